Source: an optimization exercise on an open RTL-to-GDS flow (aim: small area, a short achievable clock period and few clock cycles). Production flows keep margins and buffers that such runs may drop.
RTL that was checked went through simulation tests only; none was proved equivalent to the original.
Runs are listed by start time; runs that overlapped did not see each other's results, and the first one shown may already differ from the original design.
Some runs may be left out. An edit can pass the tests and still lose a function that they never use.
The RTL of runs 2, 9, 11 to 15 and 20 was laid out without a check of its function.
No activity file was given, so power comes from the tool's default toggle rates.

### design/flow/design.v
module ifetch(
  input clk,rst,
  input stall,             
  input redirect,          
  input [9:0] target,      
  output [9:0] fetch_addr,
  output reg [9:0] pc_id   
);
  assign fetch_addr = redirect ? target : (stall ? pc_id : pc_id + 10'd1);
  always@(posedge clk)begin
    if (rst) pc_id <= 10'h3ff;    
    else pc_id <= fetch_addr;
  end
endmodule
module decode(
  input clk,
  input [31:0] IR,
  input we,                
  input [4:0] rd_w,
  input [31:0] wdata,
  output [31:0] A,         
  output [31:0] B,         
  output [31:0] D,         
  output [31:0] Imm,
  output use_rs1, use_rs2, use_rd,
  output writes_rd,
  output is_ld, is_st, is_br, is_hlt
);
  reg [31:0] reg_b [1:31]; 
  wire [5:0] op = IR[31:26];
  wire [4:0] rd = IR[25:21];
  wire [4:0] rs1 = IR[20:16];
  wire [4:0] rs2 = IR[15:11];
  wire is_alu = ~op[5] & (op[3:0] <= 4'd5);
  assign is_ld  = (op == 6'b110000);
  assign is_st  = (op == 6'b110001);
  assign is_br  = (op[5:1] == 5'b11010);
  assign is_hlt = (op == 6'b111111);
  assign use_rs1 = is_alu | is_ld | is_st | is_br;
  assign use_rs2 = is_alu & ~op[4];
  assign use_rd  = is_st;
  assign writes_rd = (is_alu | is_ld) & (rd != 5'd0);
  assign Imm = {{16{IR[15]}},IR[15:0]};
  assign A = (rs1 == 5'd0) ? 32'd0 : reg_b[rs1];
  assign B = (rs2 == 5'd0) ? 32'd0 : reg_b[rs2];
  assign D = (rd  == 5'd0) ? 32'd0 : reg_b[rd];
  always@(posedge clk)begin
    if (we) reg_b[rd_w] <= wdata;
  end
endmodule
module exe(
  input [31:0] A,
  input [31:0] B,
  input [31:0] Imm,
  input [5:0] opcode,
  input [9:0] NPC,         
  input is_br,
  output reg [31:0] ALU_out,
  output [9:0] target,
  output cond
);
  wire [31:0] a = A;
  wire [31:0] b = opcode[4] ? Imm : B;
  always@(*) begin 
    if(~opcode[5])begin
      case(opcode[3:0])
        4'd0: ALU_out = a+b;
        4'd1: ALU_out = a-b;
        4'd2: ALU_out = a^b;
        4'd3: ALU_out = a&b;
        4'd4: ALU_out = a|b;
        4'd5: ALU_out = (a>b)?32'd1:32'd0;
        default: ALU_out = 32'd0;
      endcase
    end             
    else begin
      ALU_out = a+b;  
    end
  end
  assign cond = is_br & (opcode[0] ^ (A == 32'd0));  
  assign target = NPC + Imm[9:0];
endmodule
module wb(
  input is_ld,
  input [31:0] ALU, LMD,
  output [31:0] data
);
  assign data = is_ld ? LMD : ALU;
endmodule
module mips32(
  input clk,
  input rst,
  output [9:0] imem_addr,
  input [31:0] imem_rdata,
  output [9:0] dmem_addr,
  output [31:0] dmem_wdata,
  output dmem_we,
  output dmem_re,
  input [31:0] dmem_rdata,
  output halted
);
  reg v_id;             
  reg stop;             
  reg redirect;         
  reg [9:0] target_r;
  reg halt_r;
  reg v_ex, ld_ex, st_ex, br_ex, hlt_ex, wr_ex;
  reg [4:0] rd_ex;
  reg [5:0] op_ex;
  reg [31:0] Ax, Bx, Dx, Ix;
  reg [9:0] npc_ex;
  reg v_mem, ld_mem, st_mem, hlt_mem, wr_mem;
  reg [4:0] rd_mem;
  reg [31:0] alu_mem, D_mem;
  reg v_wb, ld_wb, wr_wb;
  reg [4:0] rd_wb;
  reg [31:0] alu_wb;
  wire [9:0] pc_id;
  wire [31:0] A, B, D, Imm;
  wire use_rs1, use_rs2, use_rd, writes_rd, is_ld, is_st, is_br, is_hlt;
  wire [31:0] alux, w_data;
  wire [9:0] targetx;
  wire sel;
  wire [31:0] IR = imem_rdata;
  wire [4:0] rd  = IR[25:21];
  wire [4:0] rs1 = IR[20:16];
  wire [4:0] rs2 = IR[15:11];
  wire live_id = v_id & ~stop;
  wire hz_ex  = v_ex  & ld_ex  & wr_ex  &
                ((use_rs1 & (rd_ex == rs1)) | (use_rs2 & (rd_ex == rs2)) | (use_rd & (rd_ex == rd)));
  wire hz_mem = v_mem & ld_mem & wr_mem &
                ((use_rs1 & (rd_mem == rs1)) | (use_rs2 & (rd_mem == rs2)) | (use_rd & (rd_mem == rd)));
  wire ld_hzd = live_id & (hz_ex | hz_mem);
  wire taken = v_ex & sel;
  ifetch i_f (
    .clk(clk), .rst(rst),
    .stall(ld_hzd), .redirect(redirect), .target(target_r),
    .fetch_addr(imem_addr), .pc_id(pc_id)
  );
  decode id(
    .clk(clk), .IR(IR),
    .we(v_wb & wr_wb), .rd_w(rd_wb), .wdata(w_data),
    .A(A), .B(B), .D(D), .Imm(Imm),
    .use_rs1(use_rs1), .use_rs2(use_rs2), .use_rd(use_rd), .writes_rd(writes_rd),
    .is_ld(is_ld), .is_st(is_st), .is_br(is_br), .is_hlt(is_hlt)
  );
  reg [31:0] fA, fB, fD;
  always@(*)begin
    if (rs1 == 5'd0) fA = 32'd0;
    else if (v_ex & wr_ex & ~ld_ex & (rd_ex == rs1)) fA = alux;
    else if (v_mem & wr_mem & ~ld_mem & (rd_mem == rs1)) fA = alu_mem;
    else if (v_wb & wr_wb & (rd_wb == rs1)) fA = w_data;
    else fA = A;
    if (rs2 == 5'd0) fB = 32'd0;
    else if (v_ex & wr_ex & ~ld_ex & (rd_ex == rs2)) fB = alux;
    else if (v_mem & wr_mem & ~ld_mem & (rd_mem == rs2)) fB = alu_mem;
    else if (v_wb & wr_wb & (rd_wb == rs2)) fB = w_data;
    else fB = B;
    if (rd == 5'd0) fD = 32'd0;
    else if (v_ex & wr_ex & ~ld_ex & (rd_ex == rd)) fD = alux;
    else if (v_mem & wr_mem & ~ld_mem & (rd_mem == rd)) fD = alu_mem;
    else if (v_wb & wr_wb & (rd_wb == rd)) fD = w_data;
    else fD = D;
  end
  always@(posedge clk)begin
    if (rst) begin
      v_id <= 1'b0;
      stop <= 1'b0;
      redirect <= 1'b0;
      v_ex <= 1'b0;
    end
    else begin
      v_id <= ~taken;                        
      redirect <= taken;
      if (live_id & is_hlt & ~taken) stop <= 1'b1;
      v_ex <= live_id & ~ld_hzd & ~taken;    
    end
    target_r <= targetx;
    ld_ex <= is_ld;
    st_ex <= is_st;
    br_ex <= is_br;
    hlt_ex <= is_hlt;
    wr_ex <= writes_rd;
    rd_ex <= rd;
    op_ex <= IR[31:26];
    Ax <= fA;
    Bx <= fB;
    Dx <= fD;
    Ix <= Imm;
    npc_ex <= pc_id + 10'd1;
  end
  exe ex(
    .A(Ax), .B(Bx), .Imm(Ix), .opcode(op_ex), .NPC(npc_ex), .is_br(br_ex),
    .ALU_out(alux), .target(targetx), .cond(sel)
  );
  always@(posedge clk)begin
    if (rst) v_mem <= 1'b0;
    else v_mem <= v_ex;
    ld_mem <= ld_ex;
    st_mem <= st_ex;
    hlt_mem <= hlt_ex;
    wr_mem <= wr_ex;
    rd_mem <= rd_ex;
    alu_mem <= alux;
    D_mem <= Dx;
  end
  assign dmem_addr = alu_mem[9:0];
  assign dmem_wdata = D_mem;
  assign dmem_we = v_mem & st_mem;
  assign dmem_re = v_mem & ld_mem;
  always@(posedge clk)begin
    if (rst) begin
      v_wb <= 1'b0;
      halt_r <= 1'b0;
    end
    else begin
      v_wb <= v_mem;
      if (v_mem & hlt_mem) halt_r <= 1'b1;
    end
    ld_wb <= ld_mem;
    wr_wb <= wr_mem;
    rd_wb <= rd_mem;
    alu_wb <= alu_mem;
  end
  wb w_b(.is_ld(ld_wb), .ALU(alu_wb), .LMD(dmem_rdata), .data(w_data));
  assign halted = halt_r;
endmodule
### design/flow/run.sh
#!/bin/bash
# synth_recipe.tcl (not shown) runs the flow's synth.tcl, then flattens the netlist and writes it again
# the make line also repeats each setting of config.mk as NAME=value (left out here)
make -C /OpenROAD-flow-scripts/flow DESIGN_CONFIG=/design/flow/config.mk WORK_HOME=/design/flow/orfs CLKGATE_MAP_FILE= SYNTH_SCRIPT=/design/flow/synth_recipe.tcl finish
### design/flow/config.mk
export PLATFORM = sky130hd
export DESIGN_NAME = mips32
export DESIGN_NICKNAME = mips32
export VERILOG_FILES = /design/flow/design.v
export SDC_FILE = /design/flow/constraint.sdc
export NUM_CORES = 8
export LEC_CHECK = 0
export CAP_MARGIN = 20
export CORE_MARGIN = 2
export CORE_UTILIZATION = 40
export SLEW_MARGIN = 20
### design/flow/constraint.sdc
create_clock -name core_clock -period 8.0 [get_ports {clk}]
set_input_delay 1.6000 -clock core_clock [delete_from_list [all_inputs] [get_ports {clk}]]
set_output_delay 1.6000 -clock core_clock [all_outputs]
set_load 0.01 [all_outputs]
==> results of run 1 <==
[metrics by stage]
step | power (mW) | utilization (%) | hold slack (ps)
finish | 17.8 | 44.9 | 325
global route | 18.4 | 44.9 | 327
CTS | 17.8 | 44.9 | 326
detailed placement | 11.4 | 42.3 | 312
global placement | 11.4 | 42.3 | 312
floorplan | 10.1 | - | 310
[routing by layer]
layer  GRT usage [%]  vias up  part of all wire [%]
li1                -    19600                     -
met1            36.3    25000                    36
met2            44.0     3282                    46
met3            6.83      793                    11
met4            17.7        0                   7.1
met5               0        -                     0
[cell type report]
cell class	count	area (um^2)	area share [%]
clock inverters	77	648	0.830
multi-input cells	2990	32500	41.6
repair buffers	245	2270	2.91
well taps	2325	2910	3.72
diodes	7	17.5	0.0224
flip-flops and latches	1269	35300	45.2
inverters	150	563	0.721
clock buffers	172	3900	4.99
[final timing paths]
check / to / slack [ps] / cells after the start
worst min register to register: D_mem[25] / 320 / 0
worst max-delay path: imem_addr[4] / 1620 / 10
worst min-delay path: D_mem[25] / 320 / 0
worst max register to register: Dx[0] / 1970 / 12
[cells in the final DEF, fill, tap and decap left out, types with 17 or more instances in the layout]
cell	instances
sky130_fd_sc_hd__nand3_1	35
sky130_fd_sc_hd__mux2_2	23
sky130_fd_sc_hd__nor3_1	56
sky130_fd_sc_hd__nand2_1	102
sky130_fd_sc_hd__a221oi_1	22
sky130_fd_sc_hd__clkbuf_16	150
sky130_fd_sc_hd__inv_1	145
sky130_fd_sc_hd__clkinv_2	32
sky130_fd_sc_hd__o31ai_1	20
sky130_fd_sc_hd__mux2i_1	332
sky130_fd_sc_hd__o22ai_1	65
sky130_fd_sc_hd__dfxtp_1	276
sky130_fd_sc_hd__o21ai_0	108
sky130_fd_sc_hd__nor2_1	303
sky130_fd_sc_hd__buf_4	120
sky130_fd_sc_hd__mux4_2	727
sky130_fd_sc_hd__ha_1	118
sky130_fd_sc_hd__clkdlybuf4s50_1	105
sky130_fd_sc_hd__clkinv_1	21
sky130_fd_sc_hd__o221ai_1	68
sky130_fd_sc_hd__xor2_1	52
sky130_fd_sc_hd__a211oi_1	288
sky130_fd_sc_hd__a21oi_1	287
sky130_fd_sc_hd__nor2b_1	17
sky130_fd_sc_hd__edfxtp_1	992
sky130_fd_sc_hd__nor2_4	32
sky130_fd_sc_hd__nor4_1	24
sky130_fd_sc_hd__a21o_1	17
sky130_fd_sc_hd__a31oi_1	21
sky130_fd_sc_hd__xnor2_1	50
[power by group through the flow]
stage	logic [mW]	clock network, mW	registers, mW
global placement	3.21	0	8.17
global route	3.50	6.80	8.05
detailed placement	3.23	0	8.16
floorplan	2.12	0	8.02
CTS	3.24	6.55	8.03
finish	3.31	6.50	8.04
[logic make-up after synthesis]
family | count (synthesis)
muxes | 1082
AOI/OAI and AO/OA | 1005
DFF | 1269
and+or+nand+nor | 680
xor gates and xnor gates | 102
buffers and inverters | 568
adders and majority gates | 121
[registers in the layout, summed over array words and instances, names as in the netlist, 16 cells and up]
name      count
Dx           32
alu_mem      32
id.reg_b    992
Ix           16
Ax           32
D_mem        32
alu_wb       32
Bx           32
[worst max-delay path, cell delays in order]
cell and delay, ps:
sky130_fd_sc_hd__clkdlybuf4s50_1 520, sky130_fd_sc_hd__nor2_1 160, sky130_fd_sc_hd__nor4bb_1 510, sky130_fd_sc_hd__nand3_1 130, sky130_fd_sc_hd__a31oi_1 270, sky130_fd_sc_hd__o21ai_1 370, sky130_fd_sc_hd__nor2b_1 290, sky130_fd_sc_hd__xnor2_1 120
sky130_fd_sc_hd__o21ai_0 220, sky130_fd_sc_hd__clkdlybuf4s50_1 590
==> impl.org, run 1 <==
** Timing
- Setup repair after global routing left no endpoint under its margin.
- The worst pin sits at a relative slew slack of 16.3%.
- The worst path meets setup with 1620 ps of slack.
- The number of failing hold endpoints at the final stage came to 0.
- The routed design could run at a clock period as short as 6380 ps.
- Number of setup violations in the final report :: 0
- Clock skew after layout :: 32.5 ps
- For the pin with the worst max-slew slack, the measured transition is 1260 ps.
- Final period util :: 79.7%
- Number of max-slew violations in the final report :: 0
- Final total negative setup slack :: 0 ps
- Max Clock Freq :: 157 MHz

** Cells and area
- Final cell count without fillers :: 7235
- Once layout is done, the placed cells without fillers occupy 78100 um^2.
- Fraction of layout cells with a size suffix above 1 :: 24.2%
- Count of nets after finishing :: 4981
- Number of inserted filler cells in the final layout :: 15200
- Layout-stage area growth over the synthesis result :: 11.4%

** Global route
- The number of global-route vias before repair is 47400.
- Entering global routing, the biggest net connects 118 pins.
- Remaining Overflow, GRT :: 0
- The first global-routing pass estimated 363 mm of wire.
- Across every metal layer, demand over resource in global routing totals 28.6%.
- The initial antenna violation count is 4.

** Yosys
- Count of mapped cells out of synthesis :: 4827
- The cell area that synthesis handed to floorplanning was 70100 um^2.
- The number of nets handed over by synthesis was 5014.
- Async S/R FF share, synth :: 0%
- Fraction of synthesized cell area taken by the top area cell type :: 42.5%
- Flops & latches, synth :: 1269
- In the post-synthesis netlist, the biggest area contributors are sky130_fd_sc_hd__edfxtp_1 (42%), sky130_fd_sc_hd__mux4_2 (23%), sky130_fd_sc_hd__dfxtp_1 (7.9%).
- The synthesized netlist devotes 4.44% of its cell area to simple gates.
- Top cells by count, synth :: sky130_fd_sc_hd__edfxtp_1 (992), sky130_fd_sc_hd__mux4_2 (727), sky130_fd_sc_hd__nor2_1 (334)
- For this run, the number of Yosys warnings is 4.
- In this run, distinct cell masters in the synthesized netlist total 94.
- Largest family of logic cells by synthesized area :: multiplexers
- Main flop type after synthesis :: sky130_fd_sc_hd__edfxtp_1
- Cell with the most instances after synthesis :: sky130_fd_sc_hd__edfxtp_1
- The share of the Yosys chip area taken by registers is 50.4%.
- Number of synthesized flops with an enable pin :: 992
- The portion of synthesized area spent on multiplexers is 28.5%.
- Post-Synth XOR/XNOR Area :: 1.27%
- The largest total area in the synthesized netlist belongs to sky130_fd_sc_hd__edfxtp_1.
- Adder and majority gate portion of the synthesized area :: 2.19%
- Synthesized area divided by synthesized cell count :: 14.5 um^2
- The synthesized netlist devotes 9.53% of its cell area to compound gates.

** Die
- The die covers 179000 um^2.
- Row generation in the floorplan step produced 153 rows.
- The floorplan step defined a core boundary enclosing 174000 um^2.
- Vertical extent of the die :: 423 um
- From left edge to right edge, the die measures 423 um.
- Initial Utilization :: 40.3%
- 121 I/O pins were placed.

** Pwr
- Clock power frac :: 36.4%
- Switching part of the total :: 29.1%
- Design internal power :: 12.7 mW
- Cell Pwr Density :: 228 nW/um^2
- Comb power frac :: 18.5%
- Peak supply drop :: 164 uV
- Relative contribution of sequential cells to total power :: 45.0%
- NetSw :: 5.19 mW
- Leakage Power :: 26.4 nW

** Routing
- The routed layout has 48700 vias.
- Wire per inst :: 35.8 um
- Detail Route Antenna Nets :: 0
- After detailed routing, the number of remaining DRC violations is 0.
- Violation count after the first detailed-route iteration :: 6956
- The first TritonRoute pass finished after 8 iterations.
- Using the TritonRoute via totals, the vias-per-cell ratio works out to 6.73.
- For this block, the routed nets add up to 259 mm of wire.

** Clocking
- Clock transition time at the flip-flop clock pins of the worst setup and hold paths :: 60 ps
- Max Buffers Root-to-Sink :: 3
- Buffers inserted to repair hold after CTS numbered 0.
- In this run, post-CTS repair resized a total of 0 instances.
- TritonCTS built the clock tree.
- H-tree level count :: 4
- Clock latency reported for the late side of the worst-skew pair :: 820 ps
- Post-CTS setup buffer count :: 0
- The root buffer cell chosen for the clock tree is sky130_fd_sc_hd__clkbuf_16.
- For this design, the sink count on the clock tree is 1269.
- Counting the buffers created by CTS gives 138.

** Min path
- Launch instance of the worst min-delay path :: Dx[25]
- Min-delay worst type :: reg -> reg

** Placed design
- Placed Instances :: 6979
- DP Wirelength :: 160 mm
- Final RePlAce weighted congestion :: 0.967
- Port Buffers :: 120
- OpenSTA, run right after detailed placement, puts the worst setup slack at 1600 ps.
- After detailed placement, the total cell area comes to 73600 um^2.

** Critical path
- Kind of capture point of the worst setup path :: output pin
- The critical path is of the in -> out type.
- Data required time at the worst endpoint :: 6400 ps
- Data arrives at the worst endpoint at 4780 ps.
- Launching instance or port of the critical path :: imem_rdata[29]
- In this run the worst path has a maximum fanout of 10.
- In this run the critical register-to-register path is launched from op_ex[4].
- Type of element launching the critical path :: primary input

** Status
- The run finished with no timing, DRC or antenna violations.

** Run
- Number of maximum-capacitance constraint violations :: 0
Testbench counts, summed over its fixed seeds: cycles 313,575.
==> inputs of run 2 (changes only) <==
==> design/flow/design.v (replaced) <==
module mips32(
  input clk,
  input rst,
  output [9:0] imem_addr,
  input [31:0] imem_rdata,
  output [9:0] dmem_addr,
  output [31:0] dmem_wdata,
  output dmem_we,
  output dmem_re,
  input [31:0] dmem_rdata,
  output halted
);
  localparam NB = 4;       
  reg [9:0] fpc;           
  reg v_id;                
  reg hold;                
  reg [31:0] ir_hold;
  reg [9:0] pc_id;
  reg pred_id;             
  reg stop;                
  reg halt_r;
  reg [NB-1:0] bt_v;
  reg [9:0] bt_pc [0:NB-1];
  reg [9:0] bt_tg [0:NB-1];
  reg [1:0] bt_ptr;
  reg v_ex, ld_ex, st_ex, br_ex, bnez_ex, wr_ex, pred_ex;
  reg f_add, f_sub, f_slt, f_xor, f_and, f_or;
  reg [4:0] rd_ex;
  reg [31:0] Ax, Bx;
  reg [9:0] Tx;            
  reg [9:0] pc_ex;
  reg a_mem, a_wbl, a_wba, a_rf;    
  reg b_mem, b_wbl, b_wba, b_rf;    
  reg ld_mem, wr_mem, we_mem, re_mem;
  reg [4:0] rd_mem;
  reg [31:0] alu_mem, d_mem;
  reg [9:0] addr_mem;
  reg ld_wb, wr_wb;
  reg [4:0] rd_wb;
  reg [31:0] alu_wb;
  reg [31:0] rf [1:31];
  wire [31:0] w_data = ld_wb ? dmem_rdata : alu_wb;
  wire [31:0] opa = ({32{a_mem}} & alu_mem) | ({32{a_wbl}} & dmem_rdata)
                  | ({32{a_wba}} & alu_wb)  | ({32{a_rf}}  & Ax);
  wire [31:0] opb = ({32{b_mem}} & alu_mem) | ({32{b_wbl}} & dmem_rdata)
                  | ({32{b_wba}} & alu_wb)  | ({32{b_rf}}  & Bx);
  wire [31:0] bb = (f_sub | f_slt) ? ~opb : opb;
  wire [33:0] sum2 = {1'b0, opa, 1'b1} + {1'b0, bb, f_sub};    
  wire [32:0] sum = sum2[33:1];
  wire [31:0] alux = ({32{f_add | f_sub}} & sum[31:0])
                   | ({32{f_slt}} & {31'd0, sum[32]})
                   | ({32{f_xor}} & (opa ^ opb))
                   | ({32{f_and}} & (opa & opb))
                   | ({32{f_or}}  & (opa | opb));
  wire taken = bnez_ex ^ (opa == 32'd0);
  wire misp = v_ex & br_ex & (taken ^ pred_ex);
  wire [9:0] fix_pc = taken ? Tx : pc_ex + 10'd1;
  wire bt_alloc = v_ex & br_ex & taken & ~pred_ex;
  wire [31:0] IR = hold ? ir_hold : imem_rdata;
  wire [5:0] op  = IR[31:26];
  wire [4:0] rd  = IR[25:21];
  wire [4:0] rs1 = IR[20:16];
  wire [4:0] rs2 = IR[15:11];
  wire [4:0] rsb = op[5] ? rd : rs2;       
  wire is_alu = ~op[5] & (op[3:0] <= 4'd5);
  wire is_ld  = (op == 6'b110000);
  wire is_st  = (op == 6'b110001);
  wire is_br  = (op[5:1] == 5'b11010);
  wire is_hlt = (op == 6'b111111);
  wire is_imm = ~op[5] & op[4];
  wire use_a  = is_alu | is_ld | is_st | is_br;
  wire use_b  = (is_alu & ~op[4]) | is_st;
  wire live   = v_id & ~stop & ~misp;
  wire ex_a  = v_ex & wr_ex & (rd_ex == rs1);
  wire ex_b  = v_ex & wr_ex & (rd_ex == rsb);
  wire mem_a = wr_mem & (rd_mem == rs1);
  wire mem_b = wr_mem & (rd_mem == rsb);
  wire wb_a  = wr_wb & (rd_wb == rs1);
  wire wb_b  = wr_wb & (rd_wb == rsb);
  wire stall = live & ld_ex & ((use_a & ex_a) | (use_b & ex_b));
  reg [31:0] ra, rb;
  integer k;
  always @(*) begin
    ra = 32'd0;
    rb = 32'd0;
    for (k = 1; k < 32; k = k + 1) begin
      ra = ra | ({32{rs1 == k}} & rf[k]);
      rb = rb | ({32{rsb == k}} & rf[k]);
    end
  end
  wire [31:0] simm = {{16{IR[15]}}, IR[15:0]};
  wire [9:0] target = pc_id + 10'd1 + IR[9:0];
  reg bt_hit;
  reg [9:0] bt_next;
  always @(*) begin
    bt_hit = 1'b0;
    bt_next = fpc + 10'd1;
    for (k = 0; k < NB; k = k + 1)
      if (bt_v[k] & (bt_pc[k] == fpc)) begin
        bt_hit = 1'b1;
        bt_next = bt_tg[k];
      end
  end
  assign imem_addr = fpc;
  always @(posedge clk) begin
    if (rst) begin
      fpc <= 10'd0;
      v_id <= 1'b0;
      hold <= 1'b0;
      stop <= 1'b0;
      halt_r <= 1'b0;
      v_ex <= 1'b0;
      wr_mem <= 1'b0;
      we_mem <= 1'b0;
      re_mem <= 1'b0;
      wr_wb <= 1'b0;
      bt_v <= {NB{1'b0}};
      bt_ptr <= 2'd0;
    end
    else begin
      fpc <= misp ? fix_pc : stall ? fpc : bt_next;
      v_id <= ~misp;
      hold <= stall;
      if (live & is_hlt) stop <= 1'b1;
      halt_r <= stop;
      v_ex <= live & ~stall & (use_a | is_hlt);
      wr_mem <= v_ex & wr_ex;
      we_mem <= v_ex & st_ex;
      re_mem <= v_ex & ld_ex;
      wr_wb <= wr_mem;
      if (bt_alloc) begin
        bt_v[bt_ptr] <= 1'b1;
        bt_ptr <= bt_ptr + 2'd1;
      end
    end
    ir_hold <= IR;
    if (~stall) begin
      pc_id <= fpc;
      pred_id <= bt_hit;
    end
    if (bt_alloc) begin
      bt_pc[bt_ptr] <= pc_ex;
      bt_tg[bt_ptr] <= Tx;
    end
    ld_ex <= is_ld;
    st_ex <= is_st;
    br_ex <= is_br;
    bnez_ex <= op[0];
    pred_ex <= pred_id;
    pc_ex <= pc_id;
    wr_ex <= (is_alu | is_ld) & (rd != 5'd0);
    rd_ex <= rd;
    f_add <= ~op[5] & (op[3:0] == 4'd0);
    f_sub <= ~op[5] & (op[3:0] == 4'd1);
    f_xor <= ~op[5] & (op[3:0] == 4'd2);
    f_and <= ~op[5] & (op[3:0] == 4'd3);
    f_or  <= ~op[5] & (op[3:0] == 4'd4);
    f_slt <= ~op[5] & (op[3:0] == 4'd5);
    a_mem <= ex_a;
    a_wbl <= ~ex_a & mem_a & ld_mem;
    a_wba <= ~ex_a & mem_a & ~ld_mem;
    a_rf  <= ~ex_a & ~mem_a;
    b_mem <= ~is_imm & ex_b;
    b_wbl <= ~is_imm & ~ex_b & mem_b & ld_mem;
    b_wba <= ~is_imm & ~ex_b & mem_b & ~ld_mem;
    b_rf  <= is_imm | (~ex_b & ~mem_b);
    Ax <= wb_a ? w_data : ra;
    Bx <= is_imm ? simm : wb_b ? w_data : rb;
    Tx <= is_br ? target : IR[9:0];
    ld_mem <= ld_ex;
    rd_mem <= rd_ex;
    alu_mem <= alux;
    d_mem <= opb;
    addr_mem <= opa[9:0] + Tx;
    ld_wb <= ld_mem;
    rd_wb <= rd_mem;
    alu_wb <= alu_mem;
    if (wr_wb) rf[rd_wb] <= w_data;
  end
  assign dmem_addr  = addr_mem;
  assign dmem_wdata = d_mem;
  assign dmem_we    = we_mem;
  assign dmem_re    = re_mem;
  assign halted     = halt_r;
endmodule
==> impl.org, run 2 <==
** Routing
- In the routed design, unresolved DRC markers number 0.
- Using the TritonRoute via totals, the vias-per-cell ratio works out to 7.43.
- The detail route stage leaves a number of antenna-violating nets equal to 0.
- Final Routed Wirelength :: 286 mm
- In the final routed layout, each cell accounts on average for 42.0 um.
- In this run, the number of DRC markers left after iteration 0 of detailed routing was 12100.
- Detailed routing inserted a total of 50600 vias.
- Pre-antenna DRT Iters :: 15

** Cells and area
- Reg with most FFs :: rf
- Fraction of layout cells with a size suffix above 1 :: 12.8%
- The library cells used most frequently in the layout, excluding fill and tap cells, are sky130_fd_sc_hd__edfxtp_1 (1083), sky130_fd_sc_hd__a22oi_1 (450), sky130_fd_sc_hd__a22o_1 (289).
- Measured on the finished design, the core utilization comes to 46.4%.
- Count of nets after finishing :: 4838
- The largest registers in the layout are rf: 992 flops, bt_pc: 40 flops, bt_tg: 40 flops.
- Most common cell after layout, fill and taps aside :: sky130_fd_sc_hd__edfxtp_1
- Max reg flops :: 992
- Layout-stage area growth over the synthesis result :: 15.5%

** Yosys
- Count of mapped cells out of synthesis :: 4520
- Of all flip-flops after synthesis, the portion carrying an async set or reset was 0%.
- sky130_fd_sc_hd__edfxtp_1 is the most common cell in the netlist.
- Synthesized area divided by synthesized cell count :: 13.3 um^2
- Flops & latches, synth :: 1361
- After synthesis, the most frequently instantiated cells are sky130_fd_sc_hd__edfxtp_1 (1083), sky130_fd_sc_hd__a22oi_1 (450), sky130_fd_sc_hd__a22o_1 (290).
- Post-synthesis net count :: 4711
- Fraction of synthesized cell area taken by the top area cell type :: 54.2%
- Top cells by area in the synthesized netlist :: sky130_fd_sc_hd__edfxtp_1 (54%), sky130_fd_sc_hd__dfxtp_1 (9.3%), sky130_fd_sc_hd__a22oi_1 (5.6%)
- For this run, the number of Yosys warnings is 1.
- Biggest area consumer among synthesized cells :: sky130_fd_sc_hd__edfxtp_1
- Number of synthesized flops with an enable pin :: 1083
- Main flop type after synthesis :: sky130_fd_sc_hd__edfxtp_1
- The number of different library cells used by synthesis comes to 88.
- The mapped netlist covers 60000 um^2.
- Part of the Yosys area used for sequential elements :: 63.4%

** Die
- For this configuration, the core starts out at a cell density of 40.2%.
- Die Span X :: 391 um
- Area of the die :: 153000 um^2
- Num ports :: 121
- The core region is 149000 um^2.
- Vertical extent of the die :: 391 um
- Number of placement rows :: 142

** Timing
- Clock period minus final worst setup slack :: 5870 ps
- Transition time at the pin with the least slew margin :: 1310 ps
- After layout, the worst path uses 73.4% of the clock period.
- The number of failing hold endpoints at the final stage is 0.
- Measured against its own limit, the worst slew margin works out to 12.5%.
- Setup violations remaining at the end of the flow were counted as 0.
- Static timing analysis puts the maximum clock frequency at 170 MHz.
- Clock skew after layout :: 72.2 ps
- Setup total negative slack on the finished layout was measured at 0 ps.
- The tightest hold path in the finished design has a slack of 347 ps.
- Setup repair after global routing left no endpoint under its margin.
- The number of max-slew violations in the final report came to 0.

** Clocking
- Clock transition time at the flip-flop clock pins of the worst setup and hold paths :: 60 ps
- Buffers added to address setup during post-CTS repair amount to 0.
- The H-tree generated during clock tree synthesis spans 4 levels.
- Max Buffers Root-to-Sink :: 3
- Total CTS buffers :: 142
- CTS Root Buffer Type :: sky130_fd_sc_hd__clkbuf_16
- Post-CTS resize count :: 0
- Sinks on Clock Net :: 1361
- Hold repair after CTS inserted 0 buffers.
- TritonCTS clock tree :: yes
- Clock latency reported for the late side of the worst-skew pair :: 810 ps

** Pwr
- Cell Pwr Density :: 243 nW/um^2
- Leakage Power :: 23.6 nW
- Peak supply drop :: 174 uV

** Critical path
- Counting both buffers and inverters, the worst setup path holds a total of 3.
- Kind of capture point of the worst setup path :: flop
- Slowest Stage Delay on Critical Path :: 970 ps
- Critical-path maximum fanout :: 16
- The worst setup path is launched from a primary input.
- In this run the critical register-to-register path is launched from hold.
- Traced cell by cell, the critical path runs through clkdlybuf4s50_1 > mux2i_4 > inv_2 > nand2_1 > a2bb2oi_2 > nor2_4 > buf_4 > a22o_1 > a221oi_1 > nand4_1 > or4_1 > o221ai_1 > o21ai_0.
- Delay-heaviest family, CP :: compound AO/OA/AOI/OAI gates
- Crit path kind :: in -> reg
- The slowest stage of the critical path belongs to the cell sky130_fd_sc_hd__a2bb2oi_2.
- At the worst endpoint, the arrival time is 6540 ps.
- Data required time at the worst endpoint :: 8670 ps
- In this run the worst setup path begins at imem_rdata[14].

** Min path
- Launch instance of the worst min-delay path :: pred_id
- The worst hold path belongs to the class reg -> reg.

** Placed design
- Routability-driven placement finished with a final weighted congestion of 1.02.
- Port Buffers :: 120
- The wire-length estimate of the detail-placed layout is 165 mm.

** Global route
- Wire length of the first global-routing pass :: 382 mm
- Global routing finished with a remaining overflow of 0.
- Via count of the first global-routing pass :: 46000
- Antenna violations before repair :: 26
- The global routing stage identified its most utilized layer as met2.
- Global routing consumed, on the met3 layer, 19.2% of the routing resources.
- Met2 layer usage reported by global route :: 50.6%
- Global routing consumed, over all layers together, 36.3% of the routing resources.
- Entering global routing, the biggest net connects 39 pins.
- Routing usage on met1 :: 43.7%

** Run
- Number of maximum-capacitance constraint violations :: 0

** Status
- The flow ran to the end and the layout has no timing, DRC or antenna violations.
[run 2: changes by cell type after synthesis, sizes merged, moves of 90 or more]
| cell | delta |
|---|---|
| a22o | +291 |
| mux4 | -727 |
| a21oi | -186 |
| a221oi | +156 |
| mux2i | -287 |
| a221o | +90 |
| nor2 | -171 |
| nand2 | +127 |
| buf | -102 |
| edfxtp | +91 |
| a211oi | -282 |
| a22oi | +445 |
[run 2: cells by family after synthesis]
family	share of synthesized area [%]
AND/OR/NAND/NOR	6.99
adder cells (fa/ha/maj)	2.64
AO/OA/AOI/OAI	19.5
multiplexers	2.13
XOR/XNOR	2.35
flip-flops	63.4
buffers and inverters	2.92
[run 2: where the power goes]
part           internal [mW]  total, mW  switching [mW]
combinational          0.664       1.92            1.26
sequential              7.87       8.04           0.175
clock                   3.83       6.86            3.03
total                   12.4       16.8            4.47
[run 2: metal layers]
layer | part of all wire, % | wire [um] | vias up
li1 | - | - | 18700
met1 | 33 | 95400 | 24300
met2 | 40 | 114000 | 5790
met3 | 18 | 51900 | 1776
met4 | 8.4 | 23900 | 24
met5 | 0.072 | 207 | -
[run 2: layout make-up]
cell class	instances	area [um^2]
fill	13100	80100
multi-input combinational	2719	20900
timing repair buffer	283	2460
clock buffer	173	3830
clock inverter	90	957
inverter	140	526
antenna	24	60.1
sequential	1361	38100
tap	2016	2520
[run 2: worst paths after layout]
path / endpoint / slack, ps / depth (start not counted)
worst min register to register: pred_ex / 350 / 0
worst max-delay path: Bx[0] / 2130 / 13
worst min-delay path: pred_ex / 350 / 0
worst max register to register: Bx[0] / 2200 / 13
[run 2: metrics by stage]
step	total power [mW]	setup WS (ps)	cell area, um^2	std cells
finish	16.8	2130	69300	6806
global placement	9.96	1690	64400	6515
floorplan	9.15	3540	60000	4520
CTS	16.7	2520	69200	6780
global route	17.2	2130	69300	6785
detailed placement	9.98	1690	64400	6517
==> inputs of run 3 (changes only) <==
==> design/flow/design.v (replaced) <==
module mips32(
  input clk,
  input rst,
  output [9:0] imem_addr,
  input [31:0] imem_rdata,
  output [9:0] dmem_addr,
  output [31:0] dmem_wdata,
  output dmem_we,
  output dmem_re,
  input [31:0] dmem_rdata,
  output halted
);
  localparam NB = 4;       
  reg [9:0] fpc;           
  reg v_q, pred_q;         
  reg [9:0] pc_q;
  reg v_sk, pred_sk;       
  reg [9:0] pc_sk;
  reg [31:0] sk;
  reg v_id, pred_id;       
  reg [9:0] pc_id;
  reg [31:0] ir;
  reg [31:1] sa, sb;       
  reg stop;                
  reg halt_r;
  reg [NB-1:0] bt_v;
  reg [9:0] bt_pc [0:NB-1];
  reg [9:0] bt_tg [0:NB-1];
  reg [1:0] bt_ptr;
  reg v_ex, ld_ex, st_ex, br_ex, bnez_ex, wr_ex, pred_ex;
  reg f_arith, f_cin, f_slt, f_xor, f_and, f_or;
  reg [4:0] rd_ex;
  reg [31:0] Ax, Bx;
  reg [9:0] Tx;            
  reg [9:0] pc_ex;
  reg ld_mem, wr_mem, we_mem, re_mem;
  reg [4:0] rd_mem;
  reg [31:0] alu_mem, d_mem;
  reg [9:0] addr_mem;
  reg ld_wb, wr_wb;
  reg [4:0] rd_wb;
  reg [31:0] alu_wb;
  reg [31:0] rf [1:31];
  wire [31:0] w_data = ld_wb ? dmem_rdata : alu_wb;
  wire [31:0] opa = Ax;
  wire [31:0] opb = Bx;
  wire [33:0] sum2 = {1'b0, opa, 1'b1} + {1'b0, opb, f_cin};   
  wire [32:0] sum = sum2[33:1];
  wire [31:0] alux = ({32{f_arith}} & sum[31:0])
                   | ({32{f_slt}} & {31'd0, sum[32]})
                   | ({32{f_xor}} & (opa ^ opb))
                   | ({32{f_and}} & (opa & opb))
                   | ({32{f_or}}  & (opa | opb));
  wire taken = bnez_ex ^ (opa == 32'd0);
  wire misp = v_ex & br_ex & (taken ^ pred_ex);
  wire [9:0] fix_pc = taken ? Tx : pc_ex + 10'd1;
  wire bt_alloc = v_ex & br_ex & taken & ~pred_ex;
  wire [5:0] op  = ir[31:26];
  wire [4:0] rd  = ir[25:21];
  wire [4:0] rs1 = ir[20:16];
  wire [4:0] rs2 = ir[15:11];
  wire [4:0] rsb = op[5] ? rd : rs2;       
  wire is_alu = ~op[5] & (op[3:0] <= 4'd5);
  wire is_ld  = (op == 6'b110000);
  wire is_st  = (op == 6'b110001);
  wire is_br  = (op[5:1] == 5'b11010);
  wire is_hlt = (op == 6'b111111);
  wire is_imm = ~op[5] & op[4];
  wire use_a  = is_alu | is_ld | is_st | is_br;
  wire use_b  = (is_alu & ~op[4]) | is_st;
  reg ex_a, ex_b, mem_a, mem_b, wb_a, wb_b, hz;
  wire stall = v_id & ~stop & hz;
  wire live = v_id & ~stop & ~misp;
  reg [31:0] ra, rb;
  integer k;
  always @(*) begin
    ra = 32'd0;
    rb = 32'd0;
    for (k = 1; k < 32; k = k + 1) begin
      ra = ra | ({32{sa[k]}} & rf[k]);
      rb = rb | ({32{sb[k]}} & rf[k]);
    end
  end
  wire is_inv = ~op[5] & ((op[3:0] == 4'd1) | (op[3:0] == 4'd5));    
  wire [31:0] simm = {{16{ir[15]}}, ir[15:0]};
  wire [9:0] target = pc_id + 10'd1 + ir[9:0];
  reg bt_hit;
  reg [9:0] bt_next;
  always @(*) begin
    bt_hit = 1'b0;
    bt_next = fpc + 10'd1;
    for (k = 0; k < NB; k = k + 1)
      if (bt_v[k] & (bt_pc[k] == fpc)) begin
        bt_hit = 1'b1;
        bt_next = bt_tg[k];
      end
  end
  wire drop = stall & v_sk & v_q;
  wire [31:0] ir_in = v_sk ? sk : imem_rdata;
  wire [4:0] rs1_in = ir_in[20:16];
  wire [4:0] rsb_in = ir_in[31] ? ir_in[25:21] : ir_in[15:11];
  reg [31:1] sa_in, sb_in;
  always @(*)
    for (k = 1; k < 32; k = k + 1) begin
      sa_in[k] = (rs1_in == k);
      sb_in[k] = (rsb_in == k);
    end
  wire [5:0] op_in = ir_in[31:26];
  wire alu_in = ~op_in[5] & (op_in[3:0] <= 4'd5);
  wire use_a_in = alu_in | (op_in == 6'b110000) | (op_in == 6'b110001) | (op_in[5:1] == 5'b11010);
  wire use_b_in = (alu_in & ~op_in[4]) | (op_in == 6'b110001);
  wire [4:0] rs1_n = stall ? rs1 : rs1_in;
  wire [4:0] rsb_n = stall ? rsb : rsb_in;
  wire use_a_n = stall ? use_a : use_a_in;
  wire use_b_n = stall ? use_b : use_b_in;
  wire issue = v_id & ~stop & ~stall;      
  wire wr_id = (is_alu | is_ld) & (rd != 5'd0);
  wire ex_a_n  = issue & wr_id & (rd == rs1_in);
  wire ex_b_n  = issue & wr_id & (rd == rsb_in);
  wire mem_a_n = v_ex & wr_ex & (rd_ex == rs1_n);
  wire mem_b_n = v_ex & wr_ex & (rd_ex == rsb_n);
  wire wb_a_n  = wr_mem & (rd_mem == rs1_n);
  wire wb_b_n  = wr_mem & (rd_mem == rsb_n);
  wire hz_n = (is_ld & ((use_a_in & ex_a_n) | (use_b_in & ex_b_n))) |
              (ld_ex & ((use_a_n & mem_a_n) | (use_b_n & mem_b_n)));
  assign imem_addr = fpc;
  always @(posedge clk) begin
    if (rst) begin
      fpc <= 10'd0;
      v_q <= 1'b0;
      v_sk <= 1'b0;
      v_id <= 1'b0;
      stop <= 1'b0;
      halt_r <= 1'b0;
      v_ex <= 1'b0;
      wr_mem <= 1'b0;
      we_mem <= 1'b0;
      re_mem <= 1'b0;
      wr_wb <= 1'b0;
      bt_v <= {NB{1'b0}};
      bt_ptr <= 2'd0;
    end
    else begin
      fpc <= misp ? fix_pc : drop ? pc_q : bt_next;
      v_q <= ~misp & ~drop;
      if (misp) begin
        v_sk <= 1'b0;
        v_id <= 1'b0;
      end
      else if (stall) begin
        if (~v_sk) v_sk <= v_q;
      end
      else begin
        v_sk <= v_sk & v_q;
        v_id <= v_sk | v_q;
      end
      if (live & ~stall & is_hlt) stop <= 1'b1;
      halt_r <= stop;
      v_ex <= live & ~stall & use_a;
      wr_mem <= v_ex & wr_ex;
      we_mem <= v_ex & st_ex;
      re_mem <= v_ex & ld_ex;
      wr_wb <= wr_mem;
      if (bt_alloc) begin
        bt_v[bt_ptr] <= 1'b1;
        bt_ptr <= bt_ptr + 2'd1;
      end
    end
    ex_a <= ex_a_n;
    ex_b <= ex_b_n;
    mem_a <= mem_a_n;
    mem_b <= mem_b_n;
    wb_a <= wb_a_n;
    wb_b <= wb_b_n;
    hz <= hz_n;
    pc_q <= fpc;
    pred_q <= bt_hit;
    if (~stall | ~v_sk) begin
      sk <= imem_rdata;
      pc_sk <= pc_q;
      pred_sk <= pred_q;
    end
    if (~stall) begin
      ir <= ir_in;
      sa <= sa_in;
      sb <= sb_in;
      pc_id <= v_sk ? pc_sk : pc_q;
      pred_id <= v_sk ? pred_sk : pred_q;
    end
    if (bt_alloc) begin
      bt_pc[bt_ptr] <= pc_ex;
      bt_tg[bt_ptr] <= Tx;
    end
    ld_ex <= is_ld;
    st_ex <= is_st;
    br_ex <= is_br;
    bnez_ex <= op[0];
    pred_ex <= pred_id;
    pc_ex <= pc_id;
    wr_ex <= wr_id;
    rd_ex <= rd;
    f_arith <= ~op[5] & ((op[3:0] == 4'd0) | (op[3:0] == 4'd1));
    f_cin <= ~op[5] & (op[3:0] == 4'd1);
    f_xor <= ~op[5] & (op[3:0] == 4'd2);
    f_and <= ~op[5] & (op[3:0] == 4'd3);
    f_or  <= ~op[5] & (op[3:0] == 4'd4);
    f_slt <= ~op[5] & (op[3:0] == 4'd5);
    Ax <= ex_a ? alux : mem_a ? alu_mem : wb_a ? w_data : ra;
    Bx <= {32{is_inv}} ^ (is_imm ? simm : ex_b ? alux : mem_b ? alu_mem : wb_b ? w_data : rb);
    Tx <= is_br ? target : ir[9:0];
    ld_mem <= ld_ex;
    rd_mem <= rd_ex;
    alu_mem <= alux;
    d_mem <= opb;
    addr_mem <= opa[9:0] + Tx;
    ld_wb <= ld_mem;
    rd_wb <= rd_mem;
    alu_wb <= alu_mem;
    if (wr_wb) rf[rd_wb] <= w_data;
  end
  assign dmem_addr  = addr_mem;
  assign dmem_wdata = d_mem;
  assign dmem_we    = we_mem;
  assign dmem_re    = re_mem;
  assign halted     = halt_r;
endmodule
--- a/design/flow/config.mk
+++ b/design/flow/config.mk
@@ -10,2 +10,3 @@
 export CORE_UTILIZATION = 40
+export SETUP_SLACK_MARGIN = 5
 export SLEW_MARGIN = 20
==> impl.org, run 3 <==
** Status
- The flow ran to the end and the layout has no timing, DRC or antenna violations.

** Critical path
- Arr. time, crit path :: 3730 ps
- STA classifies the critical path startpoint as a flop.
- Counting buffers and inverters, the worst setup path is 8 cells deep.
- Launching instance or port of the critical path :: sa[16]
- Critical-path maximum fanout :: 25
- For this run, the slowest stage of the critical path takes 750 ps.
- The most critical setup path has its endpoint at Ax[28].
- The endpoint identified for the worst register-to-register timing path is Ax[28].
- Data required time at the worst endpoint :: 8640 ps
- The slowest stage of the critical path is the sky130_fd_sc_hd__edfxtp_1 cell.
- Traced cell by cell, the critical path runs through buf_6 > a22o_1 > a221oi_1 > nand4_1 > nor3_4 > a211oi_1 > a21oi_1 > o21ai_0.
- For the worst flop-to-flop path, the logic depth is 8.
- The critical path is of the reg -> reg type.
- Reg2Reg Setup Slack :: 4910 ps
- Worst R2R Start :: sa[16]
- The number of buffers and inverters on the critical path is 1.
- Among cell families on the critical path, the largest total delay comes from compound AO/OA/AOI/OAI gates.
- The worst setup path is captured at a flop.

** Routing
- Pre-antenna DRT Iters :: 14
- Dividing the detail-routed wire length by the instance count gives 39.3 um.
- Final Routed Wirelength :: 275 mm
- Violation count after the first detailed-route iteration :: 10600
- Routed via count :: 50000
- DRC violation count after routing :: 0
- The detail route stage leaves a number of antenna-violating nets equal to 0.
- Drt via density :: 7.14

** Pwr
- Leakage Power :: 25.1 nW
- Peak supply drop :: 246 uV
- For this design the ratio of total power to cell area is 248 nW/um^2.

** Global route
- Remaining Overflow, GRT :: 0
- In the global route stage, overall resource usage came out at 32.9%.
- Antenna violations before repair :: 9
- Entering global routing, the biggest net connects 80 pins.
- Via count of the first global-routing pass :: 47000
- Wire length of the first global-routing pass :: 372 mm

** Timing
- Clock period minus final worst setup slack :: 3090 ps
- Final period util :: 38.7%
- The number of failing hold endpoints at the final stage is 0.
- Headroom to the max-slew limit came out at 20.3%.
- Transition time at the pin with the least slew margin :: 1200 ps
- The number of max-slew violations in the final report is 0.
- After layout, the worst setup slack is 4910 ps.
- Setup violations remaining at the end of the flow were counted as 0.
- Across the routed clock network, the largest skew measured is 37.8 ps.
- For the final routed database, the setup TNS stands at 0 ps.
- Static timing analysis puts the maximum clock frequency at 323 MHz.
- Setup repair after global routing could not meet its margin everywhere.

** Clocking
- Total CTS buffers :: 149
- For this design, the sink count on the clock tree is 1483.
- Clock latency reported for the late side of the worst-skew pair :: 830 ps
- The H-tree was split into 4 levels.
- Hold buffer count at CTS :: 0
- Counting along the longest clock path gives a buffer depth of 3.
- TritonCTS built the clock tree.
- Clock transition time at the flip-flop clock pins of the worst setup and hold paths :: 60 ps
- CTS Root Buffer Type :: sky130_fd_sc_hd__clkbuf_16

** Yosys
- Ranked by instance count, the synthesized netlist is headed by sky130_fd_sc_hd__edfxtp_1 (1220), sky130_fd_sc_hd__a22oi_1 (456), sky130_fd_sc_hd__a221oi_1 (265).
- In this run the biggest area consumer among cell types represents 58.1% of the synthesized area.
- Biggest area consumer among synthesized cells :: sky130_fd_sc_hd__edfxtp_1
- In the post-synthesis netlist, the cell with the most instances is sky130_fd_sc_hd__edfxtp_1.
- Main flop type after synthesis :: sky130_fd_sc_hd__edfxtp_1
- Flops & latches, synth :: 1483
- Of the synthesized area, sequential elements account for 66.5%.
- The cell area that synthesis handed to floorplanning was 63000 um^2.
- After technology mapping, the gate count stands at 4643.
- Of all flip-flops after synthesis, the portion carrying an async set or reset was 0%.
- Synthesized area divided by synthesized cell count :: 13.6 um^2
- The number of different library cells used by synthesis comes to 88.
- Counting flops with a built-in enable in the synthesized netlist gives 1220.
- When the netlist entered floorplanning its net count stood at 4802.
- Top cells by area in the synthesized netlist :: sky130_fd_sc_hd__edfxtp_1 (58%), sky130_fd_sc_hd__dfxtp_1 (8.4%), sky130_fd_sc_hd__a22oi_1 (5.4%)
- Yosys Warn Count :: 1

** Cells and area
- Reg with most FFs :: rf
- Layout-stage area growth over the synthesis result :: 16.7%
- Largest registers :: rf: 992 flops, bt_pc: 40 flops, bt_tg: 40 flops
- Registers take 42000 um^2.
- Top library cells by usage in the layout, fill and taps aside :: sky130_fd_sc_hd__edfxtp_1 (1220), sky130_fd_sc_hd__a22oi_1 (456), sky130_fd_sc_hd__a221oi_1 (257)
- The library cell used most frequently in the layout, excluding fill and tap cells, is sky130_fd_sc_hd__edfxtp_1.
- In the final layout, the multi-input gates occupy 20600 um^2.
- The net count of the finished layout is 4978.
- Max reg flops :: 992
- Number of inserted filler cells in the final layout :: 13700
- The post-route netlist has 15.0% of its cells at a drive strength greater than 1.

** Die
- Row generation in the floorplan step produced 145 rows.
- The total area inside the core boundary comes to 156000 um^2.
- The initial utilization of the core area, before any placement, comes to 40.3%.
- The die covers 161000 um^2.
- Num ports :: 121
- The die is 401 um tall.
- Die Span X :: 401 um

** Placed design
- At the placement stage, the worst setup path has a slack of 3810 ps.
- Final RePlAce weighted congestion :: 0.927
- In this run the tool buffered the top-level ports with 120 buffer cells.
- DP Wirelength :: 145 mm

** Run
- Across the run, the number of max-cap violations was 0.

** Min path
- The min-delay analysis places its worst path in the category reg -> reg.
- Launch instance of the worst min-delay path :: pred_id
==> run 3: cell types whose count changed after synthesis, moves of 24 or more <==
cell,change
sky130_fd_sc_hd__a211oi_1,+112
sky130_fd_sc_hd__a21oi_1,+86
sky130_fd_sc_hd__a221o_1,-92
sky130_fd_sc_hd__a221oi_1,+87
sky130_fd_sc_hd__a222oi_1,-66
sky130_fd_sc_hd__a22o_1,-34
sky130_fd_sc_hd__edfxtp_1,+137
sky130_fd_sc_hd__ha_1,-32
sky130_fd_sc_hd__nand2_1,-71
sky130_fd_sc_hd__nand4_1,+45
sky130_fd_sc_hd__o221ai_1,-25
sky130_fd_sc_hd__xnor2_1,-24
==> run 3: timing repair <==
| action | 4_1_cts | 5_1_grt |
|---|---|---|
| setup endpoints to repair | 222 | 84 |
| pin swaps | 30 | 52 |
| resized for setup | 280 | 163 |
| cloned | 0 | 1 |
| setup buffers | 38 | 37 |
==> run 3: worst min-delay path by stage <==
stage,to,cells after the start
after floorplan,ld_wb,0
after global placement,ld_wb,0
after detailed placement,ld_wb,0
after CTS,ld_wb,0
after global routing,ld_wb,0
final,pred_ex,0
==> run 3: kinds of logic after synthesis <==
kind of cell,share of synthesized area (%)
simple gates,6.46
flops,66.5
xor+xnor,2.07
fa+ha+maj,1.88
compound gates,18.3
mux,1.94
buf+inv,2.84
==> run 3: worst register-to-register path, stage by stage, from the launching register on <==
cell and delay [ps]:
sky130_fd_sc_hd__edfxtp_1 750, sky130_fd_sc_hd__buf_6 440, sky130_fd_sc_hd__a22o_1 380, sky130_fd_sc_hd__a221oi_1 200
sky130_fd_sc_hd__nand4_1 200, sky130_fd_sc_hd__nor3_4 460, sky130_fd_sc_hd__a211oi_1 140, sky130_fd_sc_hd__a21oi_1 190
sky130_fd_sc_hd__o21ai_0 150
==> run 3: through the flow <==
| stage | util (%) | cell area (um^2) | total power [mW] | hold slack, ps | std cells |
|---|---|---|---|---|---|
| 4_1_cts | 46.5 | 72700 | 18.0 | 333 | 6963 |
| 3_5_place_dp | 42.8 | 67000 | 11.0 | 322 | 6649 |
| 2_1_floorplan | - | 63100 | 10.2 | 310 | 4643 |
| 3_3_place_gp | 42.8 | 67000 | 11.0 | 317 | 6649 |
| 5_1_grt | 47.0 | 73500 | 18.6 | 348 | 7003 |
| 6_report | 47.0 | 73600 | 18.2 | 326 | 7006 |
==> run 3: cell type report <==
type / instances / area share [%]
Sequential cell: 1483 / 57.1
Multi-Input combinational cell: 2693 / 28.0
Clock buffer: 195 / 5.62
Timing Repair Buffer: 334 / 4.00
Tap cell: 2058 / 3.50
Clock inverter: 81 / 0.971
Inverter: 158 / 0.823
Antenna cell: 4 / 0.0136
==> run 3: power by group <==
part,internal (mW),leakage [nW],switching [mW]
Combinational,0.774,8.99,1.49
Sequential,8.72,13.7,0.183
Clock,3.96,2.38,3.09
==> run 3: layer usage <==
metal / share of wire [%] / track usage [%]
met5: 0.17 / 0.952
met4: 8.5 / 21.7
met3: 16 / 14.6
met2: 42 / 48.0
met1: 33 / 39.3
Testbench counts for the RTL of run 3, summed over its fixed seeds: cycles 269,706.
==> inputs of run 4 (changes only) <==
--- a/design/flow/config.mk
+++ b/design/flow/config.mk
@@ -10,2 +10,3 @@
 export CORE_UTILIZATION = 40
+export PLACE_DENSITY = 0.5
 export SETUP_SLACK_MARGIN = 5
==> impl.org, run 4 <==
** Status
- Result of the run :: finished clean

** Routing
- In the final routed layout, each cell accounts on average for 41.8 um.
- Met3 layer wire length in the routed design :: 43.0 mm
- For this block, the initial DRC count from the detailed router was 9485.
- The routed design uses 126 mm of met2 wire.
- DRC violation count after routing :: 0
- Wires add up to 295 mm.
- Routed via count :: 49700
- Highest signal layer in the routed design :: met5
- Dividing the detail-routed via count by the number of cells gives 7.04.
- Met1 Wirelength :: 106 mm
- Detail Route Antenna Nets :: 0
- Pre-antenna DRT Iters :: 8

** Global route
- Entering global routing, the biggest net connects 71 pins.
- Wire length of the first global-routing pass :: 392 mm
- For this run the aggregate overflow at the end of global routing stands at 0.
- Global routing consumed, over all layers together, 35.1% of the routing resources.
- The initial antenna violation count was 11.
- The number of global-route vias before repair came to 46600.

** Cells and area
- In the final layout, the registers with the most flip-flops are rf: 992 flops, bt_pc: 40 flops, bt_tg: 40 flops.
- More flip-flops sit in one register than any other, and that register is rf.
- Total non-filler cell area in the finished layout :: 74900 um^2
- Fill cells in the final layout number 13700.
- The post-route netlist has 16.8% of its cells at a drive strength greater than 1.
- Top library cells by usage in the layout, fill and taps aside :: sky130_fd_sc_hd__edfxtp_1 (1220), sky130_fd_sc_hd__a22oi_1 (455), sky130_fd_sc_hd__a22o_1 (256)
- The library cell used most frequently in the layout, excluding fill and tap cells, is sky130_fd_sc_hd__edfxtp_1.
- The register with the most flip-flops in the layout has 992 of them.
- Count of nets after finishing :: 5028
- Layout-stage area growth over the synthesis result :: 18.8%

** Pwr
- Leakage Power :: 25.6 nW
- Peak supply drop :: 241 uV
- Cell Pwr Density :: 252 nW/um^2

** Timing
- Transition time at the pin with the least slew margin :: 1220 ps
- Setup violations remaining at the end of the flow were counted as 0.
- Number of max-slew violations in the final report :: 0
- The number of failing hold endpoints at the final stage is 0.
- After layout, the minimum clock period comes to 3150 ps.
- Hold is met by 329 ps.
- In this run the tightest slew margin relative to its limit is 18.8%.
- Max Clock Freq :: 318 MHz
- Summed over all failing endpoints, the final setup total negative slack is 0 ps.
- Setup repair after global routing could not meet its margin everywhere.
- Final period util :: 39.3%
- For the final database, setup skew stands at 31.0 ps.

** Critical path
- Critical-path maximum fanout :: 31
- The worst setup path is launched from a primary input.
- The worst setup path is of the in -> reg kind.
- For the worst setup path, the data required time is 8370 ps.
- Data arrives at the worst endpoint at 3520 ps.
- STA classifies the critical path endpoint as a flop.

** Clocking
- In this run, CTS created clock tree buffers numbering 159.
- Hold buffer count at CTS :: 0
- Clock-pin slew was measured on the worst setup and hold paths at 60 ps.
- CTS Root Buffer Type :: sky130_fd_sc_hd__clkbuf_16
- TritonCTS clock tree :: yes
- The clock tree synthesis step divided the H-tree into 4 levels.
- The clock drives 1483 sinks.
- No sink is reached through more buffers than the 3 on the longest clock path.
- At the later pin of the worst-skew pair, clock insertion delay measures 820 ps.

** Yosys
- By instance count, the leading cell after synthesis is sky130_fd_sc_hd__edfxtp_1.
- Number of synthesized flops with an enable pin :: 1220
- After Yosys synthesis, full adders, half adders and majority gates account for 1.88% of the synthesized area.
- Each instance of the synthesized netlist takes up on average 13.6 um^2.
- Top cells by count, synth :: sky130_fd_sc_hd__edfxtp_1 (1220), sky130_fd_sc_hd__a22oi_1 (456), sky130_fd_sc_hd__a221oi_1 (265)
- The synthesized design devotes to its leading area cell type 58.1% of total area.
- The synthesized netlist devotes 18.3% of its cell area to compound gates.
- Counting flops with an async set or reset pin after synthesis yields a share of 0%.
- Count of mapped cells out of synthesis :: 4643
- Post-synthesis share of cell area spent on and, or, nand and nor gates :: 6.46%
- Yosys Warn Count :: 1
- For this run, the leading register cell type out of synthesis is sky130_fd_sc_hd__edfxtp_1.
- Largest family of logic cells by synthesized area :: compound AO/OA/AOI/OAI gates
- Portion of netlist area occupied by mux cells :: 1.94%
- Flops & latches, synth :: 1483
- sky130_fd_sc_hd__edfxtp_1 takes more of the synthesized area than any other cell.
- Counting every net in the synthesized netlist gives 4802.
- Yosys attributes the largest share of cell area to sky130_fd_sc_hd__edfxtp_1 (58%), sky130_fd_sc_hd__dfxtp_1 (8.4%), sky130_fd_sc_hd__a22oi_1 (5.4%).
- After synthesis the cells add up to 63000 um^2.
- The synthesized netlist devotes 2.07% of its cell area to XOR and XNOR gates.
- Sequential elements use 66.5% of the synthesized area.
- Distinct cells, synth :: 88

** Die
- Pin placement for this block handled 121 I/O pins.
- The die covers 161000 um^2.
- Die Span X :: 401 um
- For this configuration, the core starts out at a cell density of 40.3%.
- Vertical extent of the die :: 401 um
- The core region is 156000 um^2.
- Number of placement rows :: 145

** Placed design
- Input and output buffers added on the ports amount to 120.
- At the end of routability-driven placement, the weighted congestion stood at 0.919.
- DP Area :: 67200 um^2
- Detailed placement ended at an HPWL of 155 mm.

** Min path
- Min-delay worst type :: reg -> reg

** Run
- Number of maximum-capacitance constraint violations :: 0
## run 4: cell families after synthesis
| group | count (synthesis) |
|---|---|
| DFF | 1483 |
| buffers and inverters | 467 |
| xor gates and xnor gates | 149 |
| and+or+nand+nor | 809 |
| adders and majority gates | 93 |
| AOI/OAI and AO/OA | 1530 |
| muxes | 112 |
## run 4: cell type report
cell class	instances	area [um^2]	share of cell area (%)
Timing Repair inverter	1	7.51	0.0100
Clock buffer	208	4350	5.81
Clock inverter	81	890	1.19
Antenna cell	8	20.0	0.0267
Timing Repair Buffer	373	3650	4.87
Inverter	158	639	0.853
Multi-Input combinational cell	2693	20800	27.8
Tap cell	2058	2570	3.44
Sequential cell	1483	42000	56.1
## run 4: where the power goes
group          internal [mW]  leakage [nW]  switching [mW]
Sequential              8.72          13.7           0.179
Clock                   4.31          2.53            3.24
Combinational          0.829          9.30            1.57
Total                   13.9          25.6            4.99
## run 4: worst paths after layout
path                        from         end  slack [ps]  cells after the start
setup / recovery  dmem_rdata[12]  rf[17][12]        4850                      3
hold / removal            ld_mem       ld_wb         330                      0
setup reg to reg          sa[11]      Ax[20]        4910                      8
hold reg to reg           ld_mem       ld_wb         330                      0
## run 4: through the flow
| step | util [%] | cells | setup WS, ps | total power, mW |
|---|---|---|---|---|
| global placement | 43.0 | 6669 | 3870 | 11.1 |
| floorplan | - | 4643 | 4670 | 10.2 |
| finish | 47.9 | 7063 | 4850 | 18.8 |
| global route | 47.9 | 7055 | 4900 | 19.3 |
| CTS | 46.8 | 6990 | 5000 | 18.6 |
| detailed placement | 43.0 | 6669 | 3780 | 11.1 |
## run 4: repair_timing
action,in CTS,in global routing
endpoints found under the hold margin,0,0
setup endpoints to repair,218,202
cloned,0,6
setup buffers,32,54
resized for setup,323,239
pin swaps,26,77
## run 4: layer usage
| layer | GRT usage, % | vias to the layer above |
|---|---|---|
| met3 | 13.7 | 1225 |
| met2 | 52.8 | 4488 |
| met1 | 43.8 | 24700 |
| met5 | 0.506 | - |
| met4 | 17.7 | 6 |
| li1 | - | 19300 |
## run 4: critical path, stage by stage
cell                              delay [ps]
sky130_fd_sc_hd__clkdlybuf4s50_1         490
sky130_fd_sc_hd__mux2i_1                 730
sky130_fd_sc_hd__inv_1                   680
==> inputs of run 5 (changes only) <==
--- a/design/flow/config.mk
+++ b/design/flow/config.mk
@@ -10,3 +10,4 @@
 export CORE_UTILIZATION = 40
-export PLACE_DENSITY = 0.5
+export CTS_CLUSTER_DIAMETER = 100
+export CTS_CLUSTER_SIZE = 20
 export SETUP_SLACK_MARGIN = 5
==> impl.org, run 5 <==
** Status
- The flow ran to the end and the layout has no timing, DRC or antenna violations.

** Yosys
- Yosys mapped a number of flops with a built-in enable equal to 1220.
- Counting instances in the post-synthesis netlist gives the leading cell types as sky130_fd_sc_hd__edfxtp_1 (1220), sky130_fd_sc_hd__a22oi_1 (456), sky130_fd_sc_hd__a221oi_1 (265).
- Async S/R FF share, synth :: 0%
- For this run, the number of Yosys warnings is 1.
- Counting distinct cell types in the post-synthesis netlist gives 88.
- After synthesis the netlist holds a flip-flop and latch count of 1483.
- In this run the cell area of the synthesized design comes to 63000 um^2.
- Portion of netlist area occupied by mux cells :: 1.94%
- The average instance in the mapped netlist occupies 13.6 um^2.
- The synthesized netlist devotes 1.88% of its cell area to adder and majority cells.
- In the synthesized netlist, the number of instances is 4643.
- Top cells by area in the synthesized netlist :: sky130_fd_sc_hd__edfxtp_1 (58%), sky130_fd_sc_hd__dfxtp_1 (8.4%), sky130_fd_sc_hd__a22oi_1 (5.4%)
- Post-synthesis net count :: 4802
- Share of the synthesized area in compound gates (AO/OA/AOI/OAI) :: 18.3%
- After Yosys synthesis, XOR and XNOR cells account for 2.07% of the synthesized area.
- The share of synthesized area in the top cell type comes to 58.1%.
- After synthesis, the largest family of logic cells by area is compound AO/OA/AOI/OAI gates.
- Main flop type after synthesis :: sky130_fd_sc_hd__edfxtp_1
- Cell with the most instances after synthesis :: sky130_fd_sc_hd__edfxtp_1
- Part of the Yosys area used for sequential elements :: 66.5%
- Post-synthesis share of cell area spent on and, or, nand and nor gates :: 6.46%
- Summed over all instances, the cell type with the most area after synthesis is sky130_fd_sc_hd__edfxtp_1.

** Critical path
- Counting both buffers and inverters, the worst setup path holds a total of 1.
- In this design, the stage delay of the slowest critical-path cell is 750 ps.
- Arr. time, crit path :: 3820 ps
- Tracing the worst setup path back leads to its startpoint at sb[19].
- Cell-by-cell trace of the critical path :: buf_4 > a221oi_1 > nand3_1 > nor4_4 > a211oi_1 > a211oi_1 > a211oi_1 > a21oi_1 > xnor2_1
- The cell that appears most often on the critical path is sky130_fd_sc_hd__a211oi_1.
- Along the worst path, the maximum fanout reaches 32.
- Kind of capture point of the worst setup path :: flop
- The worst setup path is launched from a flop.
- Data required time at the worst endpoint :: 8680 ps
- Crit path kind :: reg -> reg
- The startpoint identified for the worst register-to-register timing path is sb[19].
- Worst-path cell with the longest stage delay :: sky130_fd_sc_hd__nor4_4
- Delay-heaviest family, CP :: compound AO/OA/AOI/OAI gates

** Routing
- Violation count after the first detailed-route iteration :: 9807
- DRC violation count after routing :: 0
- Detail Route Antenna Nets :: 0
- In the routed layout, each cell is associated on average with a via count of 7.16.
- Wire per inst :: 39.9 um
- Across all layers, the routed design uses 49100 vias.
- Final Routed Wirelength :: 274 mm
- The pre-antenna-repair detailed-routing pass consisted of 9 iterations.

** Cells and area
- The library cell used most frequently in the layout, excluding fill and tap cells, is sky130_fd_sc_hd__edfxtp_1.
- Top library cells by usage in the layout, fill and taps aside :: sky130_fd_sc_hd__edfxtp_1 (1220), sky130_fd_sc_hd__a22oi_1 (456), sky130_fd_sc_hd__a221oi_1 (257)
- Largest registers :: rf: 992 flops, bt_pc: 40 flops, bt_tg: 40 flops
- The area growth from synthesis to layout is 13.0%.
- More flip-flops sit in one register than any other, and that register is rf.
- Max reg flops :: 992
- Count of nets after finishing :: 4913
- Total non-filler cell area in the finished layout :: 71200 um^2
- The post-route netlist has 12.3% of its cells at a drive strength greater than 1.

** Global route
- All-Layer GR Usage :: 32.7%
- The initial antenna violation count was 10.
- The number of global-route vias before repair was 46300.
- Remaining Overflow, GRT :: 0
- Pin count of the biggest net entering global routing :: 80
- The first global-routing pass estimated 369 mm of wire.

** Min path
- The path class of the tightest hold or removal check is reg -> reg.
- In this run the most critical hold path is launched from ld_mem.

** Placed design
- During placement, the flow inserted port buffers numbering 120.
- DP Area :: 67000 um^2
- Final RePlAce weighted congestion :: 0.927
- Detailed placement finished with a half-perimeter wire length of 145 mm.

** Timing
- Setup repair after global routing missed its margin :: true
- Max Clock Freq :: 319 MHz
- The worst pin sits at a relative slew slack of 19.1%.
- On the final layout, the worst hold slack is 336 ps.
- Number of max-slew violations in the final report :: 0
- The routed design could run at a clock period as short as 3140 ps.
- Setup violations remaining at the end of the flow were counted as 0.
- Hold Fails Final Rpt :: 0
- For the pin with the worst max-slew slack, the measured transition is 1210 ps.
- Final period util :: 39.2%
- Clock skew after layout :: 43.7 ps
- Final total negative setup slack :: 0 ps

** Die
- The initialized floorplan defines 145 standard-cell rows.
- Pin placement for this block handled 121 I/O pins.
- The die covers 161000 um^2.
- The floorplan step defined a core boundary enclosing 156000 um^2.
- Vertical extent of the die :: 401 um
- From left edge to right edge, the die measures 401 um.
- The initial utilization of the core area, before any placement, comes to 40.3%.

** Pwr
- Cell Pwr Density :: 222 nW/um^2
- Leakage Power :: 23.9 nW
- VDD sags by at most 171 uV.

** Clocking
- CTS Root Buffer Type :: sky130_fd_sc_hd__clkbuf_16
- In this run the number of H-tree levels came out at 3.
- Clock tree synthesis found a total of 1483 sinks.
- In this run the deepest clock path goes through 3 buffers.
- The later pin in the worst-skew pair is clocked with a latency of 770 ps.
- TritonCTS clock tree :: yes
- Clock tree synthesis inserted a total of 84 buffers.
- Buffers inserted to repair hold after CTS numbered 0.
- Clock transition time at the flip-flop clock pins of the worst setup and hold paths :: 90 ps

** Run
- Max-cap violations in this run came to 0.
run 5: cell types whose count changed in the layout (fill, tap and decap cells not counted), sizes merged, moves of 10 or more:
cell / change
clkinv: -49
dlygate4sd2: +33
clkdlybuf4s15: -10
bufinv: -15
clkbuf: -88
clkinvlp: -15
buf: -56
run 5: worst paths after layout:
path,end,depth (start not counted),slack (ps)
setup / recovery,Bx[2],9,4860
hold / removal,ld_wb,0,340
setup reg to reg,Bx[2],9,4860
hold reg to reg,ld_wb,0,340
run 5: layer usage:
metal  up-vias  routed length (um)  part of all wire (%)  global-route usage (%)
li1      18900                   -                     -                       -
met1     23800               92000                    34                    39.6
met2      4882              113000                    41                    47.8
met3      1534               44200                    16                    13.2
met4        23               23500                   8.6                    21.4
met5         -                 359                  0.13                   0.922
run 5: kinds of logic after synthesis:
| family | count (synthesis) |
|---|---|
| DFF | 1483 |
| AOI/OAI and AO/OA | 1530 |
| adders and majority gates | 93 |
| buffers and inverters | 467 |
| muxes | 112 |
| xor gates and xnor gates | 149 |
| and+or+nand+nor | 809 |
run 5: timing repair:
item                       4_1_cts  5_1_grt
setup endpoints to repair      219      104
gates cloned                     0        1
buffers inserted                40       35
gates resized for setup        228      168
pin swaps                       28       54
run 5: where the power goes:
part | internal [mW] | switching, mW
Sequential | 8.71 | 0.181
Clock | 2.02 | 2.59
Combinational | 0.781 | 1.50
Total | 11.5 | 4.27
run 5: final cells by class:
cell class	instances	area, um^2
fillers	13900	85200
flip-flops and latches	1483	42000
multi-input cells	2693	20700
repair buffers	333	2990
well taps	2058	2570
clock buffers	124	2320
inverters	158	604
clock inverters	6	76.3
diodes	3	7.51
repair inverters	1	5.00
run 5: metrics by stage:
| step | power [mW] | std cells | worst slack (ps) | util [%] |
|---|---|---|---|---|
| 2_1_floorplan | 10.2 | 4643 | 4670 | - |
| 4_1_cts | 15.5 | 6819 | 5000 | 44.9 |
| 3_3_place_gp | 11.0 | 6649 | 3770 | 42.8 |
| 3_5_place_dp | 11.0 | 6649 | 3810 | 42.8 |
| 5_1_grt | 16.1 | 6856 | 4880 | 45.5 |
| 6_report | 15.8 | 6859 | 4860 | 45.5 |
==> inputs of run 6 (changes only) <==
--- a/design/flow/design.v
+++ b/design/flow/design.v
@@ -70,3 +70,3 @@
   wire use_b  = (is_alu & ~op[4]) | is_st;
-  reg ex_a, ex_b, mem_a, mem_b, wb_a, wb_b, hz;
+  reg a_ex, a_mem, a_wb, a_rf, b_imm, b_ex, b_mem, b_wb, b_rf, hz;
   wire stall = v_id & ~stop & hz;
@@ -101,8 +101,2 @@
   wire [4:0] rsb_in = ir_in[31] ? ir_in[25:21] : ir_in[15:11];
-  reg [31:1] sa_in, sb_in;
-  always @(*)
-    for (k = 1; k < 32; k = k + 1) begin
-      sa_in[k] = (rs1_in == k);
-      sb_in[k] = (rsb_in == k);
-    end
   wire [5:0] op_in = ir_in[31:26];
@@ -125,2 +119,10 @@
               (ld_ex & ((use_a_n & mem_a_n) | (use_b_n & mem_b_n)));
+  wire imm_in = ~op_in[5] & op_in[4];
+  wire imm_n = stall ? is_imm : imm_in;
+  reg [31:1] sa_n, sb_n;
+  always @(*)
+    for (k = 1; k < 32; k = k + 1) begin
+      sa_n[k] = (rs1_n == k);
+      sb_n[k] = (rsb_n == k);
+    end
   assign imem_addr = fpc;
@@ -168,9 +170,14 @@
     end
-    ex_a <= ex_a_n;
-    ex_b <= ex_b_n;
-    mem_a <= mem_a_n;
-    mem_b <= mem_b_n;
-    wb_a <= wb_a_n;
-    wb_b <= wb_b_n;
+    a_ex  <= ex_a_n;
+    a_mem <= ~ex_a_n & mem_a_n;
+    a_wb  <= ~ex_a_n & ~mem_a_n & wb_a_n;
+    a_rf  <= ~ex_a_n & ~mem_a_n & ~wb_a_n;
+    b_imm <= imm_n;
+    b_ex  <= ~imm_n & ex_b_n;
+    b_mem <= ~imm_n & ~ex_b_n & mem_b_n;
+    b_wb  <= ~imm_n & ~ex_b_n & ~mem_b_n & wb_b_n;
+    b_rf  <= ~imm_n & ~ex_b_n & ~mem_b_n & ~wb_b_n;
     hz <= hz_n;
+    sa <= sa_n;
+    sb <= sb_n;
     pc_q <= fpc;
@@ -184,4 +191,2 @@
       ir <= ir_in;
-      sa <= sa_in;
-      sb <= sb_in;
       pc_id <= v_sk ? pc_sk : pc_q;
@@ -207,4 +212,5 @@
     f_slt <= ~op[5] & (op[3:0] == 4'd5);
-    Ax <= ex_a ? alux : mem_a ? alu_mem : wb_a ? w_data : ra;
-    Bx <= {32{is_inv}} ^ (is_imm ? simm : ex_b ? alux : mem_b ? alu_mem : wb_b ? w_data : rb);
+    Ax <= ({32{a_ex}} & alux) | ({32{a_mem}} & alu_mem) | ({32{a_wb}} & w_data) | ({32{a_rf}} & ra);
+    Bx <= {32{is_inv}} ^ (({32{b_imm}} & simm) | ({32{b_ex}} & alux) | ({32{b_mem}} & alu_mem)
+                          | ({32{b_wb}} & w_data) | ({32{b_rf}} & rb));
     Tx <= is_br ? target : ir[9:0];
==> impl.org, run 6 <==
** Critical path
- Arr. time, crit path :: 3720 ps
- STA puts the critical path data required time at 8630 ps.
- In this design, the stage delay of the slowest critical-path cell is 710 ps.
- Type of element launching the critical path :: flop
- The worst setup path is of the reg -> reg kind.
- Worst-path cell with the longest stage delay :: sky130_fd_sc_hd__o21ai_1
- Delay-heaviest family, CP :: compound AO/OA/AOI/OAI gates
- Counting cells, the worst reg-to-reg path comes to 8.
- Cell-by-cell trace of the critical path :: buf_4 > a22o_1 > a221oi_1 > nand4_1 > o21ai_1 > nand2_1 > a21oi_1 > xnor2_1
- Critical-path maximum fanout :: 23
- Buffers and inverters on the worst path :: 1
- Kind of capture point of the worst setup path :: flop
- Depth of the critical timing path with buffers and inverters included :: 8

** Routing
- In the routed layout, each cell is associated on average with a via count of 7.24.
- After detailed routing, the total wire length is 266 mm.
- DRC violation count after routing :: 0
- Routed via count :: 47600
- Dividing the detail-routed wire length by the instance count gives 40.4 um.
- Detail Route Antenna Nets :: 0
- The first TritonRoute pass finished after 14 iterations.
- The detailed router finished its first iteration with 10200 violations.

** Yosys
- Biggest area consumer among synthesized cells :: sky130_fd_sc_hd__edfxtp_1
- Synthesis produced 4419 cells.
- In the synthesized netlist the async set-or-reset flop fraction comes to 0%.
- For this run, the number of Yosys warnings is 1.
- Counting instances in the post-synthesis netlist gives the leading cell types as sky130_fd_sc_hd__edfxtp_1 (1158), sky130_fd_sc_hd__dfxtp_1 (328), sky130_fd_sc_hd__a221oi_1 (327).
- Synthesis inferred 1486 register bits.
- Yosys instantiated no cell more often than sky130_fd_sc_hd__edfxtp_1.
- In this run, distinct cell masters in the synthesized netlist total 86.
- Of the post-synthesis cell area, the dominant cell type holds 56.4%.
- Top cells by area in the synthesized netlist :: sky130_fd_sc_hd__edfxtp_1 (56%), sky130_fd_sc_hd__dfxtp_1 (11%), sky130_fd_sc_hd__a221oi_1 (4.6%)
- Synthesized area divided by synthesized cell count :: 13.9 um^2
- Post-synthesis instance area :: 61600 um^2
- Post-synthesis net count :: 4578
- Number of synthesized flops with an enable pin :: 1158
- In the synthesized netlist the dominant register cell turns out to be sky130_fd_sc_hd__edfxtp_1.
- Sequential cells were found to cover 67.1% of the synthesized design area.

** Global route
- Most used routing layer in global routing :: met2
- Pin count of the biggest net entering global routing :: 49
- Remaining Overflow, GRT :: 0
- The first global-routing pass estimated 358 mm of wire.
- GR Layer Usage met3 :: 13.4%
- Antenna violations before repair :: 11
- Met2 layer usage reported by global route :: 47.9%
- Routing usage on met1 :: 40.1%
- Global routing used 32.6% of the available tracks.
- Via count of the first global-routing pass :: 44300

** Min path
- Min-delay worst type :: reg -> reg
- Worst hold stages :: 0

** Die
- Number of placement rows :: 144
- Vertical extent of the die :: 396 um
- Area of the die :: 157000 um^2
- Core Box Area :: 154000 um^2
- The initial utilization of the core area, before any placement, comes to 40.1%.
- Die Span X :: 396 um
- Num ports :: 121

** Clocking
- Clock latency reported for the late side of the worst-skew pair :: 760 ps
- Total CTS buffers :: 84
- Clock transition time at the flip-flop clock pins of the worst setup and hold paths :: 90 ps
- TritonCTS built the clock tree.
- The clock drives 1486 sinks.
- No sink is reached through more buffers than the 3 on the longest clock path.
- H-tree level count :: 3
- CTS Root Buffer Type :: sky130_fd_sc_hd__clkbuf_16

** Timing
- Slew HR :: 19.7%
- Adding up every negative setup slack in the final design gives 0 ps.
- For this run, the top clock speed supported by timing is 324 MHz.
- The number of max-slew violations in the final report was 0.
- Setup slack on the critical path of the routed design comes to 4910 ps.
- For the final database, setup skew stands at 55.6 ps.
- Setup repair after global routing could not meet its margin everywhere.
- Hold Fails Final Rpt :: 0
- Final hold slack :: 331 ps
- The clock period could shrink to 3090 ps.
- Transition time at the pin with the least slew margin :: 1200 ps
- Final period util :: 38.6%
- Number of setup violations in the final report :: 0

** Pwr
- Combinational logic burns 13.0% of the power.
- Relative contribution of sequential cells to total power :: 57.6%
- Clock power frac :: 29.5%
- The analysis attributes to cell leakage a power of 22.8 nW.
- NetSw :: 4.10 mW
- Cell Pwr Density :: 224 nW/um^2
- Switching part of the total :: 26.5%
- Design internal power :: 11.4 mW
- IR analysis of the VDD net gives a maximum drop of 169 uV.

** Run
- Max-cap violations in this run came to 0.

** Placed design
- Routability-driven placement finished with a final weighted congestion of 0.939.
- The count of buffers added on input and output ports is 120.
- DP Wirelength :: 137 mm
- Worst slack at placement :: 3870 ps

** Cells and area
- Cells fill 45.0% of the core in the end.
- Layout-stage area growth over the synthesis result :: 12.0%
- The library cell used most frequently in the layout, excluding fill and tap cells, is sky130_fd_sc_hd__edfxtp_1.
- Count of nets after finishing :: 4632
- Reg with most FFs :: rf
- The largest registers in the layout are rf: 992 flops, bt_pc: 40 flops, bt_tg: 40 flops.
- The register with the most flip-flops in the layout has 992 of them.
- Leaving out fill and tap cells, the most frequent cells in the layout are sky130_fd_sc_hd__edfxtp_1 (1158), sky130_fd_sc_hd__a221oi_1 (327), sky130_fd_sc_hd__a22o_1 (311).
- The post-route netlist has 13.2% of its cells at a drive strength greater than 1.

** Status
- The flow ran to the end and the layout has no timing, DRC or antenna violations.
==> run 6: changes by cell type after synthesis, sizes merged, moves of 62 or more <==
cell,change
edfxtp,-62
a21oi,-94
a22oi,-163
dfxtp,+65
a211oi,-110
a221oi,+63
a222oi,+108
==> run 6: kinds of logic (layout without fill, tap and decap cells) <==
logic type               Yosys count  after routing  share of synthesized area, %
XOR/XNOR                         155            155                          2.20
buffers and inverters            399            497                          2.48
AO/OA/AOI/OAI                   1392           1392                          18.0
multiplexers                     104            104                          1.84
AND/OR/NAND/NOR                  790            790                          6.40
other                              0             12                             0
flip-flops                      1486           1486                          67.1
adder cells (fa/ha/maj)           93             93                          1.93
==> run 6: per-stage QoR <==
stage          power [mW]  instance area [um^2]  cells
5_1_grt              15.9                 69000   6563
6_report             15.5                 69000   6573
4_1_cts              15.2                 68400   6535
3_3_place_gp         10.7                 65300   6371
3_5_place_dp         10.8                 65300   6371
2_1_floorplan        9.98                 61600   4419
==> run 6: layer usage <==
| layer | up-vias | wire length (um) |
|---|---|---|
| met1 | 23300 | 89800 |
| met2 | 4860 | 112000 |
| li1 | 18100 | - |
| met3 | 1328 | 43700 |
| met4 | 14 | 20100 |
| met5 | - | 293 |
==> run 6: final timing paths <==
path          start  slack, ps     end
max          sb[11]       4910  Bx[13]
min          ld_mem        330   ld_wb
max reg2reg  sb[11]       4910  Bx[13]
min reg2reg  ld_mem        330   ld_wb
==> run 6: layout make-up <==
class / instances / area, um^2
flip-flops and latches: 1486 / 41700
well taps: 2044 / 2560
fillers: 13600 / 84500
diodes: 12 / 30.0
inverters: 109 / 415
clock inverters: 6 / 73.8
repair buffers: 258 / 2220
clock buffers: 124 / 2300
multi-input cells: 2534 / 19800
==> run 6: worst register-to-register path, stage by stage (launching register included) <==
cell and delay, ps:
sky130_fd_sc_hd__dfxtp_2 490, sky130_fd_sc_hd__buf_4 450, sky130_fd_sc_hd__a22o_1 310, sky130_fd_sc_hd__a221oi_1 390, sky130_fd_sc_hd__nand4_1 160, sky130_fd_sc_hd__o21ai_1 710
sky130_fd_sc_hd__nand2_1 200, sky130_fd_sc_hd__a21oi_1 190, sky130_fd_sc_hd__xnor2_1 80
==> run 6: timing repair <==
action	CTS	global route
pin swaps	31	51
gates resized for setup	230	95
buffers inserted	34	24
hold buffers	0	0
endpoints found under the setup margin	220	57
==> run 6: power by group through the flow <==
stage / logic [mW] / registers (mW) / clock network, mW
after detailed placement: 1.69 / 9.07 / 0
after global routing: 2.11 / 8.92 / 4.82
final: 2.01 / 8.92 / 4.56
after global placement: 1.67 / 9.07 / 0
after floorplan: 1.07 / 8.91 / 0
after CTS: 1.77 / 8.89 / 4.54
Testbench counts for the RTL of run 6, summed over its fixed seeds: cycles 269,706.
==> inputs of run 7 (changes only) <==
==> design/flow/flow/run.sh (new file) <==
#!/bin/bash
# Layout flow: the standard flow's own layout (standard.sh, with the standard synthesis
# unchanged), run with plain buffers rather than delay cells on the ports
# and a deeper setup margin for the timing repair steps.
set -euo pipefail
export BUFFER_PORTS_ARGS="-buffer_cell sky130_fd_sc_hd__buf_4"
export SETUP_SLACK_MARGIN=5.3
bash standard.sh > standard.log 2>&1
==> design/flow/standard.sh (new file) <==
#!/bin/bash
# synth_recipe.tcl (not shown) runs the flow's synth.tcl, then flattens the netlist and writes it again
# the make line also repeats each setting of config.mk as NAME=value (left out here)
make -C /OpenROAD-flow-scripts/flow DESIGN_CONFIG=/design/flow/config.mk WORK_HOME=/design/flow/orfs CLKGATE_MAP_FILE= SYNTH_SCRIPT=/design/flow/synth_recipe.tcl "${@:-finish}"
--- a/design/flow/config.mk
+++ b/design/flow/config.mk
@@ -12,3 +12,2 @@
 export CTS_CLUSTER_SIZE = 20
-export SETUP_SLACK_MARGIN = 5
 export SLEW_MARGIN = 20
removed: design/flow/run.sh
==> impl.org, run 7 <==
** Status
- Result of the run :: finished clean

** Clocking
- At the later pin of the worst-skew pair, clock insertion delay measures 780 ps.
- Clock-pin slew was measured on the worst setup and hold paths at 90 ps.
- In this run the number of H-tree levels came out at 3.
- Sinks on Clock Net :: 1486
- TritonCTS created 84 clock buffers.
- CTS Root Buffer Type :: sky130_fd_sc_hd__clkbuf_16
- Max Buffers Root-to-Sink :: 3
- TritonCTS built the clock tree.
- Hold buffer count at CTS :: 0

** Timing
- Final hold slack :: 347 ps
- Based on the critical path, the design can be clocked at up to 341 MHz.
- Hold Fails Final Rpt :: 0
- Adding up every negative setup slack in the final design gives 0 ps.
- Number of setup violations in the final report :: 0
- Setup repair after global routing could not meet its margin everywhere.
- The number of max-slew violations in the final report was 0.
- Clock period minus final worst setup slack :: 2940 ps
- Clock skew after layout :: 51.6 ps
- At the pin with the least slew margin, the transition time is 1170 ps.
- Dividing the final minimum period by the clock period gives 36.7%.
- Slew HR :: 21.8%

** Yosys
- Post-synthesis net count :: 4578
- Synthesis produced 4419 cells.
- Flops & latches, synth :: 1486
- Sequential cells were found to cover 67.1% of the synthesized design area.
- In this run the mean area of a mapped cell was 13.9 um^2.
- Top cells by count, synth :: sky130_fd_sc_hd__edfxtp_1 (1158), sky130_fd_sc_hd__dfxtp_1 (328), sky130_fd_sc_hd__a221oi_1 (327)
- Main flop type after synthesis :: sky130_fd_sc_hd__edfxtp_1
- In the post-synthesis netlist, the cell with the most instances is sky130_fd_sc_hd__edfxtp_1.
- The cell area that synthesis handed to floorplanning was 61600 um^2.
- The synthesized design spends more area on one cell type than any other, namely sky130_fd_sc_hd__edfxtp_1.
- Distinct cells, synth :: 86
- After synthesis, the share of flip-flops with an asynchronous set or reset is 0%.
- Number of synthesized flops with an enable pin :: 1158
- For this run, the number of Yosys warnings is 1.
- Fraction of synthesized cell area taken by the top area cell type :: 56.4%
- By area the synthesized netlist is led by sky130_fd_sc_hd__edfxtp_1 (56%), sky130_fd_sc_hd__dfxtp_1 (11%), sky130_fd_sc_hd__a221oi_1 (4.6%).

** Pwr
- The analysis attributes to net switching a power of 4.29 mW.
- Total power after layout :: 15.9 mW
- Of the total power, the share spent switching nets is 27.0%.
- Across the VDD grid, the largest voltage drop is 200 uV.
- Registers are responsible for 56.0% of the overall power.
- For this design the ratio of total power to cell area is 225 nW/um^2.
- The internal power of the cells totals 11.6 mW.
- The clock network accounts for 29.1% of the total power.
- The analysis attributes to cell leakage a power of 23.6 nW.
- Comb power frac :: 14.9%

** Global route
- After global routing the overflow that remains totals 0.
- All-Layer GR Usage :: 33.1%
- Via count of the first global-routing pass :: 45400
- Entering global routing, the biggest net connects 53 pins.
- Wire length of the first global-routing pass :: 364 mm
- The initial antenna violation count is 11.

** Critical path
- The critical path is of the reg -> reg type.
- Data arrives at the worst endpoint at 3540 ps.
- Along the worst path, the maximum fanout reaches 17.
- Setup slack on the worst reg-to-reg path comes out at 5060 ps.
- STA classifies the critical path endpoint as a flop.
- Type of element launching the critical path :: flop
- At the worst endpoint, the required time is 8610 ps.

** Cells and area
- Relative to the synthesized area, the layout overhead comes to 14.6%.
- Max reg flops :: 992
- Final standard cell utilization of the core :: 46.0%
- Leaving out fill and tap cells, the most frequent cell in the layout is sky130_fd_sc_hd__edfxtp_1.
- With fillers left out, the area of the finished cells amounts to 70600 um^2.
- Number of inserted filler cells in the final layout :: 13500
- Top library cells by usage in the layout, fill and taps aside :: sky130_fd_sc_hd__edfxtp_1 (1158), sky130_fd_sc_hd__a221oi_1 (325), sky130_fd_sc_hd__a22o_1 (311)
- Largest registers :: rf: 992 flops, bt_pc: 40 flops, bt_tg: 40 flops
- The net count of the finished layout is 4744.
- Reg with most FFs :: rf
- Fraction of layout cells with a size suffix above 1 :: 20.6%

** Routing
- Detail Route Antenna Nets :: 0
- Dividing the detail-routed wire length by the instance count gives 40.5 um.
- For this block, the routed nets add up to 271 mm of wire.
- In the routed design, unresolved DRC markers number 0.
- After the first detailed-routing iteration, the DRC count stood at 10500.
- The first detailed-routing pass took 13 iterations.
- Using the TritonRoute via totals, the vias-per-cell ratio works out to 7.23.
- Routed via count :: 48400

** Die
- Core Box Area :: 154000 um^2
- The initial utilization of the core area, before any placement, comes to 40.1%.
- The floorplan has 144 rows.
- The die covers 157000 um^2.
- The die is 396 um wide.
- The die is 396 um tall.
- For this design the top-level I/O count stands at 121.

** Placed design
- At the end of routability-driven placement, the weighted congestion stood at 0.939.
- DP Wirelength :: 140 mm
- Once placement finished, the instance area stood at 65100 um^2.
- In this run the tool buffered the top-level ports with 120 buffer cells.

** Run
- Number of maximum-capacitance constraint violations :: 0

** Min path
- The min-delay analysis places its worst path in the category reg -> reg.
-- run 7: path summary, 6_finish.rpt --
check | startpoint | endpoint | cells after the start
hold / removal | ld_mem | ld_wb | 0
setup reg to reg | sb[2] | Bx[23] | 8
setup / recovery | sb[2] | Bx[23] | 8
hold reg to reg | ld_mem | ld_wb | 0
-- run 7: logic make-up after synthesis --
group	count (synthesis)	synth area share (%)
AND/OR/NAND/NOR	790	6.40
buffers and inverters	399	2.48
multiplexers	104	1.84
flip-flops	1486	67.1
AO/OA/AOI/OAI	1392	18.0
adder cells (fa/ha/maj)	93	1.93
XOR/XNOR	155	2.20
-- run 7: metal layers --
layer  GRT usage [%]  routed length (um)  vias to the layer above
li1                -                   -                    18300
met1            40.3               90300                    23600
met2            48.4              112000                     5011
met3            13.8               44900                     1472
met4            21.1               22900                       14
met5           0.246                 147                        -
-- run 7: worst max-delay path: stages (launching register included) --
cell and delay [ps]:
sky130_fd_sc_hd__dfxtp_2 920, sky130_fd_sc_hd__buf_4 590, sky130_fd_sc_hd__a22o_1 260, sky130_fd_sc_hd__a221oi_1 60, sky130_fd_sc_hd__nand4_1 170, sky130_fd_sc_hd__o21ai_0 220, sky130_fd_sc_hd__nand2_1 260, sky130_fd_sc_hd__a21oi_1 100
sky130_fd_sc_hd__xnor2_1 200
-- run 7: cell type report --
cell class,instances,area (um^2),share of cell area [%]
Sequential cell,1486,41700,59.1
Antenna cell,10,25.0,0.0354
Inverter,109,419,0.593
Clock inverter,6,72.6,0.103
Multi-Input combinational cell,2538,20300,28.7
Tap cell,2044,2560,3.62
Timing Repair Buffer,366,3200,4.53
Clock buffer,130,2320,3.28
-- run 7: per-stage QoR --
step | std cells | worst slack, ps
floorplan | 4419 | 4700
global placement | 6377 | 4120
detailed placement | 6377 | 4080
CTS | 6616 | 5110
global route | 6680 | 5060
finish | 6689 | 5060
-- run 7: power groups by stage --
stage	logic (mW)	registers, mW	clock network, mW
after floorplan	1.08	8.92	0
after global placement	1.69	9.04	0
after detailed placement	1.71	9.05	0
after CTS	2.09	8.89	4.59
after global routing	2.48	8.91	4.85
final	2.37	8.90	4.63
-- run 7: what timing repair did --
| item | CTS | global route |
|---|---|---|
| setup buffers | 103 | 57 |
| setup endpoints to repair | 429 | 264 |
| pin swaps | 87 | 84 |
| gates cloned | 0 | 6 |
| gates resized for setup | 361 | 147 |
==> inputs of run 8 (changes only) <==
--- a/design/flow/design.v
+++ b/design/flow/design.v
@@ -16,5 +16,2 @@
   reg [9:0] pc_q;
-  reg v_sk, pred_sk;       
-  reg [9:0] pc_sk;
-  reg [31:0] sk;
   reg v_id, pred_id;       
@@ -97,4 +94,4 @@
   end
-  wire drop = stall & v_sk & v_q;
-  wire [31:0] ir_in = v_sk ? sk : imem_rdata;
+  wire drop = stall & v_q;
+  wire [31:0] ir_in = imem_rdata;
   wire [4:0] rs1_in = ir_in[20:16];
@@ -132,3 +129,2 @@
       v_q <= 1'b0;
-      v_sk <= 1'b0;
       v_id <= 1'b0;
@@ -147,13 +143,4 @@
       v_q <= ~misp & ~drop;
-      if (misp) begin
-        v_sk <= 1'b0;
-        v_id <= 1'b0;
-      end
-      else if (stall) begin
-        if (~v_sk) v_sk <= v_q;
-      end
-      else begin
-        v_sk <= v_sk & v_q;
-        v_id <= v_sk | v_q;
-      end
+      if (misp) v_id <= 1'b0;
+      else if (~stall) v_id <= v_q;
       if (live & ~stall & is_hlt) stop <= 1'b1;
@@ -184,11 +171,6 @@
     pred_q <= bt_hit;
-    if (~stall | ~v_sk) begin
-      sk <= imem_rdata;
-      pc_sk <= pc_q;
-      pred_sk <= pred_q;
-    end
     if (~stall) begin
       ir <= ir_in;
-      pc_id <= v_sk ? pc_sk : pc_q;
-      pred_id <= v_sk ? pred_sk : pred_q;
+      pc_id <= pc_q;
+      pred_id <= pred_q;
     end
==> design/flow/run.sh (new file) <==
#!/bin/bash
# synth_recipe.tcl (not shown) runs the flow's synth.tcl, then flattens the netlist and writes it again
# the make line also repeats each setting of config.mk as NAME=value (left out here)
make -C /OpenROAD-flow-scripts/flow DESIGN_CONFIG=/design/flow/config.mk WORK_HOME=/design/flow/orfs CLKGATE_MAP_FILE= SYNTH_SCRIPT=/design/flow/synth_recipe.tcl finish
--- a/design/flow/config.mk
+++ b/design/flow/config.mk
@@ -12,2 +12,3 @@
 export CTS_CLUSTER_SIZE = 20
+export SETUP_SLACK_MARGIN = 5
 export SLEW_MARGIN = 20
removed: design/flow/flow/run.sh
removed: design/flow/standard.sh
==> impl.org, run 8 <==
** Die
- The die covers 153000 um^2.
- Num ports :: 121
- After floorplanning, the core was divided into 141 placement rows.
- Vertical extent of the die :: 391 um
- Die Span X :: 391 um
- Initial Utilization :: 40.4%
- Core Box Area :: 148000 um^2

** Yosys
- By count the netlist is led by sky130_fd_sc_hd__edfxtp_1 (1115), sky130_fd_sc_hd__a221oi_1 (327), sky130_fd_sc_hd__dfxtp_1 (327).
- Biggest area consumer among synthesized cells :: sky130_fd_sc_hd__edfxtp_1
- Async S/R FF share, synth :: 0%
- Flops & latches, synth :: 1442
- Part of the Yosys area used for sequential elements :: 66.9%
- Synthesized area divided by synthesized cell count :: 13.9 um^2
- Cell with the most instances after synthesis :: sky130_fd_sc_hd__edfxtp_1
- Yosys mapped a number of flops with a built-in enable equal to 1115.
- Count of mapped cells out of synthesis :: 4304
- In this run, distinct cell masters in the synthesized netlist total 88.
- Post-synthesis net count :: 4463
- The cell area that synthesis handed to floorplanning was 59800 um^2.
- In the synthesized netlist the dominant register cell turns out to be sky130_fd_sc_hd__edfxtp_1.
- After synthesis, the largest area contributor takes up 56.0% of total cell area.
- By area the synthesized netlist is led by sky130_fd_sc_hd__edfxtp_1 (56%), sky130_fd_sc_hd__dfxtp_1 (11%), sky130_fd_sc_hd__a221oi_1 (4.8%).
- Yosys Warn Count :: 1

** Placed design
- Counting tap cells, the placed design contains a total of 6171 instances.
- The congestion estimate from routability-driven global placement came to 0.925.
- DP Wirelength :: 140 mm
- At the placement stage, the worst setup path has a slack of 3760 ps.
- Port Buffers :: 120
- DP Area :: 63500 um^2

** Cells and area
- Excluding fillers, the count of instances in the completed layout stands at 6335.
- Registers take 40200 um^2.
- Max reg flops :: 992
- Count of nets after finishing :: 4511
- For this run, the share of the core covered by cells in the final layout is 45.0%.
- The post-route netlist has 11.7% of its cells at a drive strength greater than 1.
- Top library cells by usage in the layout, fill and taps aside :: sky130_fd_sc_hd__edfxtp_1 (1115), sky130_fd_sc_hd__a221oi_1 (327), sky130_fd_sc_hd__a22o_1 (313)
- Counting the fill cells in the layout gives 13200.
- The area growth from synthesis to layout is 11.4%.
- Reg with most FFs :: rf
- Multi-input logic area :: 19100 um^2
- Total non-filler cell area in the finished layout :: 66600 um^2
- Largest registers :: rf: 992 flops, bt_pc: 40 flops, bt_tg: 40 flops
- Leaving out fill and tap cells, the most frequent cell in the layout is sky130_fd_sc_hd__edfxtp_1.

** Routing
- Pre-antenna DRT Iters :: 13
- Wire per inst :: 41.8 um
- The routed layout has 46300 vias.
- After detailed routing, the total wire length is 265 mm.
- Violation count after the first detailed-route iteration :: 10100
- After detailed routing, the number of remaining DRC violations is 0.
- In the routed layout, each cell is associated on average with a via count of 7.31.
- Detail Route Antenna Nets :: 0

** Critical path
- STA puts the critical path data required time at 8660 ps.
- On the critical path, the stage with the largest delay is an instance of sky130_fd_sc_hd__o21ai_0.
- STA classifies the critical path endpoint as a flop.
- Crit path kind :: reg -> reg
- The largest single stage delay on the critical path is 780 ps.
- R2R depth :: 8
- In this run the worst path has a maximum fanout of 26.
- Type of element launching the critical path :: flop
- Traced cell by cell, the critical path runs through buf_4 > a22o_1 > a221oi_1 > nand4_1 > o21ai_0 > nand3_1 > a31oi_2 > xnor2_1.
- STA puts the critical path data arrival time at 3820 ps.

** Global route
- Wire length of the first global-routing pass :: 357 mm
- Via count of the first global-routing pass :: 44000
- For this run, the total global-route usage over all layers was measured as 33.7%.
- The total overflow left after global routing is 0.
- Entering global routing, the biggest net connects 47 pins.
- The initial antenna violation count is 8.

** Timing
- Of the available clock period, the critical path in the final layout requires 39.6%.
- Setup repair after global routing could not meet its margin everywhere.
- The number of failing hold endpoints at the final stage is 0.
- Across all hold checks on the routed design, the worst slack comes to 348 ps.
- Number of setup violations in the final report :: 0
- Max Clock Freq :: 316 MHz
- Transition time at the pin with the least slew margin :: 1160 ps
- Clock skew after layout :: 33.2 ps
- For the final routed database, the setup TNS stands at 0 ps.
- Worst Setup Slack, final :: 4830 ps
- The number of max-slew violations in the final report came to 0.
- In this run the tightest slew margin relative to its limit is 22.4%.
- Clock period minus final worst setup slack :: 3170 ps

** Run
- Number of maximum-capacitance constraint violations :: 0

** Clocking
- Max Buffers Root-to-Sink :: 3
- TritonCTS clock tree :: yes
- CTS saw 1442 sinks.
- Total CTS buffers :: 82
- Clock latency reported for the late side of the worst-skew pair :: 730 ps
- The H-tree generated during clock tree synthesis spans 3 levels.
- After clock tree synthesis, the clock-pin slew on the worst setup and hold paths is 90 ps.
- CTS Root Buffer Type :: sky130_fd_sc_hd__clkbuf_16
- Hold buffer count at CTS :: 0

** Min path
- The worst hold path belongs to the class reg -> reg.
- Worst hold stages :: 0

** Pwr
- Switching part of the total :: 26.6%
- The clock network is responsible for 29.8% of the overall power.
- Combinational cells account for 13.0% of the total power.
- NetSw :: 3.98 mW
- Peak supply drop :: 171 uV
- The share of total power dissipated in sequential elements is 57.2%.
- For this design the ratio of total power to cell area is 225 nW/um^2.
- Leakage Power :: 22.3 nW
- The design draws 15.0 mW.
- The internal power of the cells totals 11.0 mW.

** Status
- The run finished with no timing, DRC or antenna violations.
-- run 8: cell types whose count changed after synthesis, sizes merged, moves of 10 or more --
cell and change:
a21oi +15, edfxtp -43, mux2 -30, clkbuf -10
o221ai -10, o21ai -21, nand2 -31
-- run 8: power by group through the flow --
| stage | Sequential (mW) | Clock (mW) | Combinational (mW) |
|---|---|---|---|
| global placement | 8.73 | 0 | 1.73 |
| detailed placement | 8.73 | 0 | 1.75 |
| floorplan | 8.62 | 0 | 1.05 |
| finish | 8.57 | 4.46 | 1.94 |
| global route | 8.58 | 4.70 | 2.04 |
| CTS | 8.55 | 4.45 | 1.79 |
-- run 8: area by class of cell --
cell class                 instances  share of cell area, %
timing repair buffer             252                   3.23
clock inverter                     4                 0.0676
antenna                            4                 0.0150
clock buffer                     129                   3.42
multi-input combinational       2469                   28.7
tap                             1930                   3.62
inverter                         105                  0.595
sequential                      1442                   60.3
-- run 8: cell families (layout without fill, tap and decap cells) --
family                     after synthesis  in the layout  share of synthesized area (%)
AOI/OAI and AO/OA                     1397           1397                           18.8
xor gates and xnor gates               157            157                           2.31
adders and majority gates               93             93                           1.98
buffers and inverters                  394            490                           2.54
DFF                                   1442           1442                           66.9
muxes                                   74             74                           1.33
other                                    0              4                              0
and+or+nand+nor                        747            748                           6.17
-- run 8: worst paths after layout --
check / start / endpoint / slack [ps]
min: pred_id / pred_ex / 350
min reg2reg: pred_id / pred_ex / 350
max: sb[17] / Bx[29] / 4830
max reg2reg: sb[17] / Bx[29] / 4830
-- run 8: what timing repair did --
| item | in CTS | in global routing |
|---|---|---|
| gates cloned | 0 | 1 |
| pin swaps | 20 | 22 |
| buffers inserted | 19 | 7 |
| setup endpoints to repair | 243 | 131 |
| resized for setup | 172 | 86 |
-- run 8: worst max-delay path: cells and delay by family (launching register included) --
family                 cells  cell delay (ps)
XOR/XNOR                   1              130
flip-flops                 1              510
buffers and inverters      1              490
AO/OA/AOI/OAI              4             1610
AND/OR/NAND/NOR            2              330
-- run 8: per-layer routing --
metal | GRT usage, % | routed length (um) | vias to the layer above | share of wire, %
met3 | 14.2 | 42800 | 1319 | 16
li1 | - | - | 17700 | -
met5 | 0.702 | 92 | - | 0.035
met1 | 40.3 | 88500 | 22800 | 33
met4 | 21.2 | 21000 | 10 | 7.9
met2 | 50.0 | 112000 | 4524 | 42
Testbench counts for the RTL of run 8, summed over its fixed seeds: cycles 271,754.
==> inputs of run 9 (changes only) <==
--- a/design/flow/design.v
+++ b/design/flow/design.v
@@ -14,2 +14,3 @@
   reg [9:0] fpc;           
+  reg [9:0] fpc_o;         
   reg v_q, pred_q;         
@@ -20,2 +21,3 @@
   reg [31:1] sa, sb;       
+  reg [31:1] sa2, sb2;     
   reg stop;                
@@ -45,7 +47,10 @@
   wire [32:0] sum = sum2[33:1];
+  wire [31:0] lx = opa ^ opb;
+  wire [31:0] la = opa & opb;
+  wire [31:0] lo = opa | opb;
   wire [31:0] alux = ({32{f_arith}} & sum[31:0])
                    | ({32{f_slt}} & {31'd0, sum[32]})
-                   | ({32{f_xor}} & (opa ^ opb))
-                   | ({32{f_and}} & (opa & opb))
-                   | ({32{f_or}}  & (opa | opb));
+                   | ({32{f_xor}} & lx)
+                   | ({32{f_and}} & la)
+                   | ({32{f_or}}  & lo);
   wire taken = bnez_ex ^ (opa == 32'd0);
@@ -67,3 +72,4 @@
   wire use_b  = (is_alu & ~op[4]) | is_st;
-  reg a_ex, a_mem, a_wb, a_rf, b_imm, b_ex, b_mem, b_wb, b_rf, hz;
+  reg a_mem, a_wb, a_rf, b_imm, b_mem, b_wb, b_rf, hz;
+  reg a_add, a_slt, a_xor, a_and, a_or, b_add, b_slt, b_xor, b_and, b_or;
   wire stall = v_id & ~stop & hz;
@@ -76,4 +82,4 @@
     for (k = 1; k < 32; k = k + 1) begin
-      ra = ra | ({32{sa[k]}} & rf[k]);
-      rb = rb | ({32{sb[k]}} & rf[k]);
+      ra = ra | ({{16{sa2[k]}}, {16{sa[k]}}} & rf[k]);
+      rb = rb | ({{16{sb2[k]}}, {16{sb[k]}}} & rf[k]);
     end
@@ -124,3 +130,4 @@
     end
-  assign imem_addr = fpc;
+  wire [9:0] fpc_n = misp ? fix_pc : drop ? pc_q : bt_next;
+  assign imem_addr = fpc_o;
   always @(posedge clk) begin
@@ -128,2 +135,3 @@
       fpc <= 10'd0;
+      fpc_o <= 10'd0;
       v_q <= 1'b0;
@@ -141,3 +149,4 @@
     else begin
-      fpc <= misp ? fix_pc : drop ? pc_q : bt_next;
+      fpc <= fpc_n;
+      fpc_o <= fpc_n;
       v_q <= ~misp & ~drop;
@@ -157,3 +166,7 @@
     end
-    a_ex  <= ex_a_n;
+    a_add <= ex_a_n & ~op[5] & ((op[3:0] == 4'd0) | (op[3:0] == 4'd1));
+    a_slt <= ex_a_n & ~op[5] & (op[3:0] == 4'd5);
+    a_xor <= ex_a_n & ~op[5] & (op[3:0] == 4'd2);
+    a_and <= ex_a_n & ~op[5] & (op[3:0] == 4'd3);
+    a_or  <= ex_a_n & ~op[5] & (op[3:0] == 4'd4);
     a_mem <= ~ex_a_n & mem_a_n;
@@ -162,3 +175,7 @@
     b_imm <= imm_n;
-    b_ex  <= ~imm_n & ex_b_n;
+    b_add <= ~imm_n & ex_b_n & ~op[5] & ((op[3:0] == 4'd0) | (op[3:0] == 4'd1));
+    b_slt <= ~imm_n & ex_b_n & ~op[5] & (op[3:0] == 4'd5);
+    b_xor <= ~imm_n & ex_b_n & ~op[5] & (op[3:0] == 4'd2);
+    b_and <= ~imm_n & ex_b_n & ~op[5] & (op[3:0] == 4'd3);
+    b_or  <= ~imm_n & ex_b_n & ~op[5] & (op[3:0] == 4'd4);
     b_mem <= ~imm_n & ~ex_b_n & mem_b_n;
@@ -169,2 +186,4 @@
     sb <= sb_n;
+    sa2 <= sa_n;
+    sb2 <= sb_n;
     pc_q <= fpc;
@@ -194,4 +213,8 @@
     f_slt <= ~op[5] & (op[3:0] == 4'd5);
-    Ax <= ({32{a_ex}} & alux) | ({32{a_mem}} & alu_mem) | ({32{a_wb}} & w_data) | ({32{a_rf}} & ra);
-    Bx <= {32{is_inv}} ^ (({32{b_imm}} & simm) | ({32{b_ex}} & alux) | ({32{b_mem}} & alu_mem)
+    Ax <= ({32{a_add}} & sum[31:0]) | ({32{a_slt}} & {31'd0, sum[32]}) | ({32{a_xor}} & lx)
+        | ({32{a_and}} & la) | ({32{a_or}} & lo)
+        | ({32{a_mem}} & alu_mem) | ({32{a_wb}} & w_data) | ({32{a_rf}} & ra);
+    Bx <= {32{is_inv}} ^ (({32{b_imm}} & simm)
+                          | ({32{b_add}} & sum[31:0]) | ({32{b_slt}} & {31'd0, sum[32]}) | ({32{b_xor}} & lx)
+                          | ({32{b_and}} & la) | ({32{b_or}} & lo) | ({32{b_mem}} & alu_mem)
                           | ({32{b_wb}} & w_data) | ({32{b_rf}} & rb));
==> design/flow/flow/run.sh (new file) <==
#!/bin/bash
# Layout flow: the standard flow's own layout (standard.sh, with the standard synthesis
# unchanged), run with plain buffers rather than delay cells on the ports
# and a deeper setup margin for the timing repair steps.
set -euo pipefail
export BUFFER_PORTS_ARGS="-buffer_cell sky130_fd_sc_hd__buf_4"
export SETUP_SLACK_MARGIN=5.3
bash standard.sh > standard.log 2>&1
==> design/flow/standard.sh (new file) <==
#!/bin/bash
# synth_recipe.tcl (not shown) runs the flow's synth.tcl, then flattens the netlist and writes it again
# the make line also repeats each setting of config.mk as NAME=value (left out here)
make -C /OpenROAD-flow-scripts/flow DESIGN_CONFIG=/design/flow/config.mk WORK_HOME=/design/flow/orfs CLKGATE_MAP_FILE= SYNTH_SCRIPT=/design/flow/synth_recipe.tcl "${@:-finish}"
--- a/design/flow/config.mk
+++ b/design/flow/config.mk
@@ -12,3 +12,2 @@
 export CTS_CLUSTER_SIZE = 20
-export SETUP_SLACK_MARGIN = 5
 export SLEW_MARGIN = 20
removed: design/flow/run.sh
==> impl.org, run 9 <==
** Die
- Area of the die :: 157000 um^2
- Vertical extent of the die :: 396 um
- Die Span X :: 396 um
- In this run the standard cell core region covers 152000 um^2.
- Pin placement for this block handled 121 I/O pins.
- Initial Utilization :: 40.3%
- The floorplan has 143 rows.

** Cells and area
- The register with the most flip-flops in the layout has 992 of them.
- Leaving out fill and tap cells, the most frequent cell in the layout is sky130_fd_sc_hd__edfxtp_1.
- For this run, the post-layout net count is 4832.
- In the layout the commonest cells are sky130_fd_sc_hd__edfxtp_1 (1115), sky130_fd_sc_hd__a221oi_1 (453), sky130_fd_sc_hd__a22o_1 (430).
- Reg with most FFs :: rf
- From synthesis to final layout, the design area changed by 14.4%.
- The largest registers in the layout are rf: 992 flops, bt_pc: 40 flops, bt_tg: 40 flops.
- In the final layout, the share of cells above drive strength 1 is 19.8%.

** Yosys
- By area the synthesized netlist is led by sky130_fd_sc_hd__edfxtp_1 (55%), sky130_fd_sc_hd__dfxtp_1 (11%), sky130_fd_sc_hd__a221oi_1 (6.5%).
- Cell with the most instances after synthesis :: sky130_fd_sc_hd__edfxtp_1
- Sequential elements use 65.5% of the synthesized area.
- When the netlist entered floorplanning its net count stood at 4678.
- Of all flip-flops after synthesis, the portion carrying an async set or reset was 0%.
- Counting flops and latches in the post-synthesis netlist gives 1450.
- Synthesis handed over a netlist of 4519 instances.
- Of all cell types, the one taking the most synthesized area is sky130_fd_sc_hd__edfxtp_1.
- Yosys Warn Count :: 1
- By count the netlist is led by sky130_fd_sc_hd__edfxtp_1 (1115), sky130_fd_sc_hd__a221oi_1 (454), sky130_fd_sc_hd__a22o_1 (430).
- The most used flip-flop cell after synthesis is sky130_fd_sc_hd__edfxtp_1.
- Synthesized area divided by synthesized cell count :: 13.6 um^2
- Fraction of synthesized cell area taken by the top area cell type :: 54.5%
- Yosys mapped a number of flops with a built-in enable equal to 1115.
- Summing every instance area after synthesis gives 61400 um^2.
- Distinct cells, synth :: 88

** Critical path
- Kind of capture point of the worst setup path :: flop
- For this run, the slowest stage of the critical path takes 780 ps.
- Along the worst path, the maximum fanout reaches 19.
- Buffers and inverters on the worst path :: 1
- The critical path in this run is classified as reg -> reg.
- Data arrives at the worst endpoint at 3600 ps.
- On the critical path the largest part of the delay comes from compound AO/OA/AOI/OAI gates.
- On the critical path, the stage with the largest delay is an instance of sky130_fd_sc_hd__or4_1.
- Type of element launching the critical path :: flop
- Traced cell by cell, the critical path runs through buf_4 > a22o_1 > a221oi_1 > nand3_1 > or4_1 > a221o_1.
- Data on the critical path is required at its endpoint by 8630 ps.

** Timing
- Across the routed clock network, the largest skew measured is 50.2 ps.
- Clock period minus final worst setup slack :: 2970 ps
- Transition time at the pin with the least slew margin :: 1180 ps
- Final hold slack :: 333 ps
- Max Clock Freq :: 336 MHz
- Headroom to the max-slew limit came out at 21.3%.
- Setup repair after global routing missed its margin :: true
- Setup violations remaining at the end of the flow were counted as 0.
- Summed over all failing endpoints, the final setup total negative slack is 0 ps.
- Hold Fails Final Rpt :: 0
- Number of max-slew violations in the final report :: 0
- Dividing the final minimum period by the clock period gives 37.1%.

** Clocking
- Buffers inserted during clock tree synthesis total 82.
- TritonCTS built the clock tree.
- Sinks on Clock Net :: 1450
- The clock passes through at most 3 buffers.
- Hold buffer count at CTS :: 0
- The H-tree was split into 3 levels.
- Clock-pin slew was measured on the worst setup and hold paths at 90 ps.
- The clock reaches the later pin of the worst-skew pair after 750 ps.
- CTS Root Buffer Type :: sky130_fd_sc_hd__clkbuf_16

** Routing
- Routed via count :: 49800
- In this run the remaining antenna-violating nets after routing total 0.
- Pre-antenna DRT Iters :: 15
- For this block, the routed nets add up to 280 mm of wire.
- In the routed layout, each cell is associated on average with a via count of 7.37.
- Violation count after the first detailed-route iteration :: 10800
- DRC violation count after routing :: 0
- Wire per inst :: 41.4 um

** Pwr
- Leakage Power :: 23.4 nW
- VDD sags by at most 166 uV.
- Dividing total power by cell area gives a power density of 226 nW/um^2.
- The completed layout was analyzed and its total power is 15.9 mW.

** Global route
- For met2 alone, demand over resource in global routing was 49.8%.
- Via count of the first global-routing pass :: 46300
- Routing usage on met1 :: 41.4%
- Wire length of the first global-routing pass :: 376 mm
- For met3 alone, demand over resource in global routing was 15.5%.
- Antenna violations before repair :: 16
- Global routing consumed, over all layers together, 34.4% of the routing resources.
- Most used routing layer in global routing :: met2
- Entering global routing, the biggest net connects 45 pins.
- After global routing the overflow that remains totals 0.

** Min path
- Min-delay worst type :: reg -> reg

** Placed design
- After legalization and detailed placement, the total HPWL measured 149 mm.
- Port Buffers :: 120
- Final RePlAce weighted congestion :: 0.958

** Run
- Number of maximum-capacitance constraint violations :: 0

** Status
- Result of the run :: finished clean
## run 9: layer usage
layer	vias to the layer above	part of all wire, %
met5	-	0.053
met4	14	8.7
met3	1598	18
met2	5397	41
met1	24100	33
li1	18700	-
## run 9: final timing paths
check             cells past startpoint     end  startpoint  slack (ps)
setup / recovery                      6  Ax[26]     sa2[22]        5030
hold / removal                        0   ld_wb      ld_mem         330
setup reg to reg                      6  Ax[26]     sa2[22]        5030
hold reg to reg                       0   ld_wb      ld_mem         330
## run 9: what timing repair did
action,in CTS,in global routing
hold endpoints to repair,0,0
setup endpoints to repair,370,185
gates cloned,4,2
gates resized for setup,313,149
buffers inserted,67,66
pin swaps,61,63
## run 9: power by group
part           internal [mW]  switching, mW
sequential              8.45          0.235
combinational           1.03           1.66
clock                   1.97           2.54
total                   11.5           4.43
## run 9: layout make-up
cell class	count	area (um^2)
Antenna cell	12	30.0
Clock buffer	120	2260
Clock inverter	5	68.8
Fill cell	13400	82000
Inverter	149	561
Multi-Input combinational cell	2609	21100
Sequential cell	1450	40500
Tap cell	2030	2540
Timing Repair Buffer	381	3230
## run 9: worst reg2reg max path: cells and delay by family, from the launching register on
family	cells	cell delay [ps]
compound gates	3	1000
simple gates	2	880
flops	1	550
buf+inv	1	460
## run 9: per-stage QoR
stage / area, um^2 / util, % / std cells / setup slack (ps)
2_1_floorplan: 61700 / - / 4519 / 4670
3_3_place_gp: 65200 / 42.8 / 6480 / 3890
3_5_place_dp: 65200 / 42.8 / 6480 / 3880
4_1_cts: 69100 / 45.4 / 6676 / 5060
5_1_grt: 70200 / 46.1 / 6746 / 5000
6_report: 70300 / 46.1 / 6756 / 5030
## run 9: cells by family after synthesis
kind of cell	share of synthesized area [%]
xor+xnor	2.34
fa+ha+maj	1.93
compound gates	19.6
mux	1.47
buf+inv	2.94
simple gates	6.22
flops	65.5
==> inputs of run 10 (changes only) <==
==> design/flow/design.v: back to that of run 8 <==
==> impl.org, run 10 <==
** Status
- Result of the run :: finished clean

** Yosys
- In the synthesized netlist, the number of instances is 4304.
- The synthesized netlist contains 88 unique library cells.
- In the synthesized netlist the async set-or-reset flop fraction comes to 0%.
- Synthesized area divided by synthesized cell count :: 13.9 um^2
- Biggest area consumer among synthesized cells :: sky130_fd_sc_hd__edfxtp_1
- Top cells by count, synth :: sky130_fd_sc_hd__edfxtp_1 (1115), sky130_fd_sc_hd__a221oi_1 (327), sky130_fd_sc_hd__dfxtp_1 (327)
- Post-synthesis net count :: 4463
- By instance count, the leading cell after synthesis is sky130_fd_sc_hd__edfxtp_1.
- For this run, the number of Yosys warnings is 1.
- The most used flip-flop cell after synthesis is sky130_fd_sc_hd__edfxtp_1.
- Flops & latches, synth :: 1442
- The cell area that synthesis handed to floorplanning was 59800 um^2.
- Fraction of synthesized cell area taken by the top area cell type :: 56.0%
- Top cells by area in the synthesized netlist :: sky130_fd_sc_hd__edfxtp_1 (56%), sky130_fd_sc_hd__dfxtp_1 (11%), sky130_fd_sc_hd__a221oi_1 (4.8%)
- Counting flops with a built-in enable in the synthesized netlist gives 1115.
- Part of the Yosys area used for sequential elements :: 66.9%

** Clocking
- Clock tree synthesis inserted a total of 82 buffers.
- After clock tree synthesis, the clock-pin slew on the worst setup and hold paths is 90 ps.
- In this run the deepest clock path goes through 3 buffers.
- TritonCTS built the clock tree.
- Clock latency reported for the late side of the worst-skew pair :: 730 ps
- H-tree level count :: 3
- CTS Root Buffer Type :: sky130_fd_sc_hd__clkbuf_16
- The tree built by TritonCTS fans out to 1442 sinks.

** Global route
- The number of global-route vias before repair is 44500.
- Pin count of the biggest net entering global routing :: 47
- Antenna violations before repair :: 14
- The first global-routing pass estimated 364 mm of wire.
- Global routing finished with a remaining overflow of 0.
- All-Layer GR Usage :: 34.4%

** Routing
- In the routed layout, each cell is associated on average with a via count of 7.44.
- DRC violation count after routing :: 0
- The pre-antenna-repair detailed-routing pass consisted of 11 iterations.
- Once detail routing completed, the nets flagged for antenna violations numbered 0.
- Wire per inst :: 42.5 um
- Routed via count :: 47800
- For this block, the initial DRC count from the detailed router was 10500.
- For this block, the routed nets add up to 273 mm of wire.

** Critical path
- Slowest Stage Delay on Critical Path :: 400 ps
- STA classifies the critical path endpoint as a flop.
- Data required time at the worst endpoint :: 8640 ps
- The worst setup path is launched from a flop.
- Buffers and inverters on the worst path :: 0
- Cell-by-cell trace of the critical path :: fa_2 > a21o_4 > a311oi_4 > o41a_1 > a21o_1 > a21oi_4 > a221o_1 > a211oi_4 > nor2_1 > a21o_1
- Worst-path cell with the longest stage delay :: sky130_fd_sc_hd__fa_2
- Reg2Reg Setup Slack :: 5010 ps
- Endpoint of the worst-slack reg-to-reg timing path :: alu_mem[27]
- Of all nets on the critical path, the largest fanout is 4.
- Cell repeated most along the worst path :: sky130_fd_sc_hd__a21o_1
- Among cell families on the critical path, the largest total delay comes from compound AO/OA/AOI/OAI gates.
- Arr. time, crit path :: 3630 ps
- Crit path kind :: reg -> reg
- The worst register-to-register path begins at f_cin.
- R2R depth :: 10

** Cells and area
- Fraction of layout cells with a size suffix above 1 :: 19.7%
- The library cell used most frequently in the layout, excluding fill and tap cells, is sky130_fd_sc_hd__edfxtp_1.
- Top library cells by usage in the layout, fill and taps aside :: sky130_fd_sc_hd__edfxtp_1 (1115), sky130_fd_sc_hd__a221oi_1 (318), sky130_fd_sc_hd__a22o_1 (313)
- In the final layout, the multi-input gates occupy 19900 um^2.
- Fill cells in the final layout number 12800.
- Reg with most FFs :: rf
- After routing the design area is 68600 um^2.
- For this run, the number of standard cells in the final layout without fillers is 6429.
- In the final layout, the registers with the most flip-flops are rf: 992 flops, bt_pc: 40 flops, bt_tg: 40 flops.
- Max reg flops :: 992
- For this run, the post-layout net count is 4604.
- Flip-flop and latch area :: 40300 um^2
- Layout-stage area growth over the synthesis result :: 14.7%

** Placed design
- Buffers placed on the I/O ports in this run total 120.
- Worst slack at placement :: 4030 ps
- The wire-length estimate of the detail-placed layout is 144 mm.
- The placed instances occupy a cell area of 63300 um^2.
- Routability-driven placement finished with a final weighted congestion of 0.944.
- Once placement completed, the tool counted placed cells totaling 6174.

** Die
- The floorplan step defined a die boundary enclosing 153000 um^2.
- In this run the core area contains 141 standard-cell rows.
- The initial utilization of the core area, before any placement, comes to 40.4%.
- The die is 391 um tall.
- Core Box Area :: 148000 um^2
- Die Span X :: 391 um
- Num ports :: 121

** Timing
- The number of max-slew violations in the final report is 0.
- After layout, the minimum clock period comes to 2990 ps.
- Hold Fails Final Rpt :: 0
- Static timing analysis puts the maximum clock frequency at 335 MHz.
- Final total negative setup slack :: 0 ps
- Clock skew on the completed layout was measured at 33.6 ps.
- Slew HR :: 22.2%
- For the pin with the worst max-slew slack, the measured transition is 1170 ps.
- Setup violations remaining at the end of the flow were counted as 0.
- Setup repair after global routing could not meet its margin everywhere.
- The final critical path takes up 37.3% of the cycle.
- Setup slack on the critical path of the routed design comes to 5010 ps.

** Min path
- The path with the worst hold slack has its endpoint at ld_wb.
- In this run the most critical hold path is launched from ld_mem.
- Min-delay worst type :: reg -> reg
- Worst hold stages :: 0

** Pwr
- Peak supply drop :: 165 uV
- Leakage Power :: 23.1 nW
- In this run the power density over the cells is 224 nW/um^2.

** Run
- Number of maximum-capacitance constraint violations :: 0
==> run 10: cell types whose count changed in the layout (fill, tap and decap cells not counted), moves of 42 or more <==
| cell | before | now |
|---|---|---|
| sky130_fd_sc_hd__a221oi_1 | 453 | 318 |
| sky130_fd_sc_hd__a22o_1 | 430 | 313 |
| sky130_fd_sc_hd__a22oi_1 | 73 | 290 |
| sky130_fd_sc_hd__buf_4 | 297 | 220 |
| sky130_fd_sc_hd__nand3_1 | 49 | 138 |
| sky130_fd_sc_hd__nand4_1 | 184 | 99 |
| sky130_fd_sc_hd__o21ai_0 | 100 | 58 |
==> run 10: how the worst max path moves through the flow <==
stage / start / end / slack, ps / cells past startpoint
3_5_place_dp: Ax[23] / bt_pc[1][6] / 4030 / 7
6_report: f_cin / alu_mem[27] / 5010 / 10
2_1_floorplan: imem_rdata[31] / hz / 4610 / 10
4_1_cts: Ax[0] / alu_mem[27] / 5040 / 10
3_3_place_gp: Ax[23] / bt_pc[2][5] / 4100 / 7
5_1_grt: f_cin / alu_mem[27] / 4950 / 10
==> run 10: what timing repair did <==
action	in CTS	in global routing
pin swaps	81	87
hold buffers	0	0
hold endpoints to repair	0	0
cloned	2	5
resized for setup	363	188
endpoints found under the setup margin	373	269
setup buffers	63	47
==> run 10: worst reg2reg max path, cell delays in order (launching register included) <==
cell	delay, ps
sky130_fd_sc_hd__dfxtp_2	340
sky130_fd_sc_hd__fa_2	400
sky130_fd_sc_hd__a21o_4	240
sky130_fd_sc_hd__a311oi_4	280
sky130_fd_sc_hd__o41a_1	310
sky130_fd_sc_hd__a21o_1	230
sky130_fd_sc_hd__a21oi_4	120
sky130_fd_sc_hd__a221o_1	400
sky130_fd_sc_hd__a211oi_4	320
sky130_fd_sc_hd__nor2_1	90
sky130_fd_sc_hd__a21o_1	150
==> run 10: cells by family after synthesis <==
family | synth area share (%)
xor gates and xnor gates | 2.31
buffers and inverters | 2.54
AOI/OAI and AO/OA | 18.8
muxes | 1.33
and+or+nand+nor | 6.17
DFF | 66.9
adders and majority gates | 1.98
==> run 10: through the flow <==
| stage | utilization (%) | total power [mW] | hold WS (ps) |
|---|---|---|---|
| CTS | 45.5 | 15.1 | 338 |
| global placement | 42.7 | 10.5 | 320 |
| detailed placement | 42.7 | 10.5 | 324 |
| global route | 46.3 | 15.7 | 346 |
| finish | 46.3 | 15.4 | 333 |
| floorplan | - | 9.69 | 310 |
==> run 10: where the power goes <==
| part | internal [mW] | switching [mW] |
|---|---|---|
| registers | 8.35 | 0.247 |
| logic | 0.885 | 1.41 |
| clock network | 1.98 | 2.49 |
==> run 10: final cells by class <==
| type | count | share of cell area, % |
|---|---|---|
| Antenna cell | 11 | 0.0401 |
| Clock buffer | 121 | 3.27 |
| Clock inverter | 6 | 0.111 |
| Inverter | 105 | 0.591 |
| Multi-Input combinational cell | 2473 | 29.0 |
| Sequential cell | 1442 | 58.8 |
| Tap cell | 1930 | 3.52 |
| Timing Repair Buffer | 341 | 4.63 |
==> run 10: layer usage <==
metal / track usage (%) / vias to the layer above / wire length, um
met2: 50.9 / 5192 / 114000
met1: 40.8 / 23200 / 87800
li1: - / 17900 / -
met5: 0.415 / - / 437
met4: 22.5 / 22 / 23700
met3: 15.0 / 1509 / 46800
Testbench counts for the RTL of run 10, summed over its fixed seeds: cycles 271,754.
==> inputs of run 11 (changes only) <==
--- a/design/flow/design.v
+++ b/design/flow/design.v
@@ -94,3 +94,2 @@
   end
-  wire drop = stall & v_q;
   wire [31:0] ir_in = imem_rdata;
@@ -114,4 +113,6 @@
   wire wb_b_n  = wr_mem & (rd_mem == rsb_n);
+  wire hold;
   wire hz_n = (is_ld & ((use_a_in & ex_a_n) | (use_b_in & ex_b_n))) |
               (ld_ex & ((use_a_n & mem_a_n) | (use_b_n & mem_b_n)));
+  assign hold = hz_n & (stall ? v_id : v_q) & ~stop;
   wire imm_in = ~op_in[5] & op_in[4];
@@ -141,4 +142,4 @@
     else begin
-      fpc <= misp ? fix_pc : drop ? pc_q : bt_next;
-      v_q <= ~misp & ~drop;
+      fpc <= misp ? fix_pc : hold ? fpc : bt_next;
+      v_q <= ~misp;
       if (misp) v_id <= 1'b0;
==> impl.org, run 11 <==
** Status
- Result of the run :: finished clean

** Timing
- Hold Fails Final Rpt :: 0
- The clock arrives with 34.1 ps of skew.
- In this run the tightest slew margin relative to its limit is 19.7%.
- Clock period minus final worst setup slack :: 3160 ps
- Number of max-slew violations in the final report :: 0
- Hold timing on the final database bottoms out at a slack of 335 ps.
- For the pin with the worst max-slew slack, the measured transition is 1210 ps.
- In the finished design, the share of the clock period the worst path needs comes to 39.5%.
- Setup repair after global routing could not meet its margin everywhere.
- Number of setup violations in the final report :: 0
- Setup slack closes at 4840 ps.
- For the final routed database, the setup TNS stands at 0 ps.
- Based on the critical path, the design can be clocked at up to 317 MHz.

** Cells and area
- Total non-filler cell area in the finished layout :: 68000 um^2
- Fraction of layout cells with a size suffix above 1 :: 18.8%
- Count of nets after finishing :: 4553
- The library cell used most frequently in the layout, excluding fill and tap cells, is sky130_fd_sc_hd__edfxtp_1.
- After filler insertion, the fill cell instance count of the layout stands at 12900.
- Largest registers :: rf: 992 flops, bt_pc: 40 flops, bt_tg: 40 flops
- The register with the most flip-flops in the final layout is rf.
- Layout-stage area growth over the synthesis result :: 13.8%
- The register with the most flip-flops in the layout has 992 of them.
- Top library cells by usage in the layout, fill and taps aside :: sky130_fd_sc_hd__edfxtp_1 (1115), sky130_fd_sc_hd__a221oi_1 (321), sky130_fd_sc_hd__a22o_1 (311)

** Global route
- The total overflow left after global routing is 0.
- Via count of the first global-routing pass :: 44100
- The first global-routing pass estimated 358 mm of wire.
- Pin count of the biggest net entering global routing :: 49
- All-Layer GR Usage :: 33.7%
- Antenna violations before repair :: 18

** Yosys
- After synthesis the netlist holds a flip-flop and latch count of 1442.
- Count of mapped cells out of synthesis :: 4294
- After synthesis, the netlist uses 80 different library cells.
- Share of the synthesized area in compound gates (AO/OA/AOI/OAI) :: 18.4%
- After Yosys synthesis, and, or, nand and nor cells account for 6.44% of the synthesized area.
- Of the total synthesized cell area, the portion taken by full adders, half adders and majority gates is 1.99%.
- For this run, the leading register cell type out of synthesis is sky130_fd_sc_hd__edfxtp_1.
- Post-synthesis instance area :: 59700 um^2
- Yosys attributes the largest share of cell area to sky130_fd_sc_hd__edfxtp_1 (56%), sky130_fd_sc_hd__dfxtp_1 (11%), sky130_fd_sc_hd__a221oi_1 (4.9%).
- Portion of netlist area occupied by mux cells :: 1.37%
- For this run, the number of Yosys warnings is 1.
- Part of the Yosys area used for sequential elements :: 67.0%
- Synthesized area divided by synthesized cell count :: 13.9 um^2
- Cell with the most instances after synthesis :: sky130_fd_sc_hd__edfxtp_1
- The synthesized design contains 1115 enable-type register cells.
- Fraction of synthesized cell area taken by the top area cell type :: 56.1%
- Post-synthesis net count :: 4453
- Top cells by count, synth :: sky130_fd_sc_hd__edfxtp_1 (1115), sky130_fd_sc_hd__a221oi_1 (331), sky130_fd_sc_hd__dfxtp_1 (327)
- Largest family of logic cells by synthesized area :: compound AO/OA/AOI/OAI gates
- The synthesized design spends more area on one cell type than any other, namely sky130_fd_sc_hd__edfxtp_1.
- Async S/R FF share, synth :: 0%
- Post-Synth XOR/XNOR Area :: 2.32%

** Clocking
- Clock latency reported for the late side of the worst-skew pair :: 750 ps
- Clock transition time at the flip-flop clock pins of the worst setup and hold paths :: 80 ps
- Hold buffer count at CTS :: 0
- TritonCTS built the clock tree.
- The number of clock buffers added by TritonCTS is 82.
- Sinks on Clock Net :: 1442
- No sink is reached through more buffers than the 3 on the longest clock path.
- Clock tree synthesis selected as its root buffer the cell sky130_fd_sc_hd__clkbuf_16.
- CTS built an H-tree with a depth of 3.

** Placed design
- DP Area :: 63200 um^2
- The HPWL after detailed placement is 139 mm.
- The count of buffers added on input and output ports is 120.
- Worst slack at placement :: 3800 ps
- Final RePlAce weighted congestion :: 0.926

** Routing
- Pre-antenna DRT Iters :: 13
- Summing over every cut layer, the via total after detailed routing is 47000.
- Detailed routing placed a total of 111 mm of wire on met2.
- Violation count after the first detailed-route iteration :: 9682
- Met1 Wirelength :: 87.6 mm
- Final Routed Wirelength :: 266 mm
- The highest metal layer carrying signal wires in the routed design is met5.
- DRC violation count after routing :: 0
- Dividing the detail-routed via count by the number of cells gives 7.38.
- Once detail routing completed, the nets flagged for antenna violations numbered 0.
- Summed over all nets, wire length on met3 after detailed routing comes to 44.9 mm.
- Wire per inst :: 41.7 um

** Critical path
- Data required time at the worst endpoint :: 8620 ps
- Type of element launching the critical path :: primary input
- The endpoint identified for the worst register-to-register timing path is fpc[7].
- STA classifies the critical path endpoint as a flop.
- Arr. time, crit path :: 3780 ps
- Critical-path maximum fanout :: 10
- The worst register-to-register path has a setup slack of 4890 ps.
- Worst R2R Start :: stop
- Crit path kind :: in -> reg
- R2R depth :: 11

** Min path
- The worst hold path was traced through 0 stages.
- Launch instance of the worst min-delay path :: ld_mem
- Hold EP :: ld_wb
- The min-delay analysis places its worst path in the category reg -> reg.

** Die
- In this run the count of I/O pins placed on the die edge is 121.
- For this configuration, the core starts out at a cell density of 40.4%.
- Area of the die :: 152000 um^2
- Die Span X :: 390 um
- Row generation in the floorplan step produced 141 rows.
- The region available for standard cell placement spans 148000 um^2.
- The die is 390 um tall.

** Run
- Number of maximum-capacitance constraint violations :: 0

** Pwr
- Cell Pwr Density :: 227 nW/um^2
- The analysis attributes to cell leakage a power of 22.7 nW.
- Peak supply drop :: 169 uV
==> run 11: changes by cell type after synthesis, sizes merged, moves of 8 or more <==
cell	before	now
o21ai	100	122
buf	50	29
a21oi	110	92
clkbuf	239	253
nand2	178	192
o211ai	13	4
a41oi	8	0
nor2	172	164
xnor2	112	120
==> run 11: cell families (layout without fill, tap and decap cells) <==
logic type / Yosys count / after routing
other cells: 0 / 6
flops: 1442 / 1442
xor+xnor: 158 / 158
fa+ha+maj: 93 / 93
simple gates: 769 / 770
buf+inv: 380 / 519
mux: 69 / 69
compound gates: 1383 / 1383
==> run 11: per-stage QoR <==
stage,power [mW],util [%],std cells
floorplan,9.71,-,4294
global placement,10.5,42.7,6157
detailed placement,10.5,42.7,6157
CTS,15.1,45.3,6338
global route,15.7,45.9,6366
finish,15.4,45.9,6370
==> run 11: routing by layer <==
layer,vias up,track usage (%)
met1,23000,40.7
met2,4849,49.2
met3,1468,14.6
met4,24,21.4
met5,-,0.287
li1,17700,-
==> run 11: final cells by class <==
cell class	instances	area (um^2)	share of cell area (%)
diodes	6	15.0	0.0221
repair buffers	297	2660	3.92
multi-input cells	2473	19800	29.2
clock inverters	3	37.5	0.0552
flip-flops and latches	1442	40400	59.4
well taps	1930	2410	3.55
clock buffers	121	2270	3.34
inverters	98	370	0.545
==> run 11: timing repair <==
action | CTS | global route
setup buffers | 55 | 25
cloned | 2 | 1
pin swaps | 47 | 78
setup endpoints to repair | 382 | 229
resized for setup | 341 | 178
==> run 11: worst max-delay path by stage <==
stage,start,endpoint,slack (ps),depth (start not counted)
finish,imem_rdata[31],fpc[9],4840,12
global route,imem_rdata[31],fpc[7],4700,12
CTS,imem_rdata[31],fpc[9],4890,11
detailed placement,imem_rdata[31],fpc[3],3800,11
global placement,imem_rdata[31],fpc[5],3850,11
floorplan,imem_rdata[31],fpc[9],4400,10
==> run 11: critical path: stages <==
cell,delay (ps)
sky130_fd_sc_hd__buf_12,120
sky130_fd_sc_hd__mux2i_4,260
sky130_fd_sc_hd__buf_4,140
sky130_fd_sc_hd__xnor2_1,110
sky130_fd_sc_hd__nor3_1,90
sky130_fd_sc_hd__nand4_1,130
sky130_fd_sc_hd__a2bb2o_1,310
sky130_fd_sc_hd__and4_1,210
sky130_fd_sc_hd__nor3_4,310
sky130_fd_sc_hd__buf_6,220
sky130_fd_sc_hd__nor2_1,60
sky130_fd_sc_hd__a41o_1,200
==> run 11: power by group <==
| part | switching, mW | internal (mW) | total [mW] |
|---|---|---|---|
| clock | 2.49 | 1.98 | 4.47 |
| combinational | 1.38 | 0.877 | 2.26 |
| sequential | 0.279 | 8.39 | 8.67 |
| total | 4.15 | 11.2 | 15.4 |
==> inputs of run 12 (changes only) <==
--- a/design/flow/design.v
+++ b/design/flow/design.v
@@ -20,2 +20,3 @@
   reg [31:1] sa, sb;       
+  reg [31:1] sa2, sb2;     
   reg stop;                
@@ -45,7 +46,10 @@
   wire [32:0] sum = sum2[33:1];
+  wire [31:0] lx = opa ^ opb;
+  wire [31:0] la = opa & opb;
+  wire [31:0] lo = opa | opb;
   wire [31:0] alux = ({32{f_arith}} & sum[31:0])
                    | ({32{f_slt}} & {31'd0, sum[32]})
-                   | ({32{f_xor}} & (opa ^ opb))
-                   | ({32{f_and}} & (opa & opb))
-                   | ({32{f_or}}  & (opa | opb));
+                   | ({32{f_xor}} & lx)
+                   | ({32{f_and}} & la)
+                   | ({32{f_or}}  & lo);
   wire taken = bnez_ex ^ (opa == 32'd0);
@@ -67,3 +71,4 @@
   wire use_b  = (is_alu & ~op[4]) | is_st;
-  reg a_ex, a_mem, a_wb, a_rf, b_imm, b_ex, b_mem, b_wb, b_rf, hz;
+  reg a_mem, a_wb, a_rf, b_imm, b_mem, b_wb, b_rf, hz;
+  reg a_add, a_slt, a_xor, a_and, a_or, b_add, b_slt, b_xor, b_and, b_or;
   wire stall = v_id & ~stop & hz;
@@ -76,4 +81,4 @@
     for (k = 1; k < 32; k = k + 1) begin
-      ra = ra | ({32{sa[k]}} & rf[k]);
-      rb = rb | ({32{sb[k]}} & rf[k]);
+      ra = ra | ({{16{sa2[k]}}, {16{sa[k]}}} & rf[k]);
+      rb = rb | ({{16{sb2[k]}}, {16{sb[k]}}} & rf[k]);
     end
@@ -158,3 +163,7 @@
     end
-    a_ex  <= ex_a_n;
+    a_add <= ex_a_n & ~op[5] & ((op[3:0] == 4'd0) | (op[3:0] == 4'd1));
+    a_slt <= ex_a_n & ~op[5] & (op[3:0] == 4'd5);
+    a_xor <= ex_a_n & ~op[5] & (op[3:0] == 4'd2);
+    a_and <= ex_a_n & ~op[5] & (op[3:0] == 4'd3);
+    a_or  <= ex_a_n & ~op[5] & (op[3:0] == 4'd4);
     a_mem <= ~ex_a_n & mem_a_n;
@@ -163,3 +172,7 @@
     b_imm <= imm_n;
-    b_ex  <= ~imm_n & ex_b_n;
+    b_add <= ~imm_n & ex_b_n & ~op[5] & ((op[3:0] == 4'd0) | (op[3:0] == 4'd1));
+    b_slt <= ~imm_n & ex_b_n & ~op[5] & (op[3:0] == 4'd5);
+    b_xor <= ~imm_n & ex_b_n & ~op[5] & (op[3:0] == 4'd2);
+    b_and <= ~imm_n & ex_b_n & ~op[5] & (op[3:0] == 4'd3);
+    b_or  <= ~imm_n & ex_b_n & ~op[5] & (op[3:0] == 4'd4);
     b_mem <= ~imm_n & ~ex_b_n & mem_b_n;
@@ -170,2 +183,4 @@
     sb <= sb_n;
+    sa2 <= sa_n;
+    sb2 <= sb_n;
     pc_q <= fpc;
@@ -195,4 +210,8 @@
     f_slt <= ~op[5] & (op[3:0] == 4'd5);
-    Ax <= ({32{a_ex}} & alux) | ({32{a_mem}} & alu_mem) | ({32{a_wb}} & w_data) | ({32{a_rf}} & ra);
-    Bx <= {32{is_inv}} ^ (({32{b_imm}} & simm) | ({32{b_ex}} & alux) | ({32{b_mem}} & alu_mem)
+    Ax <= ({32{a_add}} & sum[31:0]) | ({32{a_slt}} & {31'd0, sum[32]}) | ({32{a_xor}} & lx)
+        | ({32{a_and}} & la) | ({32{a_or}} & lo)
+        | ({32{a_mem}} & alu_mem) | ({32{a_wb}} & w_data) | ({32{a_rf}} & ra);
+    Bx <= {32{is_inv}} ^ (({32{b_imm}} & simm)
+                          | ({32{b_add}} & sum[31:0]) | ({32{b_slt}} & {31'd0, sum[32]}) | ({32{b_xor}} & lx)
+                          | ({32{b_and}} & la) | ({32{b_or}} & lo) | ({32{b_mem}} & alu_mem)
                           | ({32{b_wb}} & w_data) | ({32{b_rf}} & rb));
==> impl.org, run 12 <==
** Status
- The flow ran to the end and the layout has no timing, DRC or antenna violations.

** Yosys
- The synthesized design contains 1115 enable-type register cells.
- Counting distinct cell types in the post-synthesis netlist gives 81.
- Top cells by area in the synthesized netlist :: sky130_fd_sc_hd__edfxtp_1 (54%), sky130_fd_sc_hd__dfxtp_1 (11%), sky130_fd_sc_hd__a221oi_1 (6.1%)
- Part of the Yosys area used for sequential elements :: 65.1%
- Main flop type after synthesis :: sky130_fd_sc_hd__edfxtp_1
- Async S/R FF share, synth :: 0%
- Counting flops and latches in the post-synthesis netlist gives 1450.
- In this run the mean area of a mapped cell was 13.5 um^2.
- Fraction of synthesized cell area taken by the top area cell type :: 54.2%
- Yosys Warn Count :: 1
- Ranked by instance count, the synthesized netlist is headed by sky130_fd_sc_hd__edfxtp_1 (1115), sky130_fd_sc_hd__a221oi_1 (430), sky130_fd_sc_hd__a22o_1 (407).
- Counting every instance in the synthesized netlist gives 4583.
- Post-synthesis net count :: 4742
- sky130_fd_sc_hd__edfxtp_1 is the most common cell in the netlist.
- Biggest area consumer among synthesized cells :: sky130_fd_sc_hd__edfxtp_1
- The synthesized netlist occupies a cell area of 61700 um^2.

** Critical path
- The worst setup path is launched from a flop.
- In this run the worst path has a maximum fanout of 2.
- For flop-to-flop paths, the worst setup slack is 5110 ps.
- The worst register-to-register path begins at Ax[28].
- R2R depth :: 9
- The signal on the critical path passes through buf_12 > buf_6.
- Kind of capture point of the worst setup path :: output pin
- Slowest Stage Delay on Critical Path :: 370 ps
- In this run the critical register-to-register path is captured at fpc[6].
- Data required time at the worst endpoint :: 6400 ps
- The largest individual stage delay along the critical path comes from the cell sky130_fd_sc_hd__dfxtp_4.
- Crit path kind :: reg -> out
- Arr. time, crit path :: 1350 ps

** Clocking
- The tree is rooted in a sky130_fd_sc_hd__clkbuf_16.
- After clock tree synthesis, the clock-pin slew on the worst setup and hold paths is 90 ps.
- TritonCTS clock tree :: yes
- Sinks on Clock Net :: 1450
- Clock latency reported for the late side of the worst-skew pair :: 750 ps
- The H-tree was split into 3 levels.
- Max Buffers Root-to-Sink :: 3
- Total CTS buffers :: 82

** Timing
- Clock period minus final worst setup slack :: 2950 ps
- Clock skew after layout :: 38.7 ps
- Hold timing on the final database bottoms out at a slack of 344 ps.
- Number of setup violations in the final report :: 0
- Final total negative setup slack :: 0 ps
- Number of max-slew violations in the final report :: 0
- Max Clock Freq :: 339 MHz
- Slew HR :: 23.3%
- At the pin with the least slew margin, the transition time is 1150 ps.
- Setup repair after global routing missed its margin :: true
- Across all setup checks in the final design, the least slack found is 5050 ps.
- Dividing the final minimum period by the clock period gives 36.9%.
- Hold Fails Final Rpt :: 0

** Placed design
- Port Buffers :: 120
- Worst slack at placement :: 3520 ps
- DP Wirelength :: 149 mm
- Routability-driven placement finished with a final weighted congestion of 0.949.

** Pwr
- Cell Pwr Density :: 228 nW/um^2
- IR analysis of the VDD net gives a maximum drop of 163 uV.
- Leakage Power :: 23.4 nW
- Total power after layout :: 16.0 mW

** Global route
- Global routing consumed, on the met1 layer, 41.3% of the routing resources.
- In this run the most used layer during global routing was met2.
- Wire length of the first global-routing pass :: 382 mm
- Pin count of the biggest net entering global routing :: 47
- The number of global-route vias before repair is 47200.
- Antenna violations before repair :: 16
- In the global route stage, overall resource usage came out at 34.8%.
- Met2 layer usage reported by global route :: 51.4%
- For this run, global-route usage on met3 was measured as 14.3%.
- Remaining Overflow, GRT :: 0

** Min path
- Hold EP :: ld_wb
- Counting instances, the worst hold path has a depth of 0.
- In this run the most critical hold path is launched from ld_mem.
- Min-delay worst type :: reg -> reg

** Cells and area
- Cells with a size suffix above 1 make up 18.2% of the layout.
- Leaving out fill and tap cells, the most frequent cell in the layout is sky130_fd_sc_hd__edfxtp_1.
- In the final design database the tool counted 4857 nets.
- Reg with most FFs :: rf
- Layout-stage area growth over the synthesis result :: 14.2%
- Counting the fill cells in the layout gives 13600.
- Max reg flops :: 992
- The top cell types in the final layout, fill and taps aside, are sky130_fd_sc_hd__edfxtp_1 (1115), sky130_fd_sc_hd__a221oi_1 (422), sky130_fd_sc_hd__a22o_1 (406).
- Largest registers :: rf: 992 flops, bt_pc: 40 flops, bt_tg: 40 flops

** Run
- Across the run, the number of max-cap violations was 0.

** Die
- Vertical extent of the die :: 397 um
- Num ports :: 121
- Number of placement rows :: 144
- Die Span X :: 397 um
- Core Box Area :: 154000 um^2
- Initial Utilization :: 40.2%
- Area of the die :: 157000 um^2

** Routing
- DRC violation count after routing :: 0
- The routed layout has 50600 vias.
- Dividing the detail-routed via count by the number of cells gives 7.45.
- Wire per inst :: 42.1 um
- Violation count after the first detailed-route iteration :: 10500
- Final Routed Wirelength :: 286 mm
- Detail Route Antenna Nets :: 0
- Before antenna repair, the detailed router went through 16 iterations.
[run 12: changes by cell type in the layout (fill, tap and decap cells not counted), sizes merged, moves of 17 or more]
cell	delta
nand4	+85
o21ai	+30
nor3	+17
a21oi	+25
a22o	+96
buf	+53
a22oi	-167
inv	+42
nand3	-67
or4	-22
a221oi	+99
[run 12: final cells by class]
cell class,instances,area (um^2),area share (%)
Sequential cell,1450,40500,57.4
Multi-Input combinational cell,2671,21300,30.2
Timing Repair Buffer,351,3220,4.57
Tap cell,2044,2560,3.63
Clock buffer,120,2270,3.22
Inverter,142,546,0.774
Clock inverter,6,70.1,0.0994
Antenna cell,7,17.5,0.0249
[run 12: cells by family (layout without fill, tap and decap cells)]
| kind of cell | Yosys count | count (layout) | synth area share, % |
|---|---|---|---|
| compound gates | 1510 | 1510 | 19.6 |
| xor+xnor | 158 | 158 | 2.26 |
| fa+ha+maj | 93 | 93 | 1.92 |
| buf+inv | 464 | 619 | 2.87 |
| flops | 1450 | 1450 | 65.1 |
| mux | 91 | 91 | 1.57 |
| other cells | 0 | 7 | 0 |
| simple gates | 817 | 819 | 6.66 |
[run 12: worst max path at each step]
stage                         startpoint  depth (start not counted)           end
after floorplan           imem_rdata[31]                         10        fpc[3]
after global placement    imem_rdata[31]                          9        fpc[2]
after detailed placement  imem_rdata[31]                          9        fpc[5]
after CTS                         fpc[3]                          2  imem_addr[3]
after global routing      imem_rdata[31]                         10        fpc[6]
final                             fpc[3]                          2  imem_addr[3]
[run 12: metal layers]
metal / wire length (um) / share of wire, % / vias up
li1: - / - / 19000
met1: 93800 / 33 / 24800
met2: 119000 / 42 / 5285
met3: 47100 / 16 / 1588
met4: 25200 / 8.8 / 21
met5: 362 / 0.13 / -
[run 12: critical path, delay by kind of cell, from the launching register on]
kind / cells / cell delay (ps)
flops: 1 / 370
buf+inv: 2 / 240
[run 12: through the flow]
stage	instance area [um^2]	util (%)	cells
3_3_place_gp	65400	42.6	6552
4_1_cts	69400	45.1	6732
2_1_floorplan	62000	-	4583
6_report	70500	45.9	6791
3_5_place_dp	65400	42.6	6553
5_1_grt	70500	45.8	6784
[run 12: power by group]
| part | leakage, nW | switching, mW | total [mW] | internal [mW] |
|---|---|---|---|---|
| clock network | 1.13 | 2.56 | 4.54 | 1.98 |
| registers | 13.1 | 0.241 | 8.77 | 8.53 |
| logic | 9.20 | 1.73 | 2.73 | 1.01 |
| total | 23.4 | 4.53 | 16.0 | 11.5 |
[run 12: repair_timing]
item / CTS / global route
gates resized for setup: 332 / 175
setup endpoints to repair: 238 / 179
hold buffers: 0 / 0
pin swaps: 24 / 47
endpoints found under the hold margin: 0 / 0
setup buffers: 51 / 51
gates cloned: 2 / 1
==> inputs of run 13 (changes only) <==
--- a/design/flow/design.v
+++ b/design/flow/design.v
@@ -17,2 +17,3 @@
   reg v_id, pred_id;       
+  reg bth_id;              
   reg [9:0] pc_id;
@@ -27,3 +28,3 @@
   reg [1:0] bt_ptr;
-  reg v_ex, ld_ex, st_ex, br_ex, bnez_ex, wr_ex, pred_ex;
+  reg v_ex, ld_ex, st_ex, br_ex, bnez_ex, wr_ex, pred_ex, bth_ex;
   reg f_arith, f_cin, f_slt, f_xor, f_and, f_or;
@@ -57,3 +58,3 @@
   wire [9:0] fix_pc = taken ? Tx : pc_ex + 10'd1;
-  wire bt_alloc = v_ex & br_ex & taken & ~pred_ex;
+  wire bt_alloc = v_ex & br_ex & taken & ~bth_ex;
   wire [5:0] op  = ir[31:26];
@@ -118,6 +119,13 @@
   wire wb_b_n  = wr_mem & (rd_mem == rsb_n);
-  wire hold;
-  wire hz_n = (is_ld & ((use_a_in & ex_a_n) | (use_b_in & ex_b_n))) |
-              (ld_ex & ((use_a_n & mem_a_n) | (use_b_n & mem_b_n)));
-  assign hold = hz_n & (stall ? v_id : v_q) & ~stop;
+  wire eqa_id = rd == rs1_in;
+  wire eqb_id = op_in[5] ? (rd == ir_in[25:21]) : (rd == ir_in[15:11]);
+  wire eqa_ex = rd_ex == rs1_in;
+  wire eqb_ex = op_in[5] ? (rd_ex == ir_in[25:21]) : (rd_ex == ir_in[15:11]);
+  wire hz_in = (issue & is_ld & wr_id & ((use_a_in & eqa_id) | (use_b_in & eqb_id))) |
+               (v_ex & ld_ex & wr_ex & ((use_a_in & eqa_ex) | (use_b_in & eqb_ex)));
+  wire hz_st = v_ex & ld_ex & wr_ex & ((use_a & (rd_ex == rs1)) | (use_b & (rd_ex == rsb)));
+  wire hz_n = stall ? hz_st : hz_in;
+  wire hold = ~stop & (stall ? v_id & hz_st : v_q & hz_in);
+  wire dec_tk = v_q & ~stall & ~pred_q & (op_in[5:1] == 5'b11010) & ir_in[15];
+  wire [9:0] dec_tg = pc_q + 10'd1 + ir_in[9:0];
   wire imm_in = ~op_in[5] & op_in[4];
@@ -147,4 +155,4 @@
     else begin
-      fpc <= misp ? fix_pc : hold ? fpc : bt_next;
-      v_q <= ~misp;
+      fpc <= misp ? fix_pc : dec_tk ? dec_tg : hold ? fpc : bt_next;
+      v_q <= ~misp & ~dec_tk;
       if (misp) v_id <= 1'b0;
@@ -190,3 +198,4 @@
       pc_id <= pc_q;
-      pred_id <= pred_q;
+      pred_id <= pred_q | dec_tk;
+      bth_id <= pred_q;
     end
@@ -201,2 +210,3 @@
     pred_ex <= pred_id;
+    bth_ex <= bth_id;
     pc_ex <= pc_id;
==> impl.org, run 13 <==
** Global route
- The number of global-route vias before repair is 47100.
- Summed over all layers, the global routing overflow is 0.
- The initial antenna violation count is 10.
- Entering global routing, the biggest net connects 48 pins.
- The first global-routing pass estimated 379 mm of wire.
- All-Layer GR Usage :: 34.2%

** Critical path
- In this run the worst path has a maximum fanout of 8.
- Reg2Reg Setup Slack :: 4770 ps
- Data required time at the worst endpoint :: 8630 ps
- Crit path kind :: reg -> reg
- Tracing the worst setup path back leads to its startpoint at Ax[9].
- STA classifies the critical path startpoint as a flop.
- In this run the critical register-to-register path is launched from Ax[9].
- R2R depth :: 10
- Arr. time, crit path :: 3870 ps
- Kind of capture point of the worst setup path :: flop

** Yosys
- The most common cell in the synthesized netlist is sky130_fd_sc_hd__edfxtp_1.
- Number of synthesized flops with an enable pin :: 1116
- Top cells by count, synth :: sky130_fd_sc_hd__edfxtp_1 (1116), sky130_fd_sc_hd__a221oi_1 (452), sky130_fd_sc_hd__a22o_1 (418)
- Biggest area consumer among synthesized cells :: sky130_fd_sc_hd__edfxtp_1
- In this run the biggest area consumer among cell types represents 53.9% of the synthesized area.
- Sequential cells were found to cover 64.7% of the synthesized design area.
- Main flop type after synthesis :: sky130_fd_sc_hd__edfxtp_1
- When the netlist entered floorplanning its net count stood at 4823.
- Count of mapped cells out of synthesis :: 4654
- In the post-synthesis netlist, the biggest area contributors are sky130_fd_sc_hd__edfxtp_1 (54%), sky130_fd_sc_hd__dfxtp_1 (11%), sky130_fd_sc_hd__a221oi_1 (6.4%).
- Flops & latches, synth :: 1452
- Distinct cells, synth :: 81
- Averaged over all synthesized cells, the footprint is 13.4 um^2.
- Post-synthesis instance area :: 62200 um^2
- Yosys Warn Count :: 1
- Async S/R FF share, synth :: 0%

** Cells and area
- Layout-stage area growth over the synthesis result :: 14.1%
- Final standard cell utilization of the core :: 46.1%
- Count of nets after finishing :: 4947
- The post-route netlist has 18.6% of its cells at a drive strength greater than 1.
- Largest registers :: rf: 992 flops, bt_pc: 40 flops, bt_tg: 40 flops
- Final cell count without fillers :: 6869
- Total non-filler cell area in the finished layout :: 71000 um^2
- The register with the most flip-flops in the layout has 992 of them.
- Ranked by flip-flop count, first place goes to rf.
- Most common cell after layout, fill and taps aside :: sky130_fd_sc_hd__edfxtp_1
- In the layout the commonest cells are sky130_fd_sc_hd__edfxtp_1 (1116), sky130_fd_sc_hd__a221oi_1 (449), sky130_fd_sc_hd__a22o_1 (418).

** Pwr
- Clock power frac :: 28.4%
- Cell Pwr Density :: 227 nW/um^2
- Switching part of the total :: 28.1%
- For this design the static power due to leakage is 23.7 nW.
- In this run the power spent charging and discharging nets is 4.53 mW.
- Design internal power :: 11.6 mW
- Comb power frac :: 17.2%
- Relative contribution of sequential cells to total power :: 54.4%
- The worst-case IR drop observed on VDD is 175 uV.

** Die
- In this run the standard cell core region covers 154000 um^2.
- The floorplan has 144 rows.
- The die covers 159000 um^2.
- Num ports :: 121
- In this run the horizontal extent of the chip is 398 um.
- The initial utilization of the core area, before any placement, comes to 40.3%.
- Vertical extent of the die :: 398 um

** Timing
- Final period util :: 40.4%
- Final total negative setup slack :: 0 ps
- Transition time at the pin with the least slew margin :: 1170 ps
- Hold is met by 346 ps.
- Clock period minus final worst setup slack :: 3230 ps
- Setup repair after global routing could not meet its margin everywhere.
- Max Clock Freq :: 309 MHz
- Hold Fails Final Rpt :: 0
- The number of max-slew violations in the final report came to 0.
- Clock skew after layout :: 33.0 ps
- Slew HR :: 22.2%
- Setup violations remaining at the end of the flow were counted as 0.

** Placed design
- Port buffering added 120 buffers.
- After legalization and detailed placement, the total HPWL measured 147 mm.
- Final RePlAce weighted congestion :: 0.931
- Placed Instances :: 6608
- Summing all placed instances gives a cell area of 65900 um^2.

** Clocking
- Total CTS buffers :: 84
- TritonCTS clock tree :: yes
- H-tree level count :: 3
- CTS placed an instance of sky130_fd_sc_hd__clkbuf_16 at the clock tree root.
- Sinks on Clock Net :: 1452
- The clock reaches the later pin of the worst-skew pair after 730 ps.
- Hold buffer count at CTS :: 0
- Max Buffers Root-to-Sink :: 3
- After clock tree synthesis, the clock-pin slew on the worst setup and hold paths is 90 ps.

** Routing
- DRC violation count after routing :: 0
- Pre-antenna DRT Iters :: 16
- Across all layers, the routed design uses 50400 vias.
- Final Routed Wirelength :: 281 mm
- Wire per inst :: 41.0 um
- Violation count after the first detailed-route iteration :: 10800
- Detail Route Antenna Nets :: 0
- Drt via density :: 7.33

** Min path
- Min-delay worst type :: reg -> reg
- The worst hold path passes through 0 cells.
- Launch instance of the worst min-delay path :: ld_mem

** Run
- Number of maximum-capacitance constraint violations :: 0

** Status
- The run finished with no timing, DRC or antenna violations.
==> run 13: critical path, stage by stage, from the launching register on <==
cell and delay, ps:
sky130_fd_sc_hd__dfxtp_2 350, sky130_fd_sc_hd__ha_1 350, sky130_fd_sc_hd__a21oi_1 240, sky130_fd_sc_hd__o21ai_0 100, sky130_fd_sc_hd__a221o_2 430, sky130_fd_sc_hd__o211ai_4 230
sky130_fd_sc_hd__a2111o_1 250, sky130_fd_sc_hd__a311oi_2 150, sky130_fd_sc_hd__or4_4 540, sky130_fd_sc_hd__and2_4 180, sky130_fd_sc_hd__a221o_1 300
==> run 13: cells by family after synthesis <==
family          count (synthesis)  synth area share (%)
simple gates                  841                  6.76
mux                            77                  1.32
fa+ha+maj                     103                  2.12
flops                        1452                  64.7
compound gates               1506                  19.4
buf+inv                       484                  2.99
xor+xnor                      191                  2.71
==> run 13: per-stage QoR <==
stage	total power, mW	setup WS, ps
detailed placement	11.0	3720
finish	16.1	4770
global placement	11.0	3780
floorplan	10.2	4360
global route	16.5	4750
CTS	15.7	4910
==> run 13: repair_timing <==
| action | in CTS | in global routing |
|---|---|---|
| cloned | 8 | 0 |
| resized for setup | 310 | 162 |
| pin swaps | 65 | 62 |
| setup buffers | 79 | 41 |
| endpoints found under the setup margin | 341 | 249 |
==> run 13: layer usage <==
metal | track usage (%) | wire length [um] | up-vias
met4 | 21.6 | 23000 | 18
li1 | - | - | 19200
met1 | 41.5 | 93400 | 24400
met2 | 49.9 | 116000 | 5272
met3 | 14.7 | 48200 | 1545
met5 | 0.999 | 506 | -
==> run 13: path summary, 6_finish.rpt <==
kind,end
setup / recovery,Ax[31]
hold / removal,ld_wb
setup reg to reg,Ax[31]
hold reg to reg,ld_wb
==> run 13: cell type report <==
type / instances / area, um^2
clock inverters: 8 / 108
diodes: 4 / 10.0
clock buffers: 121 / 2290
flip-flops and latches: 1452 / 40500
multi-input cells: 2722 / 21700
repair buffers: 365 / 3220
fillers: 13500 / 83200
inverters: 153 / 586
well taps: 2044 / 2560
==> run 13: power groups by stage <==
stage | Combinational (mW) | Sequential, mW | Clock (mW)
after floorplan | 1.36 | 8.80 | 0
after global placement | 2.12 | 8.91 | 0
after detailed placement | 2.14 | 8.91 | 0
after CTS | 2.44 | 8.75 | 4.55
after global routing | 2.89 | 8.78 | 4.80
final | 2.78 | 8.77 | 4.58
==> inputs of run 14 (changes only) <==
--- a/design/flow/flow/run.sh
+++ b/design/flow/flow/run.sh
@@ -6,3 +6,3 @@
 export BUFFER_PORTS_ARGS="-buffer_cell sky130_fd_sc_hd__buf_4"
-export SETUP_SLACK_MARGIN=5.3
+export SETUP_SLACK_MARGIN=5.6
 bash standard.sh > standard.log 2>&1
==> impl.org, run 14 <==
** Clocking
- The cell sitting at the root of the clock tree is a sky130_fd_sc_hd__clkbuf_16.
- Clock tree synthesis inserted a total of 83 buffers.
- Sinks on Clock Net :: 1452
- The clock reaches the later pin of the worst-skew pair after 770 ps.
- TritonCTS clock tree :: yes
- The clock passes through at most 3 buffers.
- Hold buffer count at CTS :: 0
- H-tree level count :: 3
- Clock transition time at the flip-flop clock pins of the worst setup and hold paths :: 90 ps

** Timing
- The final critical path takes up 39.4% of the cycle.
- Final hold slack :: 335 ps
- Setup repair after global routing missed its margin :: true
- Number of setup violations in the final report :: 0
- In this run the tightest slew margin relative to its limit is 20.6%.
- Max Clock Freq :: 317 MHz
- The number of failing hold endpoints at the final stage is 0.
- Summed over all failing endpoints, the final setup total negative slack is 0 ps.
- Clock period minus final worst setup slack :: 3150 ps
- The number of max-slew violations in the final report was 0.
- Clock skew on the completed layout was measured at 66.0 ps.
- For the pin with the worst max-slew slack, the measured transition is 1190 ps.

** Global route
- The first global-routing pass estimated 385 mm of wire.
- Remaining Overflow, GRT :: 0
- The initial antenna violation count was 25.
- Via count of the first global-routing pass :: 47800
- Global routing consumed, over all layers together, 34.8% of the routing resources.
- Entering global routing, the biggest net connects 48 pins.

** Routing
- Wires add up to 288 mm.
- Violation count after the first detailed-route iteration :: 11700
- The detail route stage leaves a number of antenna-violating nets equal to 0.
- DRC violation count after routing :: 0
- After detailed routing, the average wire length per cell comes to 41.3 um.
- After detailed routing, the number of vias per cell comes to 7.39.
- Pre-antenna DRT Iters :: 12
- The routed layout has 51400 vias.

** Yosys
- Number of synthesized flops with an enable pin :: 1116
- In this run the cell area of the synthesized design comes to 62200 um^2.
- Synthesized area divided by synthesized cell count :: 13.4 um^2
- Fraction of synthesized cell area taken by the top area cell type :: 53.9%
- Top cells by count, synth :: sky130_fd_sc_hd__edfxtp_1 (1116), sky130_fd_sc_hd__a221oi_1 (452), sky130_fd_sc_hd__a22o_1 (418)
- By area the synthesized netlist is led by sky130_fd_sc_hd__edfxtp_1 (54%), sky130_fd_sc_hd__dfxtp_1 (11%), sky130_fd_sc_hd__a221oi_1 (6.4%).
- Counting flops and latches in the post-synthesis netlist gives 1452.
- Main flop type after synthesis :: sky130_fd_sc_hd__edfxtp_1
- When the netlist entered floorplanning its net count stood at 4823.
- The number of different library cells used by synthesis comes to 81.
- The synthesized design spends more area on one cell type than any other, namely sky130_fd_sc_hd__edfxtp_1.
- Count of mapped cells out of synthesis :: 4654
- For this run, asynchronously set or reset flops after synthesis account for 0%.
- Part of the Yosys area used for sequential elements :: 64.7%
- Yosys Warn Count :: 1
- Cell with the most instances after synthesis :: sky130_fd_sc_hd__edfxtp_1

** Critical path
- Data on the critical path is required at its endpoint by 8680 ps.
- Worst-path cell with the longest stage delay :: sky130_fd_sc_hd__fa_2
- The worst setup path is captured at a flop.
- In this run the worst path has a maximum fanout of 2.
- Cell-by-cell trace of the critical path :: buf_8 > inv_4 > ha_4 > inv_4 > fa_2 > a21o_1 > a21oi_2 > o21bai_2 > a2111oi_4 > nor3_2 > xor2_1 > a211oi_2 > a211o_1 > a21oi_2
- Slowest Stage Delay on Critical Path :: 340 ps
- The critical path is of the in -> reg type.
- Data on the critical path arrives at its endpoint at 3830 ps.
- STA classifies the critical path startpoint as a primary input.

** Pwr
- Leakage Power :: 24.4 nW
- Across the VDD grid, the largest voltage drop is 173 uV.
- In this run the power density over the cells is 226 nW/um^2.
- The completed layout was analyzed and its total power is 16.5 mW.

** Cells and area
- Layout-stage area growth over the synthesis result :: 17.0%
- The largest registers in the layout are rf: 992 flops, bt_pc: 40 flops, bt_tg: 40 flops.
- Max reg flops :: 992
- Most common cell after layout, fill and taps aside :: sky130_fd_sc_hd__edfxtp_1
- The top cell types in the final layout, fill and taps aside, are sky130_fd_sc_hd__edfxtp_1 (1116), sky130_fd_sc_hd__a221oi_1 (439), sky130_fd_sc_hd__a22o_1 (418).
- After the last flow step, the layout net total stands at 5024.
- Reg with most FFs :: rf
- In the final layout, the share of cells above drive strength 1 is 21.9%.

** Die
- In this run the count of I/O pins placed on the die edge is 121.
- The core region is 154000 um^2.
- Area of the die :: 159000 um^2
- The floorplan step set the die width to 398 um.
- The floorplan step set the die height to 398 um.
- For this configuration, the core starts out at a cell density of 40.3%.
- Number of placement rows :: 144

** Status
- Result of the run :: finished clean

** Placed design
- Final RePlAce weighted congestion :: 0.928
- DP Wirelength :: 153 mm
- Port Buffers :: 120

** Run
- Number of maximum-capacitance constraint violations :: 0

** Min path
- The worst hold path belongs to the class reg -> reg.
==> run 14: cell counts after synthesis <==
No cell type changed its count.
==> run 14: layer usage <==
metal  vias to the layer above  part of all wire, %  track usage, %
met5                         -                 0.14           0.393
li1                      19300                    -               -
met1                     25000                   33            41.8
met2                      5489                   41            50.8
met3                      1610                   17            15.5
met4                        28                  8.2            22.1
==> run 14: cell families after synthesis <==
| logic type | after synthesis | synth area share [%] |
|---|---|---|
| AOI/OAI and AO/OA | 1506 | 19.4 |
| xor gates and xnor gates | 191 | 2.71 |
| adders and majority gates | 103 | 2.12 |
| buffers and inverters | 484 | 2.99 |
| DFF | 1452 | 64.7 |
| muxes | 77 | 1.32 |
| and+or+nand+nor | 841 | 6.76 |
==> run 14: critical path: cells and delay by family <==
| kind | cells | cell delay [ps] |
|---|---|---|
| AOI/OAI and AO/OA | 7 | 1320 |
| xor gates and xnor gates | 1 | 170 |
| adders and majority gates | 2 | 460 |
| buffers and inverters | 3 | 200 |
| and+or+nand+nor | 1 | 70 |
==> run 14: area by class of cell <==
| class | count | area, um^2 |
|---|---|---|
| clock buffer | 121 | 2260 |
| fill | 13400 | 81400 |
| timing repair buffer | 434 | 4180 |
| antenna | 14 | 35.0 |
| clock inverter | 8 | 124 |
| inverter | 153 | 586 |
| sequential | 1452 | 40500 |
| multi-input combinational | 2731 | 22500 |
| tap | 2044 | 2560 |
==> run 14: path summary, 6_finish.rpt <==
path                       from      to  slack, ps  cells past startpoint
setup / recovery  imem_rdata[0]  fpc[8]       4850                     14
hold / removal           ld_mem   ld_wb        340                      0
setup reg to reg         Bx[18]  Ax[31]       4860                     11
hold reg to reg          ld_mem   ld_wb        340                      0
==> run 14: timing repair <==
action / in CTS / in global routing
gates resized for setup: 439 / 237
setup endpoints to repair: 1008 / 423
pin swaps: 103 / 100
cloned: 2 / 15
buffers inserted: 114 / 71
==> run 14: where the power goes <==
part,internal [mW],switching (mW)
combinational,1.24,1.85
sequential,8.52,0.259
clock,2.01,2.58
==> run 14: per-stage QoR <==
step | setup slack (ps) | instances | util [%] | area [um^2]
floorplan | 4360 | 4654 | - | 62900
CTS | 4780 | 6857 | 46.1 | 71100
finish | 4850 | 6957 | 47.2 | 72800
global placement | 3820 | 6612 | 43.0 | 66200
detailed placement | 3800 | 6612 | 43.0 | 66200
global route | 4740 | 6945 | 47.2 | 72800
==> inputs of run 15 (changes only) <==
--- a/design/flow/design.v
+++ b/design/flow/design.v
@@ -17,3 +17,2 @@
   reg v_id, pred_id;       
-  reg bth_id;              
   reg [9:0] pc_id;
@@ -21,3 +20,2 @@
   reg [31:1] sa, sb;       
-  reg [31:1] sa2, sb2;     
   reg stop;                
@@ -28,3 +26,3 @@
   reg [1:0] bt_ptr;
-  reg v_ex, ld_ex, st_ex, br_ex, bnez_ex, wr_ex, pred_ex, bth_ex;
+  reg v_ex, ld_ex, st_ex, br_ex, bnez_ex, wr_ex, pred_ex;
   reg f_arith, f_cin, f_slt, f_xor, f_and, f_or;
@@ -47,10 +45,7 @@
   wire [32:0] sum = sum2[33:1];
-  wire [31:0] lx = opa ^ opb;
-  wire [31:0] la = opa & opb;
-  wire [31:0] lo = opa | opb;
   wire [31:0] alux = ({32{f_arith}} & sum[31:0])
                    | ({32{f_slt}} & {31'd0, sum[32]})
-                   | ({32{f_xor}} & lx)
-                   | ({32{f_and}} & la)
-                   | ({32{f_or}}  & lo);
+                   | ({32{f_xor}} & (opa ^ opb))
+                   | ({32{f_and}} & (opa & opb))
+                   | ({32{f_or}}  & (opa | opb));
   wire taken = bnez_ex ^ (opa == 32'd0);
@@ -58,3 +53,3 @@
   wire [9:0] fix_pc = taken ? Tx : pc_ex + 10'd1;
-  wire bt_alloc = v_ex & br_ex & taken & ~bth_ex;
+  wire bt_alloc = v_ex & br_ex & taken & ~pred_ex;
   wire [5:0] op  = ir[31:26];
@@ -72,4 +67,3 @@
   wire use_b  = (is_alu & ~op[4]) | is_st;
-  reg a_mem, a_wb, a_rf, b_imm, b_mem, b_wb, b_rf, hz;
-  reg a_add, a_slt, a_xor, a_and, a_or, b_add, b_slt, b_xor, b_and, b_or;
+  reg a_ex, a_mem, a_wb, a_rf, b_imm, b_ex, b_mem, b_wb, b_rf, hz;
   wire stall = v_id & ~stop & hz;
@@ -82,4 +76,4 @@
     for (k = 1; k < 32; k = k + 1) begin
-      ra = ra | ({{16{sa2[k]}}, {16{sa[k]}}} & rf[k]);
-      rb = rb | ({{16{sb2[k]}}, {16{sb[k]}}} & rf[k]);
+      ra = ra | ({32{sa[k]}} & rf[k]);
+      rb = rb | ({32{sb[k]}} & rf[k]);
     end
@@ -128,4 +122,2 @@
   wire hold = ~stop & (stall ? v_id & hz_st : v_q & hz_in);
-  wire dec_tk = v_q & ~stall & ~pred_q & (op_in[5:1] == 5'b11010) & ir_in[15];
-  wire [9:0] dec_tg = pc_q + 10'd1 + ir_in[9:0];
   wire imm_in = ~op_in[5] & op_in[4];
@@ -155,4 +147,4 @@
     else begin
-      fpc <= misp ? fix_pc : dec_tk ? dec_tg : hold ? fpc : bt_next;
-      v_q <= ~misp & ~dec_tk;
+      fpc <= misp ? fix_pc : hold ? fpc : bt_next;
+      v_q <= ~misp;
       if (misp) v_id <= 1'b0;
@@ -171,7 +163,3 @@
     end
-    a_add <= ex_a_n & ~op[5] & ((op[3:0] == 4'd0) | (op[3:0] == 4'd1));
-    a_slt <= ex_a_n & ~op[5] & (op[3:0] == 4'd5);
-    a_xor <= ex_a_n & ~op[5] & (op[3:0] == 4'd2);
-    a_and <= ex_a_n & ~op[5] & (op[3:0] == 4'd3);
-    a_or  <= ex_a_n & ~op[5] & (op[3:0] == 4'd4);
+    a_ex  <= ex_a_n;
     a_mem <= ~ex_a_n & mem_a_n;
@@ -180,7 +168,3 @@
     b_imm <= imm_n;
-    b_add <= ~imm_n & ex_b_n & ~op[5] & ((op[3:0] == 4'd0) | (op[3:0] == 4'd1));
-    b_slt <= ~imm_n & ex_b_n & ~op[5] & (op[3:0] == 4'd5);
-    b_xor <= ~imm_n & ex_b_n & ~op[5] & (op[3:0] == 4'd2);
-    b_and <= ~imm_n & ex_b_n & ~op[5] & (op[3:0] == 4'd3);
-    b_or  <= ~imm_n & ex_b_n & ~op[5] & (op[3:0] == 4'd4);
+    b_ex  <= ~imm_n & ex_b_n;
     b_mem <= ~imm_n & ~ex_b_n & mem_b_n;
@@ -191,4 +175,2 @@
     sb <= sb_n;
-    sa2 <= sa_n;
-    sb2 <= sb_n;
     pc_q <= fpc;
@@ -198,4 +180,3 @@
       pc_id <= pc_q;
-      pred_id <= pred_q | dec_tk;
-      bth_id <= pred_q;
+      pred_id <= pred_q;
     end
@@ -210,3 +191,2 @@
     pred_ex <= pred_id;
-    bth_ex <= bth_id;
     pc_ex <= pc_id;
@@ -220,8 +200,4 @@
     f_slt <= ~op[5] & (op[3:0] == 4'd5);
-    Ax <= ({32{a_add}} & sum[31:0]) | ({32{a_slt}} & {31'd0, sum[32]}) | ({32{a_xor}} & lx)
-        | ({32{a_and}} & la) | ({32{a_or}} & lo)
-        | ({32{a_mem}} & alu_mem) | ({32{a_wb}} & w_data) | ({32{a_rf}} & ra);
-    Bx <= {32{is_inv}} ^ (({32{b_imm}} & simm)
-                          | ({32{b_add}} & sum[31:0]) | ({32{b_slt}} & {31'd0, sum[32]}) | ({32{b_xor}} & lx)
-                          | ({32{b_and}} & la) | ({32{b_or}} & lo) | ({32{b_mem}} & alu_mem)
+    Ax <= ({32{a_ex}} & alux) | ({32{a_mem}} & alu_mem) | ({32{a_wb}} & w_data) | ({32{a_rf}} & ra);
+    Bx <= {32{is_inv}} ^ (({32{b_imm}} & simm) | ({32{b_ex}} & alux) | ({32{b_mem}} & alu_mem)
                           | ({32{b_wb}} & w_data) | ({32{b_rf}} & rb));
==> design/flow/flow/run.sh (replaced) <==
#!/bin/bash
# Layout flow: the standard flow's own layout (standard.sh, with the standard synthesis
# unchanged), run with plain buffers rather than delay cells on the ports
# and a deeper setup margin for the timing repair steps. After the
# floorplan, gates of drive strength 0 are replaced by their drive 1
# versions (same function and, mostly, the same area), which hold up
# better once the wires are routed.
set -euo pipefail
export BUFFER_PORTS_ARGS="-buffer_cell sky130_fd_sc_hd__buf_4"
export SETUP_SLACK_MARGIN=5.3
RES=orfs/results/sky130hd/mips32/base
bash standard.sh synth > standard_synth.log 2>&1
bash standard.sh "$PWD/$RES/2_1_floorplan.odb" > standard_floorplan.log 2>&1
ODB="$PWD/$RES/2_1_floorplan.odb" openroad -no_splash -exit flow/swap0.tcl > swap0.log 2>&1
bash standard.sh > standard.log 2>&1
==> design/flow/flow/swap0.tcl (new file) <==
read_liberty /OpenROAD-flow-scripts/flow/platforms/sky130hd/lib/sky130_fd_sc_hd__tt_025C_1v80.lib
read_db $::env(ODB)
set n 0
foreach inst [[ord::get_db_block] getInsts] {
  set m [[$inst getMaster] getName]
  if {[regexp {^(sky130_fd_sc_hd__[a-z0-9]+)_0$} $m -> base]} {
    replace_cell [$inst getName] ${base}_1
    incr n
  }
}
puts "swapped $n cells from drive 0 to drive 1"
write_db $::env(ODB)
==> impl.org, run 15 <==
** Routing
- Drt via density :: 7.24
- Final Routed Wirelength :: 270 mm
- Before antenna repair, the detailed router went through 16 iterations.
- The routed layout has 47700 vias.
- Wire per inst :: 41.0 um
- After the first detailed-routing iteration, the DRC count stood at 10700.
- In this run the remaining antenna-violating nets after routing total 0.
- DRC violation count after routing :: 0

** Clocking
- Sinks on Clock Net :: 1442
- H-tree level count :: 3
- The number of clock buffers added by TritonCTS is 82.
- CTS placed an instance of sky130_fd_sc_hd__clkbuf_16 at the clock tree root.
- TritonCTS clock tree :: yes
- Clock-pin slew was measured on the worst setup and hold paths at 80 ps.
- No sink is reached through more buffers than the 3 on the longest clock path.
- Clock latency reported for the late side of the worst-skew pair :: 750 ps

** Cells and area
- Fraction of layout cells with a size suffix above 1 :: 19.5%
- The final layout contains 4673 nets.
- The library cell used most frequently in the layout, excluding fill and tap cells, is sky130_fd_sc_hd__edfxtp_1.
- Number of inserted filler cells in the final layout :: 13100
- The top cell types in the final layout, fill and taps aside, are sky130_fd_sc_hd__edfxtp_1 (1115), sky130_fd_sc_hd__a221oi_1 (324), sky130_fd_sc_hd__a22o_1 (315).
- Registers take 40300 um^2.
- Layout-stage area growth over the synthesis result :: 14.9%
- Final standard cell utilization of the core :: 46.2%
- Max reg flops :: 992
- Reg with most FFs :: rf
- The largest registers in the layout are rf: 992 flops, bt_pc: 40 flops, bt_tg: 40 flops.
- Summing all multi-input logic gate instances after layout gives 20300 um^2.

** Status
- The flow ran to the end and the layout has no timing, DRC or antenna violations.

** Timing
- Transition time at the pin with the least slew margin :: 1190 ps
- Measured against its own limit, the worst slew margin works out to 20.6%.
- Clock skew after layout :: 45.1 ps
- Setup repair after global routing could not meet its margin everywhere.
- In the finished design, the share of the clock period the worst path needs comes to 37.9%.
- Hold Fails Final Rpt :: 0
- After layout, the minimum clock period comes to 3030 ps.
- In the post-route analysis, the smallest setup slack over all paths is 4970 ps.
- Final total negative setup slack :: 0 ps
- The number of max-slew violations in the final report was 0.
- Final hold analysis gives a worst-case slack of 328 ps.
- Setup violations remaining at the end of the flow were counted as 0.
- For this run, the top clock speed supported by timing is 330 MHz.

** Critical path
- Broken down by cell family, the worst path's largest delay share belongs to simple AND/OR/NAND/NOR gates.
- For this design, the slowest cell found on the critical path is sky130_fd_sc_hd__or4_4.
- The critical path is of the in -> reg type.
- Buffers and inverters on the worst path :: 1
- R2R depth :: 9
- Data required time at the worst endpoint :: 8620 ps
- For the worst setup path, the data arrival time is 3660 ps.
- The worst setup path is launched from a primary input.
- Critical-path maximum fanout :: 5
- Counting buffers and inverters, the worst setup path is 9 cells deep.
- Traced cell by cell, the critical path runs through buf_12 > mux2i_2 > xnor2_1 > or4_4 > a21oi_2 > a32o_2 > and3_4 > a21oi_4 > o21ba_4.
- In this design, the stage delay of the slowest critical-path cell is 490 ps.
- The worst setup path is captured at a flop.

** Yosys
- Counting flops with an async set or reset pin after synthesis yields a share of 0%.
- Counting flops and latches in the post-synthesis netlist gives 1442.
- Yosys Warn Count :: 1
- By instance count, the leading cell after synthesis is sky130_fd_sc_hd__edfxtp_1.
- Count of mapped cells out of synthesis :: 4368
- Synthesized area divided by synthesized cell count :: 13.8 um^2
- The mapped netlist covers 60100 um^2.
- Biggest area consumer among synthesized cells :: sky130_fd_sc_hd__edfxtp_1
- Top cells by count, synth :: sky130_fd_sc_hd__edfxtp_1 (1115), sky130_fd_sc_hd__a221oi_1 (331), sky130_fd_sc_hd__dfxtp_1 (327)
- Synthesis produced a netlist with a net count of 4527.
- In the synthesized netlist the dominant register cell turns out to be sky130_fd_sc_hd__edfxtp_1.
- Fraction of synthesized cell area taken by the top area cell type :: 55.7%
- The netlist uses 85 different library cells.
- Top cells by area in the synthesized netlist :: sky130_fd_sc_hd__edfxtp_1 (56%), sky130_fd_sc_hd__dfxtp_1 (11%), sky130_fd_sc_hd__a221oi_1 (4.8%)
- In this run, synthesis inferred 1115 flip-flops with an integrated enable.
- Part of the Yosys area used for sequential elements :: 66.6%

** Pwr
- Design internal power :: 11.2 mW
- Leakage Power :: 22.9 nW
- Of the total power, combinational logic draws 15.4%.
- Cell Pwr Density :: 224 nW/um^2
- Peak supply drop :: 161 uV
- Of the total power, the clock network draws 29.0%.
- Summed over all nets, the switching power comes to 4.21 mW.
- Relative contribution of sequential cells to total power :: 55.7%
- Net switching is 27.3% of the power.

** Placed design
- The count of buffers added on input and output ports is 120.
- Before CTS, the worst setup slack after placement is 4140 ps.
- Routability-driven placement finished with a final weighted congestion of 0.950.
- DP Wirelength :: 139 mm

** Min path
- Worst hold stages :: 0
- The path class of the tightest hold or removal check is reg -> reg.

** Global route
- Remaining Overflow, GRT :: 0
- All-Layer GR Usage :: 33.9%
- Entering global routing, the biggest net connects 35 pins.
- The first global-routing pass estimated 360 mm of wire.
- Via count of the first global-routing pass :: 44700
- The initial antenna violation count was 15.

** Die
- The initialized floorplan defines 142 standard-cell rows.
- Die Span X :: 392 um
- Initial Utilization :: 40.2%
- The die covers 153000 um^2.
- Vertical extent of the die :: 392 um
- The region available for standard cell placement spans 150000 um^2.
- 121 I/O pins were placed.

** Run
- Number of maximum-capacitance constraint violations :: 0
run 15: what timing repair did:
action / in CTS / in global routing
cloned: 8 / 3
gates resized for setup: 337 / 165
pin swaps: 78 / 84
setup buffers: 77 / 44
setup endpoints to repair: 460 / 232
hold buffers: 0 / 0
run 15: layer usage:
metal  share of wire, %  GRT usage, %  wire [um]  up-vias
met5               0.12         0.478        336        -
met4                9.2          22.9      24800       22
met3                 17          14.4      45600     1506
met2                 41          49.2     111000     4870
met1                 33          40.8      88800    23200
li1                   -             -          -    18100
run 15: kinds of logic (layout without fill, tap and decap cells):
family                   after synthesis  in the layout  synth area share, %
AND/OR/NAND/NOR                      784            791                 6.56
AO/OA/AOI/OAI                       1413           1413                 18.7
multiplexers                          61             61                 1.09
buffers and inverters                402            591                 2.55
adder cells (fa/ha/maj)               93             93                 1.97
XOR/XNOR                             173            173                 2.52
other                                  0              3                    0
flip-flops                          1442           1442                 66.6
run 15: final cells by class:
| cell class | count | area share, % |
|---|---|---|
| Tap cell | 2016 | 3.65 |
| Multi-Input combinational cell | 2531 | 29.3 |
| Sequential cell | 1442 | 58.4 |
| Timing Repair Buffer | 348 | 4.63 |
| Inverter | 107 | 0.594 |
| Timing Repair inverter | 2 | 0.0181 |
| Clock inverter | 7 | 0.136 |
| Clock buffer | 127 | 3.22 |
| Antenna cell | 3 | 0.0109 |
run 15: power by group through the flow:
| stage | Clock (mW) | Combinational (mW) | Sequential (mW) |
|---|---|---|---|
| 6_report | 4.47 | 2.37 | 8.60 |
| 3_3_place_gp | 0 | 1.74 | 8.75 |
| 4_1_cts | 4.44 | 2.09 | 8.59 |
| 2_1_floorplan | 0 | 1.08 | 8.65 |
| 3_5_place_dp | 0 | 1.76 | 8.75 |
| 5_1_grt | 4.71 | 2.47 | 8.61 |
run 15: worst paths after layout:
path	from	endpoint	slack, ps
worst max-delay path	imem_rdata[31]	fpc[4]	4970
worst max register to register	sb[25]	Bx[30]	5080
worst min-delay path	ld_mem	ld_wb	330
worst min register to register	ld_mem	ld_wb	330
run 15: per-stage QoR:
stage | instance area, um^2 | cells | total power [mW]
5_1_grt | 69100 | 6581 | 15.8
3_3_place_gp | 63700 | 6314 | 10.5
6_report | 69100 | 6583 | 15.4
2_1_floorplan | 60400 | 4368 | 9.73
4_1_cts | 67900 | 6533 | 15.1
3_5_place_dp | 63700 | 6314 | 10.5
==> inputs of run 16 (changes only) <==
--- a/design/flow/design.v
+++ b/design/flow/design.v
@@ -94,2 +94,3 @@
   end
+  wire drop = stall & v_q;
   wire [31:0] ir_in = imem_rdata;
@@ -113,11 +114,4 @@
   wire wb_b_n  = wr_mem & (rd_mem == rsb_n);
-  wire eqa_id = rd == rs1_in;
-  wire eqb_id = op_in[5] ? (rd == ir_in[25:21]) : (rd == ir_in[15:11]);
-  wire eqa_ex = rd_ex == rs1_in;
-  wire eqb_ex = op_in[5] ? (rd_ex == ir_in[25:21]) : (rd_ex == ir_in[15:11]);
-  wire hz_in = (issue & is_ld & wr_id & ((use_a_in & eqa_id) | (use_b_in & eqb_id))) |
-               (v_ex & ld_ex & wr_ex & ((use_a_in & eqa_ex) | (use_b_in & eqb_ex)));
-  wire hz_st = v_ex & ld_ex & wr_ex & ((use_a & (rd_ex == rs1)) | (use_b & (rd_ex == rsb)));
-  wire hz_n = stall ? hz_st : hz_in;
-  wire hold = ~stop & (stall ? v_id & hz_st : v_q & hz_in);
+  wire hz_n = (is_ld & ((use_a_in & ex_a_n) | (use_b_in & ex_b_n))) |
+              (ld_ex & ((use_a_n & mem_a_n) | (use_b_n & mem_b_n)));
   wire imm_in = ~op_in[5] & op_in[4];
@@ -147,4 +141,4 @@
     else begin
-      fpc <= misp ? fix_pc : hold ? fpc : bt_next;
-      v_q <= ~misp;
+      fpc <= misp ? fix_pc : drop ? pc_q : bt_next;
+      v_q <= ~misp & ~drop;
       if (misp) v_id <= 1'b0;
--- a/design/flow/flow/run.sh
+++ b/design/flow/flow/run.sh
@@ -9,3 +9,3 @@
 export BUFFER_PORTS_ARGS="-buffer_cell sky130_fd_sc_hd__buf_4"
-export SETUP_SLACK_MARGIN=5.3
+export SETUP_SLACK_MARGIN=5.0
 RES=orfs/results/sky130hd/mips32/base
==> impl.org, run 16 <==
** Min path
- In this run the worst hold path is classified as reg -> reg.
- The worst hold path begins at pred_id.

** Clocking
- TritonCTS clock tree :: yes
- CTS Root Buffer Type :: sky130_fd_sc_hd__clkbuf_16
- Max Buffers Root-to-Sink :: 3
- The tree built by TritonCTS fans out to 1442 sinks.
- H-tree level count :: 3
- Clock latency reported for the late side of the worst-skew pair :: 750 ps
- Total CTS buffers :: 82
- Hold repair after CTS inserted 0 buffers.
- Clock transition time at the flip-flop clock pins of the worst setup and hold paths :: 90 ps

** Critical path
- Data required time at the worst endpoint :: 8600 ps
- Type of element launching the critical path :: flop
- Data arrives at the worst endpoint at 3720 ps.
- The worst setup path is captured at a flop.
- Launching instance or port of the critical path :: sb[17]
- Worst R2R Start :: sb[17]
- Crit path kind :: reg -> reg
- Along the worst path, the maximum fanout reaches 22.

** Cells and area
- The post-route netlist has 14.3% of its cells at a drive strength greater than 1.
- The library cell used most frequently in the layout, excluding fill and tap cells, is sky130_fd_sc_hd__edfxtp_1.
- Layout-stage area growth over the synthesis result :: 11.0%
- The register with the most flip-flops in the layout has 992 of them.
- Number of inserted filler cells in the final layout :: 13000
- The library cells used most frequently in the layout, excluding fill and tap cells, are sky130_fd_sc_hd__edfxtp_1 (1115), sky130_fd_sc_hd__a221oi_1 (327), sky130_fd_sc_hd__a22o_1 (313).
- Count of nets after finishing :: 4511
- Largest registers :: rf: 992 flops, bt_pc: 40 flops, bt_tg: 40 flops
- Counting flops per register, the top entry is rf.

** Routing
- Routed via count :: 46700
- Violation count after the first detailed-route iteration :: 10000
- DRC violation count after routing :: 0
- Detail Route Antenna Nets :: 0
- The first detailed-routing pass ran for 10 iterations.
- Drt via density :: 7.37
- Final Routed Wirelength :: 263 mm
- In the final routed layout, each cell accounts on average for 41.6 um.

** Die
- For this configuration, the core starts out at a cell density of 40.4%.
- In this run the vertical extent of the chip is 391 um.
- Number of placement rows :: 141
- Area of the die :: 153000 um^2
- The core region is 148000 um^2.
- In this run the horizontal extent of the chip is 391 um.
- Pin placement for this block handled 121 I/O pins.

** Yosys
- Flops & latches, synth :: 1442
- Async S/R FF share, synth :: 0%
- The most used flip-flop cell after synthesis is sky130_fd_sc_hd__edfxtp_1.
- Yosys Warn Count :: 1
- Part of the Yosys area used for sequential elements :: 66.9%
- Post-synthesis net count :: 4463
- The cell count after synthesis came out at 4304.
- By instance count, the leading cell after synthesis is sky130_fd_sc_hd__edfxtp_1.
- Fraction of synthesized cell area taken by the top area cell type :: 56.0%
- Synthesized area divided by synthesized cell count :: 13.9 um^2
- Counting flops with a built-in enable in the synthesized netlist gives 1115.
- Biggest area consumer among synthesized cells :: sky130_fd_sc_hd__edfxtp_1
- The synthesized netlist occupies a cell area of 59800 um^2.
- Top cells by count, synth :: sky130_fd_sc_hd__edfxtp_1 (1115), sky130_fd_sc_hd__a221oi_1 (327), sky130_fd_sc_hd__dfxtp_1 (327)
- Distinct cells, synth :: 88
- Top cells by area in the synthesized netlist :: sky130_fd_sc_hd__edfxtp_1 (56%), sky130_fd_sc_hd__dfxtp_1 (11%), sky130_fd_sc_hd__a221oi_1 (4.8%)

** Timing
- For the pin with the worst max-slew slack, the measured transition is 1160 ps.
- Headroom to the max-slew limit came out at 23.0%.
- Setup repair after global routing missed its margin :: true
- Of the available clock period, the critical path in the final layout requires 39.1%.
- Worst Setup Slack, final :: 4880 ps
- Setup violations remaining at the end of the flow were counted as 0.
- Hold Fails Final Rpt :: 0
- Number of max-slew violations in the final report :: 0
- For the final database, setup skew stands at 34.8 ps.
- For the finished layout, the period the worst path requires is 3120 ps.
- After routing, the total negative slack on setup checks comes to 0 ps.
- Derived from the worst setup path, the maximum achievable clock frequency is 320 MHz.

** Global route
- Entering global routing, the biggest net connects 47 pins.
- The initial antenna violation count was 15.
- The number of global-route vias before repair was 43600.
- Global routing used 33.4% of the available tracks.
- Wire length of the first global-routing pass :: 354 mm
- Global routing finished with a remaining overflow of 0.

** Pwr
- In this run the static leakage power is 22.3 nW.
- Peak supply drop :: 194 uV
- Dividing total power by cell area gives a power density of 226 nW/um^2.

** Placed design
- DP Wirelength :: 142 mm
- Worst slack at placement :: 4020 ps
- The count of buffers added on input and output ports is 120.
- Final RePlAce weighted congestion :: 0.961

** Run
- Number of maximum-capacitance constraint violations :: 0

** Status
- Result of the run :: finished clean
[run 16: cell types whose count changed in the layout (fill, tap and decap cells not counted), sizes merged, moves of 8 or more]
cell	delta
nand2	-21
mux2	+8
buf	-95
clkbuf	-9
a22oi	+9
a21o	+11
diode	+9
nor2b	-9
o211ai	-18
xnor2	-18
a211oi	-10
nor2	+12
[run 16: worst max-delay path, cell delays in order, from the launching register on]
cell and delay [ps]:
sky130_fd_sc_hd__dfxtp_2 490, sky130_fd_sc_hd__buf_4 410, sky130_fd_sc_hd__a22o_1 300, sky130_fd_sc_hd__a221oi_1 340, sky130_fd_sc_hd__nand4_1 140, sky130_fd_sc_hd__o21ai_1 790, sky130_fd_sc_hd__nand2_1 200, sky130_fd_sc_hd__a21oi_1 210
sky130_fd_sc_hd__xnor2_1 80
[run 16: layout make-up]
class | instances | area [um^2] | share of cell area, %
clock buffer | 119 | 2240 | 3.38
clock inverter | 7 | 82.6 | 0.124
timing repair buffer | 252 | 1950 | 2.93
sequential | 1442 | 40200 | 60.6
inverter | 105 | 395 | 0.596
antenna | 12 | 30.0 | 0.0452
multi-input combinational | 2469 | 19100 | 28.7
tap | 1930 | 2410 | 3.64
[run 16: repair_timing]
action	in CTS	in global routing
hold endpoints to repair	0	0
gates resized for setup	77	78
pin swaps	14	23
gates cloned	0	1
setup buffers	24	6
setup endpoints to repair	205	140
[run 16: power breakdown]
part	total (mW)	leakage [nW]	switching (mW)	internal [mW]
clock	4.47	1.12	2.51	1.96
combinational	1.99	8.10	1.30	0.690
sequential	8.56	13.1	0.216	8.34
[run 16: per-layer routing]
metal | wire length (um) | vias to the layer above | GRT usage [%]
met5 | 130 | - | 0
met2 | 113000 | 4924 | 50.3
met1 | 85400 | 22600 | 39.4
met4 | 22500 | 18 | 22.2
met3 | 42700 | 1442 | 13.6
li1 | - | 17700 | -
[run 16: path summary, 6_finish.rpt]
path              endpoint  slack (ps)  cells after the start
setup / recovery     Bx[8]        4880                      8
hold / removal     pred_ex         350                      0
setup reg to reg     Bx[8]        4880                      8
hold reg to reg    pred_ex         350                      0
[run 16: kinds of logic after synthesis]
family / after synthesis / share of synthesized area [%]
flip-flops: 1442 / 66.9
AO/OA/AOI/OAI: 1397 / 18.8
AND/OR/NAND/NOR: 747 / 6.17
buffers and inverters: 394 / 2.54
XOR/XNOR: 157 / 2.31
adder cells (fa/ha/maj): 93 / 1.98
multiplexers: 74 / 1.33
[run 16: through the flow]
step	total power [mW]	cell area (um^2)	instances	utilization [%]	hold slack, ps
6_report	15.0	66400	6336	44.8	350
5_1_grt	15.4	66300	6325	44.8	368
4_1_cts	14.8	66000	6317	44.5	352
3_5_place_dp	10.5	63200	6167	42.6	333
3_3_place_gp	10.5	63200	6167	42.6	332
2_1_floorplan	9.67	59900	4304	-	310
Testbench counts for the RTL of run 16, summed over its fixed seeds: cycles 271,754.
==> inputs of run 17 (changes only) <==
--- a/design/flow/flow/run.sh
+++ b/design/flow/flow/run.sh
@@ -9,3 +9,3 @@
 export BUFFER_PORTS_ARGS="-buffer_cell sky130_fd_sc_hd__buf_4"
-export SETUP_SLACK_MARGIN=5.0
+export SETUP_SLACK_MARGIN=5.5
 RES=orfs/results/sky130hd/mips32/base
==> impl.org, run 17 <==
** Routing
- After detailed routing, the average wire length per cell comes to 42.3 um.
- Routed via count :: 48200
- Detail Route Antenna Nets :: 0
- Pre-antenna DRT Iters :: 13
- After detailed routing, the number of remaining DRC violations is 0.
- Violation count after the first detailed-route iteration :: 10600
- For this block, the routed nets add up to 275 mm of wire.
- Using the TritonRoute via totals, the vias-per-cell ratio works out to 7.40.

** Yosys
- Ranked by total cell area, the synthesized netlist is headed by sky130_fd_sc_hd__edfxtp_1 (56%), sky130_fd_sc_hd__dfxtp_1 (11%), sky130_fd_sc_hd__a221oi_1 (4.8%).
- Async S/R FF share, synth :: 0%
- After technology mapping, the gate count stands at 4304.
- Cell with the most instances after synthesis :: sky130_fd_sc_hd__edfxtp_1
- Counting every net in the synthesized netlist gives 4463.
- Yosys mapped the design onto 88 distinct sky130hd cell types.
- Flops & latches, synth :: 1442
- Top cells by count, synth :: sky130_fd_sc_hd__edfxtp_1 (1115), sky130_fd_sc_hd__a221oi_1 (327), sky130_fd_sc_hd__dfxtp_1 (327)
- Fraction of synthesized cell area taken by the top area cell type :: 56.0%
- Yosys mapped a number of flops with a built-in enable equal to 1115.
- Part of the Yosys area used for sequential elements :: 66.9%
- Post-synthesis instance area :: 59800 um^2
- Among all flip-flop cells after synthesis, the most frequent one is sky130_fd_sc_hd__edfxtp_1.
- For this run, the number of Yosys warnings is 1.
- Synthesized area divided by synthesized cell count :: 13.9 um^2
- Biggest area consumer among synthesized cells :: sky130_fd_sc_hd__edfxtp_1

** Global route
- The first global-routing pass estimated 364 mm of wire.
- For this run, the total global-route usage over all layers was measured as 34.4%.
- The initial antenna violation count came to 13.
- Remaining Overflow, GRT :: 0
- The number of global-route vias before repair was 44300.
- Pin count of the biggest net entering global routing :: 47

** Pwr
- NetSw :: 4.25 mW
- Combinational logic is responsible for 15.9% of the overall power.
- Switching part of the total :: 27.4%
- The internal power of the cells totals 11.3 mW.
- Clock power frac :: 29.0%
- Cell Pwr Density :: 221 nW/um^2
- VDD sags by at most 209 uV.
- Leakage Power :: 23.8 nW
- Total power after layout :: 15.5 mW
- Relative contribution of sequential cells to total power :: 55.2%

** Cells and area
- Final standard cell utilization of the core :: 47.4%
- Fraction of layout cells with a size suffix above 1 :: 22.7%
- Number of inserted filler cells in the final layout :: 12700
- After routing the design area is 70200 um^2.
- Count of nets after finishing :: 4676
- Final cell count without fillers :: 6503
- Counting flops per register, the top entry is rf.
- Max reg flops :: 992
- The area growth from synthesis to layout is 17.4%.
- Largest registers :: rf: 992 flops, bt_pc: 40 flops, bt_tg: 40 flops
- Top library cells by usage in the layout, fill and taps aside :: sky130_fd_sc_hd__edfxtp_1 (1115), sky130_fd_sc_hd__a22o_1 (313), sky130_fd_sc_hd__a221oi_1 (300)
- Most common cell after layout, fill and taps aside :: sky130_fd_sc_hd__edfxtp_1

** Timing
- Final hold slack :: 314 ps
- Number of max-slew violations in the final report :: 0
- Subtracting the final worst setup slack from the clock period gives 2980 ps.
- For the pin with the worst max-slew slack, the measured transition is 1110 ps.
- Setup repair after global routing could not meet its margin everywhere.
- Final period util :: 37.3%
- Derived from the worst setup path, the maximum achievable clock frequency is 335 MHz.
- Slew HR :: 25.8%
- Number of setup violations in the final report :: 0
- Hold Fails Final Rpt :: 0
- On the final layout, the worst clock skew is 28.3 ps.
- After layout, the worst setup slack is 5020 ps.
- Setup total negative slack on the finished layout was measured at 0 ps.

** Clocking
- CTS saw 1442 sinks.
- Clock transition time at the flip-flop clock pins of the worst setup and hold paths :: 90 ps
- The H-tree was split into 3 levels.
- Total CTS buffers :: 82
- Max Buffers Root-to-Sink :: 3
- Clock latency reported for the late side of the worst-skew pair :: 740 ps
- TritonCTS built the clock tree.
- CTS Root Buffer Type :: sky130_fd_sc_hd__clkbuf_16

** Status
- The run finished with no timing, DRC or antenna violations.

** Die
- Once the floorplan was initialized, standard cells occupied 40.4% of the core.
- During I/O placement, the number of pins put on the boundary was 121.
- Row generation in the floorplan step produced 141 rows.
- Core Box Area :: 148000 um^2
- Die Span X :: 391 um
- Vertical extent of the die :: 391 um
- Area of the die :: 153000 um^2

** Critical path
- The worst register-to-register path begins at sb[26].
- In this run the critical register-to-register path is captured at Bx[27].
- Data on the critical path arrives at its endpoint at 3590 ps.
- Critical-path maximum fanout :: 26
- Buffers and inverters on the worst path :: 1
- Slowest Stage Delay on Critical Path :: 660 ps
- Delay-heaviest family, CP :: compound AO/OA/AOI/OAI gates
- The signal on the critical path passes through buf_4 > a22o_1 > a221oi_1 > nand3_1 > or4_1 > a221oi_2 > o31ai_2 > xnor2_1.
- R2R depth :: 8
- The critical path is of the reg -> reg type.
- For the worst setup path, the data required time is 8610 ps.
- The largest individual stage delay along the critical path comes from the cell sky130_fd_sc_hd__or4_1.
- The worst setup path is captured at a flop.
- Reg2Reg Setup Slack :: 5020 ps
- The worst setup path is launched from a flop.
- Depth of the critical timing path with buffers and inverters included :: 8

** Placed design
- Port Buffers :: 120
- Routability-driven placement finished with a final weighted congestion of 0.953.
- DP Area :: 63600 um^2
- After detailed placement, the design holds a cell count of 6171.
- Worst slack at placement :: 4220 ps
- DP Wirelength :: 142 mm

** Min path
- Launch instance of the worst min-delay path :: ld_mem
- Hold EP :: ld_wb
- The tightest min-delay check is of the reg -> reg type.
- The worst hold path passes through 0 cells.

** Run
- Number of maximum-capacitance constraint violations :: 0
[run 17: layout make-up]
cell class / instances / area, um^2 / share of cell area, %
repair buffers: 403 / 4060 / 5.78
diodes: 10 / 25.0 / 0.0356
well taps: 1930 / 2410 / 3.44
multi-input cells: 2483 / 20600 / 29.4
inverters: 105 / 402 / 0.572
clock buffers: 123 / 2250 / 3.20
clock inverters: 7 / 82.6 / 0.118
flip-flops and latches: 1442 / 40300 / 57.5
[run 17: kinds of logic (layout without fill, tap and decap cells)]
| logic type | after synthesis | after routing | share of synthesized area (%) |
|---|---|---|---|
| compound gates | 1397 | 1397 | 18.8 |
| xor+xnor | 157 | 157 | 2.31 |
| fa+ha+maj | 93 | 93 | 1.98 |
| buf+inv | 394 | 638 | 2.54 |
| flops | 1442 | 1442 | 66.9 |
| mux | 74 | 74 | 1.33 |
| other cells | 0 | 10 | 0 |
| simple gates | 747 | 762 | 6.17 |
[run 17: worst max path at each step]
stage,startpoint,to
final,sb[26],Bx[27]
after global routing,Ax[0],Bx[19]
after CTS,Ax[2],fpc[2]
after detailed placement,Ax[0],fpc[8]
after global placement,Ax[0],bt_tg[1][4]
after floorplan,imem_rdata[31],hz
[run 17: power groups by stage]
stage	clock network (mW)	logic (mW)	registers [mW]
after floorplan	0	1.11	8.63
after global placement	0	1.79	8.73
after detailed placement	0	1.81	8.73
after CTS	4.47	2.17	8.57
after global routing	4.71	2.55	8.59
final	4.50	2.46	8.57
[run 17: timing repair]
item | CTS | global route
resized for setup | 431 | 203
hold buffers | 0 | 0
cloned | 6 | 19
setup endpoints to repair | 556 | 468
pin swaps | 100 | 107
setup buffers | 79 | 87
[run 17: routing by layer]
metal  wire, um  global-route usage [%]
met2     115000                    50.4
met4      23500                    22.1
met5        564                   0.989
met1      89700                    41.6
met3      46300                    14.4
==> inputs of run 18 (changes only) <==
--- a/design/flow/flow/run.sh
+++ b/design/flow/flow/run.sh
@@ -9,3 +9,3 @@
 export BUFFER_PORTS_ARGS="-buffer_cell sky130_fd_sc_hd__buf_4"
-export SETUP_SLACK_MARGIN=5.5
+export SETUP_SLACK_MARGIN=5.3
 RES=orfs/results/sky130hd/mips32/base
==> impl.org, run 18 <==
** Status
- Result of the run :: finished clean

** Placed design
- After legalization and detailed placement, the total HPWL measured 142 mm.
- Counting tap cells, the placed design contains a total of 6172 instances.
- Routability-driven placement finished with a final weighted congestion of 0.951.
- In this run the tool buffered the top-level ports with 120 buffer cells.
- Summing all placed instances gives a cell area of 63300 um^2.
- Before CTS, the worst setup slack after placement is 4030 ps.

** Critical path
- The worst setup path is launched from a flop.
- Across all register-to-register paths, the minimum setup slack is 5040 ps.
- Arr. time, crit path :: 3600 ps
- Of all nets on the critical path, the largest fanout is 18.
- STA classifies the critical path endpoint as a flop.
- Crit path kind :: reg -> reg
- Data required time at the worst endpoint :: 8640 ps

** Timing
- Setup violations remaining at the end of the flow were counted as 0.
- Hold Fails Final Rpt :: 0
- Based on the critical path, the design can be clocked at up to 338 MHz.
- Worst Setup Slack, final :: 5040 ps
- The smallest clock period supported by the final layout is computed as 2960 ps.
- Between clock sinks in the finished design, the worst skew comes to 60.0 ps.
- In this run the tightest slew margin relative to its limit is 26.1%.
- At the pin with the least slew margin, the transition time is 1110 ps.
- The number of max-slew violations in the final report is 0.
- After routing, the total negative slack on setup checks comes to 0 ps.
- Setup repair after global routing could not meet its margin everywhere.
- Final hold analysis gives a worst-case slack of 337 ps.
- Final period util :: 37.0%

** Yosys
- Biggest area consumer among synthesized cells :: sky130_fd_sc_hd__edfxtp_1
- Main flop type after synthesis :: sky130_fd_sc_hd__edfxtp_1
- A synthesized cell averages 13.9 um^2.
- The synthesized design contains 1115 enable-type register cells.
- After synthesis, the share of flip-flops with an asynchronous set or reset is 0%.
- The synthesized design contains 1442 register bits.
- In this run, distinct cell masters in the synthesized netlist total 88.
- Counting every net in the synthesized netlist gives 4463.
- Counting every instance in the synthesized netlist gives 4304.
- The commonest cells after synthesis are sky130_fd_sc_hd__edfxtp_1 (1115), sky130_fd_sc_hd__a221oi_1 (327), sky130_fd_sc_hd__dfxtp_1 (327).
- For this run, the number of Yosys warnings is 1.
- Post-synthesis instance area :: 59800 um^2
- The share of the Yosys chip area taken by registers is 66.9%.
- In this run the biggest area consumer among cell types represents 56.0% of the synthesized area.
- The most common cell in the synthesized netlist is sky130_fd_sc_hd__edfxtp_1.
- Sorting the synthesized cells by area gives the leading types as sky130_fd_sc_hd__edfxtp_1 (56%), sky130_fd_sc_hd__dfxtp_1 (11%), sky130_fd_sc_hd__a221oi_1 (4.8%).

** Die
- Die Span X :: 391 um
- Number of placement rows :: 141
- The die is 391 um tall.
- Initial Utilization :: 40.4%
- Core Box Area :: 148000 um^2
- The die covers 153000 um^2.
- Num ports :: 121

** Cells and area
- The library cells used most frequently in the layout, excluding fill and tap cells, are sky130_fd_sc_hd__edfxtp_1 (1115), sky130_fd_sc_hd__a221oi_1 (321), sky130_fd_sc_hd__a22o_1 (313).
- Total non-filler cell area in the finished layout :: 68400 um^2
- rf holds more flip-flops than any other register.
- For this run, the post-layout net count is 4595.
- Final cell count without fillers :: 6422
- Relative to the synthesized area, the layout overhead comes to 14.4%.
- Largest registers :: rf: 992 flops, bt_pc: 40 flops, bt_tg: 40 flops
- Most common cell after layout, fill and taps aside :: sky130_fd_sc_hd__edfxtp_1
- Final standard cell utilization of the core :: 46.2%
- The register with the most flip-flops in the layout has 992 of them.
- Of the cells placed in the final design, the portion with a size suffix greater than 1 is 19.6%.

** Pwr
- After layout, the design draws a total of 15.4 mW.
- For this design the static power due to leakage is 23.0 nW.
- IR analysis of the VDD net gives a maximum drop of 199 uV.
- Dividing total power by cell area gives a power density of 226 nW/um^2.

** Global route
- The initial antenna violation count came to 14.
- Via count of the first global-routing pass :: 44500
- Global routing used 34.2% of the available tracks.
- The first global-routing pass estimated 362 mm of wire.
- Remaining Overflow, GRT :: 0
- Entering global routing, the biggest net connects 47 pins.

** Routing
- Drt via density :: 7.38
- Met2 Wirelength :: 114 mm
- The routed design uses 43.6 mm of met3 wire.
- The first detailed-routing pass took 10 iterations.
- In the routed design, unresolved DRC markers number 0.
- The routed design has 270 mm of wire.
- In this run the remaining antenna-violating nets after routing total 0.
- Routed via count :: 47400
- After the first detailed-routing iteration, the DRC count stood at 10900.
- Wire per inst :: 42.0 um
- Highest signal layer in the routed design :: met5
- Met1 Wirelength :: 89.6 mm

** Clocking
- TritonCTS built the clock tree.
- Clock transition time at the flip-flop clock pins of the worst setup and hold paths :: 90 ps
- CTS Root Buffer Type :: sky130_fd_sc_hd__clkbuf_16
- For the worst-skew pair, the clock arrives at the later sink with an insertion delay of 780 ps.
- Sinks on Clock Net :: 1442
- The H-tree was split into 3 levels.
- Total CTS buffers :: 82
- The clock passes through at most 3 buffers.

** Run
- Across the run, the number of max-cap violations was 0.

** Min path
- Min-delay worst type :: reg -> reg
## run 18: cell types whose count changed in the layout (fill, tap and decap cells not counted), moves of 13 or more
cell / delta
sky130_fd_sc_hd__a21oi_1: +18
sky130_fd_sc_hd__a21oi_2: -19
sky130_fd_sc_hd__a221oi_1: +21
sky130_fd_sc_hd__a221oi_2: -21
sky130_fd_sc_hd__and2_4: -13
sky130_fd_sc_hd__buf_12: -16
sky130_fd_sc_hd__buf_6: -29
sky130_fd_sc_hd__dfxtp_2: +14
sky130_fd_sc_hd__mux2_2: +25
sky130_fd_sc_hd__mux2_4: -25
## run 18: worst paths after layout
path	end	cells after the start	from
setup reg to reg	Bx[15]	8	sb[29]
hold / removal	ld_wb	0	ld_mem
hold reg to reg	ld_wb	0	ld_mem
setup / recovery	Bx[15]	8	sb[29]
## run 18: kinds of logic (layout without fill, tap and decap cells)
kind of cell	after synthesis	in the layout	share of synthesized area, %
AOI/OAI and AO/OA	1397	1397	18.8
xor gates and xnor gates	157	157	2.31
adders and majority gates	93	93	1.98
buffers and inverters	394	567	2.54
DFF	1442	1442	66.9
muxes	74	74	1.33
other	0	12	0
and+or+nand+nor	747	750	6.17
## run 18: what timing repair did
action | 4_1_cts | 5_1_grt
gates resized for setup | 364 | 128
setup buffers | 59 | 48
pin swaps | 83 | 71
setup endpoints to repair | 377 | 170
hold endpoints to repair | 0 | 0
gates cloned | 2 | 1
hold buffers | 0 | 0
## run 18: final cells by class
| cell class | count | area [um^2] |
|---|---|---|
| Sequential cell | 1442 | 40300 |
| Antenna cell | 12 | 30.0 |
| Tap cell | 1930 | 2410 |
| Fill cell | 12900 | 79700 |
| Inverter | 105 | 400 |
| Timing Repair Buffer | 334 | 2970 |
| Clock inverter | 7 | 111 |
| Multi-Input combinational cell | 2471 | 19900 |
| Clock buffer | 121 | 2260 |
## run 18: power breakdown
part	leakage (nW)	total, mW	internal [mW]	switching (mW)
Sequential	13.1	8.58	8.36	0.227
Combinational	8.76	2.33	0.889	1.44
Clock	1.14	4.53	2.01	2.52
Total	23.0	15.4	11.3	4.19
## run 18: routing by layer
layer  global-route usage (%)  vias to the layer above
met5                     1.72                        -
met4                     22.6                       12
met3                     14.0                     1483
met2                     50.5                     4932
met1                     40.9                    23100
li1                         -                    17900
## run 18: worst max-delay path, cell delays in order, from the launching register on
cell                       delay, ps
sky130_fd_sc_hd__dfxtp_2         580
sky130_fd_sc_hd__buf_4           440
sky130_fd_sc_hd__a22o_1          300
sky130_fd_sc_hd__a221oi_1        240
sky130_fd_sc_hd__nand4_1         180
sky130_fd_sc_hd__o21ai_1         660
sky130_fd_sc_hd__nand2_1         170
sky130_fd_sc_hd__a21oi_2         160
sky130_fd_sc_hd__xnor2_1          70
==> inputs of run 19 (changes only) <==
--- a/design/flow/design.v
+++ b/design/flow/design.v
@@ -17,2 +17,3 @@
   reg v_id, pred_id;       
+  reg bth_id;              
   reg [9:0] pc_id;
@@ -26,3 +27,3 @@
   reg [1:0] bt_ptr;
-  reg v_ex, ld_ex, st_ex, br_ex, bnez_ex, wr_ex, pred_ex;
+  reg v_ex, ld_ex, st_ex, br_ex, bnez_ex, wr_ex, pred_ex, bth_ex;
   reg f_arith, f_cin, f_slt, f_xor, f_and, f_or;
@@ -53,3 +54,3 @@
   wire [9:0] fix_pc = taken ? Tx : pc_ex + 10'd1;
-  wire bt_alloc = v_ex & br_ex & taken & ~pred_ex;
+  wire bt_alloc = v_ex & br_ex & taken & ~bth_ex;
   wire [5:0] op  = ir[31:26];
@@ -96,2 +97,4 @@
   wire [31:0] ir_in = imem_rdata;
+  wire dec_tk = v_q & ~stall & ~pred_q & (ir_in[31:27] == 5'b11010) & ir_in[15];
+  wire [9:0] dec_tg = pc_q + 10'd1 + ir_in[9:0];
   wire [4:0] rs1_in = ir_in[20:16];
@@ -141,4 +144,4 @@
     else begin
-      fpc <= misp ? fix_pc : drop ? pc_q : bt_next;
-      v_q <= ~misp & ~drop;
+      fpc <= misp ? fix_pc : drop ? pc_q : dec_tk ? dec_tg : bt_next;
+      v_q <= ~misp & ~drop & ~dec_tk;
       if (misp) v_id <= 1'b0;
@@ -174,3 +177,4 @@
       pc_id <= pc_q;
-      pred_id <= pred_q;
+      pred_id <= pred_q | dec_tk;
+      bth_id <= pred_q;
     end
@@ -185,2 +189,3 @@
     pred_ex <= pred_id;
+    bth_ex <= bth_id;
     pc_ex <= pc_id;
==> impl.org, run 19 <==
** Global route
- All-Layer GR Usage :: 34.2%
- Entering global routing, the biggest net connects 46 pins.
- For this run the aggregate overflow at the end of global routing stands at 0.
- The number of global-route vias before repair was 44800.
- Wire length of the first global-routing pass :: 363 mm
- The initial antenna violation count came to 19.

** Critical path
- Tracing the worst setup path back leads to its startpoint at fpc[7].
- Delay-heaviest family, CP :: flip-flops
- Walking the worst path, the cells encountered are buf_6.
- Arr. time, crit path :: 1260 ps
- For the worst setup path, the data required time is 6400 ps.
- The worst setup path is captured at an output pin.
- For this run, the slowest stage of the critical path takes 400 ps.
- Together, buffers and inverters on the worst path number 1.
- Worst-path cell with the longest stage delay :: sky130_fd_sc_hd__dfxtp_4
- Type of element launching the critical path :: flop
- Across all register-to-register paths, the minimum setup slack is 5140 ps.
- The startpoint identified for the worst register-to-register timing path is Ax[6].
- Along the worst path, the maximum fanout reaches 2.
- Crit path kind :: reg -> out

** Cells and area
- Most common cell after layout, fill and taps aside :: sky130_fd_sc_hd__edfxtp_1
- Final cell count without fillers :: 6585
- Once layout is complete, the utilization of the core stands at 46.3%.
- In the final design database the tool counted 4677 nets.
- Fraction of layout cells with a size suffix above 1 :: 20.3%
- The register with the most flip-flops in the final layout is rf.
- Relative to the synthesized area, the layout overhead comes to 15.3%.
- The register with the most flip-flops in the layout has 992 of them.
- Total non-filler cell area in the finished layout :: 69300 um^2
- The largest registers in the layout are rf: 992 flops, bt_pc: 40 flops, bt_tg: 40 flops.
- Fill cells in the final layout number 13100.
- Top library cells by usage in the layout, fill and taps aside :: sky130_fd_sc_hd__edfxtp_1 (1116), sky130_fd_sc_hd__a22oi_1 (316), sky130_fd_sc_hd__a221oi_1 (308)

** Yosys
- Post-synthesis instance area :: 60100 um^2
- Main flop type after synthesis :: sky130_fd_sc_hd__edfxtp_1
- Top cells by count, synth :: sky130_fd_sc_hd__edfxtp_1 (1116), sky130_fd_sc_hd__dfxtp_1 (328), sky130_fd_sc_hd__a221oi_1 (326)
- For this run, the number of Yosys warnings is 1.
- Distinct cells, synth :: 74
- The number of nets in the synthesized netlist is 4523.
- Biggest area consumer among synthesized cells :: sky130_fd_sc_hd__edfxtp_1
- Flops & latches, synth :: 1444
- Synthesized area divided by synthesized cell count :: 13.8 um^2
- Async S/R FF share, synth :: 0%
- Count of mapped cells out of synthesis :: 4354
- Sequential elements use 66.7% of the synthesized area.
- Top cells by area in the synthesized netlist :: sky130_fd_sc_hd__edfxtp_1 (56%), sky130_fd_sc_hd__dfxtp_1 (11%), sky130_fd_sc_hd__a221oi_1 (4.8%)
- Number of synthesized flops with an enable pin :: 1116
- Summed over its instances, the top area cell type makes up 55.8% of the synthesized netlist area.
- Cell with the most instances after synthesis :: sky130_fd_sc_hd__edfxtp_1

** Routing
- The detail route stage leaves a number of antenna-violating nets equal to 0.
- After detailed routing, the average wire length per cell comes to 41.3 um.
- Drt via density :: 7.29
- For this run, the detailed router's first-pass iteration total came to 12.
- The final route contains 48000 vias.
- For this block, the initial DRC count from the detailed router was 10300.
- DRC violation count after routing :: 0
- Final Routed Wirelength :: 272 mm

** Status
- Result of the run :: finished clean

** Timing
- Setup violations remaining at the end of the flow were counted as 0.
- Clock skew on the completed layout was measured at 42.2 ps.
- The number of max-slew violations in the final report is 0.
- In this run the tightest slew margin relative to its limit is 23.6%.
- Transition time at the pin with the least slew margin :: 1150 ps
- Final hold slack :: 331 ps
- Final total negative setup slack :: 0 ps
- Clock period minus final worst setup slack :: 2860 ps
- Setup repair after global routing could not meet its margin everywhere.
- Hold Fails Final Rpt :: 0
- Final period util :: 35.7%
- Worst Setup Slack, final :: 5140 ps
- Timing would allow up to 350 MHz.

** Run
- Number of maximum-capacitance constraint violations :: 0

** Pwr
- Across the VDD grid, the largest voltage drop is 181 uV.
- Total power for the finished layout comes to 15.4 mW.
- Cell Pwr Density :: 222 nW/um^2
- Summed over all cells, the static leakage comes to 23.3 nW.

** Clocking
- TritonCTS clock tree :: yes
- Clock-pin slew was measured on the worst setup and hold paths at 90 ps.
- Total CTS buffers :: 82
- For this design, the CTS-stage hold fixing added 0 buffers.
- Sinks on Clock Net :: 1444
- H-tree level count :: 3
- At the later pin of the worst-skew pair, clock insertion delay measures 760 ps.
- Counting along the longest clock path gives a buffer depth of 3.
- The root buffer cell chosen for the clock tree is sky130_fd_sc_hd__clkbuf_16.

** Die
- During I/O placement, the number of pins put on the boundary was 121.
- Number of placement rows :: 142
- Die Span X :: 392 um
- Core Box Area :: 150000 um^2
- Area of the die :: 153000 um^2
- Vertical extent of the die :: 392 um
- Initial Utilization :: 40.2%

** Min path
- The worst hold path belongs to the class reg -> reg.
- Launch instance of the worst min-delay path :: ld_mem

** Placed design
- DP Wirelength :: 142 mm
- At the placement stage, the worst setup path has a slack of 3990 ps.
- After detailed placement, the total cell area comes to 63800 um^2.
- Placed Instances :: 6312
- During placement, the flow inserted port buffers numbering 120.
- Final RePlAce weighted congestion :: 0.933
-- run 19: logic make-up (layout without fill, tap and decap cells) --
family / after synthesis / after routing / share of synthesized area (%)
AOI/OAI and AO/OA: 1414 / 1414 / 18.7
other: 0 / 12 / 0
xor gates and xnor gates: 167 / 167 / 2.43
and+or+nand+nor: 772 / 775 / 6.39
muxes: 62 / 62 / 1.11
DFF: 1444 / 1444 / 66.7
buffers and inverters: 392 / 592 / 2.51
adders and majority gates: 103 / 103 / 2.19
-- run 19: layout make-up --
class | instances | area (um^2) | share of cell area, %
timing repair buffer | 351 | 3280 | 4.74
sequential | 1444 | 40400 | 58.3
tap | 2016 | 2520 | 3.64
antenna | 12 | 30.0 | 0.0433
clock buffer | 128 | 2270 | 3.27
inverter | 108 | 423 | 0.610
clock inverter | 5 | 70.1 | 0.101
multi-input combinational | 2521 | 20300 | 29.3
-- run 19: layer usage --
metal | wire, um | track usage (%) | up-vias | part of all wire, %
li1 | - | - | 18100 | -
met1 | 89600 | 41.7 | 23300 | 33
met2 | 113000 | 50.2 | 5062 | 42
met3 | 45400 | 13.9 | 1557 | 17
met4 | 23200 | 21.7 | 24 | 8.5
met5 | 232 | 0 | - | 0.085
-- run 19: where the power goes --
group | switching [mW] | internal [mW] | total (mW)
registers | 0.228 | 8.34 | 8.57
logic | 1.41 | 0.928 | 2.34
clock network | 2.52 | 1.99 | 4.51
-- run 19: path summary, 6_finish.rpt --
check	to	depth (start not counted)
max	imem_addr[7]	1
min	ld_wb	0
max reg2reg	Ax[31]	11
min reg2reg	ld_wb	0
-- run 19: what timing repair did --
item | CTS | global route
buffers inserted | 60 | 62
hold endpoints to repair | 0 | 0
pin swaps | 80 | 103
gates cloned | 4 | 2
gates resized for setup | 336 | 206
endpoints found under the setup margin | 385 | 173
Testbench counts for the RTL of run 19, summed over its fixed seeds: cycles 269,294.
==> inputs of run 20 (changes only) <==
--- a/design/flow/design.v
+++ b/design/flow/design.v
@@ -1 +1,14 @@
+module alu(
+  input [31:0] a, b,
+  input f_arith, f_cin, f_slt, f_xor, f_and, f_or,
+  output [31:0] y
+);
+  wire [33:0] sum2 = {1'b0, a, 1'b1} + {1'b0, b, f_cin};       
+  wire [32:0] sum = sum2[33:1];
+  assign y = ({32{f_arith}} & sum[31:0])
+           | ({32{f_slt}} & {31'd0, sum[32]})
+           | ({32{f_xor}} & (a ^ b))
+           | ({32{f_and}} & (a & b))
+           | ({32{f_or}}  & (a | b));
+endmodule
 module mips32(
@@ -44,9 +57,5 @@
   wire [31:0] opb = Bx;
-  wire [33:0] sum2 = {1'b0, opa, 1'b1} + {1'b0, opb, f_cin};   
-  wire [32:0] sum = sum2[33:1];
-  wire [31:0] alux = ({32{f_arith}} & sum[31:0])
-                   | ({32{f_slt}} & {31'd0, sum[32]})
-                   | ({32{f_xor}} & (opa ^ opb))
-                   | ({32{f_and}} & (opa & opb))
-                   | ({32{f_or}}  & (opa | opb));
+  wire [31:0] alux;
+  alu alu_ex(.a(opa), .b(opb), .f_arith(f_arith), .f_cin(f_cin), .f_slt(f_slt),
+             .f_xor(f_xor), .f_and(f_and), .f_or(f_or), .y(alux));
   wire taken = bnez_ex ^ (opa == 32'd0);
@@ -95,3 +104,2 @@
   end
-  wire drop = stall & v_q;
   wire [31:0] ir_in = imem_rdata;
@@ -117,4 +125,11 @@
   wire wb_b_n  = wr_mem & (rd_mem == rsb_n);
-  wire hz_n = (is_ld & ((use_a_in & ex_a_n) | (use_b_in & ex_b_n))) |
-              (ld_ex & ((use_a_n & mem_a_n) | (use_b_n & mem_b_n)));
+  wire eqa_id = rd == rs1_in;
+  wire eqb_id = op_in[5] ? (rd == ir_in[25:21]) : (rd == ir_in[15:11]);
+  wire eqa_ex = rd_ex == rs1_in;
+  wire eqb_ex = op_in[5] ? (rd_ex == ir_in[25:21]) : (rd_ex == ir_in[15:11]);
+  wire hz_in = (issue & is_ld & wr_id & ((use_a_in & eqa_id) | (use_b_in & eqb_id))) |
+               (v_ex & ld_ex & wr_ex & ((use_a_in & eqa_ex) | (use_b_in & eqb_ex)));
+  wire hz_st = v_ex & ld_ex & wr_ex & ((use_a & (rd_ex == rs1)) | (use_b & (rd_ex == rsb)));
+  wire hz_n = stall ? hz_st : hz_in;
+  wire hold = ~stop & (stall ? v_id & hz_st : v_q & hz_in);
   wire imm_in = ~op_in[5] & op_in[4];
@@ -144,4 +159,4 @@
     else begin
-      fpc <= misp ? fix_pc : drop ? pc_q : dec_tk ? dec_tg : bt_next;
-      v_q <= ~misp & ~drop & ~dec_tk;
+      fpc <= misp ? fix_pc : dec_tk ? dec_tg : hold ? fpc : bt_next;
+      v_q <= ~misp & ~dec_tk;
       if (misp) v_id <= 1'b0;
--- a/design/flow/config.mk
+++ b/design/flow/config.mk
@@ -13 +13,2 @@
 export SLEW_MARGIN = 20
+export SYNTH_HIERARCHICAL = 1
==> impl.org, run 20 <==
** Status
- The run finished with no timing, DRC or antenna violations.

** Critical path
- Worst R2R Start :: Bx[2]
- In this run the worst path has a maximum fanout of 5.
- The worst setup path is launched from a flop.
- STA puts the critical path data arrival time at 3600 ps.
- For the worst setup path, the data required time is 8600 ps.
- By startpoint and endpoint, the worst setup path is classified as reg -> reg.
- The worst setup path is captured at a flop.
- The critical path starts at Bx[2].

** Placed design
- Placed Instances :: 6277
- Worst slack at placement :: 4240 ps
- Port Buffers :: 120
- DP Wirelength :: 135 mm
- The congestion estimate from routability-driven global placement came to 0.936.

** Die
- The core region is 152000 um^2.
- Vertical extent of the die :: 394 um
- Initial Utilization :: 40.2%
- Num ports :: 121
- In this run the core area contains 143 standard-cell rows.
- Die Span X :: 394 um
- Area of the die :: 155000 um^2

** Pwr
- Total power after layout :: 15.5 mW
- Leakage Power :: 22.9 nW
- Peak supply drop :: 170 uV
- Cell Pwr Density :: 224 nW/um^2

** Cells and area
- Layout-stage area growth over the synthesis result :: 13.4%
- The largest registers in the layout are rf: 992 flops, bt_pc: 40 flops, bt_tg: 40 flops.
- Final cell count without fillers :: 6525
- The post-route netlist has 18.4% of its cells at a drive strength greater than 1.
- The library cells used most frequently in the layout, excluding fill and tap cells, are sky130_fd_sc_hd__edfxtp_1 (1116), sky130_fd_sc_hd__a221oi_1 (451), sky130_fd_sc_hd__a22o_1 (448).
- More flip-flops sit in one register than any other, and that register is rf.
- Count of nets after finishing :: 4604
- Most common cell after layout, fill and taps aside :: sky130_fd_sc_hd__edfxtp_1
- Cells fill 45.6% of the core in the end.
- The register with the most flip-flops in the layout has 992 of them.

** Timing
- In the post-route analysis, the smallest setup slack over all paths is 5000 ps.
- Final period util :: 37.5%
- Adding up every negative setup slack in the final design gives 0 ps.
- Across the routed clock network, the largest skew measured is 62.8 ps.
- Slew HR :: 15.4%
- Static timing analysis puts the maximum clock frequency at 333 MHz.
- Setup violations remaining at the end of the flow were counted as 0.
- Number of max-slew violations in the final report :: 0
- Hold Fails Final Rpt :: 0
- Clock period minus final worst setup slack :: 3000 ps
- Transition time at the pin with the least slew margin :: 1260 ps
- Setup repair after global routing missed its margin :: true

** Global route
- The first global-routing pass estimated 362 mm of wire.
- Global routing finished with a remaining overflow of 0.
- In the global route stage, overall resource usage came out at 33.3%.
- Antenna violations before repair :: 13
- Pin count of the biggest net entering global routing :: 47
- Via count of the first global-routing pass :: 44700

** Yosys
- Post-synthesis net count :: 4525
- Biggest area consumer among synthesized cells :: sky130_fd_sc_hd__edfxtp_1
- After synthesis the netlist holds a flip-flop and latch count of 1444.
- Synthesized area divided by synthesized cell count :: 14.0 um^2
- During synthesis, Yosys emitted a total of 7 warnings.
- The number of different library cells used by synthesis comes to 96.
- Part of the Yosys area used for sequential elements :: 65.8%
- Yosys attributes the largest share of cell area to sky130_fd_sc_hd__edfxtp_1 (55%), sky130_fd_sc_hd__dfxtp_1 (11%), sky130_fd_sc_hd__a221oi_1 (6.5%).
- Count of mapped cells out of synthesis :: 4356
- Number of synthesized flops with an enable pin :: 1116
- Post-synthesis instance area :: 60900 um^2
- In the synthesized netlist the dominant register cell turns out to be sky130_fd_sc_hd__edfxtp_1.
- For this run, asynchronously set or reset flops after synthesis account for 0%.
- The synthesized design devotes to its leading area cell type 55.0% of total area.
- After synthesis, the most frequently instantiated cells are sky130_fd_sc_hd__edfxtp_1 (1116), sky130_fd_sc_hd__a221oi_1 (455), sky130_fd_sc_hd__a22o_1 (448).
- Cell with the most instances after synthesis :: sky130_fd_sc_hd__edfxtp_1

** Clocking
- Max Buffers Root-to-Sink :: 3
- Buffers inserted during clock tree synthesis total 82.
- Sinks on Clock Net :: 1444
- TritonCTS clock tree :: yes
- The H-tree generated during clock tree synthesis spans 3 levels.
- After clock tree synthesis, the clock-pin slew on the worst setup and hold paths is 80 ps.
- The later pin in the worst-skew pair is clocked with a latency of 770 ps.
- CTS Root Buffer Type :: sky130_fd_sc_hd__clkbuf_16
- Hold buffer count at CTS :: 0

** Routing
- In the final routed layout, each cell accounts on average for 41.3 um.
- Routed via count :: 48000
- The first detailed-routing pass ran for 13 iterations.
- For this run, design rule violations remaining after detail routing come to 0.
- Violation count after the first detailed-route iteration :: 10400
- In the routed layout, each cell is associated on average with a via count of 7.35.
- In this run the remaining antenna-violating nets after routing total 0.
- Summed over all layers, the routed wires come to 270 mm.

** Min path
- Launch instance of the worst min-delay path :: ld_mem
- The path class of the tightest hold or removal check is reg -> reg.

** Run
- Max-cap violations in this run came to 0.
[run 20: changes by cell type after synthesis, sizes merged, moves of 26 or more]
| cell | delta |
|---|---|
| xor2 | +26 |
| a22o | +143 |
| a221oi | +128 |
| nand3 | -77 |
| nand4 | +63 |
| a22oi | -312 |
| o21ai | +27 |
[run 20: final timing paths]
kind,end,slack [ps],cells after the start
min reg2reg,ld_wb,340,0
max,Bx[26],5000,13
max reg2reg,Bx[26],5000,13
min,ld_wb,340,0
[run 20: cell type report]
cell class	instances	area [um^2]
antenna	12	30.0
multi-input combinational	2507	20700
timing repair buffer	284	2480
sequential	1444	40500
inverter	116	453
clock inverter	7	134
tap	2030	2540
fill	13300	82500
clock buffer	125	2240
[run 20: worst max-delay path: stages, from the launching register on]
cell and delay (ps):
sky130_fd_sc_hd__dfxtp_2 360, sky130_fd_sc_hd__inv_2 50, sky130_fd_sc_hd__ha_4 260, sky130_fd_sc_hd__a21o_1 210, sky130_fd_sc_hd__a21oi_4 220, sky130_fd_sc_hd__a211oi_4 120, sky130_fd_sc_hd__buf_4 140, sky130_fd_sc_hd__o2111a_2 290
sky130_fd_sc_hd__o21ai_2 190, sky130_fd_sc_hd__mux2i_1 200, sky130_fd_sc_hd__nand2_1 120, sky130_fd_sc_hd__a222oi_1 370, sky130_fd_sc_hd__nand3_1 140, sky130_fd_sc_hd__xor2_1 190
[run 20: through the flow]
stage | hold slack, ps | area (um^2)
3_3_place_gp | 314 | 64300
6_report | 338 | 69100
2_1_floorplan | 310 | 61200
4_1_cts | 337 | 68200
5_1_grt | 346 | 69000
3_5_place_dp | 321 | 64300
[run 20: Yosys stat by module (local to each module, per instance)]
module	area, um^2	copies in the design	cells inside
mips32	57600	1	3860
alu	3280	1	496
[run 20: logic make-up (layout without fill, tap and decap cells)]
logic type	count (synthesis)	count (layout)	synth area share, %
fa+ha+maj	103	103	2.17
xor+xnor	178	178	2.56
compound gates	1406	1406	19.0
flops	1444	1444	65.8
buf+inv	409	532	2.71
other cells	0	12	0
simple gates	738	742	6.24
mux	78	78	1.53
[run 20: per-layer routing]
metal,wire length [um],global-route usage [%]
met3,46900,15.5
met4,19800,19.0
met5,169,0.308
met2,111000,47.7
met1,91800,41.2
[run 20: power breakdown]
group | internal (mW) | switching (mW) | leakage (nW)
registers | 8.40 | 0.337 | 13.1
clock network | 1.97 | 2.55 | 1.13
logic | 0.878 | 1.34 | 8.65
total | 11.2 | 4.22 | 22.9
[run 20: repair_timing]
action,CTS,global route
setup endpoints to repair,233,229
cloned,1,3
buffers inserted,65,35
resized for setup,261,139
pin swaps,77,103
==> inputs of run 21 (changes only) <==
--- a/design/flow/design.v
+++ b/design/flow/design.v
@@ -1,14 +1 @@
-module alu(
-  input [31:0] a, b,
-  input f_arith, f_cin, f_slt, f_xor, f_and, f_or,
-  output [31:0] y
-);
-  wire [33:0] sum2 = {1'b0, a, 1'b1} + {1'b0, b, f_cin};       
-  wire [32:0] sum = sum2[33:1];
-  assign y = ({32{f_arith}} & sum[31:0])
-           | ({32{f_slt}} & {31'd0, sum[32]})
-           | ({32{f_xor}} & (a ^ b))
-           | ({32{f_and}} & (a & b))
-           | ({32{f_or}}  & (a | b));
-endmodule
 module mips32(
@@ -57,5 +44,9 @@
   wire [31:0] opb = Bx;
-  wire [31:0] alux;
-  alu alu_ex(.a(opa), .b(opb), .f_arith(f_arith), .f_cin(f_cin), .f_slt(f_slt),
-             .f_xor(f_xor), .f_and(f_and), .f_or(f_or), .y(alux));
+  wire [33:0] sum2 = {1'b0, opa, 1'b1} + {1'b0, opb, f_cin};   
+  wire [32:0] sum = sum2[33:1];
+  wire [31:0] alux = ({32{f_arith}} & sum[31:0])
+                   | ({32{f_slt}} & {31'd0, sum[32]})
+                   | ({32{f_xor}} & (opa ^ opb))
+                   | ({32{f_and}} & (opa & opb))
+                   | ({32{f_or}}  & (opa | opb));
   wire taken = bnez_ex ^ (opa == 32'd0);
@@ -104,2 +95,3 @@
   end
+  wire drop = stall & v_q;
   wire [31:0] ir_in = imem_rdata;
@@ -125,11 +117,4 @@
   wire wb_b_n  = wr_mem & (rd_mem == rsb_n);
-  wire eqa_id = rd == rs1_in;
-  wire eqb_id = op_in[5] ? (rd == ir_in[25:21]) : (rd == ir_in[15:11]);
-  wire eqa_ex = rd_ex == rs1_in;
-  wire eqb_ex = op_in[5] ? (rd_ex == ir_in[25:21]) : (rd_ex == ir_in[15:11]);
-  wire hz_in = (issue & is_ld & wr_id & ((use_a_in & eqa_id) | (use_b_in & eqb_id))) |
-               (v_ex & ld_ex & wr_ex & ((use_a_in & eqa_ex) | (use_b_in & eqb_ex)));
-  wire hz_st = v_ex & ld_ex & wr_ex & ((use_a & (rd_ex == rs1)) | (use_b & (rd_ex == rsb)));
-  wire hz_n = stall ? hz_st : hz_in;
-  wire hold = ~stop & (stall ? v_id & hz_st : v_q & hz_in);
+  wire hz_n = (is_ld & ((use_a_in & ex_a_n) | (use_b_in & ex_b_n))) |
+              (ld_ex & ((use_a_n & mem_a_n) | (use_b_n & mem_b_n)));
   wire imm_in = ~op_in[5] & op_in[4];
@@ -159,4 +144,4 @@
     else begin
-      fpc <= misp ? fix_pc : dec_tk ? dec_tg : hold ? fpc : bt_next;
-      v_q <= ~misp & ~dec_tk;
+      fpc <= misp ? fix_pc : drop ? pc_q : dec_tk ? dec_tg : bt_next;
+      v_q <= ~misp & ~drop & ~dec_tk;
       if (misp) v_id <= 1'b0;
--- a/design/flow/config.mk
+++ b/design/flow/config.mk
@@ -9,6 +9,6 @@
 export CORE_MARGIN = 2
-export CORE_UTILIZATION = 40
+export CORE_UTILIZATION = 55
 export CTS_CLUSTER_DIAMETER = 100
 export CTS_CLUSTER_SIZE = 20
+export PLACE_DENSITY = 0.65
 export SLEW_MARGIN = 20
-export SYNTH_HIERARCHICAL = 1
==> impl.org, run 21 <==
** Global route
- met2 is the most crowded layer.
- Entering global routing, the biggest net connects 43 pins.
- Met2 layer usage reported by global route :: 63.5%
- Antenna violations before repair :: 11
- Wire length of the first global-routing pass :: 349 mm
- GR Layer Usage met3 :: 21.7%
- Remaining Overflow, GRT :: 0
- Global routing consumed, on the met1 layer, 55.0% of the routing resources.
- All-Layer GR Usage :: 45.0%
- Via count of the first global-routing pass :: 44300

** Cells and area
- From synthesis to final layout, the design area changed by 12.9%.
- Top library cells by usage in the layout, fill and taps aside :: sky130_fd_sc_hd__edfxtp_1 (1116), sky130_fd_sc_hd__a22oi_1 (316), sky130_fd_sc_hd__a221oi_1 (312)
- Cells fill 62.4% of the core in the end.
- Fraction of layout cells with a size suffix above 1 :: 18.9%
- Reg with most FFs :: rf
- Most common cell after layout, fill and taps aside :: sky130_fd_sc_hd__edfxtp_1
- In the final layout, the registers with the most flip-flops are rf: 992 flops, bt_pc: 40 flops, bt_tg: 40 flops.
- Summing all non-filler instances in the final layout gives an area of 67900 um^2.
- After the last flow step, the layout net total stands at 4632.
- Max reg flops :: 992

** Routing
- Drt via density :: 8.07
- Final Routed Wirelength :: 260 mm
- Pre-antenna DRT Iters :: 9
- DRC violation count after routing :: 0
- Across all layers, the routed design uses 47800 vias.
- Violation count after the first detailed-route iteration :: 10800
- In the final routed layout, each cell accounts on average for 43.8 um.
- Once detail routing completed, the nets flagged for antenna violations numbered 0.

** Critical path
- Data required time at the worst endpoint :: 8620 ps
- Worst-path cell with the longest stage delay :: sky130_fd_sc_hd__fa_2
- Cell repeated most along the worst path :: sky130_fd_sc_hd__a21oi_2
- Kind of capture point of the worst setup path :: flop
- The worst register-to-register path begins at Ax[14].
- On the worst path, the slowest cell contributes a delay of 340 ps.
- Launching instance or port of the critical path :: imem_rdata[0]
- STA classifies the critical path startpoint as a primary input.
- Of all nets on the critical path, the largest fanout is 2.
- Arr. time, crit path :: 3590 ps
- Cell-by-cell trace of the critical path :: buf_12 > inv_12 > ha_4 > inv_2 > fa_2 > a21o_1 > a21oi_2 > o21bai_1 > a21oi_2 > o21ai_1 > and4_1 > nor3_2 > a21oi_1 > a211oi_1
- The critical path contains buffers and inverters numbering 3 combined.
- The cell family contributing the most delay on the critical path is compound AO/OA/AOI/OAI gates.
- The critical path is of the in -> reg type.

** Pwr
- Design internal power :: 11.2 mW
- IR analysis of the VDD net gives a maximum drop of 207 uV.
- The share of total power dissipated in sequential elements is 56.1%.
- Net switching is 26.7% of the power.
- Cell Pwr Density :: 225 nW/um^2
- NetSw :: 4.07 mW
- Leakage Power :: 22.9 nW
- Clock power frac :: 29.0%
- The share of total power dissipated in combinational logic is 14.9%.
- After layout, the design draws a total of 15.3 mW.

** Timing
- Of the available clock period, the critical path in the final layout requires 37.1%.
- Clock period minus final worst setup slack :: 2970 ps
- The number of failing hold endpoints at the final stage is 0.
- The clock arrives with 22.8 ps of skew.
- Setup repair after global routing missed its margin :: true
- Setup violations remaining at the end of the flow were counted as 0.
- At the pin with the least slew margin, the transition time is 1140 ps.
- The tightest hold path in the finished design has a slack of 338 ps.
- Slew HR :: 23.7%
- Final total negative setup slack :: 0 ps
- The number of max-slew violations in the final report came to 0.
- Timing would allow up to 337 MHz.

** Run
- Number of maximum-capacitance constraint violations :: 0

** Clocking
- CTS saw 1444 sinks.
- The cell sitting at the root of the clock tree is a sky130_fd_sc_hd__clkbuf_16.
- Clock latency reported for the late side of the worst-skew pair :: 720 ps
- TritonCTS clock tree :: yes
- The H-tree generated during clock tree synthesis spans 3 levels.
- In this run the deepest clock path goes through 3 buffers.
- Total CTS buffers :: 82
- Clock-pin slew was measured on the worst setup and hold paths at 90 ps.

** Yosys
- After synthesis, the share of flip-flops with an asynchronous set or reset is 0%.
- Biggest area consumer among synthesized cells :: sky130_fd_sc_hd__edfxtp_1
- The share of the Yosys chip area taken by registers is 66.7%.
- The top cell type by area accounts for 55.8% of the synthesized area.
- In this run, synthesis inferred 1116 flip-flops with an integrated enable.
- Synthesis produced a netlist with a net count of 4523.
- After synthesis, the cell types taking the most area are sky130_fd_sc_hd__edfxtp_1 (56%), sky130_fd_sc_hd__dfxtp_1 (11%), sky130_fd_sc_hd__a221oi_1 (4.8%).
- The netlist uses 74 different library cells.
- Main flop type after synthesis :: sky130_fd_sc_hd__edfxtp_1
- Top cells by count, synth :: sky130_fd_sc_hd__edfxtp_1 (1116), sky130_fd_sc_hd__dfxtp_1 (328), sky130_fd_sc_hd__a221oi_1 (326)
- For this run, the number of Yosys warnings is 1.
- Post-synthesis instance area :: 60100 um^2
- Cell with the most instances after synthesis :: sky130_fd_sc_hd__edfxtp_1
- Flops & latches, synth :: 1444
- The average instance in the mapped netlist occupies 13.8 um^2.
- Synthesis handed over a netlist of 4354 instances.

** Min path
- Min-delay worst type :: reg -> reg
- In this run the most critical hold path is launched from ld_mem.

** Die
- Once the floorplan was initialized, standard cells occupied 55.3% of the core.
- In this run the standard cell core region covers 109000 um^2.
- The die is 335 um wide.
- Number of placement rows :: 121
- In this run the vertical extent of the chip is 335 um.
- During I/O placement, the number of pins put on the boundary was 121.
- The die covers 112000 um^2.

** Status
- Result of the run :: finished clean

** Placed design
- Port buffering added 120 buffers.
- DP Wirelength :: 131 mm
- Routability-driven placement finished with a final weighted congestion of 0.929.
- DP Area :: 63000 um^2
-- run 21: cell count changes in the layout (fill, tap and decap cells not counted), sizes merged, moves of 19 or more --
cell	change
a21oi	+19
a22o	-143
or4	+25
xor2	-26
a221oi	-128
nand3	+77
o21ai	-27
a222oi	-22
nand4	-63
a22oi	+312
buf	+21
-- run 21: path summary, 6_finish.rpt --
kind                            endpoint  cells past startpoint  slack [ps]
worst max-delay path              fpc[8]                     14        5030
worst min register to register     ld_wb                      0         340
worst max register to register    Ax[25]                     12        5090
worst min-delay path               ld_wb                      0         340
-- run 21: area by class of cell --
cell class                 count  area, um^2
antenna                       11        27.5
clock buffer                 120        2260
clock inverter                 5        41.3
fill                        8086       40800
inverter                     108         423
multi-input combinational   2522       20200
sequential                  1444       40400
tap                         1414        1770
timing repair buffer         305        2750
-- run 21: worst register-to-register path: stages, from the launching register on --
cell,delay [ps]
sky130_fd_sc_hd__dfxtp_4,390
sky130_fd_sc_hd__inv_4,40
sky130_fd_sc_hd__ha_4,260
sky130_fd_sc_hd__a21o_1,180
sky130_fd_sc_hd__a21o_1,160
sky130_fd_sc_hd__a21o_1,200
sky130_fd_sc_hd__a221oi_4,380
sky130_fd_sc_hd__buf_4,190
sky130_fd_sc_hd__and2_4,140
sky130_fd_sc_hd__o21ai_4,70
sky130_fd_sc_hd__xor2_4,180
sky130_fd_sc_hd__a21o_1,200
sky130_fd_sc_hd__a221o_1,390
-- run 21: kinds of logic (layout without fill, tap and decap cells) --
| kind of cell | after synthesis | in the layout | share of synthesized area, % |
|---|---|---|---|
| other | 0 | 11 | 0 |
| adders and majority gates | 103 | 103 | 2.19 |
| AOI/OAI and AO/OA | 1414 | 1414 | 18.7 |
| muxes | 62 | 62 | 1.11 |
| DFF | 1444 | 1444 | 66.7 |
| and+or+nand+nor | 772 | 776 | 6.39 |
| buffers and inverters | 392 | 538 | 2.51 |
| xor gates and xnor gates | 167 | 167 | 2.43 |
-- run 21: repair_timing --
action / CTS / global route
endpoints found under the setup margin: 217 / 197
pin swaps: 54 / 88
setup buffers: 48 / 30
hold buffers: 0 / 0
endpoints found under the hold margin: 0 / 0
resized for setup: 269 / 199
gates cloned: 2 / 3
-- run 21: per-layer routing --
| metal | up-vias | wire [um] |
|---|---|---|
| li1 | 18000 | - |
| met1 | 23000 | 84700 |
| met2 | 5277 | 105000 |
| met3 | 1547 | 47100 |
| met4 | 22 | 22800 |
| met5 | - | 434 |
-- run 21: power groups by stage --
stage	clock, mW	sequential [mW]	combinational (mW)
detailed placement	0	8.70	1.72
floorplan	0	8.62	1.03
CTS	4.39	8.54	1.95
global placement	0	8.69	1.71
finish	4.43	8.56	2.27
global route	4.65	8.57	2.36
-- run 21: stage by stage --
| step | cells | setup WS (ps) |
|---|---|---|
| final | 5929 | 5030 |
| after CTS | 5885 | 5020 |
| after floorplan | 4354 | 4580 |
| after detailed placement | 5710 | 4150 |
| after global placement | 5710 | 4210 |
| after global routing | 5921 | 4920 |
Testbench counts for the RTL of run 21, summed over its fixed seeds: cycles 269,294.

## afterwards: timing with drivers on the ports
How much do the figures lean on ideal ports? The routed layouts below were timed once more, with nothing changed but the port constraints.
Step 1, drivers: a clkbuf_16 drives clk and a buf_2 each remaining input, both assumed.
Step 2 moves the port delays by t, midway between the first and last clock arrival at a register: inputs arrive t later, outputs are due t later. That takes back most of the time a late clock gives input paths.
Three values: ideal, step 1, step 2; two values: the first two.
run | t (ns) | setup slack, ns | slew at the worst register clock pin (ns)
run 1 | 0.897 | 1.621 / 1.599 / 1.599 | 0.07 / 0.07
run 2 | 0.877 | 2.129 / 2.196 / 1.318 | 0.07 / 0.07
run 3 | 0.901 | 4.906 / 4.906 / 4.184 | 0.07 / 0.07
run 4 | 0.889 | 4.852 / 4.905 / 4.016 | 0.07 / 0.07
run 5 | 0.823 | 4.864 / 4.864 / 4.216 | 0.10 / 0.10
run 6 | 0.822 | 4.909 / 4.909 / 4.239 | 0.10 / 0.10
run 7 | 0.835 | 5.064 / 5.056 / 4.486 | 0.10 / 0.10
run 8 | 0.810 | 4.835 / 4.835 / 4.281 | 0.10 / 0.10
run 9 | 0.811 | 5.028 / 5.028 / 4.548 | 0.10 / 0.10
run 10 | 0.811 | 5.013 / 4.988 / 4.508 | 0.09 / 0.09
run 11 | 0.808 | 4.841 / 4.845 / 4.037 | 0.10 / 0.10
run 12 | 0.813 | 5.051 / 4.967 / 4.248 | 0.09 / 0.09
run 13 | 0.803 | 4.766 / 4.766 / 4.097 | 0.10 / 0.10
run 14 | 0.823 | 4.845 / 4.802 / 4.067 | 0.10 / 0.10
run 15 | 0.821 | 4.966 / 4.920 / 4.099 | 0.10 / 0.10
run 16 | 0.810 | 4.875 / 4.875 / 4.422 | 0.10 / 0.10
run 17 | 0.813 | 5.017 / 4.990 / 4.503 | 0.10 / 0.10
run 18 | 0.835 | 5.037 / 4.964 / 4.454 | 0.11 / 0.11
run 19 | 0.827 | 5.141 / 5.052 / 4.359 | 0.10 / 0.10
run 20 | 0.823 | 4.999 / 4.999 / 4.282 | 0.10 / 0.10
run 21 | 0.781 | 5.031 / 5.012 / 4.270 | 0.10 / 0.10
After both steps setup and hold are still met in every run listed. The setup slack of run 15, which loses most, moves by -0.046 ns with the drivers and by -0.867 ns with both steps.
